From an optimization exercise on the open Yosys and OpenROAD flow, aimed at small area; shortcuts taken in it are not production practice.
Where RTL was checked, it was by simulation tests only, not by an equivalence proof against the original.
Runs are listed by start time; runs that overlapped did not see each other's results, and the first one shown may already differ from the original design.
Some runs may be left out. An edit can pass the tests and still lose a function that they never use.
The RTL of runs 4, 5, 7 and 8 was laid out without a check of its function.
The clock cells of runs 11 to 14 and 16 to 26 come from the design's own scripts or RTL, not from TritonCTS.
The flow treats the clock pin as an ideal source. Dropping or thinning the clock tree relies on that and would not hold on a real chip.

**design/flow/config.mk**
```make
export PLATFORM = sky130hd
export DESIGN_NAME = KF76489
export DESIGN_NICKNAME = KF76489
export VERILOG_FILES = /design/flow/design.v
export SDC_FILE = /design/flow/constraint.sdc
export NUM_CORES = 4
export LEC_CHECK = 0
export CAP_MARGIN = 20
export CORE_MARGIN = 2
export CORE_UTILIZATION = 40
export SLEW_MARGIN = 20
```
**design/flow/constraint.sdc**
```tcl
create_clock -name core_clock -period 6.0 [get_ports {clock}]
set_input_delay 1.2000 -clock core_clock [delete_from_list [all_inputs] [get_ports {clock}]]
set_output_delay 1.2000 -clock core_clock [all_outputs]
set_load 0.01 [all_outputs]
```
**design/flow/design.v**
```verilog
module KF76489_Attenuation (
    input   logic   [3:0]   attenuation,
    input   logic           digital_in,
    output  logic   [5:0]   analog_out
);
    always_comb begin
        casez ({digital_in, attenuation})
            5'b10000: analog_out = 6'd63;
            5'b11000: analog_out = 6'd50;
            5'b10100: analog_out = 6'd40;
            5'b11100: analog_out = 6'd32;
            5'b10010: analog_out = 6'd25;
            5'b11010: analog_out = 6'd20;
            5'b10110: analog_out = 6'd16;
            5'b11110: analog_out = 6'd13;
            5'b10001: analog_out = 6'd10;
            5'b11001: analog_out = 6'd8;
            5'b10101: analog_out = 6'd6;
            5'b11101: analog_out = 6'd5;
            5'b10011: analog_out = 6'd4;
            5'b11011: analog_out = 6'd3;
            5'b10111: analog_out = 6'd2;
            5'b11111: analog_out = 6'd0;
            default:  analog_out = 6'd0;
        endcase
    end
endmodule
module KF76489_Bus_Control_Logic (
    input   logic           clock,
    input   logic           reset,
    input   logic           CE_N,
    input   logic           WE_N,
    input   logic   [7:0]   D_IN,
    output  logic   [7:0]   internal_data_bus,
    output  logic           write_tone1_frequency_h,
    output  logic           write_tone1_frequency_l,
    output  logic           write_tone1_attenuation,
    output  logic           write_tone2_frequency_h,
    output  logic           write_tone2_frequency_l,
    output  logic           write_tone2_attenuation,
    output  logic           write_tone3_frequency_h,
    output  logic           write_tone3_frequency_l,
    output  logic           write_tone3_attenuation,
    output  logic           write_noise_control,
    output  logic           write_noise_attenuation
);
    logic           prev_write_enable_n;
    logic           write_flag;
    logic   [3:0]   stable_address;
    logic   [3:0]   prev_stable_address;
    always_ff @(posedge clock, posedge reset) begin
        if (reset)
            prev_write_enable_n <= 1'b1;
        else if (CE_N)
            prev_write_enable_n <= 1'b1;
        else
            prev_write_enable_n <= WE_N;
    end
    assign write_flag = ~prev_write_enable_n & WE_N;
    always_ff @(posedge clock, posedge reset) begin
        if (reset)
            internal_data_bus   <= 8'h00;
        else
            internal_data_bus   <= D_IN;
    end
    assign  stable_address = internal_data_bus[3:0];
    always_ff @(posedge clock, posedge reset) begin
        if (reset)
            prev_stable_address <= 4'b000;
        else if (write_flag)
            prev_stable_address <= stable_address;
        else
            prev_stable_address <= prev_stable_address;
    end
    assign  write_tone1_frequency_h = write_flag &  stable_address[0] & (stable_address[3:1] == 3'b000);
    assign  write_tone1_frequency_l = write_flag & ~stable_address[0] & (prev_stable_address == 4'b0001);
    assign  write_tone1_attenuation = write_flag &  stable_address[0] & (stable_address[3:1] == 3'b100);
    assign  write_tone2_frequency_h = write_flag &  stable_address[0] & (stable_address[3:1] == 3'b010);
    assign  write_tone2_frequency_l = write_flag & ~stable_address[0] & (prev_stable_address == 4'b0101);
    assign  write_tone2_attenuation = write_flag &  stable_address[0] & (stable_address[3:1] == 3'b110);
    assign  write_tone3_frequency_h = write_flag &  stable_address[0] & (stable_address[3:1] == 3'b001);
    assign  write_tone3_frequency_l = write_flag & ~stable_address[0] & (prev_stable_address == 4'b0011);
    assign  write_tone3_attenuation = write_flag &  stable_address[0] & (stable_address[3:1] == 3'b101);
    assign  write_noise_control     = write_flag &  stable_address[0] & (stable_address[3:1] == 3'b011);
    assign  write_noise_attenuation = write_flag &  stable_address[0] & (stable_address[3:1] == 3'b111);
endmodule
module KF76489_Tone_Generator (
    input   logic           clock,
    input   logic           clock_enable,
    input   logic           reset,
    input   logic   [7:0]   internal_data_bus,
    input   logic           write_frequency_h,
    input   logic           write_frequency_l,
    input   logic           write_attenuation,
    output  logic           cycle_out,
    output  logic   [5:0]   analog_out
);
    logic   [9:0]   frequency;
    logic   [9:0]   frequency_inv;
    logic   [3:0]   attenuation;
    always_ff @(posedge clock, posedge reset) begin
        if (reset)
            frequency       <= 10'h000;
        else if (write_frequency_h)
            frequency       <= {internal_data_bus[7:4], frequency[5:0]};
        else if (write_frequency_l)
            frequency       <= {frequency[9:6], internal_data_bus[7:2]};
        else
            frequency       <= frequency;
    end
    assign  frequency_inv = {frequency[0], frequency[1], frequency[2], frequency[3], frequency[4],
                             frequency[5], frequency[6], frequency[7], frequency[8], frequency[9]};
    always_ff @(posedge clock, posedge reset) begin
        if (reset)
            attenuation     <= 4'hF;
        else if (write_attenuation)
            attenuation     <= internal_data_bus[7:4];
        else
            attenuation     <= attenuation;
    end
    logic   [9:0]   divider_count;
    always_ff @(posedge clock, posedge reset) begin
        if (reset)
            divider_count   <= 10'h1;
        else if (~clock_enable)
            divider_count   <= divider_count;
        else if (~|divider_count)
            divider_count   <= ((~|frequency_inv) ? 10'h1 : frequency_inv) - 10'h1;
        else
            divider_count   <= divider_count - 10'h1;
    end
    logic           digital_out;
    always_ff @(posedge clock, posedge reset) begin
        if (reset) begin
            digital_out     <= 1'b0;
            cycle_out       <= 1'b0;
        end
        else if ((clock_enable) && (~|divider_count)) begin
            digital_out     <= ~digital_out;
            cycle_out       <= 1'b1;
        end
        else begin
            digital_out     <= digital_out;
            cycle_out       <= 1'b0;
        end
    end
    KF76489_Attenuation u_Attenuation (
        .attenuation        (attenuation),
        .digital_in         (digital_out),
        .analog_out         (analog_out)
    );
endmodule
module KF76489_Noise_Generator (
    input   logic           clock,
    input   logic           clock_enable,
    input   logic           reset,
    input   logic   [7:0]   internal_data_bus,
    input   logic           write_noise_control,
    input   logic           write_noise_attenuation,
    input   logic           ext_noise_gen,
    output  logic   [5:0]   analog_out
);
    logic           feedback;
    logic   [1:0]   shift_rate;
    logic   [3:0]   attenuation;
    always_ff @(posedge clock, posedge reset) begin
        if (reset)
            feedback            <= 1'b0;
        else if (write_noise_control)
            feedback            <= internal_data_bus[5];
        else
            feedback            <= feedback;
    end
    always_ff @(posedge clock, posedge reset) begin
        if (reset)
            shift_rate          <= 2'b00;
        else if (write_noise_control)
            shift_rate          <= internal_data_bus[7:6];
        else
            shift_rate          <= shift_rate;
    end
    always_ff @(posedge clock, posedge reset) begin
        if (reset)
            attenuation         <= 4'hF;
        else if (write_noise_attenuation)
            attenuation         <= internal_data_bus[7:4];
        else
            attenuation         <= attenuation;
    end
    logic   [3:0]   divider_count;
    logic           divided_clock_tap0_en;
    logic           divided_clock_tap1;
    logic           divided_clock_tap1_en;
    logic           divided_clock_tap2;
    logic           divided_clock_tap2_en;
    logic           divided_clock_tap3;
    logic           divided_clock_tap3_en;
    always_ff @(posedge clock, posedge reset) begin
        if (reset)
            divider_count       <= 4'h0;
        else if (clock_enable)
            divider_count       <= divider_count + 4'h1;
        else
            divider_count       <= divider_count;
    end
    assign  divided_clock_tap0_en = (&divider_count & clock_enable) ? 1'b1 : 1'b0;
    always_ff @(posedge clock, posedge reset) begin
        if (reset)
            divided_clock_tap1  <= 1'b0;
        else if (divided_clock_tap0_en)
            divided_clock_tap1  <= ~divided_clock_tap1;
        else
            divided_clock_tap1  <=  divided_clock_tap1;
    end
    assign  divided_clock_tap1_en = divided_clock_tap0_en & ~divided_clock_tap1;
    always_ff @(posedge clock, posedge reset) begin
        if (reset)
            divided_clock_tap2  <= 1'b0;
        else if (divided_clock_tap1_en)
            divided_clock_tap2  <= ~divided_clock_tap2;
        else
            divided_clock_tap2  <=  divided_clock_tap2;
    end
    assign  divided_clock_tap2_en = divided_clock_tap1_en & ~divided_clock_tap2;
    always_ff @(posedge clock, posedge reset) begin
        if (reset)
            divided_clock_tap3  <= 1'b0;
        else if (divided_clock_tap2_en)
            divided_clock_tap3  <= ~divided_clock_tap3;
        else
            divided_clock_tap3  <=  divided_clock_tap3;
    end
    assign  divided_clock_tap3_en = divided_clock_tap2_en & ~divided_clock_tap3;
    logic   shift;
    always_comb begin
        casez (shift_rate)
            2'b00:   shift  = divided_clock_tap1_en;
            2'b10:   shift  = divided_clock_tap2_en;
            2'b01:   shift  = divided_clock_tap3_en;
            2'b11:   shift  = ext_noise_gen;
            default: shift  = 1'b0;
        endcase
    end
    logic   [14:0]  periodic_shift_register;
    logic           periodic_noise;
    always_ff @(posedge clock, posedge reset) begin
        if (reset)
            periodic_shift_register <= 15'b100000000000000;
        else if (write_noise_control)
            periodic_shift_register <= 15'b100000000000000;
        else if (shift)
            periodic_shift_register <= {periodic_shift_register[0], periodic_shift_register[14:1]};
        else
            periodic_shift_register <= periodic_shift_register;
    end
    assign  periodic_noise = periodic_shift_register[0];
    logic   [14:0]  white_shift_register;
    logic           white_noise;
    always_ff @(posedge clock, posedge reset) begin
        if (reset)
            white_shift_register    <= 15'b100000000000000;
        else if (write_noise_control)
            white_shift_register    <= 15'b100000000000000;
        else if (shift)
            white_shift_register    <= {(white_shift_register[4] ^ white_shift_register[0]), white_shift_register[14:1]};
        else
            white_shift_register    <= white_shift_register;
    end
    assign  white_noise = white_shift_register[0];
    wire    noise = (feedback) ? white_noise : periodic_noise;
    KF76489_Attenuation u_Attenuation (
        .attenuation        (attenuation),
        .digital_in         (noise),
        .analog_out         (analog_out)
    );
endmodule
module KF76489 (
    input   logic           clock,
    input   logic           clock_enable,
    input   logic           reset,
    input   logic           CE_N,
    input   logic           WE_N,
    input   logic   [7:0]   D_IN,
    output  logic           READY,
    output  logic   [7:0]   AOUT
);
    logic   [3:0]   clock_divider_count;
    logic           divided_clock_en;
    logic   [7:0]   internal_data_bus;
    logic           write_tone1_frequency_h;
    logic           write_tone1_frequency_l;
    logic           write_tone1_attenuation;
    logic           write_tone2_frequency_h;
    logic           write_tone2_frequency_l;
    logic           write_tone2_attenuation;
    logic           write_tone3_frequency_h;
    logic           write_tone3_frequency_l;
    logic           write_tone3_attenuation;
    logic           write_noise_control;
    logic           write_noise_attenuation;
    logic           ext_noise_gen;
    logic   [5:0]   tone1_aout;
    logic   [5:0]   tone2_aout;
    logic   [5:0]   tone3_aout;
    logic   [5:0]   noise_aout;
    KF76489_Bus_Control_Logic u_Bus_Control_Logic (
        .clock                      (clock),
        .reset                      (reset),
        .CE_N                       (CE_N),
        .WE_N                       (WE_N),
        .D_IN                       (D_IN),
        .internal_data_bus          (internal_data_bus),
        .write_tone1_frequency_h    (write_tone1_frequency_h),
        .write_tone1_frequency_l    (write_tone1_frequency_l),
        .write_tone1_attenuation    (write_tone1_attenuation),
        .write_tone2_frequency_h    (write_tone2_frequency_h),
        .write_tone2_frequency_l    (write_tone2_frequency_l),
        .write_tone2_attenuation    (write_tone2_attenuation),
        .write_tone3_frequency_h    (write_tone3_frequency_h),
        .write_tone3_frequency_l    (write_tone3_frequency_l),
        .write_tone3_attenuation    (write_tone3_attenuation),
        .write_noise_control        (write_noise_control),
        .write_noise_attenuation    (write_noise_attenuation)
    );
    always_ff @(posedge clock, posedge reset) begin
        if (reset) begin
            clock_divider_count <= 4'h0;
            divided_clock_en    <= 1'b0;
        end
        else if (clock_enable) begin
            clock_divider_count <= clock_divider_count + 4'h1;
            divided_clock_en    <= (&clock_divider_count) ? 1'b1 : 1'b0;
        end
        else begin
            clock_divider_count <= clock_divider_count;
            divided_clock_en    <= 1'b0;
        end
    end
    KF76489_Tone_Generator u_Tone1 (
        .clock                      (clock),
        .clock_enable               (divided_clock_en),
        .reset                      (reset),
        .internal_data_bus          (internal_data_bus),
        .write_frequency_h          (write_tone1_frequency_h),
        .write_frequency_l          (write_tone1_frequency_l),
        .write_attenuation          (write_tone1_attenuation),
        .analog_out                 (tone1_aout)
    );
    KF76489_Tone_Generator u_Tone2 (
        .clock                      (clock),
        .clock_enable               (divided_clock_en),
        .reset                      (reset),
        .internal_data_bus          (internal_data_bus),
        .write_frequency_h          (write_tone2_frequency_h),
        .write_frequency_l          (write_tone2_frequency_l),
        .write_attenuation          (write_tone2_attenuation),
        .analog_out                 (tone2_aout)
    );
    KF76489_Tone_Generator u_Tone3 (
        .clock                      (clock),
        .clock_enable               (divided_clock_en),
        .reset                      (reset),
        .internal_data_bus          (internal_data_bus),
        .write_frequency_h          (write_tone3_frequency_h),
        .write_frequency_l          (write_tone3_frequency_l),
        .write_attenuation          (write_tone3_attenuation),
        .cycle_out                  (ext_noise_gen),
        .analog_out                 (tone3_aout)
    );
    KF76489_Noise_Generator u_Noise (
        .clock                      (clock),
        .clock_enable               (divided_clock_en),
        .reset                      (reset),
        .internal_data_bus          (internal_data_bus),
        .write_noise_control        (write_noise_control),
        .write_noise_attenuation    (write_noise_attenuation),
        .ext_noise_gen              (ext_noise_gen),
        .analog_out                 (noise_aout)
    );
    logic           prev_ce_n;
    logic           negedge_ce_n;
    logic   [4:0]   wait_count;
    always_ff @(posedge clock, posedge reset) begin
        if (reset)
            prev_ce_n   <= 1'b1;
        else
            prev_ce_n   <= CE_N;
    end
    assign  negedge_ce_n = prev_ce_n & ~CE_N;
    always_ff @(posedge clock, posedge reset) begin
        if (reset)
            wait_count  <= 5'b11111;
        else if (negedge_ce_n)
            wait_count  <= 5'b00000;
        else if (clock_enable & ~&wait_count)
            wait_count  <= wait_count + 5'd1;
        else
            wait_count  <= wait_count;
    end
    always_ff @(posedge clock, posedge reset) begin
        if (reset)
            READY       <= 1'b1;
        else if (CE_N & WE_N)
            READY       <= 1'b1;
        else if (negedge_ce_n)
            READY       <= 1'b0;
        else if (clock_enable & &wait_count[4:1])
            READY       <= 1'b1;
        else
            READY       <= READY;
    end
    always_ff @(posedge clock, posedge reset) begin
        if (reset)
            AOUT <= 1'b0;
        else
            AOUT <= {2'b0, tone1_aout} + {2'b0, tone2_aout} + {2'b0, tone3_aout} + {2'b0, noise_aout};
    end
endmodule
```
**design/flow/run.sh**
```bash
#!/bin/bash
# synth_recipe.tcl (not shown) runs the flow's synth.tcl, then flattens the netlist and writes it again
# the make line also repeats each setting of config.mk as NAME=value (left out here)
make -C /OpenROAD-flow-scripts/flow DESIGN_CONFIG=/design/flow/config.mk WORK_HOME=/design/flow/orfs CLKGATE_MAP_FILE= SYNTH_SCRIPT=/design/flow/synth_recipe.tcl finish
```
==> run notes, run 1 <==
mapped cell area 0.00828 mm2; Hold Buf Count CTS 0; # rows 52; Antenna Cells 0; CTS tree done; syn avg cell area 10.6 um2; Worst-path clk slew 0.06 ns; final setup fails 0; setup TNS 0 ns; Die Height 148 um; antenna violations before repair 0; share of layout cells above drive strength 1 17.2%; synth warn 5; worst-path maximum fanout 6; Async S/R FF share, synth 100%; Final Hold Fails 0; Worst-Skew Late Latency 0.43 ns; post-synth net total 837; I/O pins 22; clock skew 0.00685 ns; total track usage 15.6%; # H-tree levels 4; DR WL/cell 15.2 um; Post-DP HPWL 11000 um; total wire length 16200 um; commonest cells after routing, fill and taps aside 124 x dfrtp_1, 80 x nor2_1, 54 x nand2_1, 53 x mux2_2, 44 x mux2i_1; synth unique cells 70; Hold Path Origin u_Noise.divider_count[3]; Reg-to-Reg Start u_Tone3.attenuation[0]; crit path time final 3.81 ns; ys flop type dfrtp_1; Pins Over Slew Limit 0; period utilization 63.4%; WHS Path Cells 1; die width 148 um; Post-Place Cells 1035; Reg2Reg Depth 13; worst reg2reg endpoint AOUT[7]; gpl congestion 0.807; Max-Cap Viols 0; Rel. slew slack 33.9%; # resized after CTS 0; starting density of the core 40.8%; post-synthesis sequential area ratio 46.7%; WS Path Type flop to flop; first-pass iteration count of the detailed router 5; DRT iter0 DRCs 308; vias in the first global route 5606; Post-Layout Cell Count 1067; Fmax achieved 0.263 GHz; DR vias/cell 5.37; setup bufs post-CTS 0; antenna-violating nets left 0; critical path capture point type flop; crit path DAT 4.12 ns; CTS Buffer Depth 2; Hold Crit Class flop to flop; Worst Setup Start Kind flop; Post-synth EDFFs 0; R2R Setup Slk 2.19 ns; CTS sink cnt 153; Port Buf Inserts 21; CTS buffer count 17; global-route wire length before repair 27800 um; die area 0.0219 mm2; cells after synthesis 778; Synth-to-Final Area Change 12.4%; most common cell after layout, fill and taps aside dfrtp_1; RSZ-0062 raised after global routing no; status finished clean; largest net degree at the start of global routing 71; Worst Hold Endpoint u_Noise.divider_count[3]; worst path required time 6.31 ns; drc violations 0; nets@finish 843; CORE AREA 0.0203 mm2; via count 5726; Root Buffer Master clkbuf_16; worst slew pin tran 0.992 ns; total congestion overflow 0; FF+latch count, synth 153
-- logic make-up after synthesis --
family,after synthesis,synth area share (%)
adder cells (fa/ha/maj),46,8.04
XOR/XNOR,20,2.12
flip-flops,153,46.7
buffers and inverters,72,3.42
AND/OR/NAND/NOR,236,14.2
AO/OA/AOI/OAI,152,12.5
multiplexers,99,13.1
-- through the flow --
stage | utilization [%] | setup slack (ns) | instance area [um2] | hold WS (ns)
after floorplan | - | 0.727 | 8280 | 0.442
after global placement | 42.9 | 2.22 | 8710 | 0.462
after detailed placement | 42.9 | 2.16 | 8710 | 0.465
after CTS | 45.8 | 2.18 | 9310 | 0.479
after global routing | 45.8 | 2.01 | 9310 | 0.498
final | 45.8 | 2.19 | 9310 | 0.473
-- worst max-delay path: stages (launching register included) --
cell      delay, ns
dfstp_2        0.58
inv_1          0.09
ha_1           0.34
o21ai_0        0.18
o211a_1        0.20
fa_1           0.46
fa_1           0.51
ha_1           0.24
fa_1           0.41
a21o_1         0.17
a21oi_1        0.21
nor2b_1        0.07
o21ai_0        0.15
nand2b_1       0.07
-- sequential cells by signal, summed over array words and instances (netlist names), 5 cells and up --
name and cells:
AOUT 8, u_Bus_Control_Logic.internal_data_bus 8, u_Noise.periodic_shift_register 15, u_Noise.white_shift_register 15, u_Tone1.divider_count 10, u_Tone1.frequency 10, u_Tone2.divider_count 10, u_Tone2.frequency 10
u_Tone3.divider_count 10, u_Tone3.frequency 10, wait_count 5
-- cell usage after synthesis, types with 7 or more instances --
| master | instances | area (um2) |
|---|---|---|
| nor2_1 | 80 | 300 |
| o21a_1 | 10 | 75.1 |
| nand2_1 | 54 | 203 |
| nor4_1 | 9 | 56.3 |
| a21oi_1 | 32 | 160 |
| dfstp_2 | 29 | 762 |
| o211a_1 | 7 | 70.1 |
| a21o_1 | 10 | 75.1 |
| mux2i_1 | 44 | 440 |
| mux2_2 | 53 | 597 |
| o211ai_1 | 14 | 105 |
| a31oi_1 | 7 | 43.8 |
| and2_1 | 11 | 68.8 |
| nor3_1 | 17 | 85.1 |
| xnor2_1 | 11 | 96.3 |
| clkbuf_1 | 22 | 82.6 |
| o21ai_0 | 35 | 175 |
| xor2_1 | 9 | 78.8 |
| nand3_1 | 11 | 55.1 |
| ha_1 | 34 | 425 |
| fa_1 | 12 | 240 |
| buf_2 | 10 | 50.1 |
| inv_1 | 34 | 128 |
| dfrtp_1 | 124 | 3100 |
-- metal layers --
metal	global-route usage (%)	vias up	wire length (um)
met4	5.71	0	259
met3	3.18	17	484
li1	-	2787	-
met2	25.2	89	7730
met5	0	-	0
met1	20.9	2833	7710
-- final cells by class --
type,count,area [um2]
Clock buffer,19,453
Clock inverter,13,141
Fill cell,1927,11000
Inverter,34,133
Multi-Input combinational cell,553,4140
Sequential cell,153,3860
Tap cell,270,338
Timing Repair Buffer,25,240
-- how the worst max path moves through the flow --
stage	start	end	slack (ns)	cells past startpoint
6_report	u_Tone3.attenuation[0]	AOUT[7]	2.19	13
5_1_grt	u_Tone3.attenuation[0]	AOUT[7]	2.01	13
4_1_cts	u_Tone3.attenuation[0]	AOUT[7]	2.18	13
3_5_place_dp	WE_N	u_Noise.white_shift_register[3]	2.16	6
3_3_place_gp	WE_N	u_Noise.periodic_shift_register[2]	2.22	6
2_1_floorplan	reset	AOUT[0]	0.73	1
Power of run 1 is not shown: the default activity estimate is doubtful for this run.
==> run 2: changes to the inputs <==
--- a/design/flow/design.v
+++ b/design/flow/design.v
@@ -47,14 +47,12 @@
     logic           prev_write_enable_n;
     logic           write_flag;
     logic   [3:0]   stable_address;
-    logic   [3:0]   prev_stable_address;
+    logic   [1:0]   latched_tone;
     always_ff @(posedge clock, posedge reset) begin
         if (reset)
             prev_write_enable_n <= 1'b1;
-        else if (CE_N)
-            prev_write_enable_n <= 1'b1;
         else
-            prev_write_enable_n <= WE_N;
+            prev_write_enable_n <= CE_N | WE_N;
     end
     assign write_flag = ~prev_write_enable_n & WE_N;
     always_ff @(posedge clock, posedge reset) begin
@@ -66,23 +64,23 @@
     assign  stable_address = internal_data_bus[3:0];
     always_ff @(posedge clock, posedge reset) begin
         if (reset)
-            prev_stable_address <= 4'b000;
+            latched_tone <= 2'b00;
         else if (write_flag)
-            prev_stable_address <= stable_address;
-        else
-            prev_stable_address <= prev_stable_address;
+            latched_tone <= (stable_address[0] & ~stable_address[3]) ? ~stable_address[2:1] : 2'b00;
     end
-    assign  write_tone1_frequency_h = write_flag &  stable_address[0] & (stable_address[3:1] == 3'b000);
-    assign  write_tone1_frequency_l = write_flag & ~stable_address[0] & (prev_stable_address == 4'b0001);
-    assign  write_tone1_attenuation = write_flag &  stable_address[0] & (stable_address[3:1] == 3'b100);
-    assign  write_tone2_frequency_h = write_flag &  stable_address[0] & (stable_address[3:1] == 3'b010);
-    assign  write_tone2_frequency_l = write_flag & ~stable_address[0] & (prev_stable_address == 4'b0101);
-    assign  write_tone2_attenuation = write_flag &  stable_address[0] & (stable_address[3:1] == 3'b110);
-    assign  write_tone3_frequency_h = write_flag &  stable_address[0] & (stable_address[3:1] == 3'b001);
-    assign  write_tone3_frequency_l = write_flag & ~stable_address[0] & (prev_stable_address == 4'b0011);
-    assign  write_tone3_attenuation = write_flag &  stable_address[0] & (stable_address[3:1] == 3'b101);
-    assign  write_noise_control     = write_flag &  stable_address[0] & (stable_address[3:1] == 3'b011);
-    assign  write_noise_attenuation = write_flag &  stable_address[0] & (stable_address[3:1] == 3'b111);
+    wire    latch_write = write_flag &  stable_address[0];
+    wire    data_write  = write_flag & ~stable_address[0];
+    assign  write_tone1_frequency_h = latch_write & (stable_address[3:1] == 3'b000);
+    assign  write_tone1_frequency_l = data_write  & (latched_tone == 2'b11);
+    assign  write_tone1_attenuation = latch_write & (stable_address[3:1] == 3'b100);
+    assign  write_tone2_frequency_h = latch_write & (stable_address[3:1] == 3'b010);
+    assign  write_tone2_frequency_l = data_write  & (latched_tone == 2'b01);
+    assign  write_tone2_attenuation = latch_write & (stable_address[3:1] == 3'b110);
+    assign  write_tone3_frequency_h = latch_write & (stable_address[3:1] == 3'b001);
+    assign  write_tone3_frequency_l = data_write  & (latched_tone == 2'b10);
+    assign  write_tone3_attenuation = latch_write & (stable_address[3:1] == 3'b101);
+    assign  write_noise_control     = latch_write & (stable_address[3:1] == 3'b011);
+    assign  write_noise_attenuation = latch_write & (stable_address[3:1] == 3'b111);
 endmodule
 module KF76489_Tone_Generator (
     input   logic           clock,
@@ -95,39 +93,32 @@
     output  logic           cycle_out,
     output  logic   [5:0]   analog_out
 );
-    logic   [9:0]   frequency;
-    logic   [9:0]   frequency_inv;
+    logic   [9:0]   frequency_inv;       
     logic   [3:0]   attenuation;
     always_ff @(posedge clock, posedge reset) begin
         if (reset)
-            frequency       <= 10'h000;
+            frequency_inv           <= 10'h000;
         else if (write_frequency_h)
-            frequency       <= {internal_data_bus[7:4], frequency[5:0]};
+            frequency_inv[3:0]      <= {internal_data_bus[4], internal_data_bus[5],
+                                        internal_data_bus[6], internal_data_bus[7]};
         else if (write_frequency_l)
-            frequency       <= {frequency[9:6], internal_data_bus[7:2]};
-        else
-            frequency       <= frequency;
+            frequency_inv[9:4]      <= {internal_data_bus[2], internal_data_bus[3],
+                                        internal_data_bus[4], internal_data_bus[5],
+                                        internal_data_bus[6], internal_data_bus[7]};
     end
-    assign  frequency_inv = {frequency[0], frequency[1], frequency[2], frequency[3], frequency[4],
-                             frequency[5], frequency[6], frequency[7], frequency[8], frequency[9]};
     always_ff @(posedge clock, posedge reset) begin
         if (reset)
             attenuation     <= 4'hF;
         else if (write_attenuation)
             attenuation     <= internal_data_bus[7:4];
-        else
-            attenuation     <= attenuation;
     end
-    logic   [9:0]   divider_count;
+    logic   [9:0]   count;
+    wire            expired = ~|count[9:1];
     always_ff @(posedge clock, posedge reset) begin
         if (reset)
-            divider_count   <= 10'h1;
-        else if (~clock_enable)
-            divider_count   <= divider_count;
-        else if (~|divider_count)
-            divider_count   <= ((~|frequency_inv) ? 10'h1 : frequency_inv) - 10'h1;
-        else
-            divider_count   <= divider_count - 10'h1;
+            count           <= 10'h2;
+        else if (clock_enable)
+            count           <= expired ? frequency_inv : count - 10'h1;
     end
     logic           digital_out;
     always_ff @(posedge clock, posedge reset) begin
@@ -135,13 +126,9 @@
             digital_out     <= 1'b0;
             cycle_out       <= 1'b0;
         end
-        else if ((clock_enable) && (~|divider_count)) begin
-            digital_out     <= ~digital_out;
-            cycle_out       <= 1'b1;
-        end
         else begin
-            digital_out     <= digital_out;
-            cycle_out       <= 1'b0;
+            digital_out     <= digital_out ^ (clock_enable & expired);
+            cycle_out       <= clock_enable & expired;
         end
     end
     KF76489_Attenuation u_Attenuation (
@@ -164,110 +151,58 @@
     logic   [1:0]   shift_rate;
     logic   [3:0]   attenuation;
     always_ff @(posedge clock, posedge reset) begin
-        if (reset)
+        if (reset) begin
             feedback            <= 1'b0;
-        else if (write_noise_control)
-            feedback            <= internal_data_bus[5];
-        else
-            feedback            <= feedback;
-    end
-    always_ff @(posedge clock, posedge reset) begin
-        if (reset)
             shift_rate          <= 2'b00;
-        else if (write_noise_control)
+        end
+        else if (write_noise_control) begin
+            feedback            <= internal_data_bus[5];
             shift_rate          <= internal_data_bus[7:6];
-        else
-            shift_rate          <= shift_rate;
+        end
     end
     always_ff @(posedge clock, posedge reset) begin
         if (reset)
             attenuation         <= 4'hF;
         else if (write_noise_attenuation)
             attenuation         <= internal_data_bus[7:4];
-        else
-            attenuation         <= attenuation;
     end
     logic   [3:0]   divider_count;
-    logic           divided_clock_tap0_en;
-    logic           divided_clock_tap1;
-    logic           divided_clock_tap1_en;
-    logic           divided_clock_tap2;
-    logic           divided_clock_tap2_en;
-    logic           divided_clock_tap3;
-    logic           divided_clock_tap3_en;
+    logic   [3:1]   tap;
     always_ff @(posedge clock, posedge reset) begin
         if (reset)
             divider_count       <= 4'h0;
         else if (clock_enable)
             divider_count       <= divider_count + 4'h1;
-        else
-            divider_count       <= divider_count;
-    end
-    assign  divided_clock_tap0_en = (&divider_count & clock_enable) ? 1'b1 : 1'b0;
-    always_ff @(posedge clock, posedge reset) begin
-        if (reset)
-            divided_clock_tap1  <= 1'b0;
-        else if (divided_clock_tap0_en)
-            divided_clock_tap1  <= ~divided_clock_tap1;
-        else
-            divided_clock_tap1  <=  divided_clock_tap1;
     end
-    assign  divided_clock_tap1_en = divided_clock_tap0_en & ~divided_clock_tap1;
+    wire    tap0_en = &divider_count & clock_enable;
+    wire    tap1_en = tap0_en & ~tap[1];
+    wire    tap2_en = tap1_en & ~tap[2];
+    wire    tap3_en = tap2_en & ~tap[3];
     always_ff @(posedge clock, posedge reset) begin
         if (reset)
-            divided_clock_tap2  <= 1'b0;
-        else if (divided_clock_tap1_en)
-            divided_clock_tap2  <= ~divided_clock_tap2;
+            tap                 <= 3'b000;
         else
-            divided_clock_tap2  <=  divided_clock_tap2;
+            tap                 <= tap ^ {tap2_en, tap1_en, tap0_en};
     end
-    assign  divided_clock_tap2_en = divided_clock_tap1_en & ~divided_clock_tap2;
-    always_ff @(posedge clock, posedge reset) begin
-        if (reset)
-            divided_clock_tap3  <= 1'b0;
-        else if (divided_clock_tap2_en)
-            divided_clock_tap3  <= ~divided_clock_tap3;
-        else
-            divided_clock_tap3  <=  divided_clock_tap3;
-    end
-    assign  divided_clock_tap3_en = divided_clock_tap2_en & ~divided_clock_tap3;
     logic   shift;
     always_comb begin
-        casez (shift_rate)
-            2'b00:   shift  = divided_clock_tap1_en;
-            2'b10:   shift  = divided_clock_tap2_en;
-            2'b01:   shift  = divided_clock_tap3_en;
-            2'b11:   shift  = ext_noise_gen;
-            default: shift  = 1'b0;
+        case (shift_rate)
+            2'b00:   shift  = tap1_en;
+            2'b10:   shift  = tap2_en;
+            2'b01:   shift  = tap3_en;
+            default: shift  = ext_noise_gen;
         endcase
     end
-    logic   [14:0]  periodic_shift_register;
-    logic           periodic_noise;
+    logic   [14:0]  shift_register;
     always_ff @(posedge clock, posedge reset) begin
         if (reset)
-            periodic_shift_register <= 15'b100000000000000;
+            shift_register      <= 15'b100000000000000;
         else if (write_noise_control)
-            periodic_shift_register <= 15'b100000000000000;
+            shift_register      <= 15'b100000000000000;
         else if (shift)
-            periodic_shift_register <= {periodic_shift_register[0], periodic_shift_register[14:1]};
-        else
-            periodic_shift_register <= periodic_shift_register;
-    end
-    assign  periodic_noise = periodic_shift_register[0];
-    logic   [14:0]  white_shift_register;
-    logic           white_noise;
-    always_ff @(posedge clock, posedge reset) begin
-        if (reset)
-            white_shift_register    <= 15'b100000000000000;
-        else if (write_noise_control)
-            white_shift_register    <= 15'b100000000000000;
-        else if (shift)
-            white_shift_register    <= {(white_shift_register[4] ^ white_shift_register[0]), white_shift_register[14:1]};
-        else
-            white_shift_register    <= white_shift_register;
+            shift_register      <= {(feedback & shift_register[4]) ^ shift_register[0], shift_register[14:1]};
     end
-    assign  white_noise = white_shift_register[0];
-    wire    noise = (feedback) ? white_noise : periodic_noise;
+    wire    noise = shift_register[0];
     KF76489_Attenuation u_Attenuation (
         .attenuation        (attenuation),
         .digital_in         (noise),
==> run notes, run 2 <==
mapped cell area 0.00715 mm2; Synth-to-Final Area Change 13.3%; share of layout cells above drive strength 1 12.3%; Max-Cap Viols 0; most common cell after layout, fill and taps aside dfrtp_1; setup bufs post-CTS 0; Port Buf Inserts 21; Die Height 138 um; Async S/R FF share, synth 100%; period utilization 61.9%; Worst Setup Start Kind flop; WHS Path Cells 1; Worst-Skew Late Latency 0.42 ns; worst-path cell chain inv_1 > ha_1 > o21ai_0 > o211a_1 > fa_1 > fa_1 > ha_1 > fa_1 > a21o_1 > a21oi_1 > o21ai_0; Antenna Cells 0; total track usage 15.7%; Top reg by flops u_Noise.shift_register; total congestion overflow 0; CTS sink cnt 136; worst path required time 6.29 ns; Fmax achieved 0.269 GHz; CTS buffer count 17; critical path's largest stage delay 0.59 ns; Hold Buf Count CTS 0; CTS tree done; die area 0.0190 mm2; number of flip-flops in the largest register 15; DR vias/cell 5.28; antenna-violating nets left 0; DR WL/cell 15.1 um; final critical-path setup slack 2.29 ns; CORE AREA 0.0174 mm2; CTS Buffer Depth 2; crit path max-delay cell type dfstp_2; clock skew 0.00842 ns; setup TNS 0 ns; # resized after CTS 0; Reg2Reg Depth 11; syn avg cell area 11.0 um2; placed cell area 0.00754 mm2; vias in the first global route 4695; Post-synth EDFFs 0; via count 4756; crit path DAT 4.00 ns; post-synthesis sequential area ratio 48.1%; die width 138 um; Hold Crit Class flop to flop; Rel. slew slack 31.2%; synth top area cells dfrtp_1 38%, dfstp_2 10%, mux2_1 7.2%; worst hold slack 0.470 ns; WS Path Type flop to flop; crit path time final 3.71 ns; ys flop type dfrtp_1; worst slew pin tran 1.03 ns; RSZ-0062 raised after global routing no; most frequent CP cell fa_1; largest net degree at the start of global routing 95; synth warn 5; synth unique cells 64; starting density of the core 41.1%; FF+latch count, synth 136; gpl congestion 0.857; I/O pins 22; total wire length 13600 um; cells after synthesis 651; fin area 0.00811 mm2; # H-tree levels 4; post-synth net total 713; Post-DP HPWL 9420 um; global-route wire length before repair 23200 um; critical path capture point type flop; Final Hold Fails 0; commonest cells after routing, fill and taps aside 108 x dfrtp_1, 49 x nor2_1, 49 x nand2_1, 46 x inv_1, 46 x mux2_1; # rows 48; nets@finish 725; final setup fails 0; cell with the most instances after synthesis dfrtp_1; Synth top cells by count 108 x dfrtp_1, 49 x nand2_1, 49 x nor2_1, 47 x inv_1, 46 x mux2_1; drc violations 0; first-pass iteration count of the detailed router 4; Root Buffer Master clkbuf_16; Pins Over Slew Limit 0; DRT iter0 DRCs 279; antenna violations before repair 0; status finished clean; Placement Setup Slack 2.31 ns; Yosys top cell by area dfrtp_1; Worst-path clk slew 0.06 ns; top-area cell type share of the netlist area 37.8%; worst-path maximum fanout 7
run 2: cell types whose count changed after synthesis, moves of 16 or more:
cell and change:
mux2i_1 -19, a21oi_1 -17, dfrtp_1 -16, nor2_1 -31
mux2_1 +46, mux2_2 -47
run 2: layout make-up:
| cell class | instances | area [um2] |
|---|---|---|
| Inverter | 49 | 189 |
| Tap cell | 225 | 282 |
| Fill cell | 1581 | 9310 |
| Sequential cell | 136 | 3440 |
| Multi-Input combinational cell | 436 | 3410 |
| Clock inverter | 13 | 120 |
| Timing Repair Buffer | 23 | 225 |
| Clock buffer | 19 | 443 |
run 2: stage by stage:
| stage | instances | util, % |
|---|---|---|
| 2_1_floorplan | 651 | - |
| 3_3_place_gp | 869 | 43.3 |
| 3_5_place_dp | 869 | 43.3 |
| 4_1_cts | 901 | 46.5 |
| 5_1_grt | 901 | 46.5 |
| 6_report | 901 | 46.5 |
run 2: cells by family after synthesis:
family                     share of synthesized area [%]
xor gates and xnor gates                            2.33
buffers and inverters                               4.29
and+or+nand+nor                                     13.2
AOI/OAI and AO/OA                                   10.0
adders and majority gates                           9.83
muxes                                               12.3
DFF                                                 48.1
run 2: path summary, 6_finish.rpt:
kind	start	to	slack, ns
worst max-delay path	u_Tone3.attenuation[0]	AOUT[7]	2.29
max in group asynchronous	reset	wait_count[0]	3.58
worst max register to register	u_Tone3.attenuation[0]	AOUT[7]	2.29
worst min-delay path	clock_divider_count[3]	clock_divider_count[3]	0.47
worst min register to register	clock_divider_count[3]	clock_divider_count[3]	0.47
min in group asynchronous	reset	u_Tone3.count[5]	1.34
run 2: layer usage:
layer	GRT usage, %	wire length [um]
met1	20.9	6530
met2	24.9	6370
met3	4.08	504
met4	5.61	216
met5	0	0
run 2: worst max-delay path, delay by kind of cell (launching register included):
family	cells	cell delay, ns
fa+ha+maj	5	1.92
compound gates	5	0.97
flops	1	0.59
buf+inv	1	0.09
Power of run 2 is not shown: the default activity estimate is doubtful for this run.
==> run 3: changes to the inputs <==
--- a/design/flow/config.mk
+++ b/design/flow/config.mk
@@ -8,4 +8,5 @@
 export CAP_MARGIN = 20
 export CORE_MARGIN = 2
 export CORE_UTILIZATION = 40
+export CTS_BUF_LIST = sky130_fd_sc_hd__clkbuf_8
 export SLEW_MARGIN = 20
==> run notes, run 3 <==
# resized after CTS 0; Synth top cells by count 108 x dfrtp_1, 49 x nand2_1, 49 x nor2_1, 47 x inv_1, 46 x mux2_1; syn avg cell area 11.0 um2; Final Hold Fails 0; largest net degree at the start of global routing 95; setup TNS 0 ns; first-pass iteration count of the detailed router 4; Yosys top cell by area dfrtp_1; die width 138 um; ys flop type dfrtp_1; crit path DAT 4.02 ns; Max-Cap Viols 0; Top reg by flops u_Noise.shift_register; vias in the first global route 4645; share of layout cells above drive strength 1 12.3%; top-area cell type share of the netlist area 37.8%; post-synth net total 713; die area 0.0190 mm2; via count 4764; Pins Over Slew Limit 0; antenna-violating nets left 0; Post-synth EDFFs 0; starting density of the core 41.1%; critical path's largest stage delay 0.60 ns; crit path max-delay cell type dfstp_2; global-route wire length before repair 23000 um; setup bufs post-CTS 0; # rows 48; status finished clean; DRT iter0 DRCs 301; worst slew pin tran 1.04 ns; drc violations 0; post-synthesis sequential area ratio 48.1%; clock skew 0.0153 ns; total congestion overflow 0; CTS buffer count 17; Synth-to-Final Area Change 10.6%; commonest cells after routing, fill and taps aside 108 x dfrtp_1, 49 x nor2_1, 49 x nand2_1, 47 x inv_1, 46 x mux2_1; total track usage 15.6%; gpl congestion 0.857; # H-tree levels 4; most common cell after layout, fill and taps aside dfrtp_1; Hold Crit Class flop to flop; final setup fails 0; cell with the most instances after synthesis dfrtp_1; Port Buf Inserts 21; Root Buffer Master clkbuf_8; worst-path maximum fanout 7; Fmax achieved 0.269 GHz; synth warn 5; RSZ-0062 raised after global routing no; Async S/R FF share, synth 100%; nets@finish 725; DR vias/cell 5.29; fill count 1592; cells after synthesis 651; CTS Buffer Depth 2; R2R Setup Slk 2.29 ns; CP top delay family adder cells; CP Buf/Inv Count 1; CTS sink cnt 136; CORE AREA 0.0174 mm2; Rel. slew slack 30.5%; Antenna Cells 0; WS Path Type flop to flop; worst path required time 6.31 ns; most frequent CP cell fa_1; I/O pins 22; total wire length 13600 um; FF+latch count, synth 136; Die Height 138 um; Hold Buf Count CTS 0; crit path time final 3.71 ns; CTS tree done; synth unique cells 64; critical path capture point type flop; DR WL/cell 15.1 um; number of flip-flops in the largest register 15; worst-path cell chain inv_1 > ha_1 > o21ai_0 > o211a_1 > fa_1 > fa_1 > ha_1 > fa_1 > a21o_1 > a21oi_1 > o21ai_0; Worst Setup Start Kind flop; Worst-Skew Late Latency 0.45 ns; mapped cell area 0.00715 mm2; Worst-path clk slew 0.08 ns; Post-DP HPWL 9420 um; antenna violations before repair 0; synth top area cells dfrtp_1 38%, dfstp_2 10%, mux2_1 7.2%; period utilization 61.9%
run 3: metal layers:
metal,wire length [um],part of all wire (%),track usage (%)
met5,0,0,0
met2,6390,47,24.5
met4,157,1.2,4.82
met1,6560,48,21.2
met3,474,3.5,4.12
run 3: kinds of logic after synthesis:
| group | share of synthesized area, % |
|---|---|
| AOI/OAI and AO/OA | 10.0 |
| muxes | 12.3 |
| adders and majority gates | 9.83 |
| and+or+nand+nor | 13.2 |
| buffers and inverters | 4.29 |
| xor gates and xnor gates | 2.33 |
| DFF | 48.1 |
run 3: layout make-up:
cell class,count,area (um2),share of cell area [%]
multi-input combinational,436,3410,43.1
inverter,49,189,2.39
clock buffer,18,248,3.13
clock inverter,14,124,1.57
timing repair buffer,23,225,2.85
tap,225,282,3.56
sequential,136,3440,43.4
run 3: final timing paths:
kind / startpoint / endpoint / depth (start not counted)
worst max-delay path: u_Tone3.attenuation[0] / AOUT[7] / 11
worst min-delay path: clock_divider_count[3] / clock_divider_count[3] / 1
worst max register to register: u_Tone3.attenuation[0] / AOUT[7] / 11
worst min register to register: clock_divider_count[3] / clock_divider_count[3] / 1
max in group asynchronous: reset / wait_count[4] / 3
min in group asynchronous: reset / u_Tone3.count[5] / 2
run 3: stage by stage:
stage          utilization, %  instance area (um2)  setup WS [ns]  hold slack [ns]  cells
5_1_grt                  45.4                 7910           2.13            0.505    901
6_report                 45.4                 7910           2.29            0.473    901
3_3_place_gp             43.3                 7540           2.43            0.461    869
3_5_place_dp             43.3                 7540           2.31            0.463    869
2_1_floorplan               -                 7150           1.21            0.445    651
4_1_cts                  45.4                 7910           2.29            0.478    901
Power of run 3 is not shown: the default activity estimate is doubtful for this run.
==> run 4: changes to the inputs <==
--- a/design/flow/design.v
+++ b/design/flow/design.v
@@ -93,18 +93,18 @@
     output  logic           cycle_out,
     output  logic   [5:0]   analog_out
 );
-    logic   [9:0]   frequency_inv;       
+    logic   [9:0]   frequency_inv_n;     
     logic   [3:0]   attenuation;
     always_ff @(posedge clock, posedge reset) begin
         if (reset)
-            frequency_inv           <= 10'h000;
+            frequency_inv_n         <= 10'h3FF;
         else if (write_frequency_h)
-            frequency_inv[3:0]      <= {internal_data_bus[4], internal_data_bus[5],
-                                        internal_data_bus[6], internal_data_bus[7]};
+            frequency_inv_n[3:0]    <= ~{internal_data_bus[4], internal_data_bus[5],
+                                         internal_data_bus[6], internal_data_bus[7]};
         else if (write_frequency_l)
-            frequency_inv[9:4]      <= {internal_data_bus[2], internal_data_bus[3],
-                                        internal_data_bus[4], internal_data_bus[5],
-                                        internal_data_bus[6], internal_data_bus[7]};
+            frequency_inv_n[9:4]    <= ~{internal_data_bus[2], internal_data_bus[3],
+                                         internal_data_bus[4], internal_data_bus[5],
+                                         internal_data_bus[6], internal_data_bus[7]};
     end
     always_ff @(posedge clock, posedge reset) begin
         if (reset)
@@ -112,13 +112,19 @@
         else if (write_attenuation)
             attenuation     <= internal_data_bus[7:4];
     end
-    logic   [9:0]   count;
-    wire            expired = ~|count[9:1];
+    logic   [9:0]   count_n;
+    logic   [9:0]   carry;
+    wire            expired = &count_n[9:1];
+    wire            reload  = clock_enable & expired;
+    assign  carry[0] = clock_enable;
+    always_comb
+        for (int i = 0; i < 9; i++)
+            carry[i + 1] = carry[i] & count_n[i];
     always_ff @(posedge clock, posedge reset) begin
         if (reset)
-            count           <= 10'h2;
-        else if (clock_enable)
-            count           <= expired ? frequency_inv : count - 10'h1;
+            count_n         <= ~10'h2;
+        else
+            count_n         <= reload ? frequency_inv_n : count_n ^ carry;
     end
     logic           digital_out;
     always_ff @(posedge clock, posedge reset) begin
@@ -127,8 +133,8 @@
             cycle_out       <= 1'b0;
         end
         else begin
-            digital_out     <= digital_out ^ (clock_enable & expired);
-            cycle_out       <= clock_enable & expired;
+            digital_out     <= digital_out ^ reload;
+            cycle_out       <= reload;
         end
     end
     KF76489_Attenuation u_Attenuation (
@@ -344,10 +350,24 @@
         else
             READY       <= READY;
     end
+    logic   [5:0]   csa_s1;
+    logic   [6:0]   csa_c1;
+    logic   [5:0]   csa_s2;
+    logic   [6:0]   csa_c2;
+    always_comb begin
+        csa_c1[0] = 1'b0;
+        csa_c2[0] = 1'b0;
+        for (int i = 0; i < 6; i++) begin
+            csa_s1[i]     = tone1_aout[i] ^ tone2_aout[i] ^ tone3_aout[i];
+            csa_c1[i + 1] = (tone1_aout[i] & tone2_aout[i]) | (tone1_aout[i] & tone3_aout[i]) | (tone2_aout[i] & tone3_aout[i]);
+            csa_s2[i]     = csa_s1[i] ^ noise_aout[i] ^ csa_c1[i];
+            csa_c2[i + 1] = (csa_s1[i] & noise_aout[i]) | (csa_s1[i] & csa_c1[i]) | (noise_aout[i] & csa_c1[i]);
+        end
+    end
     always_ff @(posedge clock, posedge reset) begin
         if (reset)
-            AOUT <= 1'b0;
+            AOUT <= 8'h00;
         else
-            AOUT <= {2'b0, tone1_aout} + {2'b0, tone2_aout} + {2'b0, tone3_aout} + {2'b0, noise_aout};
+            AOUT <= {1'b0, csa_c1[6], csa_s2} + {1'b0, csa_c2[6:1], 1'b0};
     end
 endmodule
--- a/design/flow/config.mk
+++ b/design/flow/config.mk
@@ -9,4 +9,6 @@
 export CORE_MARGIN = 2
 export CORE_UTILIZATION = 40
 export CTS_BUF_LIST = sky130_fd_sc_hd__clkbuf_8
+export CTS_CLUSTER_DIAMETER = 100
+export CTS_CLUSTER_SIZE = 30
 export SLEW_MARGIN = 20
==> run notes, run 4 <==
share of layout cells above drive strength 1 29.5%; DR vias/cell 4.96; Fmax achieved 0.257 GHz; total congestion overflow 0; die width 137 um; total track usage 15.0%; vias in the first global route 4292; top-area cell type share of the netlist area 30.2%; starting density of the core 41.1%; first-pass iteration count of the detailed router 4; fill count 1531; via count 4191; cells after synthesis 588; FF+latch count, synth 136; CTS sink cnt 136; Synth-to-Final Area Change 11.5%; mapped cell area 0.00713 mm2; commonest cells after routing, fill and taps aside 82 x dfstp_2, 61 x ha_1, 59 x inv_1, 54 x dfrtp_1, 49 x mux2i_1; Yosys top cell by area dfstp_2; Post-synth EDFFs 0; Worst-path clk slew 0.08 ns; worst path required time 6.34 ns; post-synthesis sequential area ratio 49.2%; Hold Crit Class flop to flop; post-synth net total 674; Max-Cap Viols 0; gpl congestion 0.800; number of flip-flops in the largest register 15; Worst Setup Start Kind flop; nets@finish 693; ys flop type dfstp_2; Hold Buf Count CTS 0; period utilization 64.9%; drc violations 0; I/O pins 22; antenna-violating nets left 0; setup bufs post-CTS 0; synth warn 5; cell with the most instances after synthesis dfstp_2; # resized after CTS 0; # rows 48; Post-DP HPWL 8950 um; CTS Buffer Depth 2; crit path DAT 4.24 ns; synth unique cells 50; Post-Place Cells 813; most common cell after layout, fill and taps aside dfstp_2; CTS buffer count 17; syn avg cell area 12.1 um2; Final Hold Fails 0; final setup fails 0; Die Height 137 um; setup TNS 0 ns; clock skew 0.00875 ns; total wire length 12700 um; CORE AREA 0.0174 mm2; synth top area cells dfstp_2 30%, dfrtp_1 19%, ha_1 11%; worst slew pin tran 1.04 ns; Synth top cells by count 82 x dfstp_2, 61 x ha_1, 60 x inv_1, 54 x dfrtp_1, 49 x mux2i_1; Rel. slew slack 30.5%; RSZ-0062 raised after global routing no; DRT iter0 DRCs 132; global-route wire length before repair 21600 um; Antenna Cells 0; Worst-Skew Late Latency 0.45 ns; # H-tree levels 4; die area 0.0189 mm2; Top reg by flops u_Noise.shift_register; crit path time final 3.89 ns; CTS tree done; status finished clean; critical path capture point type flop; Async S/R FF share, synth 100%; antenna violations before repair 0; Root Buffer Master clkbuf_8; Pins Over Slew Limit 0; WS Path Type flop to flop; DR WL/cell 15.1 um; worst-path maximum fanout 8; Port Buf Inserts 21; largest net degree at the start of global routing 58; Post-Layout Cell Count 845
==> run 4: cell types whose count changed in the layout (fill, tap and decap cells not counted), sizes merged, moves of 5 or more <==
cell,before,now
o2bb2ai,6,0
nor2,49,27
mux2i,25,49
nor4,7,0
nand2,49,39
dfstp,28,82
a31oi,7,1
inv,54,60
dfrtp,108,54
a21oi,17,6
a2bb2oi,5,0
ha,37,61
a22oi,9,0
o21ai,31,17
==> run 4: worst max-delay path: stages (launching register included) <==
cell and delay, ns:
dfstp_2 0.61, inv_1 0.09, ha_1 0.32, mux2_2 0.27, o22ai_1 0.14, nand2_1 0.10
fa_1 0.51, fa_1 0.54, inv_1 0.04, ha_1 0.21, fa_1 0.44, a211oi_1 0.23
o21bai_1 0.11, a21o_1 0.19
==> run 4: final timing paths <==
kind                                                  from                    endpoint  slack (ns)  cells after the start
worst min-delay path            u_Tone2.frequency_inv_n[4]  u_Tone2.frequency_inv_n[4]        0.46                      2
worst min register to register  u_Tone2.frequency_inv_n[4]  u_Tone2.frequency_inv_n[4]        0.46                      2
worst max register to register      u_Tone1.attenuation[0]                     AOUT[7]        2.11                     13
worst max-delay path                u_Tone1.attenuation[0]                     AOUT[7]        2.11                     13
max in group asynchronous                            reset  u_Tone2.frequency_inv_n[3]        3.76                      3
min in group asynchronous                            reset                     AOUT[7]        1.22                      2
==> run 4: layout make-up <==
cell class	instances	area, um2	area share [%]
clock inverter	12	125	1.57
inverter	60	228	2.86
clock buffer	20	275	3.46
tap	225	282	3.54
multi-input combinational	366	3290	41.3
timing repair buffer	26	248	3.12
sequential	136	3510	44.1
==> run 4: routing by layer <==
| layer | GRT usage (%) | part of all wire [%] | up-vias |
|---|---|---|---|
| met3 | 3.53 | 2.5 | 23 |
| li1 | - | - | 2031 |
| met4 | 5.90 | 1.8 | 0 |
| met1 | 19.9 | 48 | 2087 |
| met2 | 23.8 | 48 | 50 |
| met5 | 0 | 0 | - |
==> run 4: stage by stage <==
| step | utilization (%) | instance area (um2) | worst slack, ns | hold WS (ns) |
|---|---|---|---|---|
| floorplan | - | 7130 | 1.30 | 0.438 |
| global placement | 43.5 | 7550 | 2.19 | 0.452 |
| detailed placement | 43.5 | 7550 | 2.11 | 0.457 |
| CTS | 45.8 | 7950 | 2.11 | 0.467 |
| global route | 45.8 | 7950 | 1.88 | 0.472 |
| finish | 45.8 | 7950 | 2.11 | 0.465 |
==> run 4: cells by family (layout without fill, tap and decap cells) <==
| logic type | after synthesis | in the layout | synth area share, % |
|---|---|---|---|
| compound gates | 49 | 49 | 4.37 |
| simple gates | 122 | 122 | 8.95 |
| buf+inv | 86 | 118 | 4.74 |
| xor+xnor | 17 | 17 | 2.09 |
| flops | 136 | 136 | 49.2 |
| fa+ha+maj | 73 | 73 | 14.1 |
| mux | 105 | 105 | 16.6 |
Power of run 4 is not shown: the default activity estimate is doubtful for this run.
==> run 5: changes to the inputs <==
--- a/design/flow/config.mk
+++ b/design/flow/config.mk
@@ -8,7 +8,7 @@
 export CAP_MARGIN = 20
 export CORE_MARGIN = 2
 export CORE_UTILIZATION = 40
-export CTS_BUF_LIST = sky130_fd_sc_hd__clkbuf_8
+export CTS_BUF_LIST = sky130_fd_sc_hd__clkbuf_16
 export CTS_CLUSTER_DIAMETER = 100
-export CTS_CLUSTER_SIZE = 30
+export CTS_CLUSTER_SIZE = 40
 export SLEW_MARGIN = 20
==> run notes, run 5 <==
cells after synthesis 588; Rel. slew slack 30.8%; Pins Over Slew Limit 0; WS Path Type flop to flop; critical path capture point type flop; final setup fails 0; DR vias/cell 5.00; final core utilization 46.7%; Worst Setup Start Kind flop; RSZ-0062 raised after global routing no; period utilization 65.1%; DR WL/cell 15.1 um; Hold Crit Class flop to flop; drc violations 0; Max-Cap Viols 0; Final Hold Fails 0; die area 0.0189 mm2; Yosys top cell by area dfstp_2; global-route wire length before repair 21600 um; Port Buf Inserts 21; Hold Path Origin u_Tone2.frequency_inv_n[4]; top-area cell type share of the netlist area 30.2%; antenna-violating nets left 0; # rows 48; gpl congestion 0.800; I/O pins 22; cell with the most instances after synthesis dfstp_2; Worst-Skew Late Latency 0.42 ns; total wire length 12700 um; worst slew pin tran 1.04 ns; Reg-to-Reg Start u_Tone1.attenuation[0]; FF+latch count, synth 136; Post-DP HPWL 8950 um; CTS tree done; status finished clean; mapped cell area 0.00713 mm2; via count 4224; synth top area cells dfstp_2 30%, dfrtp_1 19%, ha_1 11%; CTS Buffer Depth 2; final critical-path setup slack 2.09 ns; share of layout cells above drive strength 1 29.0%; # resized after CTS 0; setup bufs post-CTS 0; Top reg by flops u_Noise.shift_register; synth unique cells 50; Synth top cells by count 82 x dfstp_2, 61 x ha_1, 60 x inv_1, 54 x dfrtp_1, 49 x mux2i_1; commonest cells after routing, fill and taps aside 82 x dfstp_2, 61 x ha_1, 59 x inv_1, 54 x dfrtp_1, 49 x mux2i_1; nets@finish 693; most common cell after layout, fill and taps aside dfstp_2; Placement Setup Slack 2.11 ns; fill count 1514; CTS buffer count 17; first-pass iteration count of the detailed router 4; crit path time final 3.91 ns; critical path launch point u_Tone1.attenuation[0]; ys flop type dfstp_2; CTS sink cnt 136; synth warn 5; Hold Buf Count CTS 0; # H-tree levels 4; Worst-path clk slew 0.06 ns; worst-path maximum fanout 8; setup TNS 0 ns; post-synthesis sequential area ratio 49.2%; DRT iter0 DRCs 154; Fmax achieved 0.256 GHz; worst path required time 6.30 ns; die width 137 um; largest net degree at the start of global routing 58; vias in the first global route 4292; post-synth net total 674; Antenna Cells 0; Die Height 137 um; Root Buffer Master clkbuf_16; starting density of the core 41.1%; crit path DAT 4.21 ns; clock skew 0.00554 ns; Synth-to-Final Area Change 13.8%; Async S/R FF share, synth 100%; Post-synth EDFFs 0; total track usage 15.0%; antenna violations before repair 0; syn avg cell area 12.1 um2; total congestion overflow 0; CORE AREA 0.0174 mm2; number of flip-flops in the largest register 15
run 5: layer usage:
metal	track usage (%)	up-vias	wire length [um]
met5	0	-	0
met4	5.56	0	229
met3	3.86	22	368
met2	24.0	64	6170
met1	19.7	2103	5960
li1	-	2035	-
run 5: critical path, cell delays in order, from the launching register on:
cell      delay (ns)
dfstp_2         0.60
inv_1           0.09
ha_1            0.33
mux2_2          0.27
o22ai_1         0.14
nand2_1         0.10
fa_1            0.51
fa_1            0.54
inv_1           0.04
ha_1            0.21
fa_1            0.43
a211oi_1        0.23
o21bai_1        0.11
a21o_1          0.19
run 5: kinds of logic after synthesis:
family	after synthesis	share of synthesized area [%]
flip-flops	136	49.2
AND/OR/NAND/NOR	122	8.95
multiplexers	105	16.6
buffers and inverters	86	4.74
adder cells (fa/ha/maj)	73	14.1
AO/OA/AOI/OAI	49	4.37
XOR/XNOR	17	2.09
run 5: per-stage QoR:
step	hold slack (ns)	cell area, um2	instances
finish	0.462	8110	845
global route	0.469	8110	845
CTS	0.464	8110	845
detailed placement	0.457	7550	813
global placement	0.452	7550	813
floorplan	0.438	7130	588
run 5: cell type report:
cell class,count,area [um2],area share (%)
sequential,136,3510,43.2
multi-input combinational,366,3290,40.5
clock buffer,17,425,5.25
tap,225,282,3.47
timing repair buffer,26,248,3.05
inverter,60,228,2.81
clock inverter,15,136,1.68
run 5: path summary, 6_finish.rpt:
check,endpoint,cells past startpoint,slack (ns)
min in group asynchronous,AOUT[0],2,1.26
max,AOUT[7],13,2.09
min reg2reg,u_Tone2.frequency_inv_n[4],2,0.46
max reg2reg,AOUT[7],13,2.09
max in group asynchronous,u_Tone3.attenuation[3],3,3.73
min,u_Tone2.frequency_inv_n[4],2,0.46
Power of run 5 is not shown: the default activity estimate is doubtful for this run.
==> run 6: changes to the inputs <==
--- a/design/flow/design.v
+++ b/design/flow/design.v
@@ -3,25 +3,51 @@
     input   logic           digital_in,
     output  logic   [5:0]   analog_out
 );
+    logic   [5:0]   level;
     always_comb begin
-        casez ({digital_in, attenuation})
-            5'b10000: analog_out = 6'd63;
-            5'b11000: analog_out = 6'd50;
-            5'b10100: analog_out = 6'd40;
-            5'b11100: analog_out = 6'd32;
-            5'b10010: analog_out = 6'd25;
-            5'b11010: analog_out = 6'd20;
-            5'b10110: analog_out = 6'd16;
-            5'b11110: analog_out = 6'd13;
-            5'b10001: analog_out = 6'd10;
-            5'b11001: analog_out = 6'd8;
-            5'b10101: analog_out = 6'd6;
-            5'b11101: analog_out = 6'd5;
-            5'b10011: analog_out = 6'd4;
-            5'b11011: analog_out = 6'd3;
-            5'b10111: analog_out = 6'd2;
-            5'b11111: analog_out = 6'd0;
-            default:  analog_out = 6'd0;
+        case (attenuation)
+            4'd0 : level = 6'd8;
+            4'd1 : level = 6'd40;
+            4'd2 : level = 6'd25;
+            4'd3 : level = 6'd3;
+            4'd4 : level = 6'd13;
+            4'd5 : level = 6'd32;
+            4'd6 : level = 6'd63;
+            4'd7 : level = 6'd50;
+            4'd8 : level = 6'd16;
+            4'd9 : level = 6'd10;
+            4'd10: level = 6'd4;
+            4'd11: level = 6'd5;
+            4'd12: level = 6'd20;
+            4'd13: level = 6'd2;
+            4'd14: level = 6'd6;
+            4'd15: level = 6'd0;
+        endcase
+    end
+    assign  analog_out = digital_in ? level : 6'd0;
+endmodule
+module KF76489_Attenuation_Encode (
+    input   logic   [3:0]   attenuation,
+    output  logic   [3:0]   code
+);
+    always_comb begin
+        case (attenuation)
+            4'd0 : code = 4'd6;    
+            4'd1 : code = 4'd9;    
+            4'd2 : code = 4'd2;    
+            4'd3 : code = 4'd10;    
+            4'd4 : code = 4'd1;    
+            4'd5 : code = 4'd14;    
+            4'd6 : code = 4'd8;    
+            4'd7 : code = 4'd13;    
+            4'd8 : code = 4'd7;    
+            4'd9 : code = 4'd0;    
+            4'd10: code = 4'd12;    
+            4'd11: code = 4'd3;    
+            4'd12: code = 4'd5;    
+            4'd13: code = 4'd11;    
+            4'd14: code = 4'd4;    
+            4'd15: code = 4'd15;    
         endcase
     end
 endmodule
@@ -87,44 +113,45 @@
     input   logic           clock_enable,
     input   logic           reset,
     input   logic   [7:0]   internal_data_bus,
+    input   logic   [3:0]   attenuation_code,
     input   logic           write_frequency_h,
     input   logic           write_frequency_l,
     input   logic           write_attenuation,
     output  logic           cycle_out,
     output  logic   [5:0]   analog_out
 );
-    logic   [9:0]   frequency_inv_n;     
+    logic   [9:0]   frequency_inv;       
     logic   [3:0]   attenuation;
     always_ff @(posedge clock, posedge reset) begin
         if (reset)
-            frequency_inv_n         <= 10'h3FF;
+            frequency_inv           <= 10'h000;
         else if (write_frequency_h)
-            frequency_inv_n[3:0]    <= ~{internal_data_bus[4], internal_data_bus[5],
-                                         internal_data_bus[6], internal_data_bus[7]};
+            frequency_inv[3:0]      <= {internal_data_bus[4], internal_data_bus[5],
+                                        internal_data_bus[6], internal_data_bus[7]};
         else if (write_frequency_l)
-            frequency_inv_n[9:4]    <= ~{internal_data_bus[2], internal_data_bus[3],
-                                         internal_data_bus[4], internal_data_bus[5],
-                                         internal_data_bus[6], internal_data_bus[7]};
+            frequency_inv[9:4]      <= {internal_data_bus[2], internal_data_bus[3],
+                                        internal_data_bus[4], internal_data_bus[5],
+                                        internal_data_bus[6], internal_data_bus[7]};
     end
     always_ff @(posedge clock, posedge reset) begin
         if (reset)
             attenuation     <= 4'hF;
         else if (write_attenuation)
-            attenuation     <= internal_data_bus[7:4];
+            attenuation     <= attenuation_code;
     end
-    logic   [9:0]   count_n;
-    logic   [9:0]   carry;
-    wire            expired = &count_n[9:1];
+    logic   [9:0]   count;
+    logic   [9:0]   borrow;
+    wire            expired = ~|count[9:1];
     wire            reload  = clock_enable & expired;
-    assign  carry[0] = clock_enable;
+    assign  borrow[0] = clock_enable;
     always_comb
         for (int i = 0; i < 9; i++)
-            carry[i + 1] = carry[i] & count_n[i];
+            borrow[i + 1] = borrow[i] & ~count[i];
     always_ff @(posedge clock, posedge reset) begin
         if (reset)
-            count_n         <= ~10'h2;
+            count           <= 10'h2;
         else
-            count_n         <= reload ? frequency_inv_n : count_n ^ carry;
+            count           <= reload ? frequency_inv : count ^ borrow;
     end
     logic           digital_out;
     always_ff @(posedge clock, posedge reset) begin
@@ -148,6 +175,7 @@
     input   logic           clock_enable,
     input   logic           reset,
     input   logic   [7:0]   internal_data_bus,
+    input   logic   [3:0]   attenuation_code,
     input   logic           write_noise_control,
     input   logic           write_noise_attenuation,
     input   logic           ext_noise_gen,
@@ -170,7 +198,7 @@
         if (reset)
             attenuation         <= 4'hF;
         else if (write_noise_attenuation)
-            attenuation         <= internal_data_bus[7:4];
+            attenuation         <= attenuation_code;
     end
     logic   [3:0]   divider_count;
     logic   [3:1]   tap;
@@ -244,6 +272,7 @@
     logic   [5:0]   tone2_aout;
     logic   [5:0]   tone3_aout;
     logic   [5:0]   noise_aout;
+    logic   [3:0]   attenuation_code;
     KF76489_Bus_Control_Logic u_Bus_Control_Logic (
         .clock                      (clock),
         .reset                      (reset),
@@ -263,6 +292,10 @@
         .write_noise_control        (write_noise_control),
         .write_noise_attenuation    (write_noise_attenuation)
     );
+    KF76489_Attenuation_Encode u_Attenuation_Encode (
+        .attenuation                (internal_data_bus[7:4]),
+        .code                       (attenuation_code)
+    );
     always_ff @(posedge clock, posedge reset) begin
         if (reset) begin
             clock_divider_count <= 4'h0;
@@ -282,6 +315,7 @@
         .clock_enable               (divided_clock_en),
         .reset                      (reset),
         .internal_data_bus          (internal_data_bus),
+        .attenuation_code           (attenuation_code),
         .write_frequency_h          (write_tone1_frequency_h),
         .write_frequency_l          (write_tone1_frequency_l),
         .write_attenuation          (write_tone1_attenuation),
@@ -292,6 +326,7 @@
         .clock_enable               (divided_clock_en),
         .reset                      (reset),
         .internal_data_bus          (internal_data_bus),
+        .attenuation_code           (attenuation_code),
         .write_frequency_h          (write_tone2_frequency_h),
         .write_frequency_l          (write_tone2_frequency_l),
         .write_attenuation          (write_tone2_attenuation),
@@ -302,6 +337,7 @@
         .clock_enable               (divided_clock_en),
         .reset                      (reset),
         .internal_data_bus          (internal_data_bus),
+        .attenuation_code           (attenuation_code),
         .write_frequency_h          (write_tone3_frequency_h),
         .write_frequency_l          (write_tone3_frequency_l),
         .write_attenuation          (write_tone3_attenuation),
@@ -313,6 +349,7 @@
         .clock_enable               (divided_clock_en),
         .reset                      (reset),
         .internal_data_bus          (internal_data_bus),
+        .attenuation_code           (attenuation_code),
         .write_noise_control        (write_noise_control),
         .write_noise_attenuation    (write_noise_attenuation),
         .ext_noise_gen              (ext_noise_gen),
@@ -354,6 +391,10 @@
     logic   [6:0]   csa_c1;
     logic   [5:0]   csa_s2;
     logic   [6:0]   csa_c2;
+    logic   [6:0]   row_a;
+    logic   [6:0]   row_b;
+    logic   [7:0]   cpa_c;
+    logic   [7:0]   mix;
     always_comb begin
         csa_c1[0] = 1'b0;
         csa_c2[0] = 1'b0;
@@ -363,11 +404,19 @@
             csa_s2[i]     = csa_s1[i] ^ noise_aout[i] ^ csa_c1[i];
             csa_c2[i + 1] = (csa_s1[i] & noise_aout[i]) | (csa_s1[i] & csa_c1[i]) | (noise_aout[i] & csa_c1[i]);
         end
+        row_a    = {csa_c1[6], csa_s2};
+        row_b    = {csa_c2[6:1], 1'b0};
+        cpa_c[0] = 1'b0;
+        for (int i = 0; i < 7; i++) begin
+            mix[i]       = row_a[i] ^ row_b[i] ^ cpa_c[i];
+            cpa_c[i + 1] = (row_a[i] & row_b[i]) | (row_a[i] & cpa_c[i]) | (row_b[i] & cpa_c[i]);
+        end
+        mix[7] = cpa_c[7];
     end
     always_ff @(posedge clock, posedge reset) begin
         if (reset)
             AOUT <= 8'h00;
         else
-            AOUT <= {1'b0, csa_c1[6], csa_s2} + {1'b0, csa_c2[6:1], 1'b0};
+            AOUT <= mix;
     end
 endmodule
==> design/flow/flow/run.sh (new file) <==
#!/bin/bash
# Layout flow: the standard flow (standard.sh), with two changes.
#  - Synthesis also leaves out the half-adder cells, so that Yosys's extract_fa
#    pass does not turn every 2-input AND that shares inputs with an XOR into a
#    half adder (ABC maps that logic in fewer, smaller gates). Registers are
#    unchanged.
#  - Clock tree synthesis without dummy loads and with clkbuf_8 buffers.
# Each make run writes its full output to a log file in this folder.
set -euo pipefail

DONT_USE="sky130_fd_sc_hd__probe_p_8 sky130_fd_sc_hd__probec_p_8 sky130_fd_sc_hd__lpflow_bleeder_1 sky130_fd_sc_hd__lpflow_clkbufkapwr_1 sky130_fd_sc_hd__lpflow_clkbufkapwr_16 sky130_fd_sc_hd__lpflow_clkbufkapwr_2 sky130_fd_sc_hd__lpflow_clkbufkapwr_4 sky130_fd_sc_hd__lpflow_clkbufkapwr_8 sky130_fd_sc_hd__lpflow_clkinvkapwr_1 sky130_fd_sc_hd__lpflow_clkinvkapwr_16 sky130_fd_sc_hd__lpflow_clkinvkapwr_2 sky130_fd_sc_hd__lpflow_clkinvkapwr_4 sky130_fd_sc_hd__lpflow_clkinvkapwr_8 sky130_fd_sc_hd__lpflow_decapkapwr_12 sky130_fd_sc_hd__lpflow_decapkapwr_3 sky130_fd_sc_hd__lpflow_decapkapwr_4 sky130_fd_sc_hd__lpflow_decapkapwr_6 sky130_fd_sc_hd__lpflow_decapkapwr_8 sky130_fd_sc_hd__lpflow_inputiso0n_1 sky130_fd_sc_hd__lpflow_inputiso0p_1 sky130_fd_sc_hd__lpflow_inputiso1n_1 sky130_fd_sc_hd__lpflow_inputiso1p_1 sky130_fd_sc_hd__lpflow_inputisolatch_1 sky130_fd_sc_hd__lpflow_isobufsrc_1 sky130_fd_sc_hd__lpflow_isobufsrc_16 sky130_fd_sc_hd__lpflow_isobufsrc_2 sky130_fd_sc_hd__lpflow_isobufsrc_4 sky130_fd_sc_hd__lpflow_isobufsrc_8 sky130_fd_sc_hd__lpflow_isobufsrckapwr_16 sky130_fd_sc_hd__lpflow_lsbuf_lh_hl_isowell_tap_1 sky130_fd_sc_hd__lpflow_lsbuf_lh_hl_isowell_tap_2 sky130_fd_sc_hd__lpflow_lsbuf_lh_hl_isowell_tap_4 sky130_fd_sc_hd__lpflow_lsbuf_lh_isowell_4 sky130_fd_sc_hd__lpflow_lsbuf_lh_isowell_tap_1 sky130_fd_sc_hd__lpflow_lsbuf_lh_isowell_tap_2 sky130_fd_sc_hd__lpflow_lsbuf_lh_isowell_tap_4 sky130_fd_sc_hd__ha_1 sky130_fd_sc_hd__ha_2 sky130_fd_sc_hd__ha_4"
CTS="-sink_clustering_enable -repair_clock_nets -buf_list sky130_fd_sc_hd__clkbuf_8 -dont_use_dummy_load"

bash standard.sh "DONT_USE_CELLS=$DONT_USE" "CTS_ARGS=$CTS" finish > flow_make.log 2>&1
==> design/flow/standard.sh (new file) <==
#!/bin/bash
# synth_recipe.tcl (not shown) runs the flow's synth.tcl, then flattens the netlist and writes it again
# the make line also repeats each setting of config.mk as NAME=value (left out here)
make -C /OpenROAD-flow-scripts/flow DESIGN_CONFIG=/design/flow/config.mk WORK_HOME=/design/flow/orfs CLKGATE_MAP_FILE= SYNTH_SCRIPT=/design/flow/synth_recipe.tcl "${@:-finish}"
--- a/design/flow/config.mk
+++ b/design/flow/config.mk
@@ -8,7 +8,4 @@
 export CAP_MARGIN = 20
 export CORE_MARGIN = 2
 export CORE_UTILIZATION = 40
-export CTS_BUF_LIST = sky130_fd_sc_hd__clkbuf_16
-export CTS_CLUSTER_DIAMETER = 100
-export CTS_CLUSTER_SIZE = 40
 export SLEW_MARGIN = 20
removed: design/flow/run.sh
==> run notes, run 6 <==
share of layout cells above drive strength 1 18.2%; Hold Buf Count CTS 0; WHS Path Cells 1; placed cell area 0.00699 mm2; total track usage 15.5%; post-synth net total 613; Async S/R FF share, synth 100%; nets@finish 634; total congestion overflow 0; Hold Path Origin u_Noise.divider_count[2]; Max-Cap Viols 0; met1 Resource Use GR 19.0%; worst slew pin tran 0.950 ns; Antenna Cells 0; Final Hold Fails 0; worst path required time 6.29 ns; cells after synthesis 584; Reg-to-Reg Start u_Tone2.attenuation[0]; Hold Crit Class flop to flop; FF+latch count, synth 136; setup TNS 0 ns; worst reg2reg endpoint AOUT[6]; Fmax achieved 0.234 GHz; commonest cells after routing, fill and taps aside 108 x dfrtp_1, 60 x nand2_1, 50 x mux2_2, 38 x o21ai_0, 30 x inv_1; I/O pins 22; fin area 0.00723 mm2; Post-Synth XOR/XNOR Area 4.13%; DRT iter0 DRCs 151; RSZ-0062 raised after global routing no; Post-DP HPWL 8810 um; busiest grt layer met2; CTS buffer count 17; Worst Setup Start Kind flop; # resized after CTS 0; DR vias/cell 5.24; DR WL/cell 15.4 um; crit path DAT 4.57 ns; crit path time final 4.28 ns; total wire length 12600 um; Pins Over Slew Limit 0; Worst-Skew Late Latency 0.43 ns; Top reg by flops u_Noise.shift_register; critical path capture point type flop; top-area cell type share of the netlist area 41.1%; worst hold slack 0.477 ns; first-pass iteration count of the detailed router 4; mux share of post-synthesis cell area 11.2%; CORE AREA 0.0160 mm2; clock skew 0.0274 ns; final setup fails 0; die area 0.0175 mm2; CTS sink cnt 136; synth top area cells dfrtp_1 41%, dfstp_2 11%, mux2_2 8.6%; status finished clean; via count 4292; WS Path Type flop to flop; Synth top cells by count 108 x dfrtp_1, 60 x nand2_1, 50 x mux2_2, 38 x o21ai_0, 31 x inv_1; largest net degree at the start of global routing 69; CTS Buffer Depth 2; met3 Usage GRT 3.58%; syn avg cell area 11.3 um2; Root Buffer Master clkbuf_8; setup bufs post-CTS 0; Post-synth EDFFs 0; # rows 46; number of flip-flops in the largest register 15; die width 132 um; global-route wire length before repair 21400 um; R2R Setup Slk 1.72 ns; vias in the first global route 4369; Reg2Reg Depth 15; Yosys top cell by area dfrtp_1; worst-path maximum fanout 5; Rel. slew slack 36.2%; antenna violations before repair 0; Post-Synth Simple-Gate Area 14.6%; ys flop type dfrtp_1; Die Height 132 um; most common cell after layout, fill and taps aside dfrtp_1; CTS tree done; main combinational cell family by area after synthesis simple AND/OR/NAND/NOR gates; starting density of the core 41.1%; cell with the most instances after synthesis dfrtp_1; Worst-path clk slew 0.06 ns; Port Buf Inserts 21; gpl congestion 0.800; met2 Resource Use GR 26.5%; mapped cell area 0.00658 mm2; period utilization 71.3%; Compound-Gate Fraction of Synth Area 9.83%; post-synthesis sequential area ratio 52.3%; synth unique cells 52; synth warn 6; # H-tree levels 4; post-synthesis adder-cell area fraction 4.87%; Worst Hold Endpoint u_Noise.divider_count[2]; Synth-to-Final Area Change 9.83%; drc violations 0; antenna-violating nets left 0
[run 6: layout make-up]
| class | instances | area (um2) |
|---|---|---|
| fillers | 1538 | 8770 |
| flip-flops and latches | 136 | 3440 |
| multi-input cells | 396 | 2940 |
| well taps | 216 | 270 |
| clock buffers | 17 | 234 |
| repair buffers | 23 | 225 |
| inverters | 31 | 119 |
[run 6: worst max-delay path, stage by stage (launching register included)]
cell     delay (ns)
dfstp_2        0.56
inv_1          0.08
o21ai_0        0.19
a22oi_1        0.10
nor2b_1        0.17
fa_1           0.47
fa_1           0.58
nand3_1        0.11
fa_1           0.40
fa_1           0.38
inv_1          0.08
fa_1           0.16
inv_1          0.05
fa_1           0.35
inv_1          0.07
fa_1           0.39
[run 6: worst max path at each step]
stage	startpoint	slack [ns]	endpoint
after floorplan	reset	1.21	AOUT[0]
after global placement	u_Tone2.attenuation[0]	1.87	AOUT[6]
after detailed placement	u_Tone2.attenuation[0]	1.76	AOUT[6]
after CTS	u_Tone2.attenuation[0]	1.74	AOUT[6]
after global routing	u_Tone2.attenuation[0]	1.43	AOUT[6]
final	u_Tone2.attenuation[0]	1.72	AOUT[6]
[run 6: cell families after synthesis]
group / after synthesis
DFF: 136
and+or+nand+nor: 176
buffers and inverters: 52
AOI/OAI and AO/OA: 106
muxes: 67
xor gates and xnor gates: 31
adders and majority gates: 16
[run 6: metrics by stage]
stage,setup slack (ns),util (%),std cells
finish,1.72,45.2,819
global route,1.43,45.2,819
CTS,1.74,45.2,819
detailed placement,1.76,43.7,802
global placement,1.87,43.7,802
floorplan,1.21,-,584
[run 6: per-layer routing]
metal | up-vias | wire length [um]
met1 | 2162 | 5840
li1 | 2044 | -
met5 | - | 0
met3 | 16 | 345
met2 | 70 | 6250
met4 | 0 | 199
Power of run 6 is not shown: the default activity estimate is doubtful for this run.
==> run 7: changes to the inputs <==
--- a/design/flow/design.v
+++ b/design/flow/design.v
@@ -72,6 +72,7 @@
 );
     logic           prev_write_enable_n;
     logic           write_flag;
+    logic           write_flag_d;
     logic   [3:0]   stable_address;
     logic   [1:0]   latched_tone;
     always_ff @(posedge clock, posedge reset) begin
@@ -83,19 +84,23 @@
     assign write_flag = ~prev_write_enable_n & WE_N;
     always_ff @(posedge clock, posedge reset) begin
         if (reset)
-            internal_data_bus   <= 8'h00;
+            write_flag_d        <= 1'b0;
         else
+            write_flag_d        <= write_flag;
+    end
+    always_ff @(posedge clock) begin
+        if (~CE_N & ~WE_N)
             internal_data_bus   <= D_IN;
     end
     assign  stable_address = internal_data_bus[3:0];
     always_ff @(posedge clock, posedge reset) begin
         if (reset)
             latched_tone <= 2'b00;
-        else if (write_flag)
+        else if (write_flag_d)
             latched_tone <= (stable_address[0] & ~stable_address[3]) ? ~stable_address[2:1] : 2'b00;
     end
-    wire    latch_write = write_flag &  stable_address[0];
-    wire    data_write  = write_flag & ~stable_address[0];
+    wire    latch_write = write_flag_d &  stable_address[0];
+    wire    data_write  = write_flag_d & ~stable_address[0];
     assign  write_tone1_frequency_h = latch_write & (stable_address[3:1] == 3'b000);
     assign  write_tone1_frequency_l = data_write  & (latched_tone == 2'b11);
     assign  write_tone1_attenuation = latch_write & (stable_address[3:1] == 3'b100);
@@ -155,15 +160,13 @@
     end
     logic           digital_out;
     always_ff @(posedge clock, posedge reset) begin
-        if (reset) begin
+        if (reset)
             digital_out     <= 1'b0;
-            cycle_out       <= 1'b0;
-        end
-        else begin
+        else
             digital_out     <= digital_out ^ reload;
-            cycle_out       <= reload;
-        end
     end
+    always_ff @(posedge clock)
+        cycle_out           <= reload;
     KF76489_Attenuation u_Attenuation (
         .attenuation        (attenuation),
         .digital_in         (digital_out),
@@ -296,12 +299,19 @@
         .attenuation                (internal_data_bus[7:4]),
         .code                       (attenuation_code)
     );
+    logic           clock_enable_d;
+    always_ff @(posedge clock, posedge reset) begin
+        if (reset)
+            clock_enable_d      <= 1'b0;
+        else
+            clock_enable_d      <= clock_enable;
+    end
     always_ff @(posedge clock, posedge reset) begin
         if (reset) begin
             clock_divider_count <= 4'h0;
             divided_clock_en    <= 1'b0;
         end
-        else if (clock_enable) begin
+        else if (clock_enable_d) begin
             clock_divider_count <= clock_divider_count + 4'h1;
             divided_clock_en    <= (&clock_divider_count) ? 1'b1 : 1'b0;
         end
@@ -365,10 +375,8 @@
             prev_ce_n   <= CE_N;
     end
     assign  negedge_ce_n = prev_ce_n & ~CE_N;
-    always_ff @(posedge clock, posedge reset) begin
-        if (reset)
-            wait_count  <= 5'b11111;
-        else if (negedge_ce_n)
+    always_ff @(posedge clock) begin
+        if (negedge_ce_n)
             wait_count  <= 5'b00000;
         else if (clock_enable & ~&wait_count)
             wait_count  <= wait_count + 5'd1;
@@ -413,10 +421,5 @@
         end
         mix[7] = cpa_c[7];
     end
-    always_ff @(posedge clock, posedge reset) begin
-        if (reset)
-            AOUT <= 8'h00;
-        else
-            AOUT <= mix;
-    end
+    assign  AOUT = mix;
 endmodule
--- a/design/flow/flow/run.sh
+++ b/design/flow/flow/run.sh
@@ -5,10 +5,13 @@
 #    half adder (ABC maps that logic in fewer, smaller gates). Registers are
 #    unchanged.
 #  - Clock tree synthesis without dummy loads and with clkbuf_8 buffers.
+#  - Ports are buffered with buf_1 instead of the clkdlybuf4s50_1 that
+#    buffer_ports picks by itself (same function, 3.8 um2 instead of 10 um2).
 # Each make run writes its full output to a log file in this folder.
 set -euo pipefail
 
 DONT_USE="sky130_fd_sc_hd__probe_p_8 sky130_fd_sc_hd__probec_p_8 sky130_fd_sc_hd__lpflow_bleeder_1 sky130_fd_sc_hd__lpflow_clkbufkapwr_1 sky130_fd_sc_hd__lpflow_clkbufkapwr_16 sky130_fd_sc_hd__lpflow_clkbufkapwr_2 sky130_fd_sc_hd__lpflow_clkbufkapwr_4 sky130_fd_sc_hd__lpflow_clkbufkapwr_8 sky130_fd_sc_hd__lpflow_clkinvkapwr_1 sky130_fd_sc_hd__lpflow_clkinvkapwr_16 sky130_fd_sc_hd__lpflow_clkinvkapwr_2 sky130_fd_sc_hd__lpflow_clkinvkapwr_4 sky130_fd_sc_hd__lpflow_clkinvkapwr_8 sky130_fd_sc_hd__lpflow_decapkapwr_12 sky130_fd_sc_hd__lpflow_decapkapwr_3 sky130_fd_sc_hd__lpflow_decapkapwr_4 sky130_fd_sc_hd__lpflow_decapkapwr_6 sky130_fd_sc_hd__lpflow_decapkapwr_8 sky130_fd_sc_hd__lpflow_inputiso0n_1 sky130_fd_sc_hd__lpflow_inputiso0p_1 sky130_fd_sc_hd__lpflow_inputiso1n_1 sky130_fd_sc_hd__lpflow_inputiso1p_1 sky130_fd_sc_hd__lpflow_inputisolatch_1 sky130_fd_sc_hd__lpflow_isobufsrc_1 sky130_fd_sc_hd__lpflow_isobufsrc_16 sky130_fd_sc_hd__lpflow_isobufsrc_2 sky130_fd_sc_hd__lpflow_isobufsrc_4 sky130_fd_sc_hd__lpflow_isobufsrc_8 sky130_fd_sc_hd__lpflow_isobufsrckapwr_16 sky130_fd_sc_hd__lpflow_lsbuf_lh_hl_isowell_tap_1 sky130_fd_sc_hd__lpflow_lsbuf_lh_hl_isowell_tap_2 sky130_fd_sc_hd__lpflow_lsbuf_lh_hl_isowell_tap_4 sky130_fd_sc_hd__lpflow_lsbuf_lh_isowell_4 sky130_fd_sc_hd__lpflow_lsbuf_lh_isowell_tap_1 sky130_fd_sc_hd__lpflow_lsbuf_lh_isowell_tap_2 sky130_fd_sc_hd__lpflow_lsbuf_lh_isowell_tap_4 sky130_fd_sc_hd__ha_1 sky130_fd_sc_hd__ha_2 sky130_fd_sc_hd__ha_4"
+PORT_BUF="-inputs -outputs -buffer_cell sky130_fd_sc_hd__buf_1"
 CTS="-sink_clustering_enable -repair_clock_nets -buf_list sky130_fd_sc_hd__clkbuf_8 -dont_use_dummy_load"
 
-bash standard.sh "DONT_USE_CELLS=$DONT_USE" "CTS_ARGS=$CTS" finish > flow_make.log 2>&1
+bash standard.sh "DONT_USE_CELLS=$DONT_USE" "CTS_ARGS=$CTS" "BUFFER_PORTS_ARGS=$PORT_BUF" finish > flow_make.log 2>&1
==> run notes, run 7 <==
status finished clean; commonest cells after routing, fill and taps aside 93 x dfrtp_1, 70 x nand2_1, 46 x mux2_2, 38 x o21ai_0, 34 x nor2_1; Antenna Cells 0; total congestion overflow 0; Hold Crit Class flop to flop; Max-Cap Viols 0; period utilization 96.0%; Port Buf Inserts 21; most common cell after layout, fill and taps aside dfrtp_1; cells after synthesis 591; syn avg cell area 11.0 um2; Top reg by flops u_Noise.shift_register; Fmax achieved 0.174 GHz; DRT iter0 DRCs 235; # H-tree levels 4; CTS sink cnt 134; Synth top cells by count 93 x dfrtp_1, 70 x nand2_1, 46 x mux2_2, 39 x o21ai_0, 36 x nor2_1; Synth-to-Final Area Change 7.94%; Yosys top cell by area dfrtp_1; final core utilization 44.2%; Pins Over Slew Limit 0; via count 4345; synth warn 6; global-route wire length before repair 21600 um; gpl congestion 0.793; Worst-path clk slew 0.06 ns; top-area cell type share of the netlist area 35.7%; Worst-Skew Late Latency 0.44 ns; crit path time final 5.76 ns; antenna-violating nets left 0; sequential cell area 0.00337 mm2; starting density of the core 40.9%; die area 0.0174 mm2; cell with the most instances after synthesis dfrtp_1; mapped cell area 0.00653 mm2; number of flip-flops in the largest register 15; vias in the first global route 4262; DR WL/cell 15.5 um; CORE AREA 0.0159 mm2; Async S/R FF share, synth 86.6%; largest net degree at the start of global routing 67; WS Path Type flop to primary output; antenna violations before repair 0; fill count 1528; die width 132 um; Rel. slew slack 35.9%; Post-synth EDFFs 8; first-pass iteration count of the detailed router 5; post-synthesis sequential area ratio 51.7%; synth unique cells 61; CTS buffer count 17; synth top area cells dfrtp_1 36%, dfstp_2 9.3%, mux2_2 7.9%; ys flop type dfrtp_1; CTS tree done; Root Buffer Master clkbuf_8; drc violations 0; CTS Buffer Depth 2; total wire length 12800 um; nets@finish 641; worst hold slack 0.473 ns; DR vias/cell 5.26; clock skew 0.0198 ns; share of layout cells above drive strength 1 17.2%; final setup fails 0; I/O pins 22; # rows 46; total track usage 15.7%; worst slew pin tran 0.962 ns; worst path required time 4.80 ns; critical path capture point type primary output; Die Height 132 um; crit path DAT 4.56 ns; FF+latch count, synth 134; area occupied by multi-input gates 0.00296 mm2; Final Hold Fails 0; post-synth net total 620; Post-DP HPWL 8860 um; worst-path maximum fanout 5; Worst Setup Start Kind flop
-- run 7: per-layer routing --
metal	up-vias	global-route usage, %	wire length [um]
li1	2086	-	-
met3	18	4.00	487
met5	-	0	0
met4	0	6.40	187
met2	89	24.3	6030
met1	2152	21.3	6090
-- run 7: path summary, 6_finish.rpt --
path | from | end | slack, ns | cells after the start
max reg2reg | divided_clock_en | u_Noise.shift_register[14] | 3.36 | 4
max | u_Tone2.attenuation[0] | AOUT[6] | 0.24 | 16
min reg2reg | u_Noise.tap[1] | u_Noise.tap[1] | 0.47 | 2
max in group asynchronous | reset | u_Tone2.frequency_inv[3] | 3.94 | 3
min | u_Noise.tap[1] | u_Noise.tap[1] | 0.47 | 2
min in group asynchronous | reset | u_Noise.shift_register[1] | 0.88 | 2
-- run 7: cell type report --
type | instances | share of cell area [%]
clock buffers | 17 | 3.32
inverters | 29 | 1.58
flip-flops and latches | 134 | 47.9
multi-input cells | 406 | 42.0
repair buffers | 24 | 1.44
well taps | 216 | 3.84
-- run 7: per-stage QoR --
stage                     cells  area [um2]  setup slack, ns  TNS, ns
after floorplan             591        6530            0.723        0
after global routing        826        7040          -0.0136  -0.0136
after detailed placement    808        6790            0.526        0
after global placement      808        6790            0.601        0
final                       826        7040            0.242        0
after CTS                   825        7030           0.0371        0
-- run 7: logic make-up after synthesis --
logic type	synth area share [%]
DFF	51.7
and+or+nand+nor	15.3
buffers and inverters	3.20
AOI/OAI and AO/OA	9.39
xor gates and xnor gates	4.83
adders and majority gates	4.91
muxes	10.7
-- run 7: repair_timing --
item                                    4_1_cts  5_1_grt
hold buffers                                  0        0
resized for setup                             0        4
endpoints found under the setup margin        0        1
setup buffers                                 0        1
-- run 7: critical path: stages (launching register included) --
cell	delay, ns
dfstp_2	0.54
inv_1	0.08
o21ai_0	0.17
a22oi_1	0.09
nor2b_1	0.16
fa_1	0.46
fa_1	0.52
nand3_1	0.10
fa_1	0.39
fa_1	0.36
inv_1	0.07
fa_1	0.15
inv_1	0.05
fa_1	0.36
inv_1	0.08
fa_1	0.40
buf_1	0.14
Power of run 7 is not shown: the default activity estimate is doubtful for this run.
==> run 8: changes to the inputs <==
==> design/flow/flow/run.sh (replaced) <==
#!/bin/bash
# Layout flow: the standard flow (standard.sh) with these changes.
#  - Synthesis is the standard flow's (synth_recipe.tcl and ORFS's synth.tcl), except that
#    ABC maps the logic with flow/area.abc (area-oriented mapping, &nf -a)
#    instead of ORFS's abc_speed.script; registers are unchanged.
#  - Synthesis also leaves out the half-adder cells: Yosys's extract_fa pass
#    otherwise turns every 2-input AND that shares inputs with an XOR into a
#    half adder, which ABC cannot map into smaller gates.
#  - Ports are buffered with buf_1 instead of the clkdlybuf4s50_1 that
#    buffer_ports picks by itself (same function, 3.8 um2 instead of 10 um2).
#  - Clock tree synthesis with clkbuf_8 buffers and without dummy loads.
# Each tool's full output goes to a log file in this folder (flow_make.log,
# and ORFS's own logs under orfs/logs).
set -euo pipefail
WORK=$(pwd)

sed "/source \$::env(SCRIPTS_DIR)\/synth_preamble.tcl/a set abc_args [lreplace \$abc_args 1 1 $WORK/flow/area.abc]" \
    "$FLOW_HOME/scripts/synth.tcl" > "$WORK/synth_area.tcl"
sed "s|source \$::env(SCRIPTS_DIR)/synth.tcl|source $WORK/synth_area.tcl|" synth_recipe.tcl > "$WORK/synth_bench_area.tcl"
grep -q "flow/area.abc" "$WORK/synth_area.tcl"
grep -q "synth_area.tcl" "$WORK/synth_bench_area.tcl"

DONT_USE="sky130_fd_sc_hd__probe_p_8 sky130_fd_sc_hd__probec_p_8 sky130_fd_sc_hd__lpflow_bleeder_1 sky130_fd_sc_hd__lpflow_clkbufkapwr_1 sky130_fd_sc_hd__lpflow_clkbufkapwr_16 sky130_fd_sc_hd__lpflow_clkbufkapwr_2 sky130_fd_sc_hd__lpflow_clkbufkapwr_4 sky130_fd_sc_hd__lpflow_clkbufkapwr_8 sky130_fd_sc_hd__lpflow_clkinvkapwr_1 sky130_fd_sc_hd__lpflow_clkinvkapwr_16 sky130_fd_sc_hd__lpflow_clkinvkapwr_2 sky130_fd_sc_hd__lpflow_clkinvkapwr_4 sky130_fd_sc_hd__lpflow_clkinvkapwr_8 sky130_fd_sc_hd__lpflow_decapkapwr_12 sky130_fd_sc_hd__lpflow_decapkapwr_3 sky130_fd_sc_hd__lpflow_decapkapwr_4 sky130_fd_sc_hd__lpflow_decapkapwr_6 sky130_fd_sc_hd__lpflow_decapkapwr_8 sky130_fd_sc_hd__lpflow_inputiso0n_1 sky130_fd_sc_hd__lpflow_inputiso0p_1 sky130_fd_sc_hd__lpflow_inputiso1n_1 sky130_fd_sc_hd__lpflow_inputiso1p_1 sky130_fd_sc_hd__lpflow_inputisolatch_1 sky130_fd_sc_hd__lpflow_isobufsrc_1 sky130_fd_sc_hd__lpflow_isobufsrc_16 sky130_fd_sc_hd__lpflow_isobufsrc_2 sky130_fd_sc_hd__lpflow_isobufsrc_4 sky130_fd_sc_hd__lpflow_isobufsrc_8 sky130_fd_sc_hd__lpflow_isobufsrckapwr_16 sky130_fd_sc_hd__lpflow_lsbuf_lh_hl_isowell_tap_1 sky130_fd_sc_hd__lpflow_lsbuf_lh_hl_isowell_tap_2 sky130_fd_sc_hd__lpflow_lsbuf_lh_hl_isowell_tap_4 sky130_fd_sc_hd__lpflow_lsbuf_lh_isowell_4 sky130_fd_sc_hd__lpflow_lsbuf_lh_isowell_tap_1 sky130_fd_sc_hd__lpflow_lsbuf_lh_isowell_tap_2 sky130_fd_sc_hd__lpflow_lsbuf_lh_isowell_tap_4 sky130_fd_sc_hd__ha_1 sky130_fd_sc_hd__ha_2 sky130_fd_sc_hd__ha_4"
PORT_BUF="-inputs -outputs -buffer_cell sky130_fd_sc_hd__buf_1"
CTS="-sink_clustering_enable -repair_clock_nets -buf_list sky130_fd_sc_hd__clkbuf_8 -dont_use_dummy_load"

bash standard.sh "SYNTH_SCRIPT=$WORK/synth_bench_area.tcl" "DONT_USE_CELLS=$DONT_USE" \
    "CTS_ARGS=$CTS" "BUFFER_PORTS_ARGS=$PORT_BUF" finish > flow_make.log 2>&1
==> design/flow/flow/area.abc (new file) <==
&get -n
&st
&dc2
&dch -f
&nf -a -R 1000
&put
topo
stime -c
==> run notes, run 8 <==
crit path max-delay cell type dfstp_2; DR vias/cell 5.26; nets@finish 649; CTS Buffer Depth 2; die area 0.0163 mm2; die width 128 um; antenna violations before repair 0; Die Height 128 um; DR WL/cell 14.6 um; Async S/R FF share, synth 86.6%; antenna-violating nets left 0; share of layout cells above drive strength 1 8.41%; # H-tree levels 4; cells after synthesis 572; crit path DAT 4.57 ns; CORE AREA 0.0151 mm2; Top reg by flops u_Noise.shift_register; via count 4242; Rel. slew slack 38.2%; Port Buf Inserts 21; Root Buffer Master clkbuf_8; total congestion overflow 0; WS Path Type flop to primary output; clock skew 0.0252 ns; first-pass iteration count of the detailed router 4; Fmax achieved 0.173 GHz; FF+latch count, synth 134; Worst-path clk slew 0.08 ns; post-synth net total 601; synth unique cells 42; Final Hold Fails 0; number of flip-flops in the largest register 15; vias in the first global route 4234; worst-path cell chain a21oi_1 > a311oi_2 > fa_1 > fa_1 > nand2_1 > fa_1 > fa_1 > clkinv_1 > fa_1 > clkinv_1 > fa_1 > clkinv_1 > fa_1 > buf_1; Hold Crit Class flop to flop; # rows 45; total track usage 15.8%; Worst-Skew Late Latency 0.43 ns; CTS buffer count 17; synth top area cells dfrtp_1 38%, dfstp_2 9.8%, mux2_1 7.9%; syn avg cell area 10.7 um2; drc violations 0; Pins Over Slew Limit 0; cell with the most instances after synthesis dfrtp_1; synth warn 6; Synth-to-Final Area Change 10.2%; CTS tree done; post-synthesis sequential area ratio 54.9%; total wire length 11800 um; critical path capture point type primary output; worst slew pin tran 0.926 ns; DRT iter0 DRCs 217; Post-DP HPWL 8420 um; Antenna Cells 0; Post-synth EDFFs 8; setup TNS 0 ns; commonest cells after routing, fill and taps aside 93 x dfrtp_1, 73 x nand2_1, 53 x nor2_1, 43 x mux2_1, 41 x a21oi_1; fill count 1442; final setup fails 0; Max-Cap Viols 0; Synth top cells by count 93 x dfrtp_1, 73 x nand2_1, 53 x nor2_1, 43 x mux2_1, 43 x o21ai_0; top-area cell type share of the netlist area 37.9%; crit path time final 5.77 ns; worst path required time 4.80 ns; area occupied by multi-input gates 0.00265 mm2; most common cell after layout, fill and taps aside dfrtp_1; worst-path maximum fanout 6; global-route wire length before repair 20300 um; ys flop type dfrtp_1; Yosys top cell by area dfrtp_1; status finished clean; starting density of the core 40.7%; mapped cell area 0.00614 mm2; I/O pins 22; critical path's largest stage delay 0.58 ns; CTS sink cnt 134; sequential cell area 0.00337 mm2; Worst Setup Start Kind flop; period utilization 96.2%; gpl congestion 0.790; largest net degree at the start of global routing 78; most frequent CP cell fa_1
[run 8: worst max-delay path, delay by kind of cell (launching register included)]
kind	cells	cell delay [ns]
compound gates	2	0.42
flops	1	0.58
buf+inv	4	0.36
fa+ha+maj	7	2.71
simple gates	1	0.08
[run 8: cell families after synthesis]
kind of cell               after synthesis  synth area share [%]
DFF                                    134                  54.9
buffers and inverters                   35                  2.14
muxes                                   46                  8.38
and+or+nand+nor                        194                  14.5
adders and majority gates               16                  5.22
AOI/OAI and AO/OA                      126                  11.8
xor gates and xnor gates                21                  3.00
[run 8: final timing paths]
check | endpoint | startpoint | depth (start not counted) | slack [ns]
worst max-delay path | AOUT[6] | u_Tone1.attenuation[1] | 14 | 0.23
worst min-delay path | u_Noise.tap[1] | u_Noise.tap[1] | 2 | 0.48
worst max register to register | u_Tone3.count[9] | divided_clock_en | 7 | 3.38
worst min register to register | u_Noise.tap[1] | u_Noise.tap[1] | 2 | 0.48
max in group asynchronous | u_Noise.attenuation[1] | reset | 3 | 3.92
min in group asynchronous | u_Tone1.count[5] | reset | 2 | 0.95
[run 8: layout make-up]
| type | instances | area share, % |
|---|---|---|
| Sequential cell | 134 | 49.9 |
| Multi-Input combinational cell | 403 | 39.2 |
| Tap cell | 188 | 3.48 |
| Clock buffer | 17 | 3.46 |
| Timing Repair Buffer | 29 | 2.05 |
| Inverter | 35 | 1.98 |
[run 8: per-stage QoR]
| stage | hold slack [ns] | setup WS [ns] | std cells | area (um2) | util (%) |
|---|---|---|---|---|---|
| after global placement | 0.452 | 0.583 | 784 | 6480 | 42.9 |
| final | 0.477 | 0.228 | 806 | 6760 | 44.8 |
| after global routing | 0.497 | -0.0213 | 806 | 6760 | 44.8 |
| after detailed placement | 0.462 | 0.417 | 784 | 6480 | 42.9 |
| after CTS | 0.478 | 0.00749 | 801 | 6720 | 44.5 |
| after floorplan | 0.421 | 0.823 | 572 | 6140 | - |
[run 8: routing by layer]
| layer | up-vias | GRT usage [%] | share of wire, % |
|---|---|---|---|
| met5 | - | 0 | 0 |
| met4 | 0 | 6.66 | 2.1 |
| met3 | 20 | 3.92 | 2.6 |
| met2 | 56 | 25.0 | 48 |
| met1 | 2094 | 20.8 | 48 |
| li1 | 2072 | - | - |
[run 8: timing repair]
item                       in CTS  in global routing
gates cloned                    0                  0
setup buffers                   0                  5
pin swaps                       0                  3
setup endpoints to repair       1                  1
hold buffers                    0                  0
resized for setup               1                  5
Power of run 8 is not shown: the default activity estimate is doubtful for this run.
==> run 9: changes to the inputs <==
--- a/design/flow/design.v
+++ b/design/flow/design.v
@@ -72,7 +72,6 @@
 );
     logic           prev_write_enable_n;
     logic           write_flag;
-    logic           write_flag_d;
     logic   [3:0]   stable_address;
     logic   [1:0]   latched_tone;
     always_ff @(posedge clock, posedge reset) begin
@@ -82,25 +81,17 @@
             prev_write_enable_n <= CE_N | WE_N;
     end
     assign write_flag = ~prev_write_enable_n & WE_N;
-    always_ff @(posedge clock, posedge reset) begin
-        if (reset)
-            write_flag_d        <= 1'b0;
-        else
-            write_flag_d        <= write_flag;
-    end
-    always_ff @(posedge clock) begin
-        if (~CE_N & ~WE_N)
-            internal_data_bus   <= D_IN;
-    end
+    always_ff @(posedge clock)
+        internal_data_bus   <= D_IN;
     assign  stable_address = internal_data_bus[3:0];
     always_ff @(posedge clock, posedge reset) begin
         if (reset)
             latched_tone <= 2'b00;
-        else if (write_flag_d)
+        else if (write_flag)
             latched_tone <= (stable_address[0] & ~stable_address[3]) ? ~stable_address[2:1] : 2'b00;
     end
-    wire    latch_write = write_flag_d &  stable_address[0];
-    wire    data_write  = write_flag_d & ~stable_address[0];
+    wire    latch_write = write_flag &  stable_address[0];
+    wire    data_write  = write_flag & ~stable_address[0];
     assign  write_tone1_frequency_h = latch_write & (stable_address[3:1] == 3'b000);
     assign  write_tone1_frequency_l = data_write  & (latched_tone == 2'b11);
     assign  write_tone1_attenuation = latch_write & (stable_address[3:1] == 3'b100);
@@ -299,19 +290,12 @@
         .attenuation                (internal_data_bus[7:4]),
         .code                       (attenuation_code)
     );
-    logic           clock_enable_d;
-    always_ff @(posedge clock, posedge reset) begin
-        if (reset)
-            clock_enable_d      <= 1'b0;
-        else
-            clock_enable_d      <= clock_enable;
-    end
     always_ff @(posedge clock, posedge reset) begin
         if (reset) begin
             clock_divider_count <= 4'h0;
             divided_clock_en    <= 1'b0;
         end
-        else if (clock_enable_d) begin
+        else if (clock_enable) begin
             clock_divider_count <= clock_divider_count + 4'h1;
             divided_clock_en    <= (&clock_divider_count) ? 1'b1 : 1'b0;
         end
@@ -421,5 +405,10 @@
         end
         mix[7] = cpa_c[7];
     end
-    assign  AOUT = mix;
+    always_ff @(posedge clock, posedge reset) begin
+        if (reset)
+            AOUT <= 8'h00;
+        else
+            AOUT <= mix;
+    end
 endmodule
==> run notes, run 9 <==
status finished clean; WS Path Type flop to flop; gpl congestion 0.835; cells after synthesis 575; ys flop type dfrtp_1; drc violations 0; Reg2Reg Depth 13; critical path capture point type flop; most common cell after layout, fill and taps aside dfrtp_1; antenna violations before repair 0; Top reg by flops u_Noise.shift_register; total wire length 11700 um; total track usage 15.5%; Fmax achieved 0.235 GHz; synth unique cells 40; CP top delay family adder cells; Hold Buf Count CTS 0; Root Buffer Master clkbuf_8; Yosys top cell by area dfrtp_1; met1 Resource Use GR 20.2%; via count 4248; Antenna Cells 0; post-synthesis sequential area ratio 55.7%; Synth-to-Final Area Change 9.07%; die width 128 um; crit path time final 4.25 ns; Reg-to-Reg Start u_Tone1.attenuation[1]; starting density of the core 40.8%; total congestion overflow 0; number of cells on the critical path 13; number of flip-flops in the largest register 15; Final Hold Fails 0; # H-tree levels 4; final setup fails 0; final core utilization 44.5%; WHS Path Cells 1; die area 0.0165 mm2; post-synth net total 604; period utilization 70.8%; worst reg2reg endpoint AOUT[6]; worst slew pin tran 0.899 ns; CTS buffer count 17; worst path required time 6.30 ns; cell with the most instances after synthesis dfrtp_1; largest net degree at the start of global routing 90; most frequent CP cell fa_1; nets@finish 645; # rows 45; Port Buf Inserts 21; antenna-violating nets left 0; DRT iter0 DRCs 289; clock skew 0.0226 ns; syn avg cell area 10.7 um2; CTS sink cnt 140; worst-path cell chain o21ai_0 > a311oi_1 > fa_1 > fa_1 > nand2_1 > fa_1 > fa_1 > clkinv_1 > fa_1 > clkinv_1 > fa_1 > clkinv_1 > fa_1; top-area cell type share of the netlist area 40.1%; DR WL/cell 14.6 um; FF+latch count, synth 140; mapped cell area 0.00618 mm2; worst-path maximum fanout 9; met3 Usage GRT 4.67%; CORE AREA 0.0151 mm2; RSZ-0062 raised after global routing no; Post-synth EDFFs 0; critical path launch point u_Tone1.attenuation[1]; Worst-Skew Late Latency 0.43 ns; Max-Cap Viols 0; DR vias/cell 5.30; CTS Buffer Depth 2; I/O pins 22; Async S/R FF share, synth 87.1%; CP Buf/Inv Count 3; fin area 0.00674 mm2; global-route wire length before repair 19900 um; worst hold slack 0.476 ns; synth top area cells dfrtp_1 40%, dfstp_2 9.8%, mux2_1 8.0%; Pins Over Slew Limit 0; R2R Setup Slk 1.75 ns; commonest cells after routing, fill and taps aside 99 x dfrtp_1, 83 x nor2_1, 57 x a21oi_1, 53 x nand2_1, 44 x mux2_1; Worst-path clk slew 0.06 ns; Rel. slew slack 39.9%; Hold Path Origin u_Noise.tap[3]; vias in the first global route 4197; Hold Crit Class flop to flop; met2 Resource Use GR 24.6%; crit path max-delay cell type dfstp_2; Worst Setup Start Kind flop; synth warn 6; share of layout cells above drive strength 1 6.84%; Post-DP HPWL 8130 um; busiest grt layer met2; crit path DAT 4.55 ns; Synth top cells by count 99 x dfrtp_1, 83 x nor2_1, 57 x a21oi_1, 53 x nand2_1, 44 x mux2_1; critical path's largest stage delay 0.60 ns; CTS tree done; first-pass iteration count of the detailed router 4; Die Height 128 um; setup bufs post-CTS 0; placed cell area 0.00650 mm2; setup TNS 0 ns; Critical Path Sink AOUT[6]; # resized after CTS 0
-- run 9: cell types whose count changed after synthesis, moves of 8 or more --
cell,change
a21oi_1,+16
o21ai_0,-11
dfxtp_1,+8
nor2_1,+30
edfxtp_1,-8
nand2_1,-20
-- run 9: logic make-up (layout without fill, tap and decap cells) --
kind of cell | count (synthesis) | in the layout | share of synthesized area (%)
AOI/OAI and AO/OA | 122 | 122 | 11.2
adders and majority gates | 16 | 16 | 5.19
buffers and inverters | 29 | 68 | 1.76
DFF | 140 | 140 | 55.7
muxes | 44 | 44 | 8.02
and+or+nand+nor | 201 | 201 | 14.8
xor gates and xnor gates | 23 | 23 | 3.26
-- run 9: layout make-up --
type,instances,area [um2]
Tap cell,188,235
Clock buffer,17,234
Multi-Input combinational cell,406,2630
Inverter,29,114
Timing Repair Buffer,22,86.3
Fill cell,1432,8410
Sequential cell,140,3440
-- run 9: worst min path at each step --
stage,to,slack (ns)
final,u_Noise.tap[3],0.48
after global routing,u_Noise.tap[3],0.49
after CTS,u_Noise.tap[3],0.48
after detailed placement,u_Noise.tap[3],0.47
after global placement,u_Noise.tap[1],0.45
after floorplan,u_Noise.attenuation[0],0.42
-- run 9: metrics by stage --
step,cells,setup WS [ns]
2_1_floorplan,575,1.95
3_3_place_gp,785,1.82
3_5_place_dp,785,1.75
4_1_cts,802,1.72
5_1_grt,802,1.59
6_report,802,1.75
-- run 9: metal layers --
layer	wire (um)	up-vias	part of all wire [%]
li1	-	2053	-
met2	5600	68	48
met3	460	21	3.9
met4	224	0	1.9
met5	0	-	0
met1	5450	2106	46
-- run 9: worst register-to-register path, stage by stage, from the launching register on --
cell,delay (ns)
dfstp_2,0.60
o21ai_0,0.12
a311oi_1,0.37
fa_1,0.49
fa_1,0.60
nand2_1,0.08
fa_1,0.38
fa_1,0.38
clkinv_1,0.06
fa_1,0.16
clkinv_1,0.07
fa_1,0.36
clkinv_1,0.06
fa_1,0.40
Power of run 9 is not shown: the default activity estimate is doubtful for this run.
==> run 10: changes to the inputs <==
--- a/design/flow/design.v
+++ b/design/flow/design.v
@@ -6,21 +6,21 @@
     logic   [5:0]   level;
     always_comb begin
         case (attenuation)
-            4'd0 : level = 6'd8;
-            4'd1 : level = 6'd40;
-            4'd2 : level = 6'd25;
-            4'd3 : level = 6'd3;
-            4'd4 : level = 6'd13;
-            4'd5 : level = 6'd32;
-            4'd6 : level = 6'd63;
-            4'd7 : level = 6'd50;
-            4'd8 : level = 6'd16;
-            4'd9 : level = 6'd10;
-            4'd10: level = 6'd4;
-            4'd11: level = 6'd5;
-            4'd12: level = 6'd20;
+            4'd0 : level = 6'd20;
+            4'd1 : level = 6'd5;
+            4'd2 : level = 6'd40;
+            4'd3 : level = 6'd13;
+            4'd4 : level = 6'd63;
+            4'd5 : level = 6'd10;
+            4'd6 : level = 6'd25;
+            4'd7 : level = 6'd8;
+            4'd8 : level = 6'd3;
+            4'd9 : level = 6'd6;
+            4'd10: level = 6'd32;
+            4'd11: level = 6'd4;
+            4'd12: level = 6'd50;
             4'd13: level = 6'd2;
-            4'd14: level = 6'd6;
+            4'd14: level = 6'd16;
             4'd15: level = 6'd0;
         endcase
     end
@@ -32,21 +32,21 @@
 );
     always_comb begin
         case (attenuation)
-            4'd0 : code = 4'd6;    
-            4'd1 : code = 4'd9;    
-            4'd2 : code = 4'd2;    
-            4'd3 : code = 4'd10;    
-            4'd4 : code = 4'd1;    
-            4'd5 : code = 4'd14;    
-            4'd6 : code = 4'd8;    
+            4'd0 : code = 4'd4;    
+            4'd1 : code = 4'd5;    
+            4'd2 : code = 4'd6;    
+            4'd3 : code = 4'd11;    
+            4'd4 : code = 4'd2;    
+            4'd5 : code = 4'd9;    
+            4'd6 : code = 4'd14;    
             4'd7 : code = 4'd13;    
-            4'd8 : code = 4'd7;    
-            4'd9 : code = 4'd0;    
-            4'd10: code = 4'd12;    
-            4'd11: code = 4'd3;    
-            4'd12: code = 4'd5;    
-            4'd13: code = 4'd11;    
-            4'd14: code = 4'd4;    
+            4'd8 : code = 4'd12;    
+            4'd9 : code = 4'd7;    
+            4'd10: code = 4'd0;    
+            4'd11: code = 4'd8;    
+            4'd12: code = 4'd10;    
+            4'd13: code = 4'd1;    
+            4'd14: code = 4'd3;    
             4'd15: code = 4'd15;    
         endcase
     end
==> run notes, run 10 <==
status finished clean; final setup fails 0; total track usage 15.2%; starting density of the core 40.4%; synth unique cells 37; most frequent CP cell fa_1; Port Buf Inserts 21; R2R Setup Slk 2.23 ns; CTS Buffer Depth 2; number of flip-flops in the largest register 15; share of layout cells above drive strength 1 7.19%; synth top area cells dfrtp_1 41%, dfstp_2 9.9%, mux2_1 8.9%; top-area cell type share of the netlist area 40.7%; Worst-path clk slew 0.07 ns; Worst-Skew Late Latency 0.45 ns; Antenna Cells 0; Die Height 127 um; crit path DAT 4.08 ns; antenna violations before repair 0; # rows 45; Root Buffer Master clkbuf_8; worst path required time 6.31 ns; ys flop type dfrtp_1; first-pass iteration count of the detailed router 4; Synth top cells by count 99 x dfrtp_1, 67 x nor2_1, 54 x nand2_1, 48 x mux2_1; DR WL/cell 14.7 um; RSZ-0062 raised after global routing no; Post-DP HPWL 7730 um; worst slew pin tran 1.05 ns; gpl congestion 0.781; nets@finish 615; Hold Crit Class flop to flop; setup bufs post-CTS 0; global-route wire length before repair 19300 um; Reg2Reg Depth 11; Top reg by flops u_Noise.shift_register; CP Buf/Inv Count 2; Max-Cap Viols 0; Fmax achieved 0.265 GHz; # resized after CTS 0; Synth-to-Final Area Change 9.18%; setup TNS 0 ns; largest net degree at the start of global routing 76; Hold Buf Count CTS 0; cell with the most instances after synthesis dfrtp_1; critical path capture point type flop; Reg-to-Reg Start u_Tone2.attenuation[2]; WHS Path Cells 2; cells after synthesis 545; antenna-violating nets left 0; period utilization 62.8%; total congestion overflow 0; Post-synth EDFFs 0; most common cell after layout, fill and taps aside dfrtp_1; critical path's largest stage delay 0.59 ns; mapped cell area 0.00608 mm2; total wire length 11300 um; worst reg2reg endpoint AOUT[6]; DRT iter0 DRCs 211; synth warn 6; commonest cells after routing, fill and taps aside 99 x dfrtp_1, 67 x nor2_1, 54 x nand2_1, 48 x mux2_1; Final Hold Fails 0; # H-tree levels 4; CTS buffer count 17; worst-path cell chain nor2b_1 > o21a_1 > fa_1 > clkinv_1 > fa_1 > fa_1 > fa_1 > clkinv_1 > fa_1 > fa_1 > fa_1; Pins Over Slew Limit 0; die width 127 um; via count 4012; clock skew 0.0252 ns; worst-path maximum fanout 8; FF+latch count, synth 140; Worst Setup Start Kind flop; DR vias/cell 5.20; CORE AREA 0.0150 mm2; I/O pins 22; CTS sink cnt 140; post-synth net total 574; crit path max-delay cell type dfstp_2; Rel. slew slack 29.7%; post-synthesis sequential area ratio 56.6%; Worst Hold Endpoint u_Noise.tap[1]; Async S/R FF share, synth 87.1%; Yosys top cell by area dfrtp_1; crit path time final 3.77 ns; syn avg cell area 11.2 um2; drc violations 0; vias in the first global route 3915; die area 0.0162 mm2; CP top delay family adder cells; Hold Path Origin u_Noise.tap[1]; CTS tree done; WS Path Type flop to flop
-- run 10: cell types whose count changed after synthesis, sizes merged, moves of 5 or more --
cell	previous run	this run
nor3	8	14
clkinv	29	20
nand2b	8	3
a31oi	9	16
nor2	83	67
a21oi	57	34
nor2b	6	12
-- run 10: through the flow --
step | setup slack, ns | area, um2 | util, % | hold WS [ns] | cells
after global routing | 2.05 | 6640 | 44.2 | 0.496 | 772
after detailed placement | 2.23 | 6400 | 42.6 | 0.464 | 755
after global placement | 2.26 | 6400 | 42.6 | 0.452 | 755
after floorplan | 2.34 | 6080 | - | 0.439 | 545
after CTS | 2.21 | 6640 | 44.2 | 0.476 | 772
final | 2.23 | 6640 | 44.2 | 0.473 | 772
-- run 10: worst max-delay path by stage --
stage | end | cells past startpoint | slack [ns] | start
after floorplan | AOUT[6] | 11 | 2.34 | u_Tone2.attenuation[2]
after global placement | AOUT[6] | 11 | 2.26 | u_Tone2.attenuation[2]
final | AOUT[6] | 11 | 2.23 | u_Tone2.attenuation[2]
after detailed placement | AOUT[6] | 11 | 2.23 | u_Tone2.attenuation[2]
after global routing | AOUT[6] | 14 | 2.05 | u_Tone3.attenuation[0]
after CTS | AOUT[6] | 11 | 2.21 | u_Tone1.attenuation[2]
-- run 10: cells by family (layout without fill, tap and decap cells) --
group | count (synthesis) | after routing | synth area share, %
buffers and inverters | 20 | 59 | 1.23
flip-flops | 140 | 140 | 56.6
XOR/XNOR | 20 | 20 | 2.88
adder cells (fa/ha/maj) | 16 | 16 | 5.27
AO/OA/AOI/OAI | 104 | 104 | 9.90
AND/OR/NAND/NOR | 197 | 197 | 15.2
multiplexers | 48 | 48 | 8.89
-- run 10: metal layers --
layer	GRT usage, %	vias up	routed length [um]
li1	-	1953	-
met1	19.7	1981	5330
met2	24.4	59	5480
met3	4.27	19	327
met4	6.01	0	180
met5	0	-	0
-- run 10: cell type report --
type | count | area, um2
clock buffer | 17 | 234
fill | 1410 | 8400
inverter | 20 | 77.6
multi-input combinational | 385 | 2560
sequential | 140 | 3440
tap | 188 | 235
timing repair buffer | 22 | 86.3
-- run 10: worst min-delay path, delay by kind of cell, from the launching register on --
kind             cells  cell delay (ns)
flip-flops           1             0.34
AND/OR/NAND/NOR      2             0.11
Power of run 10 is not shown: the default activity estimate is doubtful for this run.
==> run 11: changes to the inputs <==
--- a/design/flow/flow/run.sh
+++ b/design/flow/flow/run.sh
@@ -8,7 +8,11 @@
 #    half adder, which ABC cannot map into smaller gates.
 #  - Ports are buffered with buf_1 instead of the clkdlybuf4s50_1 that
 #    buffer_ports picks by itself (same function, 3.8 um2 instead of 10 um2).
-#  - Clock tree synthesis with clkbuf_8 buffers and without dummy loads.
+#  - The clock tree is built by flow/manual_cts.tcl (run as PRE_CTS_TCL) in
+#    place of TritonCTS: 11 clkbuf_8 leaf buffers, each driving a k-means
+#    cluster of flip-flops, fed by 3 clkbuf_4 root buffers on the clock port.
+#    Every flip-flop is two buffers from the port. TritonCTS's H-tree for this
+#    design uses 17 clkbuf_8 buffers.
 # Each tool's full output goes to a log file in this folder (flow_make.log,
 # and ORFS's own logs under orfs/logs).
 set -euo pipefail
@@ -24,5 +28,8 @@
 PORT_BUF="-inputs -outputs -buffer_cell sky130_fd_sc_hd__buf_1"
 CTS="-sink_clustering_enable -repair_clock_nets -buf_list sky130_fd_sc_hd__clkbuf_8 -dont_use_dummy_load"
 
+export CLK_LEAVES=11 CLK_ROOTS=3
+export CLK_LEAF_BUF=sky130_fd_sc_hd__clkbuf_8 CLK_ROOT_BUF=sky130_fd_sc_hd__clkbuf_4
 bash standard.sh "SYNTH_SCRIPT=$WORK/synth_bench_area.tcl" "DONT_USE_CELLS=$DONT_USE" \
-    "CTS_ARGS=$CTS" "BUFFER_PORTS_ARGS=$PORT_BUF" finish > flow_make.log 2>&1
+    "CTS_ARGS=$CTS" "PRE_CTS_TCL=$WORK/flow/manual_cts.tcl" \
+    "BUFFER_PORTS_ARGS=$PORT_BUF" finish > flow_make.log 2>&1
==> design/flow/flow/manual_cts.tcl (new file) <==
# Clock tree built by hand, sourced as PRE_CTS_TCL in place of TritonCTS
# (whose H-tree for this design has 17 buffers plus dummy loads).
# Two levels: the clock port drives CLK_ROOTS root buffers (CLK_ROOT_BUF), each
# root drives some of the CLK_LEAVES leaf buffers (CLK_LEAF_BUF), and each leaf
# drives a group of clock sinks. Groups come from k-means on the placed sink
# positions, and each buffer is placed at the centre of what it drives. Every
# sink is two buffers from the port, so the tree is balanced.
set n_leaves $::env(CLK_LEAVES)
set n_roots $::env(CLK_ROOTS)

set block [ord::get_db_block]
set db [ord::get_db]
set clk_net [$block findNet clock]

# k-means on items {obj x y}; returns k groups (lists of items)
proc kmeans { items k } {
  # initial centres: items spread along x then y order
  set sorted [lsort -real -index 1 $items]
  set len [llength $sorted]
  set centres {}
  for { set i 0 } { $i < $k } { incr i } {
    set it [lindex $sorted [expr { ((2 * $i + 1) * $len) / (2 * $k) }]]
    lappend centres [list [lindex $it 1] [lindex $it 2]]
  }
  set groups {}
  for { set iter 0 } { $iter < 50 } { incr iter } {
    set new_groups {}
    foreach c $centres { lappend new_groups {} }
    foreach s $items {
      set best 0
      set best_d -1
      set i 0
      foreach c $centres {
        set d [expr { abs([lindex $s 1] - [lindex $c 0]) + abs([lindex $s 2] - [lindex $c 1]) }]
        if { $best_d < 0 || $d < $best_d } {
          set best $i
          set best_d $d
        }
        incr i
      }
      lset new_groups $best [concat [lindex $new_groups $best] [list $s]]
    }
    set groups {}
    set centres {}
    foreach g $new_groups {
      if { [llength $g] == 0 } { continue }
      lappend groups $g
      set sx 0.0
      set sy 0.0
      foreach s $g {
        set sx [expr { $sx + [lindex $s 1] }]
        set sy [expr { $sy + [lindex $s 2] }]
      }
      lappend centres [list [expr { $sx / [llength $g] }] [expr { $sy / [llength $g] }]]
    }
  }
  return $groups
}

# make a buffer driving the items' iterms, placed at their centre; returns {inst x y}
proc drive_group { name master_name g } {
  set block [ord::get_db_block]
  set master [[ord::get_db] findMaster $master_name]
  set sx 0.0
  set sy 0.0
  foreach s $g {
    set sx [expr { $sx + [lindex $s 1] }]
    set sy [expr { $sy + [lindex $s 2] }]
  }
  set cx [expr { int($sx / [llength $g]) }]
  set cy [expr { int($sy / [llength $g]) }]
  set buf [odb::dbInst_create $block $master $name]
  set net [odb::dbNet_create $block "${name}_net"]
  $net setSigType CLOCK
  $buf setLocation $cx $cy
  $buf setPlacementStatus PLACED
  foreach s $g {
    set it [lindex $s 0]
    $it disconnect
    $it connect $net
  }
  [$buf findITerm X] connect $net
  puts "manual_cts: $name ($master_name) at ($cx, $cy) drives [llength $g]"
  return [list [$buf findITerm A] $cx $cy]
}

set sinks {}
foreach it [$clk_net getITerms] {
  set loc [[$it getInst] getLocation]
  lappend sinks [list $it [lindex $loc 0] [lindex $loc 1]]
}
puts "manual_cts: [llength $sinks] clock sinks"

set leaves {}
set i 0
foreach g [kmeans $sinks $n_leaves] {
  lappend leaves [drive_group "clkbuf_leaf_$i" $::env(CLK_LEAF_BUF) $g]
  incr i
}
set i 0
foreach g [kmeans $leaves $n_roots] {
  set root [drive_group "clkbuf_root_$i" $::env(CLK_ROOT_BUF) $g]
  [lindex $root 0] connect $clk_net
  incr i
}

# TritonCTS is not run; the clock is propagated from here on.
proc clock_tree_synthesis { args } {
  puts "manual_cts: clock_tree_synthesis skipped"
  set_propagated_clock [all_clocks]
}
==> run notes, run 11 <==
Yosys top cell by area dfrtp_1; Max-Cap Viols 0; Hold Buf Count CTS 0; global-route wire length before repair 19000 um; most common cell after layout, fill and taps aside dfrtp_1; # rows 45; Synth top cells by count 99 x dfrtp_1, 67 x nor2_1, 54 x nand2_1, 48 x mux2_1; nets@finish 612; Post-DP HPWL 7730 um; Reg2Reg Depth 11; WHS Path Cells 2; period utilization 65.5%; critical path capture point type flop; synth top area cells dfrtp_1 41%, dfstp_2 9.9%, mux2_1 8.9%; CP Buf/Inv Count 2; Worst Setup Start Kind flop; Die Height 127 um; crit path DAT 4.07 ns; mapped cell area 0.00608 mm2; syn avg cell area 11.2 um2; CP top delay family adder cells; die width 127 um; worst path required time 6.14 ns; Top reg by flops u_Noise.shift_register; worst slew pin tran 1.05 ns; critical path's largest stage delay 0.60 ns; drc violations 0; Pins Over Slew Limit 0; number of cells on the critical path 11; commonest cells after routing, fill and taps aside 99 x dfrtp_1, 67 x nor2_1, 54 x nand2_1, 48 x mux2_1; Rel. slew slack 30.3%; synth warn 6; via count 3974; ys flop type dfrtp_1; synth unique cells 37; vias in the first global route 3891; cells after synthesis 545; cell with the most instances after synthesis dfrtp_1; status finished clean; CORE AREA 0.0150 mm2; top-area cell type share of the netlist area 40.7%; largest net degree at the start of global routing 76; Port Buf Inserts 21; Final Hold Fails 0; Async S/R FF share, synth 87.1%; # resized after CTS 0; total track usage 13.9%; crit path max-delay cell type dfstp_2; die area 0.0162 mm2; first-pass iteration count of the detailed router 4; post-synth net total 574; DRT iter0 DRCs 261; Post-synth EDFFs 0; crit path time final 3.93 ns; Fmax achieved 0.255 GHz; share of layout cells above drive strength 1 6.71%; I/O pins 22; Hold Crit Class flop to flop; DR WL/cell 14.5 um; starting density of the core 40.4%; WS Path Type flop to flop; Antenna Cells 0; final setup fails 0; number of flip-flops in the largest register 15; Worst-path clk slew 0.11 ns; Worst-Skew Late Latency 0.41 ns; antenna-violating nets left 0; DR vias/cell 5.17; total congestion overflow 0; FF+latch count, synth 140; post-synthesis sequential area ratio 56.6%; antenna violations before repair 0; RSZ-0062 raised after global routing no; gpl congestion 0.781; setup bufs post-CTS 0; Synth-to-Final Area Change 8.19%; total wire length 11200 um; fill count 1429; most frequent CP cell fa_1; worst-path cell chain nor2b_1 > o21a_1 > fa_1 > clkinv_1 > fa_1 > fa_1 > fa_1 > clkinv_1 > fa_1 > fa_1 > fa_1; final core utilization 43.8%; clock skew 0.143 ns; worst-path maximum fanout 8; setup TNS 0 ns
==> run 11: worst paths after layout <==
| path | start | endpoint | slack (ns) |
|---|---|---|---|
| worst max-delay path | u_Tone2.attenuation[2] | AOUT[6] | 2.07 |
| worst min-delay path | u_Tone3.frequency_inv[2] | u_Tone3.count[2] | 0.46 |
| worst max register to register | u_Tone2.attenuation[2] | AOUT[6] | 2.07 |
| worst min register to register | u_Tone3.frequency_inv[2] | u_Tone3.count[2] | 0.46 |
| max in group asynchronous | reset | u_Tone1.frequency_inv[8] | 3.86 |
| min in group asynchronous | reset | u_Noise.divider_count[3] | 0.96 |
==> run 11: metal layers <==
| metal | vias up | track usage [%] | wire (um) |
|---|---|---|---|
| met5 | - | 0 | 0 |
| met4 | 0 | 2.07 | 176 |
| met3 | 14 | 1.80 | 390 |
| met2 | 59 | 24.2 | 5440 |
| met1 | 1946 | 19.1 | 5170 |
| li1 | 1955 | - | - |
==> run 11: final cells by class <==
type / count / area [um2] / area share [%]
tap: 188 / 235 / 3.58
sequential: 140 / 3440 / 52.3
multi-input combinational: 385 / 2560 / 39.0
buffer: 14 / 174 / 2.64
inverter: 20 / 77.6 / 1.18
timing repair buffer: 22 / 86.3 / 1.31
==> run 11: through the flow <==
stage | setup slack, ns | hold slack, ns | instance area [um2] | std cells
floorplan | 2.34 | 0.439 | 6080 | 545
global placement | 2.26 | 0.452 | 6400 | 755
detailed placement | 2.23 | 0.464 | 6400 | 755
CTS | 2.06 | 0.462 | 6580 | 769
global route | 1.87 | 0.498 | 6580 | 769
finish | 2.07 | 0.462 | 6580 | 769
==> run 11: kinds of logic after synthesis <==
group / synth area share (%)
AND/OR/NAND/NOR: 15.2
AO/OA/AOI/OAI: 9.90
multiplexers: 8.89
buffers and inverters: 1.23
XOR/XNOR: 2.88
adder cells (fa/ha/maj): 5.27
flip-flops: 56.6
==> run 11: worst register-to-register path, delay by kind of cell, from the launching register on <==
| kind | cells | cell delay (ns) |
|---|---|---|
| DFF | 1 | 0.60 |
| adders and majority gates | 7 | 2.62 |
| AOI/OAI and AO/OA | 1 | 0.20 |
| and+or+nand+nor | 1 | 0.07 |
| buffers and inverters | 2 | 0.15 |
Power of run 11 is not shown: the default activity estimate is doubtful for this run.
==> run 12: changes to the inputs <==
--- a/design/flow/config.mk
+++ b/design/flow/config.mk
@@ -7,5 +7,6 @@
 export LEC_CHECK = 0
 export CAP_MARGIN = 20
 export CORE_MARGIN = 2
-export CORE_UTILIZATION = 40
+export CORE_UTILIZATION = 65
+export PLACE_DENSITY = 0.75
 export SLEW_MARGIN = 20
==> run notes, run 12 <==
synth top area cells dfrtp_1 41%, dfstp_2 9.9%, mux2_1 8.9%; Yosys top cell by area dfrtp_1; clock skew 0.0395 ns; status finished clean; Fmax achieved 0.259 GHz; Top reg by flops u_Noise.shift_register; Synth top cells by count 99 x dfrtp_1, 67 x nor2_1, 54 x nand2_1, 48 x mux2_1; synth warn 6; setup TNS 0 ns; Synth-to-Final Area Change 6.73%; Die Height 101 um; worst path required time 6.21 ns; period utilization 64.4%; Antenna Cells 0; final critical-path setup slack 2.14 ns; syn avg cell area 11.2 um2; # resized after CTS 0; starting density of the core 66.4%; most common cell after layout, fill and taps aside dfrtp_1; Post-DP HPWL 7740 um; ys flop type dfrtp_1; Pins Over Slew Limit 0; die area 0.0101 mm2; total track usage 22.2%; nets@finish 613; Placement Setup Slack 2.14 ns; CORE AREA 0.00915 mm2; Worst-Skew Late Latency 0.35 ns; share of layout cells above drive strength 1 6.87%; top-area cell type share of the netlist area 40.7%; die width 101 um; total wire length 10900 um; global-route wire length before repair 18500 um; met3 Usage GRT 2.15%; Worst-path clk slew 0.09 ns; critical path capture point type flop; total congestion overflow 0; Max-Cap Viols 0; worst slew pin tran 1.05 ns; DR WL/cell 15.7 um; post-synth net total 574; Hold Crit Class flop to flop; met1 Resource Use GR 30.1%; synth unique cells 37; Async S/R FF share, synth 87.1%; drc violations 0; gpl congestion 0.867; DRT iter0 DRCs 208; # rows 35; Hold Buf Count CTS 0; largest net degree at the start of global routing 67; mapped cell area 0.00608 mm2; FF+latch count, synth 140; worst-path maximum fanout 8; met2 Resource Use GR 38.9%; via count 4007; first-pass iteration count of the detailed router 6; antenna-violating nets left 0; I/O pins 22; number of flip-flops in the largest register 15; Port Buf Inserts 21; commonest cells after routing, fill and taps aside 99 x dfrtp_1, 67 x nor2_1, 54 x nand2_1, 48 x mux2_1; vias in the first global route 4018; post-synthesis sequential area ratio 56.6%; Final Hold Fails 0; WS Path Type flop to flop; busiest grt layer met2; final setup fails 0; Worst Setup Start Kind flop; cell with the most instances after synthesis dfrtp_1; setup bufs post-CTS 0; antenna violations before repair 1; Post-synth EDFFs 0; DR vias/cell 5.78; Rel. slew slack 29.2%; crit path time final 3.86 ns; RSZ-0062 raised after global routing no; crit path DAT 4.08 ns; cells after synthesis 545
==> run 12: cell counts after synthesis <==
Identical to the previous run, type by type.
==> run 12: path summary, 6_finish.rpt <==
check | from | end | slack, ns | depth (start not counted)
min reg2reg | u_Tone1.frequency_inv[0] | u_Tone1.count[0] | 0.46 | 2
min | u_Tone1.frequency_inv[0] | u_Tone1.count[0] | 0.46 | 2
max in group asynchronous | reset | u_Bus_Control_Logic.latched_tone[0] | 3.77 | 3
min in group asynchronous | reset | u_Noise.shift_register[7] | 0.97 | 2
max reg2reg | u_Tone2.attenuation[2] | AOUT[6] | 2.14 | 11
max | u_Tone2.attenuation[2] | AOUT[6] | 2.14 | 11
==> run 12: cells by family (layout without fill, tap and decap cells) <==
family / Yosys count / after routing / synth area share (%)
compound gates: 104 / 104 / 9.90
flops: 140 / 140 / 56.6
mux: 48 / 48 / 8.89
buf+inv: 20 / 57 / 1.23
simple gates: 197 / 197 / 15.2
xor+xnor: 20 / 20 / 2.88
fa+ha+maj: 16 / 16 / 5.27
==> run 12: layout make-up <==
class | count | area [um2]
fillers | 681 | 2660
multi-input cells | 385 | 2560
repair buffers | 23 | 93.8
flip-flops and latches | 140 | 3440
inverters | 20 | 77.6
well taps | 111 | 139
plain buffers | 14 | 174
==> run 12: stage by stage <==
| stage | cells | area [um2] | hold WS [ns] | util, % |
|---|---|---|---|---|
| 3_5_place_dp | 679 | 6310 | 0.464 | 69.0 |
| 4_1_cts | 693 | 6490 | 0.461 | 70.9 |
| 5_1_grt | 693 | 6490 | 0.494 | 70.9 |
| 2_1_floorplan | 545 | 6080 | 0.439 | - |
| 6_report | 693 | 6490 | 0.462 | 70.9 |
| 3_3_place_gp | 679 | 6310 | 0.451 | 69.0 |
==> run 12: layer usage <==
metal  routed length [um]  vias to the layer above
met5                   11                        -
met4                  257                        2
met3                  351                       24
met2                 5360                       73
met1                 4910                     1951
li1                     -                     1957
==> run 12: worst max-delay path: stages, from the launching register on <==
cell      delay (ns)
dfstp_2         0.59
nor2b_1         0.07
o21a_1          0.20
fa_1            0.51
clkinv_1        0.08
fa_1            0.58
fa_1            0.20
fa_1            0.18
clkinv_1        0.08
fa_1            0.41
fa_1            0.41
fa_1            0.43
Power of run 12 is not shown: the default activity estimate is doubtful for this run.
==> run 13: changes to the inputs <==
--- a/design/flow/flow/run.sh
+++ b/design/flow/flow/run.sh
@@ -9,7 +9,7 @@
 #  - Ports are buffered with buf_1 instead of the clkdlybuf4s50_1 that
 #    buffer_ports picks by itself (same function, 3.8 um2 instead of 10 um2).
 #  - The clock tree is built by flow/manual_cts.tcl (run as PRE_CTS_TCL) in
-#    place of TritonCTS: 11 clkbuf_8 leaf buffers, each driving a k-means
+#    place of TritonCTS: 9 clkbuf_8 leaf buffers, each driving a k-means
 #    cluster of flip-flops, fed by 3 clkbuf_4 root buffers on the clock port.
 #    Every flip-flop is two buffers from the port. TritonCTS's H-tree for this
 #    design uses 17 clkbuf_8 buffers.
@@ -28,7 +28,7 @@
 PORT_BUF="-inputs -outputs -buffer_cell sky130_fd_sc_hd__buf_1"
 CTS="-sink_clustering_enable -repair_clock_nets -buf_list sky130_fd_sc_hd__clkbuf_8 -dont_use_dummy_load"
 
-export CLK_LEAVES=11 CLK_ROOTS=3
+export CLK_LEAVES=9 CLK_ROOTS=3
 export CLK_LEAF_BUF=sky130_fd_sc_hd__clkbuf_8 CLK_ROOT_BUF=sky130_fd_sc_hd__clkbuf_4
 bash standard.sh "SYNTH_SCRIPT=$WORK/synth_bench_area.tcl" "DONT_USE_CELLS=$DONT_USE" \
     "CTS_ARGS=$CTS" "PRE_CTS_TCL=$WORK/flow/manual_cts.tcl" \
==> run notes, run 13 <==
die width 101 um; Port Buf Inserts 21; Worst-Skew Late Latency 0.38 ns; Post-DP HPWL 7740 um; Final Hold Fails 0; most frequent CP cell fa_1; Post-Place Cells 679; critical path's largest stage delay 0.59 ns; Fmax achieved 0.259 GHz; number of flip-flops in the largest register 15; post-synth net total 574; first-pass iteration count of the detailed router 4; total wire length 10800 um; critical path capture point type flop; Synth top cells by count 99 x dfrtp_1, 67 x nor2_1, 54 x nand2_1, 48 x mux2_1; synth warn 6; I/O pins 22; final core utilization 70.6%; synth unique cells 37; # resized after CTS 0; final setup fails 0; synth top area cells dfrtp_1 41%, dfstp_2 9.9%, mux2_1 8.9%; cell with the most instances after synthesis dfrtp_1; largest net degree at the start of global routing 67; setup bufs post-CTS 0; drc violations 0; Hold Buf Count CTS 0; worst-path cell chain nor2b_1 > o21a_1 > fa_1 > clkinv_1 > fa_1 > fa_1 > fa_1 > clkinv_1 > fa_1 > fa_1 > fa_1; period utilization 64.2%; clock skew 0.0930 ns; Synth-to-Final Area Change 6.32%; antenna violations before repair 1; Async S/R FF share, synth 87.1%; antenna-violating nets left 0; Pins Over Slew Limit 0; Die Height 101 um; # rows 35; DR WL/cell 15.7 um; most common cell after layout, fill and taps aside dfrtp_1; cells after synthesis 545; CP Buf/Inv Count 2; FF+latch count, synth 140; share of layout cells above drive strength 1 6.55%; die area 0.0101 mm2; Rel. slew slack 30.0%; Max-Cap Viols 0; via count 4018; Yosys top cell by area dfrtp_1; CORE AREA 0.00915 mm2; worst-path maximum fanout 8; worst path required time 6.23 ns; Post-synth EDFFs 0; crit path max-delay cell type dfstp_2; crit path time final 3.85 ns; Hold Crit Class flop to flop; total track usage 22.0%; total congestion overflow 0; crit path DAT 4.08 ns; CP top delay family adder cells; Top reg by flops u_Noise.shift_register; DRT iter0 DRCs 179; worst slew pin tran 1.04 ns; setup TNS 0 ns; post-synthesis sequential area ratio 56.6%; nets@finish 611; status finished clean; starting density of the core 66.4%; commonest cells after routing, fill and taps aside 99 x dfrtp_1, 67 x nor2_1, 54 x nand2_1, 48 x mux2_1; Post-Layout Cell Count 692; mapped cell area 0.00608 mm2; ys flop type dfrtp_1; top-area cell type share of the netlist area 40.7%; WS Path Type flop to flop; syn avg cell area 11.2 um2; Worst Setup Start Kind flop; global-route wire length before repair 18400 um; RSZ-0062 raised after global routing no; worst hold slack 0.455 ns; Worst-path clk slew 0.12 ns; gpl congestion 0.867; DR vias/cell 5.81; vias in the first global route 3977
==> run 13: cell counts after synthesis <==
No cell type changed its count.
==> run 13: kinds of logic after synthesis <==
| family | after synthesis | share of synthesized area, % |
|---|---|---|
| AND/OR/NAND/NOR | 197 | 15.2 |
| buffers and inverters | 20 | 1.23 |
| adder cells (fa/ha/maj) | 16 | 5.27 |
| AO/OA/AOI/OAI | 104 | 9.90 |
| multiplexers | 48 | 8.89 |
| flip-flops | 140 | 56.6 |
| XOR/XNOR | 20 | 2.88 |
==> run 13: layout make-up <==
cell class	count	area, um2
sequential	140	3440
fill	681	2690
multi-input combinational	385	2560
buffer	12	146
tap	111	139
timing repair buffer	23	93.8
inverter	20	77.6
antenna	1	2.50
==> run 13: worst paths after layout <==
path	startpoint	end	slack (ns)	cells after the start
hold / removal	u_Tone3.frequency_inv[0]	u_Tone3.count[0]	0.46	2
hold reg to reg	u_Tone3.frequency_inv[0]	u_Tone3.count[0]	0.46	2
setup / recovery	u_Tone2.attenuation[2]	AOUT[6]	2.15	11
min in group asynchronous	reset	u_Tone3.frequency_inv[7]	0.93	2
max in group asynchronous	reset	u_Tone3.digital_out	3.76	3
setup reg to reg	u_Tone2.attenuation[2]	AOUT[6]	2.15	11
==> run 13: metal layers <==
layer / vias to the layer above / routed length (um) / share of wire (%) / track usage, %
met5: - / 0 / 0 / 0
met4: 0 / 290 / 2.7 / 5.27
met3: 25 / 360 / 3.3 / 1.87
met2: 71 / 5320 / 49 / 39.0
met1: 1967 / 4860 / 45 / 29.8
li1: 1955 / - / - / -
==> run 13: stage by stage <==
step	instance area, um2	setup WS [ns]
5_1_grt	6460	2.03
3_5_place_dp	6310	2.14
3_3_place_gp	6310	2.26
4_1_cts	6460	2.14
6_report	6460	2.15
2_1_floorplan	6080	2.34
==> run 13: tightest hold or removal path, cell delays in order (launching register included) <==
cell	delay [ns]
dfrtp_1	0.36
nand2_1	0.06
o21ai_0	0.08
Power of run 13 is not shown: the default activity estimate is doubtful for this run.
==> run 14: changes to the inputs <==
--- a/design/flow/flow/run.sh
+++ b/design/flow/flow/run.sh
@@ -9,7 +9,7 @@
 #  - Ports are buffered with buf_1 instead of the clkdlybuf4s50_1 that
 #    buffer_ports picks by itself (same function, 3.8 um2 instead of 10 um2).
 #  - The clock tree is built by flow/manual_cts.tcl (run as PRE_CTS_TCL) in
-#    place of TritonCTS: 9 clkbuf_8 leaf buffers, each driving a k-means
+#    place of TritonCTS: 10 clkbuf_8 leaf buffers, each driving a k-means
 #    cluster of flip-flops, fed by 3 clkbuf_4 root buffers on the clock port.
 #    Every flip-flop is two buffers from the port. TritonCTS's H-tree for this
 #    design uses 17 clkbuf_8 buffers.
@@ -28,7 +28,7 @@
 PORT_BUF="-inputs -outputs -buffer_cell sky130_fd_sc_hd__buf_1"
 CTS="-sink_clustering_enable -repair_clock_nets -buf_list sky130_fd_sc_hd__clkbuf_8 -dont_use_dummy_load"
 
-export CLK_LEAVES=9 CLK_ROOTS=3
+export CLK_LEAVES=10 CLK_ROOTS=3
 export CLK_LEAF_BUF=sky130_fd_sc_hd__clkbuf_8 CLK_ROOT_BUF=sky130_fd_sc_hd__clkbuf_4
 bash standard.sh "SYNTH_SCRIPT=$WORK/synth_bench_area.tcl" "DONT_USE_CELLS=$DONT_USE" \
     "CTS_ARGS=$CTS" "PRE_CTS_TCL=$WORK/flow/manual_cts.tcl" \
--- a/design/flow/config.mk
+++ b/design/flow/config.mk
@@ -7,6 +7,5 @@
 export LEC_CHECK = 0
 export CAP_MARGIN = 20
 export CORE_MARGIN = 2
-export CORE_UTILIZATION = 65
-export PLACE_DENSITY = 0.75
+export CORE_UTILIZATION = 40
 export SLEW_MARGIN = 20
==> run notes, run 14 <==
CORE AREA 0.0150 mm2; Worst-path clk slew 0.09 ns; crit path max-delay cell type dfstp_2; share of layout cells above drive strength 1 6.55%; mapped cell area 0.00608 mm2; DR WL/cell 14.5 um; Hold Buf Count CTS 0; post-synthesis adder-cell area fraction 5.27%; post-synthesis sequential area ratio 56.6%; setup TNS 0 ns; # rows 45; number of flip-flops in the largest register 15; die area 0.0162 mm2; cells after synthesis 545; largest net degree at the start of global routing 76; setup bufs post-CTS 0; global-route wire length before repair 18900 um; die width 127 um; Reg2Reg Depth 11; Post-Synth XOR/XNOR Area 2.88%; Pins Over Slew Limit 0; status finished clean; final setup fails 0; Synth top cells by count 99 x dfrtp_1, 67 x nor2_1, 54 x nand2_1, 48 x mux2_1; I/O pins 22; # resized after CTS 0; Hold Crit Class flop to flop; syn avg cell area 11.2 um2; Post-synth EDFFs 0; DR vias/cell 5.17; Async S/R FF share, synth 87.1%; Die Height 127 um; FF+latch count, synth 140; antenna-violating nets left 0; commonest cells after routing, fill and taps aside 99 x dfrtp_1, 67 x nor2_1, 54 x nand2_1, 48 x mux2_1; via count 3971; WHS Path Cells 1; worst-path cell chain nand3b_1 > nand2_1 > fa_1 > clkinv_1 > fa_1 > fa_1 > fa_1 > clkinv_1 > fa_1 > fa_1 > fa_1; post-synth net total 574; cell with the most instances after synthesis dfrtp_1; gpl congestion 0.781; most frequent CP cell fa_1; ys flop type dfrtp_1; drc violations 0; mux share of post-synthesis cell area 8.89%; Post-Synth Simple-Gate Area 15.2%; clock skew 0.0613 ns; WS Path Type flop to flop; worst path required time 6.22 ns; worst-path maximum fanout 9; crit path time final 3.77 ns; RSZ-0062 raised after global routing no; synth warn 6; total track usage 13.8%; main combinational cell family by area after synthesis simple AND/OR/NAND/NOR gates; top-area cell type share of the netlist area 40.7%; most common cell after layout, fill and taps aside dfrtp_1; Antenna Cells 0; Worst Setup Start Kind flop; Post-DP HPWL 7730 um; synth top area cells dfrtp_1 41%, dfstp_2 9.9%, mux2_1 8.9%; synth unique cells 37; period utilization 62.8%; vias in the first global route 3882; Fmax achieved 0.265 GHz; starting density of the core 40.4%; Yosys top cell by area dfrtp_1; total wire length 11100 um; first-pass iteration count of the detailed router 4; Final Hold Fails 0; total congestion overflow 0; nets@finish 611; antenna violations before repair 1; Synth-to-Final Area Change 7.96%; Worst-Skew Late Latency 0.37 ns; Rel. slew slack 30.4%; Max-Cap Viols 0; Compound-Gate Fraction of Synth Area 9.90%; Port Buf Inserts 21; critical path capture point type flop; worst slew pin tran 1.04 ns; DRT iter0 DRCs 221; critical path's largest stage delay 0.61 ns; crit path DAT 3.99 ns; Top reg by flops u_Noise.shift_register
[run 14: cell families (layout without fill, tap and decap cells)]
kind of cell	Yosys count	count (layout)
xor+xnor	20	20
simple gates	197	197
compound gates	104	104
mux	48	48
flops	140	140
buf+inv	20	55
fa+ha+maj	16	16
[run 14: worst paths after layout]
check,startpoint,to,slack (ns)
max reg2reg,u_Tone1.attenuation[2],AOUT[6],2.23
max in group asynchronous,reset,u_Tone1.count[4],3.82
min reg2reg,u_Tone1.frequency_inv[9],u_Tone1.count[9],0.46
min,u_Tone1.frequency_inv[9],u_Tone1.count[9],0.46
max,u_Tone1.attenuation[2],AOUT[6],2.23
min in group asynchronous,reset,u_Noise.divider_count[3],1.03
[run 14: critical path, delay by kind of cell, from the launching register on]
kind / cells / cell delay, ns
flip-flops: 1 / 0.61
adder cells (fa/ha/maj): 7 / 2.66
AND/OR/NAND/NOR: 2 / 0.20
buffers and inverters: 2 / 0.15
[run 14: cell type report]
class	count	area, um2
multi-input cells	385	2560
flip-flops and latches	140	3440
well taps	188	235
repair buffers	22	86.3
inverters	20	77.6
fillers	1427	8470
plain buffers	13	160
[run 14: metal layers]
metal	track usage [%]	up-vias	part of all wire, %
met5	0	-	0.12
met4	2.46	2	2.0
met3	1.17	15	2.8
met2	23.9	60	48
met1	19.4	1945	47
li1	-	1949	-
[run 14: metrics by stage]
| stage | setup slack [ns] | std cells | instance area [um2] | util (%) | hold slack, ns |
|---|---|---|---|---|---|
| floorplan | 2.34 | 545 | 6080 | - | 0.439 |
| global placement | 2.26 | 755 | 6400 | 42.6 | 0.452 |
| detailed placement | 2.23 | 755 | 6400 | 42.6 | 0.464 |
| CTS | 2.21 | 768 | 6560 | 43.7 | 0.457 |
| global route | 2.04 | 768 | 6560 | 43.7 | 0.489 |
| finish | 2.23 | 768 | 6560 | 43.7 | 0.464 |
Power of run 14 is not shown: the default activity estimate is doubtful for this run.
==> run 15: changes to the inputs <==
--- a/design/flow/design.v
+++ b/design/flow/design.v
@@ -30,26 +30,11 @@
     input   logic   [3:0]   attenuation,
     output  logic   [3:0]   code
 );
-    always_comb begin
-        case (attenuation)
-            4'd0 : code = 4'd4;    
-            4'd1 : code = 4'd5;    
-            4'd2 : code = 4'd6;    
-            4'd3 : code = 4'd11;    
-            4'd4 : code = 4'd2;    
-            4'd5 : code = 4'd9;    
-            4'd6 : code = 4'd14;    
-            4'd7 : code = 4'd13;    
-            4'd8 : code = 4'd12;    
-            4'd9 : code = 4'd7;    
-            4'd10: code = 4'd0;    
-            4'd11: code = 4'd8;    
-            4'd12: code = 4'd10;    
-            4'd13: code = 4'd1;    
-            4'd14: code = 4'd3;    
-            4'd15: code = 4'd15;    
-        endcase
-    end
+    wire    [15:0]  value = 16'd1 << attenuation;
+    assign  code[0] = |(value & 16'hE2AA);
+    assign  code[1] = |(value & 16'hD25C);
+    assign  code[2] = |(value & 16'h83C7);
+    assign  code[3] = |(value & 16'h99E8);
 endmodule
 module KF76489_Bus_Control_Logic (
     input   logic           clock,
--- a/design/flow/flow/run.sh
+++ b/design/flow/flow/run.sh
@@ -8,11 +8,7 @@
 #    half adder, which ABC cannot map into smaller gates.
 #  - Ports are buffered with buf_1 instead of the clkdlybuf4s50_1 that
 #    buffer_ports picks by itself (same function, 3.8 um2 instead of 10 um2).
-#  - The clock tree is built by flow/manual_cts.tcl (run as PRE_CTS_TCL) in
-#    place of TritonCTS: 10 clkbuf_8 leaf buffers, each driving a k-means
-#    cluster of flip-flops, fed by 3 clkbuf_4 root buffers on the clock port.
-#    Every flip-flop is two buffers from the port. TritonCTS's H-tree for this
-#    design uses 17 clkbuf_8 buffers.
+#  - Clock tree synthesis with clkbuf_8 buffers and without dummy loads.
 # Each tool's full output goes to a log file in this folder (flow_make.log,
 # and ORFS's own logs under orfs/logs).
 set -euo pipefail
@@ -28,8 +24,5 @@
 PORT_BUF="-inputs -outputs -buffer_cell sky130_fd_sc_hd__buf_1"
 CTS="-sink_clustering_enable -repair_clock_nets -buf_list sky130_fd_sc_hd__clkbuf_8 -dont_use_dummy_load"
 
-export CLK_LEAVES=10 CLK_ROOTS=3
-export CLK_LEAF_BUF=sky130_fd_sc_hd__clkbuf_8 CLK_ROOT_BUF=sky130_fd_sc_hd__clkbuf_4
 bash standard.sh "SYNTH_SCRIPT=$WORK/synth_bench_area.tcl" "DONT_USE_CELLS=$DONT_USE" \
-    "CTS_ARGS=$CTS" "PRE_CTS_TCL=$WORK/flow/manual_cts.tcl" \
-    "BUFFER_PORTS_ARGS=$PORT_BUF" finish > flow_make.log 2>&1
+    "CTS_ARGS=$CTS" "BUFFER_PORTS_ARGS=$PORT_BUF" finish > flow_make.log 2>&1
removed: design/flow/flow/manual_cts.tcl
==> run notes, run 15 <==
status finished clean; post-synthesis sequential area ratio 56.0%; CP Buf/Inv Count 2; CTS Buffer Depth 2; # rows 44; worst slew pin tran 0.863 ns; # resized after CTS 0; number of flip-flops in the largest register 15; Synth-to-Final Area Change 9.65%; uppermost layer routed met4; Root Buffer Master clkbuf_8; via count 4066; top-area cell type share of the netlist area 41.3%; most common cell after layout, fill and taps aside dfrtp_1; worst-path maximum fanout 7; syn avg cell area 10.6 um2; Final Hold Fails 0; fill count 1368; post-synth net total 595; Worst Setup Start Kind flop; Fmax achieved 0.258 GHz; CTS tree done; Post-synth EDFFs 0; worst path required time 6.27 ns; DRT iter0 DRCs 204; total track usage 15.5%; WHS Path Cells 2; period utilization 64.6%; met2 routed WL 5540 um; Die Height 126 um; synth warn 5; CP top delay family adder cells; first-pass iteration count of the detailed router 4; Hold Path Origin u_Tone1.frequency_inv[6]; CTS buffer count 17; CORE AREA 0.0146 mm2; cell with the most instances after synthesis dfrtp_1; nets@finish 638; total wire length 11500 um; Hold Buf Count CTS 0; WS Path Type flop to flop; vias in the first global route 4052; crit path time final 3.88 ns; DR vias/cell 5.14; largest net degree at the start of global routing 72; most frequent CP cell fa_1; FF+latch count, synth 136; synth top area cells dfrtp_1 41%, dfstp_2 10%, mux2_1 6.0%; I/O pins 22; die width 126 um; antenna-violating nets left 0; critical path's largest stage delay 0.58 ns; Async S/R FF share, synth 89.7%; Rel. slew slack 42.4%; Worst-path clk slew 0.09 ns; Worst-Skew Late Latency 0.44 ns; # H-tree levels 4; ys flop type dfrtp_1; Post-DP HPWL 7860 um; worst-path cell chain nor2b_1 > nor2_1 > o21ai_0 > nand2_1 > fa_1 > clkinv_1 > fa_1 > nand2_1 > fa_1 > fa_1 > clkinv_1 > fa_1 > fa_1 > fa_1; DRT met1 WL 5510 um; DR WL/cell 14.6 um; commonest cells after routing, fill and taps aside 99 x dfrtp_1, 81 x nand2_1, 60 x nor2_1, 58 x o21ai_0, 35 x a21oi_1; antenna violations before repair 0; clock skew 0.0398 ns; crit path max-delay cell type dfstp_2; Antenna Cells 0; gpl congestion 0.772; R2R Setup Slk 2.12 ns; setup bufs post-CTS 0; global-route wire length before repair 19500 um; Max-Cap Viols 0; Synth top cells by count 99 x dfrtp_1, 81 x nand2_1, 60 x nor2_1, 58 x o21ai_0, 35 x a21oi_1; final setup fails 0; total congestion overflow 0; CTS sink cnt 136; Worst Hold Endpoint u_Tone1.count[6]; share of layout cells above drive strength 1 7.41%; crit path DAT 4.15 ns; Pins Over Slew Limit 0; setup TNS 0 ns; RSZ-0062 raised after global routing no; cells after synthesis 566; Reg-to-Reg Start u_Tone3.attenuation[2]; drc violations 0; starting density of the core 41.1%; critical path capture point type flop; synth unique cells 37; routed wl met3 338 um; Yosys top cell by area dfrtp_1; Hold Crit Class flop to flop; die area 0.0160 mm2; Port Buf Inserts 21; mapped cell area 0.00600 mm2; Top reg by flops u_Noise.shift_register; Reg2Reg Depth 14; worst reg2reg endpoint AOUT[6]
## run 15: cell types whose count changed in the layout (fill, tap and decap cells not counted), sizes merged, moves of 5 or more
cell,previous run,this run
a31oi,16,6
mux2,48,32
nand2,54,81
nor2,67,60
o21ai,34,58
xnor2,9,14
## run 15: worst max path at each step
| stage | start | slack, ns | end | cells after the start |
|---|---|---|---|---|
| floorplan | WE_N | 2.31 | u_Noise.shift_register[0] | 6 |
| finish | u_Tone3.attenuation[2] | 2.12 | AOUT[6] | 14 |
| global placement | u_Tone2.attenuation[2] | 2.24 | AOUT[6] | 11 |
| detailed placement | u_Tone2.attenuation[2] | 2.18 | AOUT[6] | 11 |
| global route | u_Tone2.digital_out | 2.02 | AOUT[6] | 13 |
| CTS | u_Tone2.attenuation[2] | 2.15 | AOUT[6] | 11 |
## run 15: cell type report
cell class / instances / area [um2] / share of cell area [%]
flip-flops and latches: 136 / 3360 / 51.1
multi-input cells: 409 / 2570 / 39.1
repair buffers: 24 / 101 / 1.54
inverters: 21 / 81.3 / 1.24
well taps: 184 / 230 / 3.50
clock buffers: 17 / 234 / 3.56
## run 15: tightest hold or removal path, cell delays in order, from the launching register on
cell,delay [ns]
dfrtp_1,0.35
nand2_1,0.05
o21ai_0,0.06
## run 15: cells by family (layout without fill, tap and decap cells)
| kind of cell | after synthesis | count (layout) | synth area share (%) |
|---|---|---|---|
| DFF | 136 | 136 | 56.0 |
| AOI/OAI and AO/OA | 119 | 119 | 11.0 |
| buffers and inverters | 21 | 62 | 1.31 |
| muxes | 33 | 33 | 6.17 |
| and+or+nand+nor | 212 | 212 | 16.0 |
| adders and majority gates | 16 | 16 | 5.34 |
| xor gates and xnor gates | 29 | 29 | 4.23 |
## run 15: metal layers
| layer | GRT usage [%] | up-vias |
|---|---|---|
| met1 | 19.9 | 1981 |
| li1 | - | 2012 |
| met5 | 0 | - |
| met4 | 5.56 | 0 |
| met3 | 4.43 | 11 |
| met2 | 25.0 | 62 |
## run 15: per-stage QoR
step           cell area [um2]  setup WS (ns)  hold slack [ns]  utilization, %  instances
2_1_floorplan             6000           2.31            0.439               -        566
3_3_place_gp              6340           2.24            0.453            43.5        774
3_5_place_dp              6340           2.18            0.469            43.5        774
4_1_cts                   6580           2.15            0.474            45.1        791
5_1_grt                   6580           2.02            0.502            45.1        791
6_report                  6580           2.12            0.472            45.1        791
Power of run 15 is not shown: the default activity estimate is doubtful for this run.
==> run 16: changes to the inputs <==
--- a/design/flow/design.v
+++ b/design/flow/design.v
@@ -4,26 +4,13 @@
     output  logic   [5:0]   analog_out
 );
     logic   [5:0]   level;
-    always_comb begin
-        case (attenuation)
-            4'd0 : level = 6'd20;
-            4'd1 : level = 6'd5;
-            4'd2 : level = 6'd40;
-            4'd3 : level = 6'd13;
-            4'd4 : level = 6'd63;
-            4'd5 : level = 6'd10;
-            4'd6 : level = 6'd25;
-            4'd7 : level = 6'd8;
-            4'd8 : level = 6'd3;
-            4'd9 : level = 6'd6;
-            4'd10: level = 6'd32;
-            4'd11: level = 6'd4;
-            4'd12: level = 6'd50;
-            4'd13: level = 6'd2;
-            4'd14: level = 6'd16;
-            4'd15: level = 6'd0;
-        endcase
-    end
+    wire    [15:0]  value = 16'd1 << attenuation;
+    assign  level[0] = |(value & 16'h015A);
+    assign  level[1] = |(value & 16'h3330);
+    assign  level[2] = |(value & 16'h0A1B);
+    assign  level[3] = |(value & 16'h00FC);
+    assign  level[4] = |(value & 16'h5051);
+    assign  level[5] = |(value & 16'h1414);
     assign  analog_out = digital_in ? level : 6'd0;
 endmodule
 module KF76489_Attenuation_Encode (
--- a/design/flow/flow/run.sh
+++ b/design/flow/flow/run.sh
@@ -8,7 +8,11 @@
 #    half adder, which ABC cannot map into smaller gates.
 #  - Ports are buffered with buf_1 instead of the clkdlybuf4s50_1 that
 #    buffer_ports picks by itself (same function, 3.8 um2 instead of 10 um2).
-#  - Clock tree synthesis with clkbuf_8 buffers and without dummy loads.
+#  - The clock tree is built by flow/manual_cts.tcl (run as PRE_CTS_TCL) in
+#    place of TritonCTS: 10 clkbuf_8 leaf buffers, each driving a k-means
+#    cluster of flip-flops, fed by 3 clkbuf_4 root buffers on the clock port.
+#    Every flip-flop is two buffers from the port. TritonCTS's H-tree for this
+#    design uses 17 clkbuf_8 buffers.
 # Each tool's full output goes to a log file in this folder (flow_make.log,
 # and ORFS's own logs under orfs/logs).
 set -euo pipefail
@@ -24,5 +28,8 @@
 PORT_BUF="-inputs -outputs -buffer_cell sky130_fd_sc_hd__buf_1"
 CTS="-sink_clustering_enable -repair_clock_nets -buf_list sky130_fd_sc_hd__clkbuf_8 -dont_use_dummy_load"
 
+export CLK_LEAVES=10 CLK_ROOTS=3
+export CLK_LEAF_BUF=sky130_fd_sc_hd__clkbuf_8 CLK_ROOT_BUF=sky130_fd_sc_hd__clkbuf_4
 bash standard.sh "SYNTH_SCRIPT=$WORK/synth_bench_area.tcl" "DONT_USE_CELLS=$DONT_USE" \
-    "CTS_ARGS=$CTS" "BUFFER_PORTS_ARGS=$PORT_BUF" finish > flow_make.log 2>&1
+    "CTS_ARGS=$CTS" "PRE_CTS_TCL=$WORK/flow/manual_cts.tcl" \
+    "BUFFER_PORTS_ARGS=$PORT_BUF" finish > flow_make.log 2>&1
==> design/flow/flow/manual_cts.tcl: back to that of run 11 <==
==> run notes, run 16 <==
mapped cell area 0.00595 mm2; setup bufs post-CTS 0; synth unique cells 39; setup TNS 0 ns; Fmax achieved 0.238 GHz; Post-synth EDFFs 0; Hold Crit Class flop to flop; Async S/R FF share, synth 89.7%; nets@finish 624; # rows 44; Hold Path Origin u_Noise.tap[2]; synth top area cells dfrtp_1 42%, dfstp_2 10%, fa_1 5.4%; die width 126 um; post-synthesis sequential area ratio 56.5%; Port Buf Inserts 21; met2 routed WL 5100 um; cells after synthesis 556; top-area cell type share of the netlist area 41.6%; I/O pins 22; worst hold slack 0.482 ns; starting density of the core 41.0%; Worst-path clk slew 0.08 ns; via count 4003; share of layout cells above drive strength 1 6.91%; CORE AREA 0.0145 mm2; total wire length 11100 um; Post-Place Cells 764; Pins Over Slew Limit 0; antenna violations before repair 1; worst slew pin tran 0.933 ns; Max-Cap Viols 0; Top reg by flops u_Noise.shift_register; drc violations 0; placed cell area 0.00629 mm2; global-route wire length before repair 19200 um; final setup fails 0; Post-Layout Cell Count 778; post-synth net total 585; crit path time final 4.20 ns; FF+latch count, synth 136; vias in the first global route 4010; WS Path Type flop to flop; Synth-to-Final Area Change 8.45%; crit path DAT 4.41 ns; commonest cells after routing, fill and taps aside 99 x dfrtp_1, 68 x nor2_1, 68 x nand2_1, 58 x o21ai_0, 36 x a21oi_1; synth warn 4; Reg-to-Reg Start u_Tone3.attenuation[2]; R2R Setup Slk 1.80 ns; period utilization 70.0%; Synth top cells by count 99 x dfrtp_1, 68 x nand2_1, 68 x nor2_1, 58 x o21ai_0, 36 x a21oi_1; ys flop type dfrtp_1; total congestion overflow 0; DRT met1 WL 5350 um; largest net degree at the start of global routing 68; DR WL/cell 14.2 um; cell with the most instances after synthesis dfrtp_1; routed wl met3 365 um; status finished clean; Yosys top cell by area dfrtp_1; syn avg cell area 10.7 um2; gpl congestion 0.847; Worst-Skew Late Latency 0.40 ns; Rel. slew slack 37.3%; Die Height 126 um; Worst Setup Start Kind flop; Hold Buf Count CTS 0; worst-path maximum fanout 7; clock skew 0.141 ns; number of flip-flops in the largest register 15; first-pass iteration count of the detailed router 4; most common cell after layout, fill and taps aside dfrtp_1; antenna-violating nets left 0; critical path capture point type flop; # resized after CTS 0; DR vias/cell 5.15; die area 0.0159 mm2; Final Hold Fails 0; fin area 0.00646 mm2; worst path required time 6.21 ns; RSZ-0062 raised after global routing no; critical path launch point u_Tone3.attenuation[2]; total track usage 14.1%; DRT iter0 DRCs 192; uppermost layer routed met4; Post-DP HPWL 7790 um
==> run 16: worst paths after layout <==
path                                           to  cells after the start
min in group asynchronous  clock_divider_count[0]                      2
max in group asynchronous        u_Tone2.count[6]                      3
min                                u_Noise.tap[2]                      1
min reg2reg                        u_Noise.tap[2]                      1
max                                       AOUT[6]                     11
max reg2reg                               AOUT[6]                     11
==> run 16: layer usage <==
layer	vias to the layer above	GRT usage [%]
met5	-	0
met4	0	3.23
met3	22	1.23
met2	59	23.5
met1	1917	20.3
li1	2005	-
==> run 16: per-stage QoR <==
stage | utilization, % | setup slack [ns]
detailed placement | 43.3 | 1.76
global route | 44.4 | 1.64
global placement | 43.3 | 1.78
floorplan | - | 1.90
CTS | 44.4 | 1.81
finish | 44.4 | 1.80
==> run 16: cell families after synthesis <==
logic type               synth area share [%]
AND/OR/NAND/NOR                          15.6
flip-flops                               56.5
AO/OA/AOI/OAI                            12.6
multiplexers                             5.27
XOR/XNOR                                 3.68
buffers and inverters                    1.01
adder cells (fa/ha/maj)                  5.38
==> run 16: area by class of cell <==
| type | count | area (um2) |
|---|---|---|
| multi-input cells | 404 | 2540 |
| fillers | 1391 | 8080 |
| diodes | 1 | 2.50 |
| plain buffers | 13 | 160 |
| flip-flops and latches | 136 | 3360 |
| repair buffers | 24 | 101 |
| well taps | 184 | 230 |
| inverters | 16 | 62.6 |
==> run 16: worst max-delay path, stage by stage (launching register included) <==
cell and delay [ns]:
dfstp_2 0.58, nor2_1 0.08, nor3b_1 0.25, fa_1 0.49, fa_1 0.59, nand2_1 0.07
fa_1 0.38, fa_1 0.39, fa_1 0.39, fa_1 0.37, clkinv_1 0.07, fa_1 0.40
Power of run 16 is not shown: the default activity estimate is doubtful for this run.
==> run 17: changes to the inputs <==
--- a/design/flow/flow/run.sh
+++ b/design/flow/flow/run.sh
@@ -9,8 +9,8 @@
 #  - Ports are buffered with buf_1 instead of the clkdlybuf4s50_1 that
 #    buffer_ports picks by itself (same function, 3.8 um2 instead of 10 um2).
 #  - The clock tree is built by flow/manual_cts.tcl (run as PRE_CTS_TCL) in
-#    place of TritonCTS: 10 clkbuf_8 leaf buffers, each driving a k-means
-#    cluster of flip-flops, fed by 3 clkbuf_4 root buffers on the clock port.
+#    place of TritonCTS: 9 clkbuf_8 leaf buffers, each driving a balanced
+#    k-means cluster of flip-flops, fed by 3 clkbuf_4 root buffers on the clock port.
 #    Every flip-flop is two buffers from the port. TritonCTS's H-tree for this
 #    design uses 17 clkbuf_8 buffers.
 # Each tool's full output goes to a log file in this folder (flow_make.log,
@@ -28,7 +28,7 @@
 PORT_BUF="-inputs -outputs -buffer_cell sky130_fd_sc_hd__buf_1"
 CTS="-sink_clustering_enable -repair_clock_nets -buf_list sky130_fd_sc_hd__clkbuf_8 -dont_use_dummy_load"
 
-export CLK_LEAVES=10 CLK_ROOTS=3
+export CLK_LEAVES=9 CLK_ROOTS=3
 export CLK_LEAF_BUF=sky130_fd_sc_hd__clkbuf_8 CLK_ROOT_BUF=sky130_fd_sc_hd__clkbuf_4
 bash standard.sh "SYNTH_SCRIPT=$WORK/synth_bench_area.tcl" "DONT_USE_CELLS=$DONT_USE" \
     "CTS_ARGS=$CTS" "PRE_CTS_TCL=$WORK/flow/manual_cts.tcl" \
--- a/design/flow/flow/manual_cts.tcl
+++ b/design/flow/flow/manual_cts.tcl
@@ -3,8 +3,9 @@
 # Two levels: the clock port drives CLK_ROOTS root buffers (CLK_ROOT_BUF), each
 # root drives some of the CLK_LEAVES leaf buffers (CLK_LEAF_BUF), and each leaf
 # drives a group of clock sinks. Groups come from k-means on the placed sink
-# positions, and each buffer is placed at the centre of what it drives. Every
-# sink is two buffers from the port, so the tree is balanced.
+# positions, with each group held to its fair share of the sinks, and each
+# buffer is placed at the centre of what it drives. Every sink is two buffers
+# from the port, so the tree is balanced.
 set n_leaves $::env(CLK_LEAVES)
 set n_roots $::env(CLK_ROOTS)
 
@@ -24,21 +25,30 @@
   }
   set groups {}
   for { set iter 0 } { $iter < 50 } { incr iter } {
+    # assign items to the nearest centre that still has room, nearest pairs first
+    set cap [expr { ($len + $k - 1) / $k }]
+    set pairs {}
+    set ii 0
+    foreach s $items {
+      set ci 0
+      foreach c $centres {
+        lappend pairs [list [expr { abs([lindex $s 1] - [lindex $c 0]) + abs([lindex $s 2] - [lindex $c 1]) }] $ii $ci]
+        incr ci
+      }
+      incr ii
+    }
     set new_groups {}
-    foreach c $centres { lappend new_groups {} }
-    foreach s $items {
-      set best 0
-      set best_d -1
-      set i 0
-      foreach c $centres {
-        set d [expr { abs([lindex $s 1] - [lindex $c 0]) + abs([lindex $s 2] - [lindex $c 1]) }]
-        if { $best_d < 0 || $d < $best_d } {
-          set best $i
-          set best_d $d
-        }
-        incr i
-      }
-      lset new_groups $best [concat [lindex $new_groups $best] [list $s]]
+    set counts {}
+    foreach c $centres { lappend new_groups {}; lappend counts 0 }
+    set done {}
+    foreach p [lsort -real -index 0 $pairs] {
+      set ii [lindex $p 1]
+      set ci [lindex $p 2]
+      if { [dict exists $done $ii] } { continue }
+      if { [lindex $counts $ci] >= $cap } { continue }
+      dict set done $ii 1
+      lset counts $ci [expr { [lindex $counts $ci] + 1 }]
+      lset new_groups $ci [concat [lindex $new_groups $ci] [list [lindex $items $ii]]]
     }
     set groups {}
     set centres {}
==> run notes, run 17 <==
status finished clean; Port Buf Inserts 21; synth unique cells 39; R2R Setup Slk 1.75 ns; Die Height 126 um; most common cell after layout, fill and taps aside dfrtp_1; die area 0.0159 mm2; # resized after CTS 0; Pins Over Slew Limit 0; antenna violations before repair 0; via count 4011; Rel. slew slack 35.5%; commonest cells after routing, fill and taps aside 99 x dfrtp_1, 68 x nor2_1, 68 x nand2_1, 58 x o21ai_0, 36 x a21oi_1; critical path capture point type flop; DR WL/cell 14.3 um; WHS Path Cells 2; crit path time final 4.25 ns; Synth top cells by count 99 x dfrtp_1, 68 x nand2_1, 68 x nor2_1, 58 x o21ai_0, 36 x a21oi_1; most frequent CP cell fa_1; DR vias/cell 5.17; Post-Place Cells 764; total wire length 11100 um; drc violations 0; Placement Setup Slack 1.76 ns; Post-Layout Cell Count 776; vias in the first global route 3998; final core utilization 44.3%; Post-synth EDFFs 0; cells after synthesis 556; starting density of the core 41.0%; WS Path Type flop to flop; period utilization 70.8%; Worst-Skew Late Latency 0.36 ns; post-synth net total 585; total track usage 14.2%; worst reg2reg endpoint AOUT[6]; share of layout cells above drive strength 1 6.76%; top-area cell type share of the netlist area 41.6%; post-synthesis sequential area ratio 56.5%; number of flip-flops in the largest register 15; worst-path maximum fanout 8; FF+latch count, synth 136; ys flop type dfrtp_1; Reg-to-Reg Start u_Tone1.attenuation[2]; final critical-path setup slack 1.75 ns; final setup fails 0; Hold Buf Count CTS 0; Final Hold Fails 0; nets@finish 623; clock skew 0.0403 ns; DRT iter0 DRCs 227; Post-DP HPWL 7790 um; worst-path cell chain nor2_1 > nor3b_1 > fa_1 > fa_1 > nand2_1 > fa_1 > fa_1 > fa_1 > fa_1 > clkinv_1 > fa_1; mapped cell area 0.00595 mm2; worst path required time 6.22 ns; Hold Crit Class flop to flop; antenna-violating nets left 0; Hold Path Origin u_Tone2.frequency_inv[0]; Fmax achieved 0.235 GHz; critical path's largest stage delay 0.60 ns; Yosys top cell by area dfrtp_1; largest net degree at the start of global routing 68; Synth-to-Final Area Change 8.17%; RSZ-0062 raised after global routing no; total congestion overflow 0; Worst-path clk slew 0.09 ns; Worst Hold Endpoint u_Tone2.count[0]; Worst Setup Start Kind flop; first-pass iteration count of the detailed router 4; syn avg cell area 10.7 um2; # rows 44; crit path max-delay cell type dfstp_2; Async S/R FF share, synth 89.7%; crit path DAT 4.46 ns; global-route wire length before repair 19300 um; Top reg by flops u_Noise.shift_register; worst slew pin tran 0.965 ns; synth warn 4; setup TNS 0 ns; I/O pins 22; Antenna Cells 0; cell with the most instances after synthesis dfrtp_1; CORE AREA 0.0145 mm2; setup bufs post-CTS 0; Reg2Reg Depth 11; gpl congestion 0.847; Max-Cap Viols 0; synth top area cells dfrtp_1 42%, dfstp_2 10%, fa_1 5.4%; die width 126 um
run 17: cell types whose count changed in the layout (fill, tap and decap cells not counted):
| cell | delta |
|---|---|
| diode_2 | -1 |
| clkbuf_8 | -1 |
run 17: cells by family after synthesis:
group	after synthesis	synth area share (%)
adder cells (fa/ha/maj)	16	5.38
buffers and inverters	16	1.01
AO/OA/AOI/OAI	131	12.6
AND/OR/NAND/NOR	204	15.6
multiplexers	28	5.27
flip-flops	136	56.5
XOR/XNOR	25	3.68
run 17: how the worst max path moves through the flow:
stage	end	cells past startpoint	startpoint
final	AOUT[6]	11	u_Tone1.attenuation[2]
after global routing	AOUT[6]	11	u_Tone1.attenuation[2]
after CTS	AOUT[6]	11	u_Tone1.attenuation[2]
after detailed placement	AOUT[6]	11	u_Tone1.attenuation[2]
after global placement	AOUT[6]	11	u_Tone1.attenuation[2]
after floorplan	u_Noise.shift_register[0]	6	WE_N
run 17: worst max-delay path, delay by kind of cell, from the launching register on:
kind                       cells  cell delay (ns)
buffers and inverters          1             0.07
adders and majority gates      7             3.00
and+or+nand+nor                3             0.45
DFF                            1             0.60
run 17: metrics by stage:
step,hold WS (ns),instance area (um2)
6_report,0.463,6440
5_1_grt,0.508,6440
4_1_cts,0.461,6440
3_5_place_dp,0.469,6290
3_3_place_gp,0.459,6290
2_1_floorplan,0.442,5950
run 17: final cells by class:
cell class / instances / area, um2
buffer: 12 / 146
fill: 1390 / 8090
tap: 184 / 230
timing repair buffer: 24 / 101
sequential: 136 / 3360
multi-input combinational: 404 / 2540
inverter: 16 / 62.6
run 17: routing by layer:
layer	track usage, %	wire, um
met5	0	0
met4	3.04	251
met2	23.5	5130
met1	20.6	5410
met3	1.19	345
Power of run 17 is not shown: the default activity estimate is doubtful for this run.
==> run 18: changes to the inputs <==
--- a/design/flow/flow/run.sh
+++ b/design/flow/flow/run.sh
@@ -10,7 +10,8 @@
 #    buffer_ports picks by itself (same function, 3.8 um2 instead of 10 um2).
 #  - The clock tree is built by flow/manual_cts.tcl (run as PRE_CTS_TCL) in
 #    place of TritonCTS: 9 clkbuf_8 leaf buffers, each driving a balanced
-#    k-means cluster of flip-flops, fed by 3 clkbuf_4 root buffers on the clock port.
+#    k-means cluster of flip-flops, fed by one clkbuf_8 root buffer on the
+#    clock port.
 #    Every flip-flop is two buffers from the port. TritonCTS's H-tree for this
 #    design uses 17 clkbuf_8 buffers.
 # Each tool's full output goes to a log file in this folder (flow_make.log,
@@ -28,8 +29,8 @@
 PORT_BUF="-inputs -outputs -buffer_cell sky130_fd_sc_hd__buf_1"
 CTS="-sink_clustering_enable -repair_clock_nets -buf_list sky130_fd_sc_hd__clkbuf_8 -dont_use_dummy_load"
 
-export CLK_LEAVES=9 CLK_ROOTS=3
-export CLK_LEAF_BUF=sky130_fd_sc_hd__clkbuf_8 CLK_ROOT_BUF=sky130_fd_sc_hd__clkbuf_4
+export CLK_LEAVES=9 CLK_ROOTS=1
+export CLK_LEAF_BUF=sky130_fd_sc_hd__clkbuf_8 CLK_ROOT_BUF=sky130_fd_sc_hd__clkbuf_8
 bash standard.sh "SYNTH_SCRIPT=$WORK/synth_bench_area.tcl" "DONT_USE_CELLS=$DONT_USE" \
     "CTS_ARGS=$CTS" "PRE_CTS_TCL=$WORK/flow/manual_cts.tcl" \
     "BUFFER_PORTS_ARGS=$PORT_BUF" finish > flow_make.log 2>&1
==> run notes, run 18 <==
status finished clean; antenna-violating nets left 0; drc violations 0; Rel. slew slack 35.6%; WS Path Type flop to flop; Yosys top cell by area dfrtp_1; R2R Setup Slk 1.75 ns; worst reg2reg endpoint AOUT[6]; commonest cells after routing, fill and taps aside 99 x dfrtp_1, 68 x nor2_1, 68 x nand2_1, 58 x o21ai_0, 36 x a21oi_1; DRT iter0 DRCs 196; starting density of the core 41.0%; worst hold slack 0.483 ns; final critical-path setup slack 1.75 ns; synth top area cells dfrtp_1 42%, dfstp_2 10%, fa_1 5.4%; FF+latch count, synth 136; global-route wire length before repair 19200 um; worst path required time 6.28 ns; DR WL/cell 14.4 um; total wire length 11100 um; synth warn 4; # resized after CTS 0; crit path DAT 4.52 ns; Fmax achieved 0.235 GHz; Die Height 126 um; I/O pins 22; total track usage 14.2%; Post-synth EDFFs 0; Final Hold Fails 0; period utilization 70.8%; nets@finish 621; largest net degree at the start of global routing 68; RSZ-0062 raised after global routing no; gpl congestion 0.847; Placement Setup Slack 1.76 ns; post-synthesis sequential area ratio 56.5%; via count 3992; Synth-to-Final Area Change 8.03%; Top reg by flops u_Noise.shift_register; cell with the most instances after synthesis dfrtp_1; crit path time final 4.25 ns; Reg-to-Reg Start u_Tone1.attenuation[2]; Hold Crit Class flop to flop; setup bufs post-CTS 0; first-pass iteration count of the detailed router 4; critical path capture point type flop; Post-DP HPWL 7790 um; number of flip-flops in the largest register 15; Post-Place Cells 764; most common cell after layout, fill and taps aside dfrtp_1; Worst-path clk slew 0.09 ns; Worst Setup Start Kind flop; top-area cell type share of the netlist area 41.6%; Antenna Cells 0; Worst-Skew Late Latency 0.40 ns; ys flop type dfrtp_1; post-synth net total 585; setup TNS 0 ns; share of layout cells above drive strength 1 6.44%; Reg2Reg Depth 11; cells after synthesis 556; total congestion overflow 0; Worst Hold Endpoint u_Noise.tap[2]; antenna violations before repair 0; worst-path maximum fanout 8; vias in the first global route 3981; worst slew pin tran 0.958 ns; Port Buf Inserts 21; die area 0.0159 mm2; clock skew 0.0167 ns; DR vias/cell 5.16; synth unique cells 39; die width 126 um; Synth top cells by count 99 x dfrtp_1, 68 x nand2_1, 68 x nor2_1, 58 x o21ai_0, 36 x a21oi_1; Pins Over Slew Limit 0; WHS Path Cells 1; Hold Path Origin u_Noise.tap[2]; Post-Layout Cell Count 774; Max-Cap Viols 0; CORE AREA 0.0145 mm2; Hold Buf Count CTS 0; final setup fails 0; syn avg cell area 10.7 um2; Async S/R FF share, synth 89.7%; # rows 44; mapped cell area 0.00595 mm2
-- run 18: routing by layer --
layer  part of all wire, %  track usage [%]  up-vias
met2                    46             23.5       65
met1                    49             20.6     1918
li1                      -                -     1994
met4                   1.6             2.59        0
met3                   3.4             1.40       15
met5                     0                0        -
-- run 18: worst max-delay path by stage --
stage               depth (start not counted)                   start  slack [ns]                         to
finish                                     11  u_Tone1.attenuation[2]        1.75                    AOUT[6]
global route                               11  u_Tone1.attenuation[2]        1.59                    AOUT[6]
CTS                                        11  u_Tone1.attenuation[2]        1.74                    AOUT[6]
detailed placement                         11  u_Tone1.attenuation[2]        1.76                    AOUT[6]
global placement                           11  u_Tone1.attenuation[2]        1.78                    AOUT[6]
floorplan                                   6                    WE_N        1.90  u_Noise.shift_register[0]
-- run 18: kinds of logic after synthesis --
kind of cell / after synthesis / synth area share (%)
DFF: 136 / 56.5
AOI/OAI and AO/OA: 131 / 12.6
adders and majority gates: 16 / 5.38
muxes: 28 / 5.27
buffers and inverters: 16 / 1.01
and+or+nand+nor: 204 / 15.6
xor gates and xnor gates: 25 / 3.68
-- run 18: stage by stage --
| step | area (um2) | util [%] |
|---|---|---|
| 5_1_grt | 6430 | 44.3 |
| 3_5_place_dp | 6290 | 43.3 |
| 3_3_place_gp | 6290 | 43.3 |
| 4_1_cts | 6430 | 44.3 |
| 6_report | 6430 | 44.3 |
| 2_1_floorplan | 5950 | - |
-- run 18: layout make-up --
| type | instances | area [um2] |
|---|---|---|
| buffer | 10 | 138 |
| fill | 1391 | 8100 |
| inverter | 16 | 62.6 |
| multi-input combinational | 404 | 2540 |
| sequential | 136 | 3360 |
| tap | 184 | 230 |
| timing repair buffer | 24 | 101 |
-- run 18: worst max-delay path, cell delays in order (launching register included) --
cell and delay [ns]:
dfstp_2 0.60, nor2_1 0.09, nor3b_1 0.29, fa_1 0.48, fa_1 0.59, nand2_1 0.07, fa_1 0.38, fa_1 0.39
fa_1 0.39, fa_1 0.37, clkinv_1 0.07, fa_1 0.40
Power of run 18 is not shown: the default activity estimate is doubtful for this run.
==> run 19: changes to the inputs <==
--- a/design/flow/design.v
+++ b/design/flow/design.v
@@ -5,12 +5,12 @@
 );
     logic   [5:0]   level;
     wire    [15:0]  value = 16'd1 << attenuation;
-    assign  level[0] = |(value & 16'h015A);
-    assign  level[1] = |(value & 16'h3330);
-    assign  level[2] = |(value & 16'h0A1B);
-    assign  level[3] = |(value & 16'h00FC);
-    assign  level[4] = |(value & 16'h5051);
-    assign  level[5] = |(value & 16'h1414);
+    assign  level[0] = |(value & 16'h5A80);
+    assign  level[1] = |(value & 16'h0CCC);
+    assign  level[2] = |(value & 16'hD850);
+    assign  level[3] = |(value & 16'h3F00);
+    assign  level[4] = |(value & 16'h8A0A);
+    assign  level[5] = |(value & 16'h2828);
     assign  analog_out = digital_in ? level : 6'd0;
 endmodule
 module KF76489_Attenuation_Encode (
@@ -18,10 +18,10 @@
     output  logic   [3:0]   code
 );
     wire    [15:0]  value = 16'd1 << attenuation;
-    assign  code[0] = |(value & 16'hE2AA);
-    assign  code[1] = |(value & 16'hD25C);
-    assign  code[2] = |(value & 16'h83C7);
-    assign  code[3] = |(value & 16'h99E8);
+    assign  code[0] = |(value & 16'h1D55);
+    assign  code[1] = |(value & 16'h2DA3);
+    assign  code[2] = |(value & 16'h7C38);
+    assign  code[3] = |(value & 16'h6617);
 endmodule
 module KF76489_Bus_Control_Logic (
     input   logic           clock,
@@ -103,7 +103,7 @@
     end
     always_ff @(posedge clock, posedge reset) begin
         if (reset)
-            attenuation     <= 4'hF;
+            attenuation     <= 4'h0;
         else if (write_attenuation)
             attenuation     <= attenuation_code;
     end
@@ -162,7 +162,7 @@
     end
     always_ff @(posedge clock, posedge reset) begin
         if (reset)
-            attenuation         <= 4'hF;
+            attenuation         <= 4'h0;
         else if (write_noise_attenuation)
             attenuation         <= attenuation_code;
     end
==> run notes, run 19 <==
# rows 44; Yosys top cell by area dfrtp_1; post-synth net total 586; worst-path cell chain and3_1 > o21a_1 > fa_1 > clkinv_1 > fa_1 > fa_1 > fa_1 > fa_1 > fa_1 > clkinv_1 > fa_1; R2R Setup Slk 1.86 ns; WS Path Type flop to flop; worst path required time 6.29 ns; cell with the most instances after synthesis dfrtp_1; Post-Place Cells 764; Post-DP HPWL 7650 um; final setup fails 0; Post-synth EDFFs 0; cells after synthesis 557; ys flop type dfrtp_1; worst slew pin tran 0.849 ns; setup TNS 0 ns; Pins Over Slew Limit 0; Worst-Skew Late Latency 0.41 ns; status finished clean; critical path launch point u_Tone1.attenuation[1]; crit path time final 4.14 ns; Worst Setup Start Kind flop; top-area cell type share of the netlist area 48.5%; worst-path maximum fanout 6; CORE AREA 0.0145 mm2; main combinational cell family by area after synthesis simple AND/OR/NAND/NOR gates; Async S/R FF share, synth 89.7%; Max-Cap Viols 0; total congestion overflow 0; first-pass iteration count of the detailed router 4; mapped cell area 0.00594 mm2; Synth top cells by count 115 x dfrtp_1, 73 x nand2_1, 62 x nor2_1, 50 x o21ai_0, 39 x a21oi_1; Fmax achieved 0.242 GHz; Hold Crit Class flop to flop; vias in the first global route 3902; most common cell after layout, fill and taps aside dfrtp_1; Reg2Reg Depth 11; die width 126 um; die area 0.0158 mm2; DRT iter0 DRCs 175; synth top area cells dfrtp_1 48%, mux2_1 6.6%, fa_1 5.4%; total track usage 13.8%; RSZ-0062 raised after global routing no; critical path capture point type flop; Final Hold Fails 0; Antenna Cells 0; Post-Layout Cell Count 774; Post-Synth XOR/XNOR Area 3.24%; via count 4055; critical path's largest stage delay 0.54 ns; number of flip-flops in the largest register 15; syn avg cell area 10.7 um2; # resized after CTS 0; Compound-Gate Fraction of Synth Area 11.9%; Top reg by flops u_Noise.shift_register; antenna-violating nets left 0; DR WL/cell 14.2 um; Die Height 126 um; sequential cell area 0.00334 mm2; Synth-to-Final Area Change 7.92%; global-route wire length before repair 18700 um; starting density of the core 40.9%; synth unique cells 35; Rel. slew slack 43.1%; Reg-to-Reg Start u_Tone1.attenuation[1]; antenna violations before repair 0; area occupied by multi-input gates 0.00252 mm2; fill count 1415; DR vias/cell 5.24; share of layout cells above drive strength 1 3.56%; clock skew 0.0194 ns; post-synthesis sequential area ratio 56.3%; Worst-path clk slew 0.10 ns; most frequent CP cell fa_1; Post-Synth Simple-Gate Area 15.3%; post-synthesis adder-cell area fraction 5.39%; drc violations 0; crit path DAT 4.42 ns; nets@finish 621; crit path max-delay cell type fa_1; setup bufs post-CTS 0; Critical Path Sink AOUT[6]; largest net degree at the start of global routing 66; Hold Buf Count CTS 0; worst reg2reg endpoint AOUT[6]; mux share of post-synthesis cell area 6.64%; FF+latch count, synth 136; period utilization 68.9%; synth warn 4; Port Buf Inserts 21; total wire length 11000 um; I/O pins 22; gpl congestion 0.810; commonest cells after routing, fill and taps aside 115 x dfrtp_1, 73 x nand2_1, 62 x nor2_1, 50 x o21ai_0, 39 x a21oi_1
[run 19: cell count changes after synthesis, sizes merged, moves of 4 or more]
cell / delta
nand2: +5
o21ai: -8
nand3: +4
or3: -4
clkinv: +5
nor2: -6
and3: +4
dfstp: -16
mux2: +8
dfrtp: +16
[run 19: worst max-delay path, delay by kind of cell (launching register included)]
kind / cells / cell delay [ns]
AOI/OAI and AO/OA: 1 / 0.19
adders and majority gates: 7 / 3.03
buffers and inverters: 2 / 0.15
DFF: 1 / 0.44
and+or+nand+nor: 1 / 0.20
[run 19: layout make-up]
class / count / share of cell area [%]
sequential: 136 / 52.1
multi-input combinational: 400 / 39.4
tap: 184 / 3.59
buffer: 10 / 2.15
timing repair buffer: 23 / 1.46
inverter: 21 / 1.27
[run 19: logic make-up (layout without fill, tap and decap cells)]
kind of cell    count (synthesis)  after routing
fa+ha+maj                      16             16
xor+xnor                       22             22
buf+inv                        21             54
flops                         136            136
mux                            35             35
simple gates                  202            202
compound gates                125            125
[run 19: per-stage QoR]
stage          cell area (um2)  setup slack (ns)  hold WS (ns)  util [%]
2_1_floorplan             5940              1.90         0.443         -
3_3_place_gp              6270              1.89         0.459      43.2
3_5_place_dp              6270              1.85         0.470      43.2
4_1_cts                   6410              1.84         0.485      44.1
5_1_grt                   6410              1.69         0.499      44.1
6_report                  6410              1.86         0.483      44.1
[run 19: worst min-delay path by stage]
stage                             start                        to  cells past startpoint  slack [ns]
2_1_floorplan  u_Tone3.frequency_inv[6]          u_Tone3.count[6]                      2        0.44
3_3_place_gp             u_Noise.tap[2]            u_Noise.tap[2]                      1        0.46
3_5_place_dp             u_Noise.tap[2]            u_Noise.tap[2]                      1        0.47
4_1_cts                  u_Noise.tap[2]            u_Noise.tap[2]                      1        0.49
5_1_grt        u_Noise.divider_count[3]  u_Noise.divider_count[3]                      1        0.50
6_report       u_Noise.divider_count[3]  u_Noise.divider_count[3]                      1        0.48
[run 19: routing by layer]
metal	up-vias	wire length [um]	track usage [%]
li1	1981	-	-
met1	1989	5260	19.7
met2	73	5130	23.3
met3	12	417	1.61
met4	0	172	2.20
met5	-	0	0
Power of run 19 is not shown: the default activity estimate is doubtful for this run.
==> run 20: changes to the inputs <==
--- a/design/flow/flow/run.sh
+++ b/design/flow/flow/run.sh
@@ -9,11 +9,11 @@
 #  - Ports are buffered with buf_1 instead of the clkdlybuf4s50_1 that
 #    buffer_ports picks by itself (same function, 3.8 um2 instead of 10 um2).
 #  - The clock tree is built by flow/manual_cts.tcl (run as PRE_CTS_TCL) in
-#    place of TritonCTS: 9 clkbuf_8 leaf buffers, each driving a balanced
-#    k-means cluster of flip-flops, fed by one clkbuf_8 root buffer on the
-#    clock port.
-#    Every flip-flop is two buffers from the port. TritonCTS's H-tree for this
-#    design uses 17 clkbuf_8 buffers.
+#    place of TritonCTS: 9 inv_8 leaf inverters, each driving a balanced
+#    k-means cluster of flip-flops, fed by one inv_8 root inverter on the
+#    clock port. Every flip-flop is two inverters from the port, so its clock
+#    is not inverted. TritonCTS's H-tree for this design uses 17 clkbuf_8
+#    buffers.
 # Each tool's full output goes to a log file in this folder (flow_make.log,
 # and ORFS's own logs under orfs/logs).
 set -euo pipefail
@@ -30,7 +30,7 @@
 CTS="-sink_clustering_enable -repair_clock_nets -buf_list sky130_fd_sc_hd__clkbuf_8 -dont_use_dummy_load"
 
 export CLK_LEAVES=9 CLK_ROOTS=1
-export CLK_LEAF_BUF=sky130_fd_sc_hd__clkbuf_8 CLK_ROOT_BUF=sky130_fd_sc_hd__clkbuf_8
+export CLK_LEAF_BUF=sky130_fd_sc_hd__inv_8 CLK_ROOT_BUF=sky130_fd_sc_hd__inv_8
 bash standard.sh "SYNTH_SCRIPT=$WORK/synth_bench_area.tcl" "DONT_USE_CELLS=$DONT_USE" \
     "CTS_ARGS=$CTS" "PRE_CTS_TCL=$WORK/flow/manual_cts.tcl" \
     "BUFFER_PORTS_ARGS=$PORT_BUF" finish > flow_make.log 2>&1
--- a/design/flow/flow/manual_cts.tcl
+++ b/design/flow/flow/manual_cts.tcl
@@ -5,7 +5,8 @@
 # drives a group of clock sinks. Groups come from k-means on the placed sink
 # positions, with each group held to its fair share of the sinks, and each
 # buffer is placed at the centre of what it drives. Every sink is two buffers
-# from the port, so the tree is balanced.
+# from the port, so the tree is balanced. The "buffers" may be inverters: with
+# two on every path the clock at the flip-flops is not inverted.
 set n_leaves $::env(CLK_LEAVES)
 set n_roots $::env(CLK_ROOTS)
 
@@ -89,7 +90,12 @@
     $it disconnect
     $it connect $net
   }
-  [$buf findITerm X] connect $net
+  # output pin: X for a buffer, Y for an inverter
+  set out [$buf findITerm X]
+  if { $out == "NULL" || $out == "" } {
+    set out [$buf findITerm Y]
+  }
+  $out connect $net
   puts "manual_cts: $name ($master_name) at ($cx, $cy) drives [llength $g]"
   return [list [$buf findITerm A] $cx $cy]
 }
@@ -114,6 +120,12 @@
   incr i
 }
 
+# The tree may be built of inverters (an even number on every path); they
+# must stay as placed, so ORFS's cloning of clock inverters is skipped too.
+proc repair_clock_inverters { args } {
+  puts "manual_cts: repair_clock_inverters skipped"
+}
+
 # TritonCTS is not run; the clock is propagated from here on.
 proc clock_tree_synthesis { args } {
   puts "manual_cts: clock_tree_synthesis skipped"
==> run notes, run 20 <==
most frequent CP cell fa_1; crit path max-delay cell type fa_1; setup TNS 0 ns; Top reg by flops u_Noise.shift_register; antenna violations before repair 0; largest net degree at the start of global routing 66; Reg2Reg Depth 11; total congestion overflow 0; Hold Buf Count CTS 0; Port Buf Inserts 21; DR WL/cell 14.1 um; mux share of post-synthesis cell area 6.64%; post-synthesis sequential area ratio 56.3%; status finished clean; synth warn 4; worst-path cell chain and3_1 > o21a_1 > fa_1 > clkinv_1 > fa_1 > fa_1 > fa_1 > fa_1 > fa_1 > clkinv_1 > fa_1; nets@finish 621; Post-Synth XOR/XNOR Area 3.24%; synth unique cells 35; Post-Synth Simple-Gate Area 15.3%; syn avg cell area 10.7 um2; DRT iter0 DRCs 197; commonest cells after routing, fill and taps aside 115 x dfrtp_1, 73 x nand2_1, 62 x nor2_1, 50 x o21ai_0, 39 x a21oi_1; Antenna Cells 0; gpl congestion 0.810; crit path time final 4.13 ns; Synth-to-Final Area Change 7.50%; RSZ-0062 raised after global routing no; cells after synthesis 557; top-area cell type share of the netlist area 48.5%; setup bufs post-CTS 0; die area 0.0158 mm2; Worst-path clk slew 0.09 ns; ys flop type dfrtp_1; total wire length 10900 um; Rel. slew slack 42.3%; # rows 44; cell with the most instances after synthesis dfrtp_1; Die Height 126 um; total track usage 13.8%; FF+latch count, synth 136; main combinational cell family by area after synthesis simple AND/OR/NAND/NOR gates; WS Path Type flop to flop; Pins Over Slew Limit 0; Final Hold Fails 0; Fmax achieved 0.242 GHz; Yosys top cell by area dfrtp_1; Hold Crit Class flop to flop; # resized after CTS 0; placed cell area 0.00627 mm2; crit path DAT 4.23 ns; Worst Setup Start Kind flop; worst path required time 6.10 ns; fin area 0.00638 mm2; most common cell after layout, fill and taps aside dfrtp_1; worst slew pin tran 0.861 ns; clock skew 0.0166 ns; critical path capture point type flop; fill count 1423; first-pass iteration count of the detailed router 4; vias in the first global route 3900; critical path's largest stage delay 0.54 ns; area occupied by multi-input gates 0.00252 mm2; number of flip-flops in the largest register 15; via count 4058; DR vias/cell 5.24; final setup fails 0; period utilization 68.9%; post-synth net total 586; Post-synth EDFFs 0; sequential cell area 0.00334 mm2; Async S/R FF share, synth 89.7%; Worst-Skew Late Latency 0.22 ns; CORE AREA 0.0145 mm2; worst-path maximum fanout 6; post-synthesis adder-cell area fraction 5.39%; starting density of the core 40.9%; synth top area cells dfrtp_1 48%, mux2_1 6.6%, fa_1 5.4%; I/O pins 22; drc violations 0; share of layout cells above drive strength 1 3.56%; Max-Cap Viols 0; Post-DP HPWL 7650 um; global-route wire length before repair 18600 um; mapped cell area 0.00594 mm2; Compound-Gate Fraction of Synth Area 11.9%; Synth top cells by count 115 x dfrtp_1, 73 x nand2_1, 62 x nor2_1, 50 x o21ai_0, 39 x a21oi_1; antenna-violating nets left 0; die width 126 um; WHS Path Cells 1
run 20: changes by cell type in the layout (fill, tap and decap cells not counted):
cell      before  now
clkbuf_8      10    0
inv_8          0   10
run 20: final timing paths:
path	end	slack [ns]	start
setup reg to reg	AOUT[6]	1.87	u_Tone1.attenuation[1]
hold reg to reg	u_Noise.divider_count[3]	0.48	u_Noise.divider_count[3]
max in group asynchronous	u_Tone1.frequency_inv[8]	3.63	reset
setup / recovery	AOUT[6]	1.87	u_Tone1.attenuation[1]
hold / removal	u_Noise.divider_count[3]	0.48	u_Noise.divider_count[3]
min in group asynchronous	u_Noise.shift_register[11]	1.13	reset
run 20: per-layer routing:
layer  track usage (%)  share of wire, %
met1              19.6                48
met2              23.4                47
met3              1.10               3.0
met4              2.71               2.0
met5                 0                 0
run 20: layout make-up:
cell class                 count  area share, %
sequential                   136           52.3
tap                          184           3.61
timing repair buffer          23           1.47
multi-input combinational    400           39.5
inverter                      31           3.04
run 20: cell families (layout without fill, tap and decap cells):
family | after synthesis | in the layout
XOR/XNOR | 22 | 22
AND/OR/NAND/NOR | 202 | 202
AO/OA/AOI/OAI | 125 | 125
multiplexers | 35 | 35
adder cells (fa/ha/maj) | 16 | 16
buffers and inverters | 21 | 54
flip-flops | 136 | 136
run 20: per-stage QoR:
step,hold slack [ns],util [%],instances,setup WS (ns)
floorplan,0.443,-,557,1.90
global placement,0.459,43.2,764,1.89
detailed placement,0.470,43.2,764,1.85
CTS,0.484,43.9,774,1.85
global route,0.497,43.9,774,1.70
finish,0.481,43.9,774,1.87
run 20: worst max-delay path: cells and delay by family (launching register included):
kind | cells | cell delay, ns
simple gates | 1 | 0.20
fa+ha+maj | 7 | 3.03
buf+inv | 2 | 0.15
flops | 1 | 0.43
compound gates | 1 | 0.19
Power of run 20 is not shown: the default activity estimate is doubtful for this run.
==> run 21: changes to the inputs <==
--- a/design/flow/flow/run.sh
+++ b/design/flow/flow/run.sh
@@ -29,7 +29,7 @@
 PORT_BUF="-inputs -outputs -buffer_cell sky130_fd_sc_hd__buf_1"
 CTS="-sink_clustering_enable -repair_clock_nets -buf_list sky130_fd_sc_hd__clkbuf_8 -dont_use_dummy_load"
 
-export CLK_LEAVES=9 CLK_ROOTS=1
+export CLK_LEAVES=7 CLK_ROOTS=1
 export CLK_LEAF_BUF=sky130_fd_sc_hd__inv_8 CLK_ROOT_BUF=sky130_fd_sc_hd__inv_8
 bash standard.sh "SYNTH_SCRIPT=$WORK/synth_bench_area.tcl" "DONT_USE_CELLS=$DONT_USE" \
     "CTS_ARGS=$CTS" "PRE_CTS_TCL=$WORK/flow/manual_cts.tcl" \
==> run notes, run 21 <==
global-route wire length before repair 18700 um; Die Height 126 um; final setup fails 0; # rows 44; mapped cell area 0.00594 mm2; Top reg by flops u_Noise.shift_register; crit path DAT 4.22 ns; ys flop type dfrtp_1; share of layout cells above drive strength 1 3.23%; # resized after CTS 0; Post-synth EDFFs 0; commonest cells after routing, fill and taps aside 115 x dfrtp_1, 73 x nand2_1, 62 x nor2_1, 50 x o21ai_0, 39 x a21oi_1; period utilization 68.8%; Synth top cells by count 115 x dfrtp_1, 73 x nand2_1, 62 x nor2_1, 50 x o21ai_0, 39 x a21oi_1; Port Buf Inserts 21; first-pass iteration count of the detailed router 4; Post-DP HPWL 7650 um; drc violations 0; fill count 1424; Pins Over Slew Limit 0; DR vias/cell 5.21; Hold Buf Count CTS 0; status finished clean; total wire length 10900 um; Placement Setup Slack 1.85 ns; DR WL/cell 14.1 um; post-synth net total 586; clock skew 0.0107 ns; placed cell area 0.00627 mm2; largest net degree at the start of global routing 66; synth top area cells dfrtp_1 48%, mux2_1 6.6%, fa_1 5.4%; die width 126 um; Max-Cap Viols 0; most common cell after layout, fill and taps aside dfrtp_1; via count 4023; cell with the most instances after synthesis dfrtp_1; Antenna Cells 0; syn avg cell area 10.7 um2; setup bufs post-CTS 0; CORE AREA 0.0145 mm2; total congestion overflow 0; I/O pins 22; worst path required time 6.09 ns; Fmax achieved 0.242 GHz; Worst-path clk slew 0.10 ns; final critical-path setup slack 1.87 ns; synth warn 4; setup TNS 0 ns; worst-path maximum fanout 6; post-synthesis sequential area ratio 56.3%; WS Path Type flop to flop; gpl congestion 0.810; DRT iter0 DRCs 185; die area 0.0158 mm2; antenna-violating nets left 0; cells after synthesis 557; Synth-to-Final Area Change 7.12%; busiest grt layer met2; synth unique cells 35; total track usage 13.8%; RSZ-0062 raised after global routing no; worst hold slack 0.482 ns; Hold Crit Class flop to flop; crit path time final 4.13 ns; starting density of the core 40.9%; critical path capture point type flop; FF+latch count, synth 136; top-area cell type share of the netlist area 48.5%; met3 Usage GRT 1.36%; Worst-Skew Late Latency 0.21 ns; nets@finish 619; number of flip-flops in the largest register 15; vias in the first global route 3921; met1 Resource Use GR 19.9%; fin area 0.00636 mm2; Async S/R FF share, synth 89.7%; met2 Resource Use GR 23.6%; worst slew pin tran 0.854 ns; antenna violations before repair 0; Worst Setup Start Kind flop; Rel. slew slack 42.7%; Final Hold Fails 0; Yosys top cell by area dfrtp_1
-- run 21: cells by family (layout without fill, tap and decap cells) --
family / count (synthesis) / in the layout / share of synthesized area (%)
AO/OA/AOI/OAI: 125 / 125 / 11.9
multiplexers: 35 / 35 / 6.64
flip-flops: 136 / 136 / 56.3
adder cells (fa/ha/maj): 16 / 16 / 5.39
AND/OR/NAND/NOR: 202 / 202 / 15.3
XOR/XNOR: 22 / 22 / 3.24
buffers and inverters: 21 / 52 / 1.33
-- run 21: metrics by stage --
step	util, %	instances
2_1_floorplan	-	557
3_3_place_gp	43.2	764
3_5_place_dp	43.2	764
4_1_cts	43.8	772
5_1_grt	43.8	772
6_report	43.8	772
-- run 21: worst paths after layout --
path,start,to,slack [ns],cells after the start
max reg2reg,u_Tone1.attenuation[1],AOUT[6],1.87,11
min in group asynchronous,reset,u_Noise.shift_register[9],1.12,2
max in group asynchronous,reset,u_Tone1.count[9],3.64,3
min reg2reg,u_Noise.divider_count[3],u_Noise.divider_count[3],0.48,1
min,u_Noise.divider_count[3],u_Noise.divider_count[3],0.48,1
max,u_Tone1.attenuation[1],AOUT[6],1.87,11
-- run 21: routing by layer --
layer,vias to the layer above,share of wire [%]
met1,1985,49
met5,-,0
met3,11,3.3
met4,0,1.4
met2,44,47
li1,1983,-
-- run 21: final cells by class --
type	count	area, um2	share of cell area (%)
sequential	136	3340	52.5
multi-input combinational	400	2520	39.7
tap	184	230	3.62
inverter	29	171	2.69
timing repair buffer	23	93.8	1.47
-- run 21: critical path, cell delays in order, from the launching register on --
cell and delay, ns:
dfrtp_1 0.44, and3_1 0.20, o21a_1 0.19, fa_1 0.54, clkinv_1 0.08, fa_1 0.50
fa_1 0.45, fa_1 0.39, fa_1 0.38, fa_1 0.37, clkinv_1 0.07, fa_1 0.40
Power of run 21 is not shown: the default activity estimate is doubtful for this run.
==> run 22: changes to the inputs <==
--- a/design/flow/flow/run.sh
+++ b/design/flow/flow/run.sh
@@ -9,7 +9,7 @@
 #  - Ports are buffered with buf_1 instead of the clkdlybuf4s50_1 that
 #    buffer_ports picks by itself (same function, 3.8 um2 instead of 10 um2).
 #  - The clock tree is built by flow/manual_cts.tcl (run as PRE_CTS_TCL) in
-#    place of TritonCTS: 9 inv_8 leaf inverters, each driving a balanced
+#    place of TritonCTS: 7 inv_8 leaf inverters, each driving a balanced
 #    k-means cluster of flip-flops, fed by one inv_8 root inverter on the
 #    clock port. Every flip-flop is two inverters from the port, so its clock
 #    is not inverted. TritonCTS's H-tree for this design uses 17 clkbuf_8
==> run notes, run 22 <==
status finished clean; Post-DP HPWL 7650 um; CORE AREA 0.0145 mm2; most common cell after layout, fill and taps aside dfrtp_1; gpl congestion 0.810; # resized after CTS 0; worst-path maximum fanout 6; post-synth net total 586; # rows 44; final setup fails 0; FF+latch count, synth 136; starting density of the core 40.9%; number of flip-flops in the largest register 15; Fmax achieved 0.242 GHz; fin area 0.00636 mm2; vias in the first global route 3921; DRT iter0 DRCs 185; worst hold slack 0.482 ns; Port Buf Inserts 21; antenna-violating nets left 0; fill count 1424; crit path time final 4.13 ns; total congestion overflow 0; cells after synthesis 557; Hold Crit Class flop to flop; mapped cell area 0.00594 mm2; setup bufs post-CTS 0; Worst Setup Start Kind flop; Worst-Skew Late Latency 0.21 ns; post-synthesis sequential area ratio 56.3%; ys flop type dfrtp_1; WS Path Type flop to flop; Async S/R FF share, synth 89.7%; synth top area cells dfrtp_1 48%, mux2_1 6.6%, fa_1 5.4%; synth unique cells 35; Rel. slew slack 42.7%; first-pass iteration count of the detailed router 4; period utilization 68.8%; Synth-to-Final Area Change 7.12%; Synth top cells by count 115 x dfrtp_1, 73 x nand2_1, 62 x nor2_1, 50 x o21ai_0, 39 x a21oi_1; share of layout cells above drive strength 1 3.23%; Antenna Cells 0; crit path DAT 4.22 ns; Hold Buf Count CTS 0; antenna violations before repair 0; Max-Cap Viols 0; I/O pins 22; DR vias/cell 5.21; die area 0.0158 mm2; worst slew pin tran 0.854 ns; Placement Setup Slack 1.85 ns; Top reg by flops u_Noise.shift_register; global-route wire length before repair 18700 um; Final Hold Fails 0; total wire length 10900 um; Post-synth EDFFs 0; Die Height 126 um; syn avg cell area 10.7 um2; top-area cell type share of the netlist area 48.5%; placed cell area 0.00627 mm2; worst path required time 6.09 ns; RSZ-0062 raised after global routing no; nets@finish 619; cell with the most instances after synthesis dfrtp_1; critical path capture point type flop; largest net degree at the start of global routing 66; die width 126 um; drc violations 0; clock skew 0.0107 ns; setup TNS 0 ns; Yosys top cell by area dfrtp_1; synth warn 4; via count 4023; commonest cells after routing, fill and taps aside 115 x dfrtp_1, 73 x nand2_1, 62 x nor2_1, 50 x o21ai_0, 39 x a21oi_1; DR WL/cell 14.1 um; final critical-path setup slack 1.87 ns; Pins Over Slew Limit 0; Worst-path clk slew 0.10 ns; total track usage 13.8%
## run 22: cell counts after synthesis
No cell type changed its count.
## run 22: metal layers
layer  up-vias  track usage, %  wire length, um
li1       1983               -                -
met1      1985            19.9             5330
met2        44            23.6             5070
met3        11            1.36              360
met4         0            1.87              150
met5         -               0                0
## run 22: path summary, 6_finish.rpt
path,start,endpoint,slack [ns],cells after the start
setup / recovery,u_Tone1.attenuation[1],AOUT[6],1.87,11
hold / removal,u_Noise.divider_count[3],u_Noise.divider_count[3],0.48,1
setup reg to reg,u_Tone1.attenuation[1],AOUT[6],1.87,11
hold reg to reg,u_Noise.divider_count[3],u_Noise.divider_count[3],0.48,1
max in group asynchronous,reset,u_Tone1.count[9],3.64,3
min in group asynchronous,reset,u_Noise.shift_register[9],1.12,2
## run 22: metrics by stage
step | instances | util (%)
floorplan | 557 | -
global route | 772 | 43.8
detailed placement | 764 | 43.2
global placement | 764 | 43.2
CTS | 772 | 43.8
finish | 772 | 43.8
## run 22: area by class of cell
| class | count | area, um2 | area share, % |
|---|---|---|---|
| flip-flops and latches | 136 | 3340 | 52.5 |
| multi-input cells | 400 | 2520 | 39.7 |
| well taps | 184 | 230 | 3.62 |
| inverters | 29 | 171 | 2.69 |
| repair buffers | 23 | 93.8 | 1.47 |
## run 22: critical path: stages, from the launching register on
cell and delay [ns]:
dfrtp_1 0.44, and3_1 0.20, o21a_1 0.19, fa_1 0.54, clkinv_1 0.08, fa_1 0.50
fa_1 0.45, fa_1 0.39, fa_1 0.38, fa_1 0.37, clkinv_1 0.07, fa_1 0.40
## run 22: kinds of logic after synthesis
| logic type | share of synthesized area [%] |
|---|---|
| mux | 6.64 |
| fa+ha+maj | 5.39 |
| compound gates | 11.9 |
| buf+inv | 1.33 |
| xor+xnor | 3.24 |
| simple gates | 15.3 |
| flops | 56.3 |
Power of run 22 is not shown: the default activity estimate is doubtful for this run.
==> run 23: changes to the inputs <==
--- a/design/flow/flow/run.sh
+++ b/design/flow/flow/run.sh
@@ -29,7 +29,7 @@
 PORT_BUF="-inputs -outputs -buffer_cell sky130_fd_sc_hd__buf_1"
 CTS="-sink_clustering_enable -repair_clock_nets -buf_list sky130_fd_sc_hd__clkbuf_8 -dont_use_dummy_load"
 
-export CLK_LEAVES=7 CLK_ROOTS=1
+export CLK_LEAVES=6 CLK_ROOTS=1
 export CLK_LEAF_BUF=sky130_fd_sc_hd__inv_8 CLK_ROOT_BUF=sky130_fd_sc_hd__inv_8
 bash standard.sh "SYNTH_SCRIPT=$WORK/synth_bench_area.tcl" "DONT_USE_CELLS=$DONT_USE" \
     "CTS_ARGS=$CTS" "PRE_CTS_TCL=$WORK/flow/manual_cts.tcl" \
==> run notes, run 23 <==
status finished clean; synth unique cells 35; commonest cells after routing, fill and taps aside 115 x dfrtp_1, 73 x nand2_1, 62 x nor2_1, 50 x o21ai_0, 39 x a21oi_1; ys flop type dfrtp_1; die width 126 um; Synth top cells by count 115 x dfrtp_1, 73 x nand2_1, 62 x nor2_1, 50 x o21ai_0, 39 x a21oi_1; syn avg cell area 10.7 um2; # rows 44; top-area cell type share of the netlist area 48.5%; fill count 1425; die area 0.0158 mm2; Hold Crit Class flop to flop; post-synthesis sequential area ratio 56.3%; gpl congestion 0.810; Post-DP HPWL 7650 um; number of flip-flops in the largest register 15; FF+latch count, synth 136; Compound-Gate Fraction of Synth Area 11.9%; critical path's largest stage delay 0.54 ns; Async S/R FF share, synth 89.7%; worst-path cell chain and3_1 > o21a_1 > fa_1 > clkinv_1 > fa_1 > fa_1 > fa_1 > fa_1 > fa_1 > clkinv_1 > fa_1; main combinational cell family by area after synthesis simple AND/OR/NAND/NOR gates; mux share of post-synthesis cell area 6.64%; Pins Over Slew Limit 0; antenna violations before repair 0; period utilization 69.0%; first-pass iteration count of the detailed router 4; Worst-Skew Late Latency 0.21 ns; RSZ-0062 raised after global routing no; Port Buf Inserts 21; Max-Cap Viols 0; via count 4031; synth warn 4; largest net degree at the start of global routing 66; worst-path maximum fanout 6; setup bufs post-CTS 0; drc violations 0; share of layout cells above drive strength 1 3.07%; # resized after CTS 0; mapped cell area 0.00594 mm2; clock skew 0.0129 ns; DRT iter0 DRCs 154; synth top area cells dfrtp_1 48%, mux2_1 6.6%, fa_1 5.4%; starting density of the core 40.9%; global-route wire length before repair 18800 um; final critical-path setup slack 1.86 ns; DRT met1 WL 5290 um; nets@finish 618; cell with the most instances after synthesis dfrtp_1; vias in the first global route 3901; uppermost layer routed met4; Synth-to-Final Area Change 6.93%; met2 routed WL 5180 um; CP Buf/Inv Count 2; routed wl met3 320 um; most frequent CP cell fa_1; Yosys top cell by area dfrtp_1; Fmax achieved 0.242 GHz; Die Height 126 um; cells after synthesis 557; critical path capture point type flop; total congestion overflow 0; post-synth net total 586; Final Hold Fails 0; crit path max-delay cell type fa_1; Top reg by flops u_Noise.shift_register; most common cell after layout, fill and taps aside dfrtp_1; DR WL/cell 14.2 um; Hold Buf Count CTS 0; Antenna Cells 0; post-synthesis adder-cell area fraction 5.39%; WS Path Type flop to flop; crit path time final 4.14 ns; final setup fails 0; crit path DAT 4.22 ns; Post-synth EDFFs 0; Post-Synth Simple-Gate Area 15.3%; total wire length 10900 um; worst path required time 6.08 ns; CP top delay family adder cells; CORE AREA 0.0145 mm2; Post-Synth XOR/XNOR Area 3.24%; worst slew pin tran 0.860 ns; setup TNS 0 ns; Worst-path clk slew 0.11 ns; Rel. slew slack 42.4%; Placement Setup Slack 1.85 ns; total track usage 13.8%; DR vias/cell 5.23; antenna-violating nets left 0; Worst Setup Start Kind flop; I/O pins 22
## run 23: cell counts after synthesis
Identical to the previous run, type by type.
## run 23: final cells by class
class / count / area, um2 / share of cell area [%]
timing repair buffer: 23 / 93.8 / 1.48
inverter: 28 / 160 / 2.52
multi-input combinational: 400 / 2520 / 39.8
tap: 184 / 230 / 3.62
sequential: 136 / 3340 / 52.6
## run 23: logic make-up after synthesis
kind of cell / after synthesis
simple gates: 202
xor+xnor: 22
compound gates: 125
flops: 136
mux: 35
fa+ha+maj: 16
buf+inv: 21
## run 23: path summary, 6_finish.rpt
check / depth (start not counted) / slack (ns) / start / endpoint
setup / recovery: 11 / 1.86 / u_Tone1.attenuation[1] / AOUT[6]
hold / removal: 1 / 0.48 / u_Noise.divider_count[3] / u_Noise.divider_count[3]
setup reg to reg: 11 / 1.86 / u_Tone1.attenuation[1] / AOUT[6]
hold reg to reg: 1 / 0.48 / u_Noise.divider_count[3] / u_Noise.divider_count[3]
max in group asynchronous: 3 / 3.64 / reset / u_Tone1.count[7]
min in group asynchronous: 2 / 1.13 / reset / u_Noise.shift_register[9]
## run 23: per-stage QoR
| step | std cells | hold WS [ns] | util, % | instance area, um2 |
|---|---|---|---|---|
| after floorplan | 557 | 0.443 | - | 5940 |
| after global placement | 764 | 0.459 | 43.2 | 6270 |
| after detailed placement | 764 | 0.470 | 43.2 | 6270 |
| after CTS | 771 | 0.488 | 43.7 | 6350 |
| after global routing | 771 | 0.500 | 43.7 | 6350 |
| final | 771 | 0.484 | 43.7 | 6350 |
## run 23: worst reg2reg max path: cells and delay by family (launching register included)
family	cells	cell delay, ns
DFF	1	0.44
adders and majority gates	7	3.04
and+or+nand+nor	1	0.20
AOI/OAI and AO/OA	1	0.19
buffers and inverters	2	0.15
## run 23: per-layer routing
| metal | up-vias | track usage, % |
|---|---|---|
| li1 | 1977 | - |
| met5 | - | 0 |
| met3 | 11 | 1.23 |
| met1 | 1996 | 19.6 |
| met2 | 47 | 23.9 |
| met4 | 0 | 2.00 |
Power of run 23 is not shown: the default activity estimate is doubtful for this run.
==> run 24: changes to the inputs <==
--- a/design/flow/config.mk
+++ b/design/flow/config.mk
@@ -7,5 +7,6 @@
 export LEC_CHECK = 0
 export CAP_MARGIN = 20
 export CORE_MARGIN = 2
-export CORE_UTILIZATION = 40
+export CORE_UTILIZATION = 60
+export PLACE_DENSITY = 0.7
 export SLEW_MARGIN = 20
==> run notes, run 24 <==
FF+latch count, synth 136; Pins Over Slew Limit 0; setup bufs post-CTS 0; worst reg2reg endpoint AOUT[6]; setup TNS 0 ns; Async S/R FF share, synth 89.7%; WHS Path Cells 1; # rows 36; Rel. slew slack 30.7%; synth unique cells 35; Yosys top cell by area dfrtp_1; number of flip-flops in the largest register 15; antenna violations before repair 0; clock skew 0.00506 ns; cell with the most instances after synthesis dfrtp_1; top-area cell type share of the netlist area 48.5%; crit path max-delay cell type fa_1; via count 3997; DR WL/cell 14.7 um; Reg-to-Reg Start u_Tone1.attenuation[3]; Reg2Reg Depth 11; vias in the first global route 3694; Worst-path clk slew 0.11 ns; worst path required time 6.08 ns; cells after synthesis 557; first-pass iteration count of the detailed router 4; Post-synth EDFFs 0; syn avg cell area 10.7 um2; total congestion overflow 0; total track usage 20.8%; synth warn 4; die width 103 um; synth top area cells dfrtp_1 48%, mux2_1 6.6%, fa_1 5.4%; worst-path cell chain and3_1 > o21a_1 > fa_1 > clkinv_1 > fa_1 > fa_1 > fa_1 > fa_1 > fa_1 > clkinv_1 > fa_1; worst-path maximum fanout 6; starting density of the core 61.3%; Synth top cells by count 115 x dfrtp_1, 73 x nand2_1, 62 x nor2_1, 50 x o21ai_0, 39 x a21oi_1; WS Path Type flop to flop; worst slew pin tran 1.04 ns; Hold Buf Count CTS 0; crit path time final 4.14 ns; critical path capture point type flop; share of layout cells above drive strength 1 3.07%; Worst-Skew Late Latency 0.20 ns; Hold Crit Class flop to flop; gpl congestion 0.821; most frequent CP cell fa_1; DRT iter0 DRCs 164; Fmax achieved 0.242 GHz; die area 0.0107 mm2; ys flop type dfrtp_1; R2R Setup Slk 1.86 ns; final setup fails 0; most common cell after layout, fill and taps aside dfrtp_1; CORE AREA 0.00968 mm2; drc violations 0; # resized after CTS 0; global-route wire length before repair 17700 um; RSZ-0062 raised after global routing no; Post-DP HPWL 7540 um; DR vias/cell 5.55; crit path DAT 4.22 ns; period utilization 68.9%; post-synthesis sequential area ratio 56.3%; Max-Cap Viols 0; status finished clean; Top reg by flops u_Noise.shift_register; Port Buf Inserts 21; Worst Hold Endpoint u_Noise.tap[2]; Final Hold Fails 0; Hold Path Origin u_Noise.tap[2]; Antenna Cells 0; largest net degree at the start of global routing 86; Worst Setup Start Kind flop; total wire length 10600 um; Die Height 103 um; antenna-violating nets left 0; nets@finish 618; Synth-to-Final Area Change 5.90%; post-synth net total 586; mapped cell area 0.00594 mm2; commonest cells after routing, fill and taps aside 115 x dfrtp_1, 73 x nand2_1, 62 x nor2_1, 50 x o21ai_0, 39 x a21oi_1; critical path's largest stage delay 0.54 ns; I/O pins 22
run 24: metal layers:
metal | up-vias | routed length (um) | track usage (%)
met5 | - | 0 | 0
met4 | 0 | 167 | 3.04
met3 | 11 | 241 | 1.14
met2 | 54 | 5210 | 36.1
met1 | 1947 | 5000 | 29.8
li1 | 1985 | - | -
run 24: final cells by class:
class                           instances  area (um2)
Fill cell                             816        3390
Inverter                               28         163
Multi-Input combinational cell        400        2520
Sequential cell                       136        3340
Tap cell                              133         166
Timing Repair Buffer                   23        93.8
run 24: kinds of logic after synthesis:
family	synth area share, %
compound gates	11.9
xor+xnor	3.24
fa+ha+maj	5.39
buf+inv	1.33
flops	56.3
mux	6.64
simple gates	15.3
run 24: metrics by stage:
step | hold slack [ns] | utilization (%) | cell area (um2) | std cells | setup slack, ns
after floorplan | 0.443 | - | 5940 | 557 | 1.90
after global placement | 0.456 | 64.1 | 6210 | 713 | 1.90
after detailed placement | 0.464 | 64.1 | 6210 | 713 | 1.86
after CTS | 0.479 | 64.9 | 6290 | 720 | 1.84
after global routing | 0.509 | 64.9 | 6290 | 720 | 1.71
final | 0.477 | 64.9 | 6290 | 720 | 1.86
run 24: worst max-delay path, delay by kind of cell (launching register included):
kind	cells	cell delay, ns
compound gates	1	0.19
fa+ha+maj	7	3.03
buf+inv	2	0.14
flops	1	0.44
simple gates	1	0.21
run 24: worst max path at each step:
| stage | start | end | slack [ns] | cells after the start |
|---|---|---|---|---|
| final | u_Tone1.attenuation[3] | AOUT[6] | 1.86 | 11 |
| after CTS | u_Tone1.attenuation[3] | AOUT[6] | 1.84 | 11 |
| after floorplan | WE_N | u_Noise.shift_register[0] | 1.90 | 6 |
| after global placement | u_Tone1.attenuation[3] | AOUT[6] | 1.90 | 11 |
| after global routing | u_Tone1.attenuation[3] | AOUT[6] | 1.71 | 11 |
| after detailed placement | u_Tone1.attenuation[3] | AOUT[6] | 1.86 | 11 |
Power of run 24 is not shown: the default activity estimate is doubtful for this run.
==> run 25: changes to the inputs <==
--- a/design/flow/flow/run.sh
+++ b/design/flow/flow/run.sh
@@ -8,14 +8,6 @@
 #    half adder, which ABC cannot map into smaller gates.
 #  - Ports are buffered with buf_1 instead of the clkdlybuf4s50_1 that
 #    buffer_ports picks by itself (same function, 3.8 um2 instead of 10 um2).
-#  - The clock tree is built by flow/manual_cts.tcl (run as PRE_CTS_TCL) in
-#    place of TritonCTS: 7 inv_8 leaf inverters, each driving a balanced
-#    k-means cluster of flip-flops, fed by one inv_8 root inverter on the
-#    clock port. Every flip-flop is two inverters from the port, so its clock
-#    is not inverted. TritonCTS's H-tree for this design uses 17 clkbuf_8
-#    buffers.
-# Each tool's full output goes to a log file in this folder (flow_make.log,
-# and ORFS's own logs under orfs/logs).
 set -euo pipefail
 WORK=$(pwd)
 
==> run notes, run 25 <==
synth unique cells 35; worst slew pin tran 1.04 ns; mapped cell area 0.00594 mm2; gpl congestion 0.821; uppermost layer routed met4; Worst-Skew Late Latency 0.20 ns; Final Hold Fails 0; area occupied by multi-input gates 0.00252 mm2; met2 routed WL 5210 um; drc violations 0; setup bufs post-CTS 0; total wire length 10600 um; Synth top cells by count 115 x dfrtp_1, 73 x nand2_1, 62 x nor2_1, 50 x o21ai_0, 39 x a21oi_1; RSZ-0062 raised after global routing no; Post-DP HPWL 7540 um; worst-path maximum fanout 6; die area 0.0107 mm2; Synth-to-Final Area Change 5.90%; cells after synthesis 557; Pins Over Slew Limit 0; fill count 816; most common cell after layout, fill and taps aside dfrtp_1; synth warn 4; routed wl met3 241 um; Async S/R FF share, synth 89.7%; CORE AREA 0.00968 mm2; post-synth net total 586; total congestion overflow 0; Hold Crit Class flop to flop; status finished clean; sequential cell area 0.00334 mm2; # rows 36; largest net degree at the start of global routing 86; Yosys top cell by area dfrtp_1; # resized after CTS 0; synth top area cells dfrtp_1 48%, mux2_1 6.6%, fa_1 5.4%; total track usage 20.8%; DR WL/cell 14.7 um; WS Path Type flop to flop; Top reg by flops u_Noise.shift_register; top-area cell type share of the netlist area 48.5%; worst path required time 6.08 ns; Port Buf Inserts 21; Antenna Cells 0; nets@finish 618; Post-synth EDFFs 0; number of flip-flops in the largest register 15; clock skew 0.00506 ns; Hold Buf Count CTS 0; starting density of the core 61.3%; Worst-path clk slew 0.11 ns; Fmax achieved 0.242 GHz; crit path time final 4.14 ns; global-route wire length before repair 17700 um; setup TNS 0 ns; Rel. slew slack 30.7%; ys flop type dfrtp_1; Die Height 103 um; via count 3997; crit path DAT 4.22 ns; share of layout cells above drive strength 1 3.07%; DRT met1 WL 5000 um; I/O pins 22; vias in the first global route 3694; Max-Cap Viols 0; cell with the most instances after synthesis dfrtp_1; Worst Setup Start Kind flop; first-pass iteration count of the detailed router 4; critical path capture point type flop; die width 103 um; antenna-violating nets left 0; post-synthesis sequential area ratio 56.3%; DRT iter0 DRCs 164; commonest cells after routing, fill and taps aside 115 x dfrtp_1, 73 x nand2_1, 62 x nor2_1, 50 x o21ai_0, 39 x a21oi_1; syn avg cell area 10.7 um2; period utilization 68.9%; final setup fails 0; FF+latch count, synth 136; DR vias/cell 5.55; antenna violations before repair 0
==> run 25: layout make-up <==
cell class,instances,share of cell area [%]
inverters,28,2.59
multi-input cells,400,40.1
well taps,133,2.65
repair buffers,23,1.49
flip-flops and latches,136,53.1
==> run 25: worst paths after layout <==
check                                       startpoint                         end  slack [ns]  cells after the start
worst max-delay path            u_Tone1.attenuation[3]                     AOUT[6]        1.86                     11
worst min-delay path                    u_Noise.tap[2]              u_Noise.tap[2]        0.48                      1
worst max register to register  u_Tone1.attenuation[3]                     AOUT[6]        1.86                     11
worst min register to register          u_Noise.tap[2]              u_Noise.tap[2]        0.48                      1
max in group asynchronous                        reset  u_Noise.shift_register[14]        3.89                      3
min in group asynchronous                        reset   u_Noise.shift_register[9]        1.12                      2
==> run 25: layer usage <==
layer / GRT usage, % / up-vias
li1: - / 1985
met1: 29.8 / 1947
met2: 36.1 / 54
met3: 1.14 / 11
met4: 3.04 / 0
met5: 0 / -
==> run 25: worst max-delay path: stages, from the launching register on <==
cell	delay (ns)
dfrtp_1	0.44
and3_1	0.21
o21a_1	0.19
fa_1	0.54
clkinv_1	0.08
fa_1	0.50
fa_1	0.44
fa_1	0.39
fa_1	0.39
fa_1	0.37
clkinv_1	0.06
fa_1	0.40
==> run 25: logic make-up after synthesis <==
logic type,synth area share [%]
AOI/OAI and AO/OA,11.9
adders and majority gates,5.39
muxes,6.64
DFF,56.3
buffers and inverters,1.33
xor gates and xnor gates,3.24
and+or+nand+nor,15.3
==> run 25: stage by stage <==
step                      setup slack (ns)  hold slack [ns]  instances  utilization [%]  area [um2]
after floorplan                       1.90            0.443        557                -        5940
after global placement                1.90            0.456        713             64.1        6210
after detailed placement              1.86            0.464        713             64.1        6210
after CTS                             1.84            0.479        720             64.9        6290
after global routing                  1.71            0.509        720             64.9        6290
final                                 1.86            0.477        720             64.9        6290
Power of run 25 is not shown: the default activity estimate is doubtful for this run.
==> run 26: changes to the inputs <==
--- a/design/flow/design.v
+++ b/design/flow/design.v
@@ -42,17 +42,17 @@
     output  logic           write_noise_control,
     output  logic           write_noise_attenuation
 );
-    logic           prev_write_enable_n;
     logic           write_flag;
     logic   [3:0]   stable_address;
     logic   [1:0]   latched_tone;
+    logic           prev_write_enable;
     always_ff @(posedge clock, posedge reset) begin
         if (reset)
-            prev_write_enable_n <= 1'b1;
+            prev_write_enable   <= 1'b0;
         else
-            prev_write_enable_n <= CE_N | WE_N;
+            prev_write_enable   <= ~(CE_N | WE_N);
     end
-    assign write_flag = ~prev_write_enable_n & WE_N;
+    assign write_flag = prev_write_enable & WE_N;
     always_ff @(posedge clock)
         internal_data_bus   <= D_IN;
     assign  stable_address = internal_data_bus[3:0];
@@ -324,12 +324,14 @@
     logic           prev_ce_n;
     logic           negedge_ce_n;
     logic   [4:0]   wait_count;
+    logic           prev_ce;
     always_ff @(posedge clock, posedge reset) begin
         if (reset)
-            prev_ce_n   <= 1'b1;
+            prev_ce     <= 1'b0;
         else
-            prev_ce_n   <= CE_N;
+            prev_ce     <= ~CE_N;
     end
+    assign  prev_ce_n = ~prev_ce;
     assign  negedge_ce_n = prev_ce_n & ~CE_N;
     always_ff @(posedge clock) begin
         if (negedge_ce_n)
==> run notes, run 26 <==
status finished clean; total congestion overflow 0; Hold Path Origin u_Noise.divider_count[3]; Synth top cells by count 117 x dfrtp_1, 76 x nand2_1, 70 x nor2_1, 55 x o21ai_0, 46 x a21oi_1; Max-Cap Viols 0; worst slew pin tran 0.881 ns; clock skew 0.0161 ns; Post-DP HPWL 7830 um; CORE AREA 0.00968 mm2; final setup fails 0; gpl congestion 0.822; synth warn 4; WHS Path Cells 1; Post-synth EDFFs 0; Port Buf Inserts 21; total wire length 11100 um; starting density of the core 61.3%; Yosys top cell by area dfrtp_1; Hold Buf Count CTS 0; Worst-Skew Late Latency 0.20 ns; Async S/R FF share, synth 89.7%; area occupied by multi-input gates 0.00253 mm2; global-route wire length before repair 18800 um; WS Path Type flop to flop; # resized after CTS 0; Worst Hold Endpoint u_Noise.divider_count[3]; Reg-to-Reg Start u_Tone1.attenuation[2]; worst-path maximum fanout 7; Die Height 103 um; post-synth net total 594; R2R Setup Slk 1.72 ns; fill count 810; syn avg cell area 10.5 um2; FF+latch count, synth 136; number of flip-flops in the largest register 15; RSZ-0062 raised after global routing no; drc violations 0; DR WL/cell 15.3 um; antenna-violating nets left 0; Top reg by flops u_Noise.shift_register; largest net degree at the start of global routing 64; cells after synthesis 565; cell with the most instances after synthesis dfrtp_1; setup TNS 0 ns; synth top area cells dfrtp_1 49%, mux2_1 6.3%, fa_1 5.4%; Post-Place Cells 722; Synth-to-Final Area Change 6.07%; nets@finish 627; Placement Setup Slack 1.75 ns; ys flop type dfrtp_1; worst reg2reg endpoint AOUT[6]; placed cell area 0.00621 mm2; sequential cell area 0.00334 mm2; Worst-path clk slew 0.11 ns; synth unique cells 38; I/O pins 22; Rel. slew slack 41.0%; share of layout cells above drive strength 1 3.02%; Reg2Reg Depth 13; Pins Over Slew Limit 0; period utilization 71.4%; via count 4143; crit path DAT 4.36 ns; mapped cell area 0.00593 mm2; # rows 36; Antenna Cells 0; Worst Setup Start Kind flop; critical path capture point type flop; Fmax achieved 0.234 GHz; Hold Crit Class flop to flop; worst path required time 6.07 ns; fin area 0.00629 mm2; Final Hold Fails 0; most common cell after layout, fill and taps aside dfrtp_1; total track usage 21.9%; top-area cell type share of the netlist area 49.4%; Post-Layout Cell Count 729; die width 103 um; first-pass iteration count of the detailed router 4; antenna violations before repair 0; die area 0.0107 mm2; crit path time final 4.28 ns; DR vias/cell 5.68; DRT iter0 DRCs 226; post-synthesis sequential area ratio 56.3%; final critical-path setup slack 1.72 ns; vias in the first global route 3932; setup bufs post-CTS 0; critical path launch point u_Tone1.attenuation[2]; commonest cells after routing, fill and taps aside 117 x dfrtp_1, 76 x nand2_1, 70 x nor2_1, 55 x o21ai_0, 46 x a21oi_1
## run 26: critical path, stage by stage, from the launching register on
cell and delay (ns):
dfrtp_1 0.45, nor2b_1 0.20, o21ai_0 0.10, o21ai_0 0.09, nand2_1 0.11, fa_1 0.52, nor4_1 0.53, nand2_1 0.14
fa_1 0.40, fa_1 0.41, fa_1 0.39, fa_1 0.37, clkinv_1 0.06, fa_1 0.40
## run 26: worst max-delay path by stage
| stage | to | slack (ns) | cells past startpoint |
|---|---|---|---|
| global placement | AOUT[6] | 1.90 | 13 |
| global route | AOUT[6] | 1.45 | 13 |
| CTS | AOUT[6] | 1.72 | 13 |
| floorplan | AOUT[6] | 1.99 | 11 |
| detailed placement | AOUT[6] | 1.75 | 13 |
| finish | AOUT[6] | 1.72 | 13 |
## run 26: layer usage
| layer | routed length, um | up-vias | track usage [%] |
|---|---|---|---|
| met5 | 0 | - | 0 |
| met4 | 143 | 0 | 3.64 |
| met3 | 235 | 13 | 1.21 |
| met2 | 5480 | 69 | 36.0 |
| met1 | 5280 | 2033 | 33.2 |
| li1 | - | 2028 | - |
## run 26: cell families (layout without fill, tap and decap cells)
kind of cell | after synthesis | after routing | share of synthesized area, %
adders and majority gates | 16 | 16 | 5.40
xor gates and xnor gates | 19 | 19 | 2.81
muxes | 33 | 33 | 6.26
DFF | 136 | 136 | 56.3
and+or+nand+nor | 209 | 209 | 15.6
AOI/OAI and AO/OA | 132 | 132 | 12.4
buffers and inverters | 20 | 51 | 1.27
## run 26: area by class of cell
cell class	count	area share, %
sequential	136	53.1
multi-input combinational	409	40.2
tap	133	2.64
inverter	27	2.49
timing repair buffer	24	1.61
## run 26: stage by stage
step,hold slack [ns],utilization (%)
CTS,0.487,64.9
floorplan,0.443,-
global route,0.507,65.0
global placement,0.456,64.1
finish,0.480,65.0
detailed placement,0.469,64.1
Power of run 26 is not shown: the default activity estimate is doubtful for this run.

## separate check: timing with driven ports
No port has a modelled driver above. Below, the same layouts with a new extraction and two added sets of constraints.
Step 1 (the two cells are an assumption about what drives the block):
set clk [get_ports {clock}]
set_driving_cell -lib_cell sky130_fd_sc_hd__clkbuf_16 $clk
set_driving_cell -lib_cell sky130_fd_sc_hd__buf_2 [delete_from_list [all_inputs] $clk]
Step 2, shift: input delay + t, output delay - t, t = (earliest + latest rising clock arrival at the registers) / 2. This alone moves slack from input paths to output paths.
a / b / c = ideal ports / drivers / drivers and shift; a / b = the first two.
| run | t, ns | slack for setup (ns) | hold slack, ns |
|---|---|---|---|
| run 1 | 0.472 | 2.194 / 2.194 / 2.194 | 0.473 / 0.473 / 0.473 |
| run 2 | 0.458 | 2.287 / 2.287 / 2.287 | 0.470 / 0.470 / 0.470 |
| run 3 | 0.476 | 2.288 / 2.288 / 2.288 | 0.473 / 0.473 / 0.473 |
| run 4 | 0.477 | 2.106 / 2.106 / 2.106 | 0.465 / 0.465 / 0.465 |
| run 5 | 0.454 | 2.093 / 2.093 / 2.093 | 0.462 / 0.462 / 0.462 |
| run 6 | 0.454 | 1.719 / 1.719 / 1.719 | 0.477 / 0.477 / 0.477 |
| run 7 | 0.467 | 0.242 / 0.206 / 0.672 | 0.473 / 0.473 / 0.473 |
| run 8 | 0.455 | 0.228 / 0.194 / 0.649 | 0.477 / 0.477 / 0.477 |
| run 9 | 0.456 | 1.753 / 1.753 / 1.753 | 0.476 / 0.476 / 0.476 |
| run 10 | 0.470 | 2.231 / 2.231 / 2.231 | 0.473 / 0.473 / 0.473 |
| run 11 | 0.396 | 2.073 / 2.073 / 2.073 | 0.462 / 0.462 / 0.462 |
| run 12 | 0.378 | 2.136 / 2.136 / 2.136 | 0.462 / 0.462 / 0.462 |
| run 13 | 0.385 | 2.146 / 2.146 / 2.146 | 0.455 / 0.455 / 0.455 |
| run 14 | 0.392 | 2.229 / 2.229 / 2.229 | 0.464 / 0.464 / 0.464 |
| run 15 | 0.456 | 2.124 / 2.124 / 2.124 | 0.472 / 0.472 / 0.472 |
| run 16 | 0.387 | 1.798 / 1.798 / 1.798 | 0.482 / 0.482 / 0.482 |
| run 17 | 0.379 | 1.751 / 1.751 / 1.751 | 0.463 / 0.463 / 0.463 |
| run 18 | 0.425 | 1.752 / 1.752 / 1.752 | 0.483 / 0.483 / 0.483 |
| run 19 | 0.435 | 1.864 / 1.864 / 1.864 | 0.483 / 0.483 / 0.483 |
| run 20 | 0.264 | 1.868 / 1.868 / 1.868 | 0.481 / 0.481 / 0.481 |
| run 21 | 0.251 | 1.873 / 1.873 / 1.873 | 0.482 / 0.482 / 0.482 |
| run 22 | 0.251 | 1.873 / 1.873 / 1.873 | 0.482 / 0.482 / 0.482 |
| run 23 | 0.253 | 1.862 / 1.862 / 1.862 | 0.484 / 0.484 / 0.484 |
| run 24 | 0.241 | 1.864 / 1.864 / 1.864 | 0.477 / 0.477 / 0.477 |
| run 25 | 0.241 | 1.864 / 1.864 / 1.864 | 0.477 / 0.477 / 0.477 |
| run 26 | 0.239 | 1.719 / 1.719 / 1.719 | 0.480 / 0.480 / 0.480 |
After both steps setup and hold are still met in every run listed.
